This is an optimization exercise on Yosys and OpenROAD, whose aim is small area, not a production implementation. RTL that was checked went through simulation tests only; none was proved equivalent to the original. Runs are listed by start time; runs that overlapped did not see each other's results, and the first one shown may already differ from the original design. Not every run is shown, and edits may drop behaviour that the tests do not exercise. Only the layout flow was run in runs 16 and 22; the RTL was not checked for function there. In runs 13 to 19 and 21 to 23 the design's own scripts or RTL, not TritonCTS, make the clock network. The flow treats the clock pin as an ideal source. Dropping or thinning the clock tree relies on that and would not hold on a real chip. Power is estimated from default activity; no workload was simulated.

## design/flow/config.mk

```make
export PLATFORM = sky130hd
export DESIGN_NAME = flight_top
export DESIGN_NICKNAME = flight_top
export VERILOG_FILES = /design/flow/design.v
export SDC_FILE = /design/flow/constraint.sdc
export NUM_CORES = 4
export LEC_CHECK = 0
export CAP_MARGIN = 20
export CORE_MARGIN = 2
export CORE_UTILIZATION = 40
export SLEW_MARGIN = 20
```

## design/flow/constraint.sdc

```tcl
create_clock -name core_clock -period 10.0 [get_ports {clk100mhz}]
set_input_delay 2.0000 -clock core_clock [delete_from_list [all_inputs] [get_ports {clk100mhz}]]
set_output_delay 2.0000 -clock core_clock [all_outputs]
set_load 0.01 [all_outputs]
```

## design/flow/design.v

```verilog
module tick_gen (
    input  logic clk,
    input  logic rst,
    output logic tick
);
    logic [16:0] count;
    always_ff @(posedge clk) begin
        if (rst) begin
            count <= 0;
            tick  <= 1'b0;
        end else begin
            if (count == 17'd99999) begin
                count <= 0;
                tick  <= 1'b1;
            end else begin
                count <= count + 1;
                tick  <= 1'b0;
            end
        end
    end
endmodule
module pid_axis (
    input  logic clk,
    input  logic rst,
    input  logic tick,
    input  logic signed [15:0] setpoint,
    input  logic signed [15:0] measurement,
    input  logic signed [15:0] kp,
    input  logic signed [15:0] ki,
    input  logic signed [15:0] kd,
    output logic signed [15:0] control
);
    logic signed [15:0] error;
    logic signed [15:0] prev_error;
    logic signed [31:0] integral;
    always_ff @(posedge clk) begin
        if (rst) begin
            error      <= 0;
            prev_error <= 0;
            integral   <= 0;
            control    <= 0;
        end else if (tick) begin
            error <= setpoint - measurement;
            integral <= integral + error;
            control <= ((kp * error) +
                        (ki * integral[23:8]) +
                        (kd * (error - prev_error))) >>> 8;
            prev_error <= error;
        end
    end
endmodule
module plant_axis (
    input  logic clk,
    input  logic rst,
    input  logic tick,
    input  logic signed [15:0] control,
    input  logic signed [15:0] disturbance,
    output logic signed [15:0] angle
);
    logic signed [15:0] rate;
    always_ff @(posedge clk) begin
        if (rst) begin
            rate  <= 0;
            angle <= 0;
        end else if (tick) begin
            rate  <= rate + control + disturbance;
            angle <= angle + rate;
        end
    end
endmodule
module pwm_gen (
    input  logic clk,
    input  logic rst,
    input  logic [15:0] duty,
    output logic pwm
);
    logic [18:0] count;
    always_ff @(posedge clk) begin
        if (rst) begin
            count <= 0;
            pwm   <= 1'b0;
        end else begin
            count <= count + 1;
            pwm <= (count < duty);
        end
    end
endmodule
module flight_top (
    input  logic        clk100mhz,
    input  logic        btnC,
    input  logic [15:0] sw,
    output logic [15:0] led
);
    logic rst;
    assign rst = btnC;
    logic tick;
    tick_gen TG (.clk(clk100mhz), .rst(rst), .tick(tick));
    logic signed [15:0] disturbance;
    assign disturbance = {8'd0, sw[7:0]};
    logic signed [15:0] angle;
    logic signed [15:0] control;
    pid_axis PID (
        .clk(clk100mhz),
        .rst(rst),
        .tick(tick),
        .setpoint(16'd0),
        .measurement(angle),
        .kp(16'd80),
        .ki(16'd2),
        .kd(16'd40),
        .control(control)
    );
    plant_axis PLANT (
        .clk(clk100mhz),
        .rst(rst),
        .tick(tick),
        .control(control),
        .disturbance(disturbance),
        .angle(angle)
    );
    logic pwm;
    pwm_gen PWM (
        .clk(clk100mhz),
        .rst(rst),
        .duty(control[15:0]),
        .pwm(pwm)
    );
    assign led[7:0]  = angle[15:8];
    assign led[15:8] = control[15:8];
endmodule
```

## design/flow/run.sh

```bash
#!/bin/bash
# synth_recipe.tcl (not shown) runs the flow's synth.tcl, then flattens the netlist and writes it again
# the make line also repeats each setting of config.mk as NAME=value (left out here)
make -C /OpenROAD-flow-scripts/flow DESIGN_CONFIG=/design/flow/config.mk WORK_HOME=/design/flow/orfs CLKGATE_MAP_FILE= SYNTH_SCRIPT=/design/flow/synth_recipe.tcl finish
```

==> impl_metrics.json, run 1 <==
{
  "status": "complete, no violations",
  "avgSynthCellArea_um2": 8.55,
  "die_x_um": 150,
  "cts_max_path_buffers": 2,
  "whs_path_depth": 1,
  "core_um2": 21000,
  "place_ws_ns": 4.04,
  "rsz0062_at_grt": "no",
  "grtUsageTotal": 0.173,
  "cp.depth": 27,
  "ys.flop_type": "dfxtp_1",
  "synth_edf_count": 0,
  "overflow": 0,
  "fin_skew_ns": 0.00860,
  "post-route-period-util": 0.599,
  "cpLargestDelayFamily": "compound AO/OA/AOI/OAI gates",
  "die_area_um2": 22600,
  "htreeDepth": 3,
  "ant_nets": 0,
  "worstPathRequired_ns": 10.23,
  "postCtsSetupBuffers": 0,
  "hold_buffers": 0,
  "tightest_slew_ns": 0.764,
  "clk_pin_slew_worst_paths_ns": 0.08,
  "slowest_delay_ns": 0.51,
  "avgViaCountPerCell": 5.12,
  "worstSetupPathType": "register to register",
  "synthTopCellsByArea": "dfxtp_1, ha_1, xnor2_1",
  "startpoint_type": "register",
  "drv_cap": 0,
  "final_core_util": 0.438,
  "grt_pass1_wl_um": 31300,
  "async_flop_share": 0,
  "synth-warning-count": 4,
  "drtIter0Drc": 268,
  "ys_top_cells_by_count": "nor2_1, dfxtp_1, ha_1, inv_1, xnor2_1",
  "setup-tns-final_ns": 0,
  "post_cts_resized": 0,
  "drc_errors": 0,
  "initial_core_util": 0.407,
  "grt_pass1_vias": 6332,
  "first_pass_iters": 5,
  "crit_path_end_kind": "register",
  "path_buf_inv": 2,
  "fin_nets": 1144,
  "arrival_ns": 6.23,
  "finalMaxSlewViolations": 0,
  "root_buffer": "clkbuf_16",
  "finalNonFillerCells": 1276,
  "ys_types": 62,
  "hold_path_class": "register to register",
  "grt_use_met2": 0.280,
  "antennaDiodeCount": 0,
  "wire_per_inst_um": 14.1,
  "reg2regPathDepth": 27,
  "dpl.cell_count": 1260,
  "dp_hpwl_um": 13700,
  "cts_buffers": 9,
  "synth_top_cell_by_area": "dfxtp_1",
  "netlist.area_leader.share": 0.257,
  "io_buffers": 17,
  "syn_area_um2": 8550,
  "area_growth_pct": 7.55,
  "hold_viol": 0,
  "io-pin-count": 34,
  "fp-row-count": 53,
  "min_period_ns": 5.99,
  "ff_latch_area_um2": 2210,
  "fmax_ghz": 0.167,
  "syn_inst": 1001,
  "relSlewSlack": 0.491,
  "die_h_um": 150,
  "drive_gt1_frac": 0.0350,
  "cts.sinks": 110,
  "worst_slack_ns": 4.01,
  "grtUsageMet3": 0.0167,
  "use_met1": 0.244,
  "vias": 6535,
  "gp_congestion": 0.810,
  "yosysMostFrequentCell": "nor2_1",
  "ys_ff_latch": 110,
  "path_max_fanout": 5,
  "antenna_found_initial": 0,
  "busiest_layer": "met2",
  "multi_input_area_um2": 5870,
  "ys_seq_area_frac": 0.257,
  "grt_start_max_net_pins": 57,
  "slowest_stage": "fa_1",
  "clk_latency_ns": 0.36,
  "cts_tree": "done",
  "fillers": 2120,
  "finalWirelength_um": 18000,
  "setup_viol": 0
}
-- worst reg2reg max path, stage by stage (launching register included) --
cell and delay, ns:
dfxtp_1 0.43, inv_1 0.11, ha_1 0.21, nor2b_1 0.10, o21ai_0 0.10, a21oi_1 0.21
o21ai_0 0.13, a21boi_0 0.42, nor2_1 0.14, ha_1 0.32, ha_1 0.35, nor2b_1 0.15
o21ai_0 0.16, nand2b_1 0.11, and2_1 0.17, o21ai_0 0.15, nand2b_1 0.11, xnor2_1 0.16
fa_1 0.51, inv_1 0.05, ha_1 0.22, or3_1 0.38, a211o_1 0.31, a31oi_1 0.28
o21bai_1 0.11, xnor2_1 0.14, xnor2_1 0.22, o22ai_1 0.12
-- placed cells by master, fill, tap and decap left out, types with 19 or more instances in the layout --
cell type / Yosys / layout
nor2_1: 146 / 146
fa_1: 25 / 25
a21oi_1: 52 / 52
nand2_1: 48 / 48
ha_1: 105 / 105
nor3_1: 24 / 24
dfxtp_1: 110 / 109
inv_1: 77 / 77
xor2_1: 37 / 37
mux2i_1: 54 / 54
nand3_1: 19 / 19
o21ai_0: 26 / 26
xnor2_1: 65 / 65
-- sequential cells by signal, summed over array words and instances (netlist names) --
register        count
TG.tick             1
PID.prev_error     13
PID.integral       23
PLANT.rate         16
PID.control         8
PLANT.angle        16
PID.error          16
TG.count           17
-- logic make-up after synthesis --
logic type | count (synthesis) | share of synthesized area
AO/OA/AOI/OAI | 166 | 0.126
XOR/XNOR | 102 | 0.104
adder cells (fa/ha/maj) | 130 | 0.212
buffers and inverters | 120 | 0.0600
flip-flops | 110 | 0.257
multiplexers | 55 | 0.0645
other | 1 | 0.000438
AND/OR/NAND/NOR | 317 | 0.175
-- worst paths after layout --
path	slack, ns	from	to
setup / recovery	4.01	PID.error[0]	PID.control[7]
hold / removal	0.46	TG.count[0]	TG.count[0]
setup reg to reg	4.01	PID.error[0]	PID.control[7]
hold reg to reg	0.46	TG.count[0]	TG.count[0]
-- per-layer routing --
layer | share of wire | up-vias
met2 | 0.45 | 60
met3 | 0.022 | 13
met4 | 0.013 | 0
met1 | 0.52 | 3026
met5 | 0 | -
li1 | - | 3436
-- area by class of cell --
class                   count  share of cell area
well taps                 275              0.0374
repair buffers             20              0.0207
clock inverters             7             0.00870
flip-flops and latches    110               0.240
multi-input cells         778               0.638
clock buffers               9              0.0245
inverters                  77              0.0314
-- stage by stage --
stage | instance area [um2] | hold slack (ns)
after floorplan | 8580 | 0.430
after global placement | 8890 | 0.449
after detailed placement | 8890 | 0.449
after CTS | 9200 | 0.468
after global routing | 9200 | 0.486
final | 9200 | 0.463
Power of run 1 is not shown: the default activity estimate is doubtful for this run.
==> run 2: changes to the inputs <==
==> design/flow/design.v (replaced) <==
module flight_top (
    input  logic        clk100mhz,
    input  logic        btnC,
    input  logic [15:0] sw,
    output logic [15:0] led
);
    logic rst;
    assign rst = btnC;
    logic [16:0] m;
    logic        fresh;    
    logic        upd;
    assign upd = m[16] & m[15] & m[10] & m[9] & m[7] & m[5];
    always_ff @(posedge clk100mhz) begin
        if (rst)      m <= 17'd0;
        else if (upd) m <= 17'd1;
        else          m <= m + 17'd1;
        fresh <= rst | (fresh & ~upd);
    end
    logic [4:0] t;
    assign t = m[4:0];
    logic hz, p1, p2;
    assign hz = (m[16:7] == 10'd0);
    assign p1 = hz & ~m[6] &  m[5] & ~t[4];     
    assign p2 = hz &  m[6] & ~m[5];             
    logic lo8, lo16, t0, t31;
    assign lo8  = ~t[4] & ~t[3];
    assign lo16 = ~t[4];
    assign t0   = (t == 5'd0);
    assign t31  = (t == 5'd31);
    logic [7:0]  L, N, C, Il;
    logic [15:0] R, E, Ih;
    logic [12:0] P;
    logic [7:0]  V;
    logic L_t, N_t, C_t, Il_t, R_t, E_t, Ih_t, P_t;
    assign L_t  = L[7];
    assign N_t  = N[7];
    assign C_t  = C[7];
    assign Il_t = Il[7];
    assign R_t  = R[15];
    assign E_t  = E[15];
    assign Ih_t = Ih[15];
    assign P_t  = P[12];
    logic vsel, astr;
    assign vsel = V[t[2:0]];
    assign astr = t[3] ? vsel : L_t;
    logic cr_q, cr_in, r_x, r_s, r_c;
    assign cr_in = t0 ? 1'b0 : cr_q;
    assign r_x   = lo8 & (p1 ? N_t : C_t);
    assign {r_c, r_s} = R_t + r_x + cr_in;
    logic cd_q, cd_in, d_s, d_c;
    assign cd_in = t0 ? 1'b0 : cd_q;
    assign {d_c, d_s} = astr + R_t + cd_in;
    logic nf_q, nf_in, neg_o;
    assign nf_in = t0 ? 1'b0 : nf_q;
    assign neg_o = astr ^ nf_in;
    logic ci_q, ci_in, sg_q, i_a, i_b, i_s, i_c;
    assign ci_in = t0 ? 1'b0 : ci_q;
    assign i_a   = lo8 ? Il_t : Ih_t;
    assign i_b   = t[4] ? sg_q : E_t;
    assign {i_c, i_s} = i_a + i_b + ci_in;
    logic g1, g3, g5, g7;
    assign g1 = (t[3:0] != 4'd0);
    assign g3 = t[3] | t[2] | (t[1] & t[0]);
    assign g5 = t[3] | (t[2] & (t[1] | t[0]));
    assign g7 = t[3] | (t[2] & t[1] & t[0]);
    logic x1, x2, x3, x4, x5;
    assign x1 =   g7 & E[6];
    assign x2 = ~(g3 & E[2]);
    assign x3 = ~(g5 & P[2]);
    assign x4 = ~(g3 & P[0]);
    assign x5 =   g1 & Ih[8];
    logic [3:0] k_q, k_in;
    assign k_in = t0 ? 4'b0111 : k_q;
    logic sa, ca, sb, cb, sc, cc, sd, cd;
    assign {ca, sa} = x1 + x2 + k_in[0];
    assign {cb, sb} = x3 + x4 + k_in[1];
    assign {cc, sc} = x5 + sa + k_in[2];
    assign {cd, sd} = sb + sc + k_in[3];
    always_ff @(posedge clk100mhz) begin
        cr_q <= r_c;
        cd_q <= d_c;
        nf_q <= nf_in | astr;
        ci_q <= i_c;
        sg_q <= t[4] ? sg_q : E_t;
        k_q  <= {cd, cc, cb, ca};
    end
    logic w_l, w_n1, w_n2, w_r, w_e, w_p, w_il, w_ih;
    assign w_l  = p2 & lo8;
    assign w_n1 = p1 & t[3];
    assign w_n2 = p2 & ~t[4] & t[3];
    assign w_r  = (p1 | p2) & lo16;
    assign w_e  = p2 & lo16;
    assign w_p  = p2 & (t < 5'd13);
    assign w_il = p2 & lo8;
    assign w_ih = p2 & (t[4] ^ t[3]);
    logic L_h, N_h, C_h, R_h, E_h, P_h, Il_h, Ih_h;
    assign L_h  = ~fresh & (w_l  ? d_s : L_t);
    assign N_h  = ~fresh & (w_n1 ? sd : w_n2 ? d_s : N_t);
    assign C_h  = ~fresh & (w_n2 ? N_t : C_t);
    assign R_h  = ~fresh & (w_r  ? r_s : R_t);
    assign E_h  = ~fresh & (w_e  ? neg_o : E_t);
    assign P_h  = ~fresh & (w_p  ? E_t : P_t);
    assign Il_h = ~fresh & (w_il ? i_s : Il_t);
    assign Ih_h = ~fresh & (w_ih ? i_s : Ih_t);
    always_ff @(posedge clk100mhz) begin
        L  <= {L[6:0], L_h};
        C  <= {C[6:0], C_h};
        R  <= {R[14:0], R_h};
        E  <= {E[14:0], E_h};
        P  <= {P[11:0], P_h};
        Il <= {Il[6:0], Il_h};
        Ih <= {Ih[14:0], Ih_h};
        if (upd)
            N <= {sw[1], sw[2], sw[3], sw[4], sw[5], sw[6], sw[7], sw[0]};
        else
            N <= {N[6:0], N_h};
        if (rst)      V <= 8'd0;
        else if (upd) V <= {N[0], N[1], N[2], N[3], N[4], N[5], N[6], N[7]};
    end
    assign led = {8'd0, V};
endmodule
==> impl_metrics.json, run 2 <==
{
  "post_cts_resized": 0,
  "ys_types": 43,
  "wire_per_inst_um": 12.5,
  "initial_core_util": 0.410,
  "yosysMostFrequentCell": "dfxtp_1",
  "fp-row-count": 36,
  "fin_skew_ns": 0.00514,
  "tightest_slew_ns": 1.05,
  "avgSynthCellArea_um2": 11.7,
  "synth-warning-count": 1,
  "htreeDepth": 4,
  "avgViaCountPerCell": 4.43,
  "clk_latency_ns": 0.50,
  "finalWirelength_um": 6400,
  "rsz0062_at_grt": "no",
  "whs_path_depth": 0,
  "grt_pass1_vias": 2253,
  "ys_top_cells_by_count": "dfxtp_1, nand2_1, nor2_1, inv_1, a21oi_1",
  "hold_buffers": 0,
  "synthTopCellsByArea": "dfxtp_1, nand2_1, fa_1",
  "startpoint_type": "register",
  "cts_buffers": 17,
  "slowest_stage": "dfxtp_1",
  "antenna_found_initial": 0,
  "setup-tns-final_ns": 0,
  "worstPathCellList": "inv_1, ha_1, nand2_1, nor2_1, or2_2, fa_1, fa_1, fa_1, o41ai_1, o21ai_0",
  "drive_gt1_frac": 0.135,
  "fillers": 880,
  "netlist.area_leader.share": 0.639,
  "overflow": 0,
  "ant_nets": 0,
  "hold_path_class": "register to register",
  "placed_area_um2": 4230,
  "die_h_um": 104,
  "fin_nets": 399,
  "ff_latch_area_um2": 2560,
  "first_pass_iters": 6,
  "synth_top_cell_by_area": "dfxtp_1",
  "io-pin-count": 34,
  "worstSetupPathType": "register to register",
  "slowest_delay_ns": 0.53,
  "arrival_ns": 3.89,
  "hold_ws_ns": 0.322,
  "root_buffer": "clkbuf_8",
  "drv_cap": 0,
  "core_um2": 9770,
  "vias": 2270,
  "path_max_fanout": 7,
  "ys_seq_area_frac": 0.639,
  "relSlewSlack": 0.294,
  "die_area_um2": 10800,
  "mostFrequentLayoutCells": "dfxtp_1, nand2_1, nor2_1",
  "area_growth_pct": 21.6,
  "multi_input_area_um2": 1280,
  "async_flop_share": 0,
  "drc_errors": 0,
  "antennaDiodeCount": 0,
  "fmax_ghz": 0.285,
  "crit_path_end_kind": "register",
  "clk_pin_slew_worst_paths_ns": 0.06,
  "grtUsageTotal": 0.133,
  "crit_top_cell": "fa_1",
  "cts_tree": "done",
  "syn_inst": 343,
  "postCtsSetupBuffers": 0,
  "ys_ff_latch": 128,
  "layout_commonest_cell": "dfxtp_1",
  "io_buffers": 17,
  "synth_edf_count": 0,
  "cts.sinks": 128,
  "cts_max_path_buffers": 2,
  "power_leakage_nw": 1.88,
  "power_mw": 1.20,
  "drtIter0Drc": 101,
  "hold_viol": 0,
  "status": "complete, no violations",
  "worstPathRequired_ns": 10.38,
  "design_area_um2": 4880,
  "power.density_nw_per_um2": 246,
  "die_x_um": 104,
  "setup_viol": 0,
  "finalMaxSlewViolations": 0,
  "grt_start_max_net_pins": 19,
  "min_period_ns": 3.51,
  "largest_reg_flops": 17,
  "ir_worst_vdd_v": 0.000179,
  "dp_hpwl_um": 4000,
  "post-route-period-util": 0.351,
  "syn_area_um2": 4010,
  "ys.flop_type": "dfxtp_1",
  "grt_pass1_wl_um": 11000,
  "reg2regPathDepth": 10,
  "top_register": "m",
  "gp_congestion": 0.714
}
run 2: cell count changes after synthesis, sizes merged, moves of 41 or more:
cell / previous run / this run
inv: 77 / 15
mux2i: 54 / 7
ha: 105 / 7
xnor2: 65 / 11
nor2: 146 / 29
a21oi: 53 / 12
run 2: cells by family after synthesis:
group | count (synthesis) | share of synthesized area
flip-flops | 128 | 0.639
AND/OR/NAND/NOR | 117 | 0.151
buffers and inverters | 34 | 0.0490
other | 1 | 0.000935
AO/OA/AOI/OAI | 24 | 0.0362
multiplexers | 12 | 0.0390
XOR/XNOR | 13 | 0.0284
adder cells (fa/ha/maj) | 14 | 0.0568
run 2: path summary, 6_finish.rpt:
check	startpoint	to	slack, ns
setup / recovery	m[0]	N[0]	6.49
setup reg to reg	m[0]	N[0]	6.49
hold reg to reg	P[3]	P[4]	0.32
hold / removal	P[3]	P[4]	0.32
run 2: worst max-delay path, delay by kind of cell (launching register included):
kind / cells / cell delay (ns)
adders and majority gates: 4 / 1.68
DFF: 1 / 0.53
buffers and inverters: 1 / 0.11
and+or+nand+nor: 3 / 0.59
AOI/OAI and AO/OA: 2 / 0.47
run 2: where the power goes:
group	internal, mW	switching (mW)
logic	0.00793	0.00964
registers	0.512	0.00274
clock network	0.435	0.232
run 2: through the flow:
stage / utilization / worst slack [ns] / std cells
2_1_floorplan: - / 6.95 / 350
3_3_place_gp: 0.433 / 6.50 / 481
3_5_place_dp: 0.433 / 6.51 / 481
4_1_cts: 0.499 / 6.49 / 512
5_1_grt: 0.499 / 6.25 / 512
6_report: 0.499 / 6.49 / 512
run 2: final cells by class:
class                   count  share of cell area
clock buffers              17              0.0849
clock inverters            14              0.0472
inverters                  15              0.0115
multi-input cells         188               0.262
flip-flops and latches    128               0.525
well taps                 133              0.0341
repair buffers             17              0.0349
run 2: per-layer routing:
layer  vias up  routed length, um  GRT usage  part of all wire
li1       1144                  -          -                 -
met4         0                 86     0.0695             0.013
met2        26               3050      0.195              0.48
met1      1092               3080      0.170              0.48
met5         -                  0          0                 0
met3         8                186     0.0489             0.029
==> run 3: changes to the inputs <==
--- a/design/flow/config.mk
+++ b/design/flow/config.mk
@@ -8,4 +8,7 @@
 export CAP_MARGIN = 20
 export CORE_MARGIN = 2
 export CORE_UTILIZATION = 40
+export CTS_BUF_LIST = sky130_fd_sc_hd__clkbuf_4
+export CTS_CLUSTER_DIAMETER = 60
+export CTS_CLUSTER_SIZE = 20
 export SLEW_MARGIN = 20
==> impl_metrics.json, run 3 <==
{
  "die_h_um": 104,
  "worstSetupPathType": "register to register",
  "async_flop_share": 0,
  "relSlewSlack": 0.300,
  "ys_types": 43,
  "avgViaCountPerCell": 4.37,
  "die_x_um": 104,
  "netlist.area_leader.share": 0.639,
  "finalNonFillerCells": 512,
  "overflow": 0,
  "finalWirelength_um": 6090,
  "ant_nets": 0,
  "p_int_mw": 0.748,
  "drtIter0Drc": 97,
  "dp_hpwl_um": 4000,
  "clk_latency_ns": 0.49,
  "holdPathEnd": "Ih[3]",
  "ys_ff_latch": 128,
  "setup_viol": 0,
  "seqPwrFrac": 0.537,
  "synth-warning-count": 1,
  "wire_per_inst_um": 11.9,
  "largest_reg_flops": 17,
  "ir_worst_vdd_v": 0.000148,
  "dpl.cell_count": 481,
  "synth_edf_count": 0,
  "antennaDiodeCount": 0,
  "postCtsSetupBuffers": 0,
  "top_register": "m",
  "syn_inst": 343,
  "finalMaxSlewViolations": 0,
  "reg2reg_slack_ns": 6.50,
  "fillers": 925,
  "hold_path_class": "register to register",
  "min_period_ns": 3.50,
  "core_um2": 9770,
  "path_max_fanout": 7,
  "worstPathRequired_ns": 10.37,
  "io-pin-count": 34,
  "initial_core_util": 0.410,
  "whs_path_depth": 0,
  "hold_buffers": 0,
  "clk_pin_slew_worst_paths_ns": 0.13,
  "layout_commonest_cell": "dfxtp_1",
  "cts_max_path_buffers": 2,
  "cts_buffers": 17,
  "r2r-end": "N[0]",
  "ys.flop_type": "dfxtp_1",
  "arrival_ns": 3.88,
  "grtUsageTotal": 0.124,
  "synth_top_cell_by_area": "dfxtp_1",
  "setup-tns-final_ns": 0,
  "startpoint_type": "register",
  "gp_congestion": 0.714,
  "power_mw": 0.958,
  "reg2reg_from": "m[0]",
  "clkPwrFrac": 0.445,
  "avgSynthCellArea_um2": 11.7,
  "fin_nets": 399,
  "hold_viol": 0,
  "fp-row-count": 36,
  "mostFrequentLayoutCells": "dfxtp_1, nand2_1, nor2_1",
  "swShare": 0.219,
  "vias": 2236,
  "hold_ws_ns": 0.320,
  "fmax_ghz": 0.285,
  "multi_input_area_um2": 1280,
  "synthTopCellsByArea": "dfxtp_1, nand2_1, fa_1",
  "io_buffers": 17,
  "power.density_nw_per_um2": 209,
  "antenna_found_initial": 0,
  "crit_path_end_kind": "register",
  "status": "complete, no violations",
  "drive_gt1_frac": 0.135,
  "htreeDepth": 4,
  "ff_latch_area_um2": 2560,
  "syn_area_um2": 4010,
  "ys_top_cells_by_count": "dfxtp_1, nand2_1, nor2_1, inv_1, a21oi_1",
  "ys_seq_area_frac": 0.639,
  "min-delay-start": "Ih[2]",
  "grt_pass1_vias": 2185,
  "grt_start_max_net_pins": 19,
  "final_core_util": 0.470,
  "rsz0062_at_grt": "no",
  "tightest_slew_ns": 1.04,
  "p_comb_frac": 0.018,
  "first_pass_iters": 4,
  "post_cts_resized": 0,
  "yosysMostFrequentCell": "dfxtp_1",
  "fin_skew_ns": 0.0182,
  "cts_tree": "done",
  "drc_errors": 0,
  "area_growth_pct": 14.5,
  "drv_cap": 0,
  "switchingPower_mw": 0.209,
  "reg2regPathDepth": 10,
  "grt_pass1_wl_um": 10400,
  "post-route-period-util": 0.350,
  "root_buffer": "clkbuf_4",
  "die_area_um2": 10800,
  "cts.sinks": 128,
  "power_leakage_nw": 1.76
}
-- run 3: cell counts after synthesis --
No cell type changed its count.
-- run 3: worst max path at each step --
stage | slack (ns) | startpoint | end
6_report | 6.50 | m[0] | N[0]
5_1_grt | 6.24 | m[0] | N[0]
2_1_floorplan | 6.95 | m[0] | N[0]
4_1_cts | 6.48 | m[0] | N[0]
3_5_place_dp | 6.51 | m[0] | N[0]
3_3_place_gp | 6.50 | m[0] | N[0]
-- run 3: layer usage --
| metal | share of wire | up-vias | GRT usage | wire length (um) |
|---|---|---|---|---|
| li1 | - | 1140 | - | - |
| met1 | 0.50 | 1062 | 0.165 | 3070 |
| met2 | 0.45 | 27 | 0.183 | 2750 |
| met3 | 0.030 | 7 | 0.0414 | 184 |
| met4 | 0.013 | 0 | 0.0550 | 79 |
| met5 | 0 | - | 0 | 0 |
-- run 3: final cells by class --
| class | count | share of cell area |
|---|---|---|
| sequential | 128 | 0.558 |
| multi-input combinational | 188 | 0.278 |
| clock inverter | 14 | 0.0501 |
| timing repair buffer | 17 | 0.0371 |
| tap | 133 | 0.0362 |
| clock buffer | 17 | 0.0278 |
| inverter | 15 | 0.0123 |
-- run 3: power groups by stage --
stage | Combinational, mW | Sequential [mW] | Clock [mW]
floorplan | 0.0148 | 0.524 | 0
global placement | 0.0174 | 0.526 | 0
detailed placement | 0.0179 | 0.526 | 0
CTS | 0.0180 | 0.514 | 0.439
global route | 0.0204 | 0.515 | 0.461
finish | 0.0176 | 0.514 | 0.426
-- run 3: worst max-delay path: stages (launching register included) --
cell     delay (ns)
dfxtp_1        0.55
inv_1          0.11
ha_1           0.23
nand2_1        0.12
nor2_1         0.13
or2_2          0.34
fa_1           0.49
fa_1           0.53
fa_1           0.43
o41ai_1        0.34
o21ai_0        0.13
-- run 3: cells by family (layout without fill, tap and decap cells) --
logic type / Yosys count / count (layout) / share of synthesized area
xor+xnor: 13 / 13 / 0.0284
other cells: 1 / 8 / 0.000935
flops: 128 / 128 / 0.639
buf+inv: 34 / 63 / 0.0490
simple gates: 117 / 117 / 0.151
compound gates: 24 / 24 / 0.0362
mux: 12 / 12 / 0.0390
fa+ha+maj: 14 / 14 / 0.0568
-- run 3: metrics by stage --
step                      area [um2]  setup slack (ns)
after floorplan                 4040              6.95
after global placement          4230              6.50
after detailed placement        4230              6.51
after CTS                       4590              6.48
after global routing            4590              6.24
final                           4590              6.50
==> run 4: changes to the inputs <==
--- a/design/flow/config.mk
+++ b/design/flow/config.mk
@@ -8,7 +8,7 @@
 export CAP_MARGIN = 20
 export CORE_MARGIN = 2
 export CORE_UTILIZATION = 40
-export CTS_BUF_LIST = sky130_fd_sc_hd__clkbuf_4
-export CTS_CLUSTER_DIAMETER = 60
-export CTS_CLUSTER_SIZE = 20
+export CTS_BUF_LIST = sky130_fd_sc_hd__clkbuf_8
+export CTS_CLUSTER_DIAMETER = 100
+export CTS_CLUSTER_SIZE = 40
 export SLEW_MARGIN = 20
==> impl_metrics.json, run 4 <==
{
  "swShare": 0.210,
  "ys_top_cells_by_count": "dfxtp_1, nand2_1, nor2_1, inv_1, a21oi_1",
  "grt_start_max_net_pins": 19,
  "initial_core_util": 0.410,
  "fp-row-count": 36,
  "worstPathCellList": "inv_1, ha_1, nand2_1, nor2_1, or2_2, fa_1, fa_1, fa_1, o41ai_1, o21ai_0",
  "crit_path_end_kind": "register",
  "slowest_delay_ns": 0.54,
  "reg2reg_from": "m[0]",
  "min-delay-start": "Ih[2]",
  "die_area_um2": 10800,
  "clk_latency_ns": 0.41,
  "htreeDepth": 4,
  "power.density_nw_per_um2": 221,
  "io_buffers": 17,
  "synth-warning-count": 1,
  "fin_skew_ns": 0.00874,
  "rsz0062_at_grt": "no",
  "design_area_um2": 4700,
  "synth_mux_area_frac": 0.0390,
  "cts_tree": "done",
  "finalWirelength_um": 6110,
  "cts_max_path_buffers": 2,
  "root_buffer": "clkbuf_8",
  "seqPwrFrac": 0.494,
  "ys_ff_latch": 128,
  "synth_edf_count": 0,
  "yosysMostFrequentCell": "dfxtp_1",
  "arrival_ns": 3.79,
  "synth_compound_area_frac": 0.0362,
  "slowest_stage": "dfxtp_1",
  "hold_buffers": 0,
  "ys_seq_area_frac": 0.639,
  "min_period_ns": 3.50,
  "grt_pass1_wl_um": 10500,
  "worstPathRequired_ns": 10.29,
  "cts_buffers": 17,
  "mostFrequentLayoutCells": "dfxtp_1, nand2_1, nor2_1",
  "power_leakage_nw": 1.80,
  "vias": 2238,
  "post_cts_resized": 0,
  "clk_pin_slew_worst_paths_ns": 0.08,
  "netlist.area_leader.share": 0.639,
  "status": "complete, no violations",
  "tightest_slew_ns": 1.03,
  "fmax_ghz": 0.286,
  "gp_congestion": 0.714,
  "top_register": "m",
  "largest_reg_flops": 17,
  "fin_nets": 399,
  "drtIter0Drc": 99,
  "switchingPower_mw": 0.219,
  "die_h_um": 104,
  "synth_top_cell_by_area": "dfxtp_1",
  "cts.sinks": 128,
  "grt_pass1_vias": 2211,
  "place_ws_ns": 6.51,
  "p_comb_frac": 0.017,
  "synthTopCellsByArea": "dfxtp_1, nand2_1, fa_1",
  "synth-simple-area-share": 0.151,
  "synth_xor_area_frac": 0.0284,
  "drive_gt1_frac": 0.135,
  "crit_top_cell": "fa_1",
  "multi_input_area_um2": 1280,
  "synth_fa_ha_area_frac": 0.0568,
  "setup-tns-final_ns": 0,
  "hold_viol": 0,
  "ys.flop_type": "dfxtp_1",
  "syn_inst": 343,
  "worst_slack_ns": 6.50,
  "dp_hpwl_um": 4000,
  "antenna_found_initial": 0,
  "antennaDiodeCount": 0,
  "ys_types": 43,
  "finalMaxSlewViolations": 0,
  "layout_commonest_cell": "dfxtp_1",
  "ir_worst_vdd_v": 0.000211,
  "die_x_um": 104,
  "hold_path_class": "register to register",
  "ant_nets": 0,
  "drv_cap": 0,
  "async_flop_share": 0,
  "worstSetupPathType": "register to register",
  "relSlewSlack": 0.308,
  "startpoint_type": "register",
  "clkPwrFrac": 0.489,
  "synth_top_family_by_area": "simple AND/OR/NAND/NOR gates",
  "core_um2": 9770,
  "crit_path_start": "m[0]",
  "first_pass_iters": 4,
  "postCtsSetupBuffers": 0,
  "setup_viol": 0,
  "grtUsageTotal": 0.126,
  "ff_latch_area_um2": 2560,
  "io-pin-count": 34,
  "path_max_fanout": 7,
  "drc_errors": 0,
  "fillers": 918,
  "wire_per_inst_um": 11.9,
  "avgSynthCellArea_um2": 11.7,
  "area_growth_pct": 17.1,
  "p_int_mw": 0.821,
  "post-route-period-util": 0.350,
  "syn_area_um2": 4010,
  "overflow": 0,
  "avgViaCountPerCell": 4.37,
  "placed_area_um2": 4230
}
-- run 4: metal layers --
metal,part of all wire,GRT usage,wire length (um)
met1,0.49,0.165,2990
met2,0.46,0.186,2800
met3,0.037,0.0432,225
met4,0.014,0.0579,84
met5,0,0,0
-- run 4: critical path: cells and delay by family, from the launching register on --
family | cells | cell delay [ns]
buffers and inverters | 1 | 0.11
AO/OA/AOI/OAI | 2 | 0.47
adder cells (fa/ha/maj) | 4 | 1.68
flip-flops | 1 | 0.54
AND/OR/NAND/NOR | 3 | 0.59
-- run 4: worst paths after layout --
check / to / slack [ns] / cells after the start
worst max-delay path: N[0] / 6.50 / 10
worst min-delay path: Ih[3] / 0.32 / 0
worst max register to register: N[0] / 6.50 / 10
worst min register to register: Ih[3] / 0.32 / 0
-- run 4: area by class of cell --
type,instances,area share
clock buffer,17,0.0498
clock inverter,14,0.0490
inverter,15,0.0120
multi-input combinational,188,0.272
sequential,128,0.546
tap,133,0.0354
timing repair buffer,17,0.0362
-- run 4: cell families (layout without fill, tap and decap cells) --
logic type      after synthesis  after routing
compound gates               24             24
simple gates                117            117
buf+inv                      34             63
fa+ha+maj                    14             14
xor+xnor                     13             13
other cells                   1              8
mux                          12             12
flops                       128            128
-- run 4: power groups by stage --
stage / Clock, mW / Combinational [mW] / Sequential, mW
after floorplan: 0 / 0.0148 / 0.524
after global placement: 0 / 0.0174 / 0.526
after detailed placement: 0 / 0.0179 / 0.526
after CTS: 0.525 / 0.0180 / 0.514
after global routing: 0.547 / 0.0204 / 0.514
final: 0.509 / 0.0175 / 0.514
-- run 4: metrics by stage --
| step | cells | power (mW) | utilization | hold slack (ns) |
|---|---|---|---|---|
| finish | 512 | 1.04 | 0.481 | 0.321 |
| floorplan | 350 | 0.539 | - | 0.310 |
| global placement | 481 | 0.543 | 0.433 | 0.310 |
| detailed placement | 481 | 0.544 | 0.433 | 0.312 |
| global route | 512 | 1.08 | 0.481 | 0.332 |
| CTS | 512 | 1.06 | 0.481 | 0.326 |
==> run 5: changes to the inputs <==
==> design/flow/flow/run.sh (new file) <==
#!/bin/bash
# Standard layout, with small port buffers and a clock tree without dummy loads.
set -euo pipefail
bash standard.sh finish \
  BUFFER_PORTS_ARGS="-buffer_cell sky130_fd_sc_hd__buf_1" \
  CTS_ARGS="-sink_clustering_enable -repair_clock_nets -dont_use_dummy_load -sink_clustering_size 32 -sink_clustering_max_diameter 100 -buf_list sky130_fd_sc_hd__clkbuf_8" \
  > make.log 2>&1
==> design/flow/standard.sh (new file) <==
#!/bin/bash
# synth_recipe.tcl (not shown) runs the flow's synth.tcl, then flattens the netlist and writes it again
# the make line also repeats each setting of config.mk as NAME=value (left out here)
make -C /OpenROAD-flow-scripts/flow DESIGN_CONFIG=/design/flow/config.mk WORK_HOME=/design/flow/orfs CLKGATE_MAP_FILE= SYNTH_SCRIPT=/design/flow/synth_recipe.tcl "${@:-finish}"
--- a/design/flow/config.mk
+++ b/design/flow/config.mk
@@ -8,7 +8,4 @@
 export CAP_MARGIN = 20
 export CORE_MARGIN = 2
 export CORE_UTILIZATION = 40
-export CTS_BUF_LIST = sky130_fd_sc_hd__clkbuf_8
-export CTS_CLUSTER_DIAMETER = 100
-export CTS_CLUSTER_SIZE = 40
 export SLEW_MARGIN = 20
removed: design/flow/run.sh
==> impl_metrics.json, run 5 <==
{
  "reg2reg_from": "m[0]",
  "seqPwrFrac": 0.615,
  "cts.sinks": 128,
  "post_cts_resized": 0,
  "postCtsSetupBuffers": 0,
  "dp_hpwl_um": 4010,
  "first_pass_iters": 4,
  "layout_commonest_cell": "dfxtp_1",
  "clkPwrFrac": 0.366,
  "r2r-end": "N[0]",
  "hold_buffers": 0,
  "antennaDiodeCount": 0,
  "core_um2": 9770,
  "hold_viol": 0,
  "finalNonFillerCells": 499,
  "finalWirelength_um": 6030,
  "fp-row-count": 36,
  "yosysMostFrequentCell": "dfxtp_1",
  "ys_types": 43,
  "hold_ws_ns": 0.295,
  "crit_top_cell": "fa_1",
  "path_buf_inv": 1,
  "avgSynthCellArea_um2": 11.7,
  "ys_top_cells_by_count": "dfxtp_1, nand2_1, nor2_1, inv_1, a21oi_1",
  "root_buffer": "clkbuf_8",
  "area_growth_pct": 8.92,
  "holdPathEnd": "L[5]",
  "htreeDepth": 4,
  "grtUsageTotal": 0.124,
  "whs_path_depth": 0,
  "mostFrequentLayoutCells": "dfxtp_1, nand2_1, nor2_1",
  "drc_errors": 0,
  "grt_start_max_net_pins": 19,
  "status": "complete, no violations",
  "async_flop_share": 0,
  "synthTopCellsByArea": "dfxtp_1, nand2_1, fa_1",
  "slowest_stage": "fa_1",
  "antenna_found_initial": 0,
  "relSlewSlack": 0.584,
  "multi_input_area_um2": 1280,
  "post-route-period-util": 0.343,
  "worstPathCellList": "inv_1, ha_1, nand2_1, nor2_1, or2_2, fa_1, fa_1, fa_1, o41ai_1, o21ai_0",
  "top_register": "m",
  "tightest_slew_ns": 0.625,
  "placed_area_um2": 4130,
  "netlist.area_leader.share": 0.639,
  "power.density_nw_per_um2": 191,
  "syn_inst": 343,
  "die_x_um": 104,
  "drtIter0Drc": 81,
  "fin_skew_ns": 0.0346,
  "fin_nets": 400,
  "grt_pass1_vias": 2264,
  "hold_path_class": "register to register",
  "ant_nets": 0,
  "worstPathRequired_ns": 10.30,
  "worstSetupPathType": "register to register",
  "clk_latency_ns": 0.42,
  "cpLargestDelayFamily": "adder cells",
  "cts_buffers": 17,
  "ff_latch_area_um2": 2560,
  "clk_pin_slew_worst_paths_ns": 0.08,
  "path_max_fanout": 7,
  "io_buffers": 17,
  "fmax_ghz": 0.291,
  "drv_cap": 0,
  "vias": 2219,
  "reg2reg_slack_ns": 6.57,
  "min-delay-start": "L[4]",
  "die_h_um": 104,
  "min_period_ns": 3.43,
  "overflow": 0,
  "synth_top_cell_by_area": "dfxtp_1",
  "crit_path_end_kind": "register",
  "syn_area_um2": 4010,
  "arrival_ns": 3.74,
  "largest_reg_flops": 17,
  "avgViaCountPerCell": 4.45,
  "finalMaxSlewViolations": 0,
  "setup-tns-final_ns": 0,
  "power_leakage_nw": 1.65,
  "setup_viol": 0,
  "ys_ff_latch": 128,
  "ir_worst_vdd_v": 0.000130,
  "slowest_delay_ns": 0.53,
  "design_area_um2": 4370,
  "switchingPower_mw": 0.169,
  "grt_pass1_wl_um": 10400,
  "startpoint_type": "register",
  "wire_per_inst_um": 12.1,
  "synth-warning-count": 1,
  "rsz0062_at_grt": "no",
  "dpl.cell_count": 481,
  "drive_gt1_frac": 0.104,
  "final_core_util": 0.447,
  "p_comb_frac": 0.018,
  "cts_max_path_buffers": 2,
  "ys_seq_area_frac": 0.639,
  "ys.flop_type": "dfxtp_1",
  "die_area_um2": 10800,
  "swShare": 0.202,
  "p_int_mw": 0.667,
  "synth_edf_count": 0,
  "gp_congestion": 0.722,
  "initial_core_util": 0.410,
  "fillers": 933,
  "io-pin-count": 34,
  "reg2regPathDepth": 10,
  "cts_tree": "done"
}
==> run 5: cell counts after synthesis <==
Identical to the previous run, type by type.
==> run 5: cells by family after synthesis <==
family / Yosys count / synth area share
compound gates: 24 / 0.0362
xor+xnor: 13 / 0.0284
fa+ha+maj: 14 / 0.0568
buf+inv: 34 / 0.0490
flops: 128 / 0.639
mux: 12 / 0.0390
other cells: 1 / 0.000935
simple gates: 117 / 0.151
==> run 5: cell type report <==
| cell class | instances | area share |
|---|---|---|
| sequential | 128 | 0.587 |
| tap | 133 | 0.0381 |
| inverter | 15 | 0.0129 |
| clock buffer | 17 | 0.0536 |
| timing repair buffer | 18 | 0.0163 |
| multi-input combinational | 188 | 0.292 |
==> run 5: worst max-delay path by stage <==
stage	depth (start not counted)	start	slack [ns]	to
after floorplan	10	m[0]	6.95	N[0]
after global placement	10	m[0]	6.53	N[0]
final	10	m[0]	6.57	N[0]
after CTS	10	m[0]	6.55	N[0]
after global routing	10	m[0]	6.37	N[0]
after detailed placement	10	m[0]	6.56	N[0]
==> run 5: per-stage QoR <==
step                      total power, mW  worst slack [ns]
final                               0.836              6.57
after global placement              0.541              6.53
after global routing                0.875              6.37
after CTS                           0.850              6.55
after detailed placement            0.541              6.56
after floorplan                     0.539              6.95
==> run 5: power by group through the flow <==
| stage | combinational (mW) | clock, mW | sequential, mW |
|---|---|---|---|
| after floorplan | 0.0148 | 0 | 0.524 |
| after global placement | 0.0150 | 0 | 0.526 |
| after detailed placement | 0.0156 | 0 | 0.526 |
| after CTS | 0.0157 | 0.320 | 0.514 |
| after global routing | 0.0176 | 0.343 | 0.515 |
| final | 0.0153 | 0.306 | 0.515 |
==> run 5: routing by layer <==
metal	up-vias	share of wire	routed length (um)	GRT usage
met3	8	0.038	231	0.0445
met4	0	0.015	91	0.0656
met1	1054	0.49	2960	0.158
li1	1127	-	-	-
met5	-	0	0	0
met2	30	0.45	2740	0.184
==> run 6: changes to the inputs <==
==> design/flow/flow/run.sh (replaced) <==
#!/bin/bash
# Standard layout, with small port buffers and a clock tree without dummy loads.
set -euo pipefail
bash standard.sh finish \
  BUFFER_PORTS_ARGS="-buffer_cell sky130_fd_sc_hd__buf_1" \
  CTS_ARGS="-sink_clustering_enable -repair_clock_nets -dont_use_dummy_load -sink_clustering_size 20 -sink_clustering_max_diameter 60 -buf_list sky130_fd_sc_hd__clkbuf_4" \
  > make.log 2>&1
==> impl_metrics.json, run 6 <==
{
  "dp_hpwl_um": 4010,
  "min_period_ns": 3.45,
  "layout_commonest_cell": "dfxtp_1",
  "initial_core_util": 0.410,
  "antenna_found_initial": 0,
  "final_core_util": 0.436,
  "worstPathCellList": "inv_1, ha_1, nand2_1, nor2_1, or2_2, fa_1, fa_1, fa_1, o41ai_1, o21ai_0",
  "overflow": 0,
  "finalNonFillerCells": 499,
  "fmax_ghz": 0.290,
  "synth_edf_count": 0,
  "synth_top_cell_by_area": "dfxtp_1",
  "dpl.cell_count": 481,
  "first_pass_iters": 5,
  "async_flop_share": 0,
  "ys_ff_latch": 128,
  "cpLargestDelayFamily": "adder cells",
  "slowest_delay_ns": 0.53,
  "hold_buffers": 0,
  "rsz0062_at_grt": "no",
  "ys_top_cells_by_count": "dfxtp_1, nand2_1, nor2_1, inv_1, a21oi_1",
  "root_buffer": "clkbuf_4",
  "fp-row-count": 36,
  "grtUsageTotal": 0.122,
  "fillers": 949,
  "placed_area_um2": 4130,
  "worst_slack_ns": 6.56,
  "htreeDepth": 4,
  "slowest_stage": "dfxtp_1",
  "drive_gt1_frac": 0.104,
  "power_leakage_nw": 1.61,
  "worstSetupPathType": "register to register",
  "reg2reg_slack_ns": 6.56,
  "io_buffers": 17,
  "ir_worst_vdd_v": 0.000118,
  "path_buf_inv": 1,
  "hold_ws_ns": 0.281,
  "drtIter0Drc": 70,
  "worstPathRequired_ns": 10.39,
  "setup-tns-final_ns": 0,
  "finalWirelength_um": 6000,
  "place_ws_ns": 6.56,
  "crit_path_end_kind": "register",
  "mostFrequentLayoutCells": "dfxtp_1, nand2_1, nor2_1",
  "syn_area_um2": 4010,
  "clk_latency_ns": 0.49,
  "path_max_fanout": 7,
  "post-route-period-util": 0.345,
  "cts_max_path_buffers": 2,
  "io-pin-count": 34,
  "top_register": "m",
  "relSlewSlack": 0.583,
  "design_area_um2": 4260,
  "cts_tree": "done",
  "ys_types": 43,
  "antennaDiodeCount": 0,
  "die_h_um": 104,
  "ys.flop_type": "dfxtp_1",
  "crit_top_cell": "fa_1",
  "status": "complete, no violations",
  "largest_reg_flops": 17,
  "grt_start_max_net_pins": 19,
  "fin_skew_ns": 0.0534,
  "clk_pin_slew_worst_paths_ns": 0.12,
  "grt_pass1_vias": 2237,
  "drv_cap": 0,
  "wire_per_inst_um": 12.0,
  "setup_viol": 0,
  "avgSynthCellArea_um2": 11.7,
  "netlist.area_leader.share": 0.639,
  "hold_path_class": "register to register",
  "power.density_nw_per_um2": 177,
  "syn_inst": 343,
  "finalMaxSlewViolations": 0,
  "postCtsSetupBuffers": 0,
  "post_cts_resized": 0,
  "grt_pass1_wl_um": 10300,
  "arrival_ns": 3.83,
  "vias": 2233,
  "avgViaCountPerCell": 4.47,
  "core_um2": 9770,
  "fin_nets": 400,
  "tightest_slew_ns": 0.625,
  "ys_seq_area_frac": 0.639,
  "gp_congestion": 0.722,
  "die_x_um": 104,
  "power_mw": 0.754,
  "area_growth_pct": 6.27,
  "synth-warning-count": 1,
  "yosysMostFrequentCell": "dfxtp_1",
  "ant_nets": 0,
  "cts.sinks": 128,
  "cts_buffers": 17,
  "startpoint_type": "register",
  "die_area_um2": 10800,
  "drc_errors": 0,
  "synthTopCellsByArea": "dfxtp_1, nand2_1, fa_1",
  "hold_viol": 0
}
run 6: cells by family (layout without fill, tap and decap cells):
logic type,Yosys count,count (layout),share of synthesized area
simple gates,117,117,0.151
mux,12,12,0.0390
xor+xnor,13,13,0.0284
fa+ha+maj,14,14,0.0568
other cells,1,8,0.000935
compound gates,24,24,0.0362
flops,128,128,0.639
buf+inv,34,50,0.0490
run 6: final timing paths:
kind          end  start  cells after the start
max          N[0]   m[0]                     10
min          L[5]   L[4]                      0
max reg2reg  N[0]   m[0]                     10
min reg2reg  L[5]   L[4]                      0
run 6: layout make-up:
cell class | count | area (um2) | area share
clock buffer | 17 | 128 | 0.0299
timing repair buffer | 18 | 71.3 | 0.0167
tap | 133 | 166 | 0.0390
sequential | 128 | 2560 | 0.601
inverter | 15 | 56.3 | 0.0132
multi-input combinational | 188 | 1280 | 0.300
run 6: layer usage:
metal / up-vias / track usage / part of all wire
li1: 1129 / - / -
met4: 0 / 0.0685 / 0.016
met3: 9 / 0.0370 / 0.029
met5: - / 0 / 0
met2: 29 / 0.180 / 0.45
met1: 1066 / 0.160 / 0.51
run 6: power by group:
part           leakage [nW]  internal [mW]  switching [mW]  total [mW]
Combinational         0.498        0.00587         0.00957      0.0154
Sequential             1.03          0.511         0.00262       0.514
Clock                0.0782         0.0779           0.146       0.224
==> run 7: changes to the inputs <==
--- a/design/flow/config.mk
+++ b/design/flow/config.mk
@@ -7,5 +7,6 @@
 export LEC_CHECK = 0
 export CAP_MARGIN = 20
 export CORE_MARGIN = 2
-export CORE_UTILIZATION = 40
+export CORE_UTILIZATION = 75
+export PLACE_DENSITY = 0.85
 export SLEW_MARGIN = 20
==> impl_metrics.json, run 7 <==
{
  "status": "complete, no violations",
  "synth-warning-count": 1,
  "cts_max_path_buffers": 2,
  "setup_viol": 0,
  "synthTopCellsByArea": "dfxtp_1, nand2_1, fa_1",
  "slowest_stage": "fa_1",
  "synth_top_cell_by_area": "dfxtp_1",
  "hold_buffers": 0,
  "avgViaCountPerCell": 5.23,
  "path_buf_inv": 1,
  "async_flop_share": 0,
  "ys_ff_latch": 128,
  "dp_hpwl_um": 4270,
  "startpoint_type": "register",
  "hold_ws_ns": 0.309,
  "post-route-period-util": 0.365,
  "grt_pass1_wl_um": 10800,
  "io_buffers": 17,
  "grt_pass1_vias": 2327,
  "ys_top_cells_by_count": "dfxtp_1, nand2_1, nor2_1, inv_1, a21oi_1",
  "place_ws_ns": 6.55,
  "die_x_um": 77.1,
  "min_period_ns": 3.65,
  "switchingPower_mw": 0.154,
  "path_max_fanout": 7,
  "initial_core_util": 0.780,
  "power_leakage_nw": 1.60,
  "fmax_ghz": 0.274,
  "fp-row-count": 26,
  "holdPathEnd": "P[10]",
  "drc_errors": 0,
  "postCtsSetupBuffers": 0,
  "finalMaxSlewViolations": 0,
  "syn_inst": 343,
  "swShare": 0.205,
  "cp.depth": 10,
  "worstSetupPathType": "register to register",
  "final_core_util": 0.812,
  "whs_path_depth": 0,
  "top_register": "m",
  "post_cts_resized": 0,
  "root_buffer": "clkbuf_4",
  "crit_path_end_kind": "register",
  "crit_top_cell": "fa_1",
  "die_h_um": 77.1,
  "ir_worst_vdd_v": 0.000157,
  "drive_gt1_frac": 0.101,
  "netlist.area_leader.share": 0.639,
  "mostFrequentLayoutCells": "dfxtp_1, nand2_1, nor2_1",
  "ff_latch_area_um2": 2560,
  "yosysMostFrequentCell": "dfxtp_1",
  "worstPathCellList": "inv_1, ha_1, nand2_1, nor2_1, or2_2, fa_1, fa_1, fa_1, o41ai_1, o21ai_0",
  "reg2reg_slack_ns": 6.35,
  "drv_cap": 0,
  "area_growth_pct": 4.12,
  "worst_slack_ns": 6.35,
  "largest_reg_flops": 17,
  "gp_congestion": 0.824,
  "slowest_delay_ns": 0.53,
  "hold_path_class": "register to register",
  "finalWirelength_um": 6270,
  "p_comb_frac": 0.021,
  "core_um2": 5140,
  "setup-tns-final_ns": 0,
  "die_area_um2": 5950,
  "seqPwrFrac": 0.686,
  "ys_types": 43,
  "fillers": 331,
  "cts_tree": "done",
  "power.density_nw_per_um2": 179,
  "arrival_ns": 4.01,
  "clk_pin_slew_worst_paths_ns": 0.11,
  "dpl.cell_count": 418,
  "antenna_found_initial": 0,
  "ys.flop_type": "dfxtp_1",
  "synth_edf_count": 0,
  "finalNonFillerCells": 435,
  "clk_latency_ns": 0.50,
  "worstPathRequired_ns": 10.36,
  "layout_commonest_cell": "dfxtp_1",
  "reg2regPathDepth": 10,
  "io-pin-count": 34,
  "r2r-end": "N[0]",
  "syn_area_um2": 4010,
  "fin_nets": 399,
  "multi_input_area_um2": 1280,
  "relSlewSlack": 0.362,
  "min-delay-start": "P[9]",
  "cts.sinks": 128,
  "avgSynthCellArea_um2": 11.7,
  "rsz0062_at_grt": "no",
  "fin_skew_ns": 0.0477,
  "antennaDiodeCount": 0,
  "clkPwrFrac": 0.292,
  "drtIter0Drc": 111,
  "ant_nets": 0,
  "cpLargestDelayFamily": "adder cells",
  "grtUsageTotal": 0.243,
  "hold_viol": 0,
  "first_pass_iters": 6,
  "wire_per_inst_um": 14.4,
  "tightest_slew_ns": 0.952,
  "p_int_mw": 0.595,
  "vias": 2276,
  "grt_start_max_net_pins": 19,
  "cts_buffers": 17,
  "htreeDepth": 4,
  "ys_seq_area_frac": 0.639,
  "reg2reg_from": "m[0]",
  "overflow": 0
}
[run 7: cell counts after synthesis]
No cell type changed its count.
[run 7: worst reg2reg max path: cells and delay by family, from the launching register on]
| family | cells | cell delay, ns |
|---|---|---|
| adders and majority gates | 4 | 1.68 |
| and+or+nand+nor | 3 | 0.60 |
| AOI/OAI and AO/OA | 2 | 0.59 |
| DFF | 1 | 0.51 |
| buffers and inverters | 1 | 0.11 |
[run 7: power by group through the flow]
stage | clock (mW) | combinational (mW) | sequential (mW)
floorplan | 0 | 0.0148 | 0.524
global placement | 0 | 0.0152 | 0.525
detailed placement | 0 | 0.0156 | 0.526
CTS | 0.227 | 0.0159 | 0.514
global route | 0.245 | 0.0181 | 0.514
finish | 0.219 | 0.0160 | 0.514
[run 7: logic make-up after synthesis]
kind of cell,share of synthesized area
AO/OA/AOI/OAI,0.0362
XOR/XNOR,0.0284
buffers and inverters,0.0490
flip-flops,0.639
AND/OR/NAND/NOR,0.151
multiplexers,0.0390
other,0.000935
adder cells (fa/ha/maj),0.0568
[run 7: layout make-up]
cell class / instances / area share
timing repair buffer: 17 / 0.0153
sequential: 128 / 0.614
multi-input combinational: 188 / 0.306
clock buffer: 17 / 0.0306
inverter: 15 / 0.0135
tap: 70 / 0.0210
[run 7: metal layers]
layer | global-route usage | up-vias | wire length [um]
li1 | - | 1132 | -
met1 | 0.315 | 1085 | 2910
met2 | 0.360 | 51 | 3020
met3 | 0.0835 | 8 | 249
met4 | 0.129 | 0 | 82
met5 | 0 | - | 0
[run 7: worst max-delay path by stage]
stage,start,endpoint
global placement,m[0],N[0]
finish,m[0],N[0]
detailed placement,m[0],N[0]
floorplan,m[0],N[0]
global route,m[0],N[0]
CTS,m[0],N[0]
[run 7: through the flow]
| step | instance area [um2] | power (mW) |
|---|---|---|
| 4_1_cts | 4180 | 0.756 |
| 5_1_grt | 4180 | 0.777 |
| 6_report | 4180 | 0.748 |
| 2_1_floorplan | 4040 | 0.539 |
| 3_5_place_dp | 4050 | 0.541 |
| 3_3_place_gp | 4050 | 0.541 |
==> run 8: changes to the inputs <==
--- a/design/flow/design.v
+++ b/design/flow/design.v
@@ -11,9 +11,8 @@
     logic        upd;
     assign upd = m[16] & m[15] & m[10] & m[9] & m[7] & m[5];
     always_ff @(posedge clk100mhz) begin
-        if (rst)      m <= 17'd0;
-        else if (upd) m <= 17'd1;
-        else          m <= m + 17'd1;
+        if (rst) m <= 17'd0;
+        else     m <= (m + 17'd1) & ~({17{upd}} & 17'd100000);
         fresh <= rst | (fresh & ~upd);
     end
     logic [4:0] t;
@@ -45,42 +44,36 @@
     assign astr = t[3] ? vsel : L_t;
     logic cr_q, cr_in, r_x, r_s, r_c;
     assign cr_in = t0 ? 1'b0 : cr_q;
-    assign r_x   = lo8 & (p1 ? N_t : C_t);
+    assign r_x   = lo8 & (m[6] ? C_t : N_t);
     assign {r_c, r_s} = R_t + r_x + cr_in;
-    logic cd_q, cd_in, d_s, d_c;
-    assign cd_in = t0 ? 1'b0 : cd_q;
-    assign {d_c, d_s} = astr + R_t + cd_in;
     logic nf_q, nf_in, neg_o;
     assign nf_in = t0 ? 1'b0 : nf_q;
     assign neg_o = astr ^ nf_in;
-    logic ci_q, ci_in, sg_q, i_a, i_b, i_s, i_c;
-    assign ci_in = t0 ? 1'b0 : ci_q;
-    assign i_a   = lo8 ? Il_t : Ih_t;
-    assign i_b   = t[4] ? sg_q : E_t;
-    assign {i_c, i_s} = i_a + i_b + ci_in;
+    logic sg_q;
     logic g1, g3, g5, g7;
     assign g1 = (t[3:0] != 4'd0);
     assign g3 = t[3] | t[2] | (t[1] & t[0]);
     assign g5 = t[3] | (t[2] & (t[1] | t[0]));
     assign g7 = t[3] | (t[2] & t[1] & t[0]);
     logic x1, x2, x3, x4, x5;
-    assign x1 =   g7 & E[6];
-    assign x2 = ~(g3 & E[2]);
-    assign x3 = ~(g5 & P[2]);
-    assign x4 = ~(g3 & P[0]);
-    assign x5 =   g1 & Ih[8];
+    assign x1 = m[6] ? astr : (g7 & E[6]);
+    assign x2 = m[6] ? R_t  : ~(g3 & E[2]);
+    assign x3 = m[6] ? (lo8 ? Il_t : Ih_t) : ~(g5 & P[2]);
+    assign x4 = m[6] ? (t[4] ? sg_q : E_t) : ~(g3 & P[0]);
+    assign x5 = g1 & Ih[8];
     logic [3:0] k_q, k_in;
-    assign k_in = t0 ? 4'b0111 : k_q;
+    assign k_in = t0 ? {1'b0, 1'b1, ~m[6], ~m[6]} : k_q;
     logic sa, ca, sb, cb, sc, cc, sd, cd;
     assign {ca, sa} = x1 + x2 + k_in[0];
     assign {cb, sb} = x3 + x4 + k_in[1];
     assign {cc, sc} = x5 + sa + k_in[2];
     assign {cd, sd} = sb + sc + k_in[3];
+    logic d_s, i_s;
+    assign d_s = sa;
+    assign i_s = sb;
     always_ff @(posedge clk100mhz) begin
         cr_q <= r_c;
-        cd_q <= d_c;
         nf_q <= nf_in | astr;
-        ci_q <= i_c;
         sg_q <= t[4] ? sg_q : E_t;
         k_q  <= {cd, cc, cb, ca};
     end
==> impl_metrics.json, run 8 <==
{
  "status": "complete, no violations",
  "io_buffers": 17,
  "overflow": 0,
  "worstPathRequired_ns": 10.37,
  "largest_reg_flops": 17,
  "worstPathCellList": "mux2i_1, mux4_2, o21a_1, mux2i_1, fa_1, fa_1, fa_1, nor3_1, o41ai_2",
  "drc_errors": 0,
  "drtIter0Drc": 175,
  "hold_path_class": "register to register",
  "post_cts_resized": 0,
  "worst_slack_ns": 6.33,
  "multi_input_area_um2": 1290,
  "min_period_ns": 3.67,
  "top_register": "m",
  "worstSetupPathType": "register to register",
  "crit_top_cell": "fa_1",
  "die_x_um": 76.7,
  "synth_top_family_by_area": "simple AND/OR/NAND/NOR gates",
  "netlist.area_leader.share": 0.636,
  "synth_mux_area_frac": 0.0492,
  "cts.sinks": 126,
  "syn_area_um2": 3970,
  "path_max_fanout": 10,
  "io-pin-count": 34,
  "core_um2": 5110,
  "vias": 2353,
  "drive_gt1_frac": 0.102,
  "antenna_found_initial": 0,
  "die_h_um": 76.7,
  "wire_per_inst_um": 16.0,
  "crit_path_end_kind": "register",
  "initial_core_util": 0.777,
  "cpLargestDelayFamily": "adder cells",
  "hold_buffers": 0,
  "grt_pass1_wl_um": 11300,
  "grt_pass1_vias": 2380,
  "synthTopCellsByArea": "dfxtp_1, mux2_2, fa_1",
  "hold_viol": 0,
  "clk_latency_ns": 0.51,
  "antennaDiodeCount": 0,
  "synth_edf_count": 0,
  "synth_xor_area_frac": 0.0265,
  "htreeDepth": 4,
  "area_growth_pct": 4.32,
  "post-route-period-util": 0.367,
  "place_ws_ns": 6.32,
  "root_buffer": "clkbuf_4",
  "ys_top_cells_by_count": "dfxtp_1, nor2_1, a21oi_1, nand2_1, o21ai_0",
  "power.density_nw_per_um2": 182,
  "syn_inst": 333,
  "setup-tns-final_ns": 0,
  "ys_ff_latch": 126,
  "gp_congestion": 0.836,
  "yosysMostFrequentCell": "dfxtp_1",
  "tightest_slew_ns": 1.03,
  "layout_commonest_cell": "dfxtp_1",
  "synth_top_cell_by_area": "dfxtp_1",
  "rsz0062_at_grt": "no",
  "grt_start_max_net_pins": 24,
  "ys_seq_area_frac": 0.636,
  "fillers": 319,
  "startpoint_type": "register",
  "ff_latch_area_um2": 2520,
  "mostFrequentLayoutCells": "dfxtp_1, nor2_1, a21oi_1",
  "cts_buffers": 17,
  "synth-simple-area-share": 0.119,
  "ir_worst_vdd_v": 0.000170,
  "finalWirelength_um": 6770,
  "fmax_ghz": 0.272,
  "grtUsageTotal": 0.259,
  "fin_skew_ns": 0.0324,
  "ys_types": 44,
  "path_buf_inv": 0,
  "finalMaxSlewViolations": 0,
  "fin_nets": 385,
  "fp-row-count": 26,
  "power_leakage_nw": 1.61,
  "synth-warning-count": 1,
  "avgSynthCellArea_um2": 11.9,
  "postCtsSetupBuffers": 0,
  "clk_pin_slew_worst_paths_ns": 0.09,
  "setup_viol": 0,
  "relSlewSlack": 0.310,
  "slowest_stage": "fa_1",
  "cts_max_path_buffers": 2,
  "ant_nets": 0,
  "drv_cap": 0,
  "synth_compound_area_frac": 0.0750,
  "dp_hpwl_um": 4580,
  "avgViaCountPerCell": 5.56,
  "ys.flop_type": "dfxtp_1",
  "async_flop_share": 0,
  "arrival_ns": 4.04,
  "first_pass_iters": 5,
  "die_area_um2": 5890,
  "slowest_delay_ns": 0.59,
  "cts_tree": "done",
  "synth_fa_ha_area_frac": 0.0473
}
run 8: changes by cell type after synthesis, moves of 5 or more:
cell,before,now
mux2_2,3,10
a21oi_1,12,19
o21ai_0,5,14
xor2_1,2,8
nor2_1,29,20
xnor2_1,11,4
nand2_1,48,17
and4_1,0,5
nand4_1,0,9
run 8: layout make-up:
class | count | area share
Inverter | 12 | 0.0109
Tap cell | 70 | 0.0212
Timing Repair Buffer | 18 | 0.0172
Multi-Input combinational cell | 180 | 0.311
Sequential cell | 126 | 0.609
Clock buffer | 17 | 0.0308
run 8: layer usage:
layer / vias to the layer above / GRT usage / share of wire
li1: 1140 / - / -
met1: 1125 / 0.323 / 0.43
met2: 67 / 0.393 / 0.50
met3: 21 / 0.0941 / 0.044
met4: 0 / 0.142 / 0.030
met5: - / 0 / 0
run 8: metrics by stage:
stage               cell area (um2)   util  instances  power (mW)  hold WS (ns)
detailed placement             4010  0.786        406       0.547         0.313
global placement               4010  0.786        406       0.545         0.310
CTS                            4140  0.811        423       0.760         0.299
global route                   4140  0.811        423       0.783         0.307
finish                         4140  0.811        423       0.755         0.301
floorplan                      4000      -        340       0.541         0.310
run 8: kinds of logic (layout without fill, tap and decap cells):
family | count (synthesis) | count (layout)
compound gates | 48 | 48
xor+xnor | 12 | 12
fa+ha+maj | 12 | 12
buf+inv | 34 | 47
flops | 126 | 126
mux | 17 | 17
other cells | 1 | 8
simple gates | 83 | 83
run 8: worst paths after layout:
| path | cells after the start | to | from | slack (ns) |
|---|---|---|---|---|
| setup reg to reg | 9 | N[0] | m[0] | 6.33 |
| hold / removal | 0 | P[4] | P[3] | 0.30 |
| setup / recovery | 9 | N[0] | m[0] | 6.33 |
| hold reg to reg | 0 | P[4] | P[3] | 0.30 |
run 8: report_power, final:
group,internal (mW),switching (mW)
Sequential,0.506,0.00340
Clock,0.0775,0.142
Combinational,0.0107,0.0148
Total,0.594,0.161
==> run 9: changes to the inputs <==
--- a/design/flow/design.v
+++ b/design/flow/design.v
@@ -88,10 +88,10 @@
     assign w_ih = p2 & (t[4] ^ t[3]);
     logic L_h, N_h, C_h, R_h, E_h, P_h, Il_h, Ih_h;
     assign L_h  = ~fresh & (w_l  ? d_s : L_t);
-    assign N_h  = ~fresh & (w_n1 ? sd : w_n2 ? d_s : N_t);
+    assign N_h  = w_n1 ? sd : w_n2 ? d_s : N_t;
     assign C_h  = ~fresh & (w_n2 ? N_t : C_t);
     assign R_h  = ~fresh & (w_r  ? r_s : R_t);
-    assign E_h  = ~fresh & (w_e  ? neg_o : E_t);
+    assign E_h  = w_e  ? neg_o : E_t;
     assign P_h  = ~fresh & (w_p  ? E_t : P_t);
     assign Il_h = ~fresh & (w_il ? i_s : Il_t);
     assign Ih_h = ~fresh & (w_ih ? i_s : Ih_t);
==> design/flow/flow/run.sh (replaced) <==
#!/bin/bash
# Standard layout with: small port buffers, one shared tie cell, and a clock
# tree without dummy loads.
set -euo pipefail
bash standard.sh finish \
  SKIP_REPAIR_TIE_FANOUT=1 \
  BUFFER_PORTS_ARGS="-buffer_cell sky130_fd_sc_hd__buf_1" \
  CTS_ARGS="-sink_clustering_enable -repair_clock_nets -dont_use_dummy_load -buf_list sky130_fd_sc_hd__clkbuf_4" \
  > make.log 2>&1
--- a/design/flow/config.mk
+++ b/design/flow/config.mk
@@ -5,8 +5,8 @@
 export SDC_FILE = /design/flow/constraint.sdc
 export NUM_CORES = 4
 export LEC_CHECK = 0
-export CAP_MARGIN = 20
+export CAP_MARGIN = 0
 export CORE_MARGIN = 2
 export CORE_UTILIZATION = 75
 export PLACE_DENSITY = 0.85
-export SLEW_MARGIN = 20
+export SLEW_MARGIN = 0
==> impl_metrics.json, run 9 <==
{
  "hold_path_class": "register to register",
  "post_cts_resized": 0,
  "fillers": 333,
  "grt_start_max_net_pins": 22,
  "slowest_stage": "fa_1",
  "yosysMostFrequentCell": "dfxtp_1",
  "use_met1": 0.324,
  "io_buffers": 17,
  "ys_seq_area_frac": 0.641,
  "postCtsSetupBuffers": 0,
  "worstSetupPathType": "register to register",
  "area_growth_pct": 4.26,
  "path_buf_inv": 0,
  "ir_worst_vdd_v": 0.000165,
  "finalMaxSlewViolations": 0,
  "finalWirelength_um": 7030,
  "rsz0062_at_grt": "no",
  "post-route-period-util": 0.374,
  "root_buffer": "clkbuf_4",
  "initial_core_util": 0.776,
  "drive_gt1_frac": 0.0820,
  "synthTopCellsByArea": "dfxtp_1, nand2_1, fa_1",
  "top_register": "m",
  "reg2reg_from": "m[0]",
  "syn_area_um2": 3940,
  "antenna_found_initial": 0,
  "min-delay-start": "E[0]",
  "crit_top_cell": "fa_1",
  "vias": 2462,
  "drtIter0Drc": 171,
  "min_period_ns": 3.74,
  "holdPathEnd": "E[1]",
  "drv_cap": 0,
  "slowest_delay_ns": 0.57,
  "setup_viol": 0,
  "power.density_nw_per_um2": 184,
  "layout_commonest_cell": "dfxtp_1",
  "cpLargestDelayFamily": "adder cells",
  "largest_reg_flops": 17,
  "fin_nets": 398,
  "overflow": 0,
  "setup-tns-final_ns": 0,
  "crit_path_end_kind": "register",
  "worstPathCellList": "mux4_2, nand2_1, nand3_1, a21o_1, fa_1, fa_1, fa_1, nand2_1, a2bb2oi_1, nand2b_1, a31oi_1",
  "busiest_layer": "met2",
  "power_mw": 0.757,
  "reg2regPathDepth": 11,
  "avgViaCountPerCell": 5.65,
  "io-pin-count": 34,
  "cp.depth": 11,
  "fmax_ghz": 0.267,
  "startpoint_type": "register",
  "ys_ff_latch": 126,
  "whs_path_depth": 0,
  "antennaDiodeCount": 0,
  "relSlewSlack": 0.310,
  "tightest_slew_ns": 1.03,
  "path_max_fanout": 8,
  "grtUsageTotal": 0.265,
  "grt_pass1_vias": 2504,
  "async_flop_share": 0,
  "reg2reg_slack_ns": 6.26,
  "die_h_um": 76.5,
  "r2r-end": "N[0]",
  "htreeDepth": 4,
  "cts.sinks": 126,
  "status": "complete, no violations",
  "drc_errors": 0,
  "hold_viol": 0,
  "power_leakage_nw": 1.58,
  "ys_types": 47,
  "synth_edf_count": 0,
  "syn_inst": 352,
  "wire_per_inst_um": 16.1,
  "clk_latency_ns": 0.50,
  "ys_top_cells_by_count": "dfxtp_1, nand2_1, a21oi_1, nor2_1, nand3_1",
  "netlist.area_leader.share": 0.641,
  "core_um2": 5070,
  "synth_top_cell_by_area": "dfxtp_1",
  "cts_max_path_buffers": 2,
  "cts_tree": "done",
  "clk_pin_slew_worst_paths_ns": 0.11,
  "synth-warning-count": 1,
  "die_area_um2": 5850,
  "first_pass_iters": 5,
  "cts_buffers": 17,
  "avgSynthCellArea_um2": 11.2,
  "fp-row-count": 26,
  "grt_pass1_wl_um": 11700,
  "fin_skew_ns": 0.0394,
  "grtUsageMet3": 0.0912,
  "die_x_um": 76.5,
  "arrival_ns": 4.16,
  "gp_congestion": 0.834,
  "hold_buffers": 0,
  "ant_nets": 0,
  "dp_hpwl_um": 4760,
  "grt_use_met2": 0.418,
  "mostFrequentLayoutCells": "dfxtp_1, nand2_1, a21oi_1",
  "worstPathRequired_ns": 10.41,
  "ys.flop_type": "dfxtp_1"
}
## run 9: logic make-up (layout without fill, tap and decap cells)
kind of cell / Yosys count / count (layout) / synth area share
AOI/OAI and AO/OA: 41 / 41 / 0.0623
xor gates and xnor gates: 9 / 9 / 0.0200
adders and majority gates: 12 / 12 / 0.0477
buffers and inverters: 30 / 44 / 0.0378
DFF: 126 / 126 / 0.641
muxes: 8 / 8 / 0.0289
other: 1 / 1 / 0.000952
and+or+nand+nor: 125 / 125 / 0.162
## run 9: metal layers
metal  part of all wire  up-vias  wire, um
li1                   -     1187         -
met1               0.43     1173      3010
met2               0.49       81      3430
met3              0.053       21       374
met4              0.031        0       221
met5                  0        -         0
## run 9: how the worst max path moves through the flow
stage,end,from
3_3_place_gp,N[0],m[0]
4_1_cts,N[0],m[0]
5_1_grt,N[0],m[0]
2_1_floorplan,N[0],m[0]
3_5_place_dp,N[0],m[0]
6_report,N[0],m[0]
## run 9: where the power goes
group	internal [mW]	switching, mW
registers	0.506	0.00333
clock network	0.0776	0.143
logic	0.0105	0.0159
total	0.595	0.162
## run 9: through the flow
stage | instances | instance area (um2) | util | setup WS, ns | hold WS, ns
floorplan | 352 | 3940 | - | 6.65 | 0.310
global placement | 419 | 3980 | 0.784 | 6.37 | 0.310
detailed placement | 419 | 3980 | 0.784 | 6.32 | 0.312
CTS | 436 | 4110 | 0.809 | 6.23 | 0.313
global route | 436 | 4110 | 0.809 | 6.06 | 0.320
finish | 436 | 4110 | 0.809 | 6.26 | 0.316
## run 9: layout make-up
| type | count | area (um2) | share of cell area |
|---|---|---|---|
| clock buffers | 17 | 128 | 0.0311 |
| inverters | 10 | 37.5 | 0.00914 |
| multi-input cells | 196 | 1270 | 0.308 |
| flip-flops and latches | 126 | 2520 | 0.614 |
| well taps | 70 | 87.6 | 0.0213 |
| repair buffers | 17 | 63.8 | 0.0155 |
==> run 10: changes to the inputs <==
--- a/design/flow/config.mk
+++ b/design/flow/config.mk
@@ -5,8 +5,9 @@
 export SDC_FILE = /design/flow/constraint.sdc
 export NUM_CORES = 4
 export LEC_CHECK = 0
-export CAP_MARGIN = 0
+export ABC_AREA = 1
+export CAP_MARGIN = 20
 export CORE_MARGIN = 2
 export CORE_UTILIZATION = 75
 export PLACE_DENSITY = 0.85
-export SLEW_MARGIN = 0
+export SLEW_MARGIN = 20
==> impl_metrics.json, run 10 <==
{
  "setup-tns-final_ns": 0,
  "reg2regPathDepth": 13,
  "core_um2": 5070,
  "synth-warning-count": 1,
  "root_buffer": "clkbuf_4",
  "reg2reg_slack_ns": 6.51,
  "setup_viol": 0,
  "vias": 2471,
  "syn_area_um2": 3930,
  "worstPathRequired_ns": 10.41,
  "fp-row-count": 26,
  "area_growth_pct": 4.58,
  "async_flop_share": 0,
  "synth_top_cell_by_area": "dfxtp_1",
  "ys_types": 38,
  "hold_buffers": 0,
  "ant_nets": 0,
  "ys_ff_latch": 126,
  "ys_top_cells_by_count": "dfxtp_1, nand2_1, nor2_1, inv_1, o21ai_0",
  "min-delay-start": "P[5]",
  "rsz0062_at_grt": "no",
  "worstPathCellList": "inv_1, ha_1, nand3_1, inv_1, o21ai_0, inv_1, fa_1, fa_1, fa_1, inv_1, o21ai_0, inv_1, a21oi_1",
  "io-pin-count": 34,
  "ys.flop_type": "dfxtp_1",
  "drv_cap": 0,
  "clk_pin_slew_worst_paths_ns": 0.10,
  "power.density_nw_per_um2": 180,
  "avgViaCountPerCell": 5.16,
  "finalWirelength_um": 6080,
  "slowest_stage": "fa_1",
  "holdPathEnd": "P[6]",
  "whs_path_depth": 0,
  "hold_path_class": "register to register",
  "arrival_ns": 3.90,
  "dp_hpwl_um": 4250,
  "cts_buffers": 17,
  "fmax_ghz": 0.287,
  "mostFrequentLayoutCells": "dfxtp_1, nand2_1, nor2_1",
  "antennaDiodeCount": 0,
  "htreeDepth": 4,
  "worstSetupPathType": "register to register",
  "netlist.area_leader.share": 0.641,
  "r2r-end": "N[0]",
  "grt_pass1_wl_um": 11000,
  "ys_seq_area_frac": 0.641,
  "die_h_um": 76.4,
  "syn_inst": 388,
  "status": "complete, no violations",
  "grt_pass1_vias": 2493,
  "cts.sinks": 126,
  "die_area_um2": 5840,
  "drive_gt1_frac": 0.0905,
  "antenna_found_initial": 0,
  "cts_max_path_buffers": 2,
  "min_period_ns": 3.49,
  "path_max_fanout": 9,
  "power_mw": 0.742,
  "drc_errors": 0,
  "postCtsSetupBuffers": 0,
  "power_leakage_nw": 1.69,
  "grtUsageTotal": 0.247,
  "yosysMostFrequentCell": "dfxtp_1",
  "crit_top_cell": "inv_1",
  "avgSynthCellArea_um2": 10.1,
  "cts_tree": "done",
  "post-route-period-util": 0.349,
  "synth_edf_count": 0,
  "finalMaxSlewViolations": 0,
  "grt_start_max_net_pins": 19,
  "hold_viol": 0,
  "slowest_delay_ns": 0.53,
  "overflow": 0,
  "fin_skew_ns": 0.0357,
  "layout_commonest_cell": "dfxtp_1",
  "worst_slack_ns": 6.51,
  "fillers": 319,
  "drtIter0Drc": 110,
  "final_core_util": 0.811,
  "die_x_um": 76.4,
  "ir_worst_vdd_v": 0.000129,
  "initial_core_util": 0.775,
  "crit_path_end_kind": "register",
  "io_buffers": 17,
  "place_ws_ns": 6.55,
  "post_cts_resized": 0,
  "wire_per_inst_um": 12.7,
  "first_pass_iters": 6,
  "largest_reg_flops": 17,
  "top_register": "m",
  "synthTopCellsByArea": "dfxtp_1, nand2_1, nor2_1",
  "reg2reg_from": "m[0]",
  "crit_path_start": "m[0]",
  "gp_congestion": 0.867,
  "fin_nets": 441,
  "hold_ws_ns": 0.297,
  "clk_latency_ns": 0.49,
  "startpoint_type": "register"
}
run 10: changes by cell type after synthesis, moves of 5 or more:
cell,change
nor3_1,+8
nand2b_1,-6
o21ai_0,+21
xnor2_1,-5
inv_2,+5
nor2_1,+31
nor2b_1,-7
inv_1,+25
clkbuf_1,-5
run 10: area by class of cell:
cell class | count | area (um2) | share of cell area
Multi-Input combinational cell | 208 | 1160 | 0.281
Clock buffer | 17 | 128 | 0.0310
Timing Repair Buffer | 17 | 63.8 | 0.0155
Sequential cell | 126 | 2520 | 0.613
Tap cell | 70 | 87.6 | 0.0213
Inverter | 41 | 155 | 0.0377
run 10: worst max-delay path, delay by kind of cell (launching register included):
kind                       cells  cell delay (ns)
and+or+nand+nor                1             0.18
AOI/OAI and AO/OA              3             0.50
adders and majority gates      4             1.79
DFF                            1             0.50
buffers and inverters          5             0.46
run 10: worst max-delay path by stage:
stage	endpoint	slack, ns	depth (start not counted)
2_1_floorplan	N[0]	6.99	14
3_3_place_gp	N[0]	6.66	13
3_5_place_dp	N[0]	6.55	13
4_1_cts	N[0]	6.53	13
5_1_grt	N[0]	6.27	13
6_report	N[0]	6.51	13
run 10: cell families after synthesis:
family | count (synthesis) | share of synthesized area
fa+ha+maj | 12 | 0.0477
other cells | 1 | 0.000953
flops | 126 | 0.641
simple gates | 141 | 0.169
mux | 1 | 0.00382
xor+xnor | 2 | 0.00445
buf+inv | 54 | 0.0646
compound gates | 51 | 0.0681
run 10: power breakdown:
group | internal (mW) | switching [mW]
clock | 0.0776 | 0.138
sequential | 0.505 | 0.00267
combinational | 0.00632 | 0.0123
total | 0.589 | 0.153
run 10: metrics by stage:
| step | instance area [um2] | cells |
|---|---|---|
| after floorplan | 3930 | 388 |
| after global placement | 3990 | 462 |
| after detailed placement | 3990 | 462 |
| after CTS | 4110 | 479 |
| after global routing | 4110 | 479 |
| final | 4110 | 479 |
run 10: metal layers:
| layer | track usage | vias to the layer above | routed length [um] |
|---|---|---|---|
| met1 | 0.310 | 1130 | 2730 |
| met4 | 0.124 | 0 | 87 |
| met2 | 0.373 | 65 | 2950 |
| met5 | 0 | - | 0 |
| met3 | 0.0972 | 9 | 313 |
| li1 | - | 1267 | - |
==> run 11: changes to the inputs <==
--- a/design/flow/config.mk
+++ b/design/flow/config.mk
@@ -5,7 +5,6 @@
 export SDC_FILE = /design/flow/constraint.sdc
 export NUM_CORES = 4
 export LEC_CHECK = 0
-export ABC_AREA = 1
 export CAP_MARGIN = 20
 export CORE_MARGIN = 2
 export CORE_UTILIZATION = 75
==> impl_metrics.json, run 11 <==
{
  "grtUsageTotal": 0.265,
  "overflow": 0,
  "drtIter0Drc": 171,
  "fp-row-count": 26,
  "grt_start_max_net_pins": 22,
  "cts.sinks": 126,
  "cpLargestDelayFamily": "adder cells",
  "fin_nets": 398,
  "cts_tree": "done",
  "die_x_um": 76.5,
  "relSlewSlack": 0.310,
  "hold_path_class": "register to register",
  "finalMaxSlewViolations": 0,
  "initial_core_util": 0.776,
  "syn_inst": 352,
  "grt_pass1_wl_um": 11700,
  "min-delay-start": "E[0]",
  "gp_congestion": 0.834,
  "multi_input_area_um2": 1270,
  "grt_pass1_vias": 2504,
  "fillers": 333,
  "dp_hpwl_um": 4760,
  "cts_max_path_buffers": 2,
  "ys_types": 47,
  "antennaDiodeCount": 0,
  "crit_path_start": "m[0]",
  "die_h_um": 76.5,
  "path_buf_inv": 0,
  "die_area_um2": 5850,
  "root_buffer": "clkbuf_4",
  "core_um2": 5070,
  "worstPathCellList": "mux4_2, nand2_1, nand3_1, a21o_1, fa_1, fa_1, fa_1, nand2_1, a2bb2oi_1, nand2b_1, a31oi_1",
  "netlist.area_leader.share": 0.641,
  "ff_latch_area_um2": 2520,
  "crit_top_cell": "fa_1",
  "first_pass_iters": 5,
  "postCtsSetupBuffers": 0,
  "post-route-period-util": 0.374,
  "avgViaCountPerCell": 5.65,
  "slowest_stage": "fa_1",
  "io-pin-count": 34,
  "ys_top_cells_by_count": "dfxtp_1, nand2_1, a21oi_1, nor2_1, nand3_1",
  "wire_per_inst_um": 16.1,
  "post_cts_resized": 0,
  "drv_cap": 0,
  "rsz0062_at_grt": "no",
  "finalNonFillerCells": 436,
  "arrival_ns": 4.16,
  "cts_buffers": 17,
  "status": "complete, no violations",
  "syn_area_um2": 3940,
  "io_buffers": 17,
  "path_max_fanout": 8,
  "worst_slack_ns": 6.26,
  "ys_seq_area_frac": 0.641,
  "worstPathRequired_ns": 10.41,
  "fin_skew_ns": 0.0394,
  "clk_latency_ns": 0.50,
  "setup_viol": 0,
  "synthTopCellsByArea": "dfxtp_1, nand2_1, fa_1",
  "drive_gt1_frac": 0.0820,
  "slowest_delay_ns": 0.57,
  "synth_top_cell_by_area": "dfxtp_1",
  "dpl.cell_count": 419,
  "fmax_ghz": 0.267,
  "setup-tns-final_ns": 0,
  "startpoint_type": "register",
  "yosysMostFrequentCell": "dfxtp_1",
  "hold_buffers": 0,
  "synth-warning-count": 1,
  "ant_nets": 0,
  "crit_path_end_kind": "register",
  "vias": 2462,
  "largest_reg_flops": 17,
  "ir_worst_vdd_v": 0.000165,
  "synth_edf_count": 0,
  "place_ws_ns": 6.32,
  "power.density_nw_per_um2": 184,
  "async_flop_share": 0,
  "worstSetupPathType": "register to register",
  "avgSynthCellArea_um2": 11.2,
  "finalWirelength_um": 7030,
  "layout_commonest_cell": "dfxtp_1",
  "power_leakage_nw": 1.58,
  "reg2reg_slack_ns": 6.26,
  "htreeDepth": 4,
  "area_growth_pct": 4.26,
  "clk_pin_slew_worst_paths_ns": 0.11,
  "top_register": "m",
  "mostFrequentLayoutCells": "dfxtp_1, nand2_1, a21oi_1",
  "hold_ws_ns": 0.316,
  "reg2reg_from": "m[0]",
  "antenna_found_initial": 0,
  "drc_errors": 0,
  "ys_ff_latch": 126,
  "ys.flop_type": "dfxtp_1",
  "min_period_ns": 3.74,
  "tightest_slew_ns": 1.03,
  "hold_viol": 0
}
run 11: cell count changes after synthesis, moves of 6 or more:
cell      change
nor2_1       -31
inv_1        -25
o21ai_0      -21
nor3_1        -8
nor2b_1       +7
nand2b_1      +6
run 11: cell type report:
type | instances | share of cell area
Clock buffer | 17 | 0.0311
Sequential cell | 126 | 0.614
Inverter | 10 | 0.00914
Multi-Input combinational cell | 196 | 0.308
Tap cell | 70 | 0.0213
Timing Repair Buffer | 17 | 0.0155
run 11: through the flow:
step	power, mW	utilization	cell area [um2]
after floorplan	0.542	-	3940
after global placement	0.546	0.784	3980
after detailed placement	0.548	0.784	3980
after CTS	0.762	0.809	4110
after global routing	0.786	0.809	4110
final	0.757	0.809	4110
run 11: path summary, 6_finish.rpt:
kind	cells past startpoint	endpoint
max	11	N[0]
min reg2reg	0	E[1]
min	0	E[1]
max reg2reg	11	N[0]
run 11: worst register-to-register path: stages (launching register included):
cell       delay [ns]
dfxtp_1          0.50
mux4_2           0.54
nand2_1          0.08
nand3_1          0.11
a21o_1           0.22
fa_1             0.57
fa_1             0.52
fa_1             0.52
nand2_1          0.07
a2bb2oi_1        0.15
nand2b_1         0.15
a31oi_1          0.25
run 11: power breakdown:
group | switching [mW] | total (mW) | leakage (nW) | internal [mW]
combinational | 0.0159 | 0.0264 | 0.485 | 0.0105
sequential | 0.00333 | 0.510 | 1.02 | 0.506
clock | 0.143 | 0.221 | 0.0782 | 0.0776
total | 0.162 | 0.757 | 1.58 | 0.595
run 11: cell families (layout without fill, tap and decap cells):
kind of cell / count (synthesis) / after routing / synth area share
AOI/OAI and AO/OA: 41 / 41 / 0.0623
adders and majority gates: 12 / 12 / 0.0477
DFF: 126 / 126 / 0.641
muxes: 8 / 8 / 0.0289
other: 1 / 1 / 0.000952
buffers and inverters: 30 / 44 / 0.0378
and+or+nand+nor: 125 / 125 / 0.162
xor gates and xnor gates: 9 / 9 / 0.0200
run 11: per-layer routing:
layer,wire length (um),vias to the layer above,track usage
li1,-,1187,-
met1,3010,1173,0.324
met2,3430,81,0.418
met3,374,21,0.0912
met4,221,0,0.138
met5,0,-,0
==> run 12: changes to the inputs <==
--- a/design/flow/flow/run.sh
+++ b/design/flow/flow/run.sh
@@ -4,6 +4,7 @@
 set -euo pipefail
 bash standard.sh finish \
   SKIP_REPAIR_TIE_FANOUT=1 \
+  POST_FLOORPLAN_TCL="$PWD/flow/downsize.tcl" \
   BUFFER_PORTS_ARGS="-buffer_cell sky130_fd_sc_hd__buf_1" \
   CTS_ARGS="-sink_clustering_enable -repair_clock_nets -dont_use_dummy_load -buf_list sky130_fd_sc_hd__clkbuf_4" \
   > make.log 2>&1
==> design/flow/flow/downsize.tcl (new file) <==
# Timing has several ns of slack, so give every logic gate the smallest
# drive strength of its kind (the cell with the least area); registers and
# adders are left as they are. Later repair steps still upsize any cell that
# needs it for slew or capacitance.
set db [ord::get_db]
set block [ord::get_db_block]
set n 0
set saved 0.0
foreach inst [$block getInsts] {
  set m [[$inst getMaster] getName]
  if {![regexp {^(sky130_fd_sc_hd__([a-z0-9]+))_([0-9]+)$} $m -> base kind drive]} { continue }
  if {[regexp {^(df|edf|sdf|dl|fa|ha|conb|tap|fill|decap|diode|clk)} $kind]} { continue }
  set best $m
  set barea [[$inst getMaster] getArea]
  foreach d {0 1 2 4 6 8 12 16} {
    set cand "${base}_$d"
    if {$cand eq $m} { continue }
    set cm [$db findMaster $cand]
    if {$cm eq "NULL" || $cm eq ""} { continue }
    if {[llength [get_lib_cells -quiet */$cand]] == 0} { continue }
    set lc [get_lib_cells */$cand]
    if {[get_property $lc dont_use]} { continue }
    if {[$cm getArea] < $barea} { set best $cand; set barea [$cm getArea] }
  }
  if {$best ne $m} {
    set saved [expr {$saved + ([[$inst getMaster] getArea] - $barea) / 1e6}]
    replace_cell [$inst getName] [get_lib_cells */$best]
    incr n
  }
}
puts "downsize: $n cells made smaller, [format %.1f $saved] um2 saved"
==> impl_metrics.json, run 12 <==
{
  "die_h_um": 76.5,
  "io_buffers": 17,
  "worstSetupPathType": "register to register",
  "finalMaxSlewViolations": 0,
  "path_max_fanout": 8,
  "slowest_stage": "fa_1",
  "rsz0062_at_grt": "no",
  "synthTopCellsByArea": "dfxtp_1, nand2_1, fa_1",
  "grt_pass1_wl_um": 11200,
  "grtUsageTotal": 0.256,
  "synth_top_cell_by_area": "dfxtp_1",
  "min_period_ns": 3.76,
  "synth_edf_count": 0,
  "drv_cap": 0,
  "placed_area_um2": 3950,
  "ys_seq_area_frac": 0.641,
  "avgViaCountPerCell": 5.44,
  "first_pass_iters": 5,
  "fmax_ghz": 0.266,
  "initial_core_util": 0.776,
  "htreeDepth": 4,
  "avgSynthCellArea_um2": 11.2,
  "holdPathEnd": "Il[5]",
  "crit_path_end_kind": "register",
  "area_growth_pct": 3.50,
  "relSlewSlack": 0.292,
  "wire_per_inst_um": 15.1,
  "vias": 2372,
  "netlist.area_leader.share": 0.641,
  "hold_buffers": 0,
  "final_core_util": 0.803,
  "reg2regPathDepth": 11,
  "ys_ff_latch": 126,
  "async_flop_share": 0,
  "hold_path_class": "register to register",
  "mostFrequentLayoutCells": "dfxtp_1, nand2_1, a21oi_1",
  "drc_errors": 0,
  "setup-tns-final_ns": 0,
  "largest_reg_flops": 17,
  "io-pin-count": 34,
  "setup_viol": 0,
  "whs_path_depth": 0,
  "overflow": 0,
  "grt_start_max_net_pins": 22,
  "worstPathCellList": "mux4_2, nand2_1, nand3_1, a21o_1, fa_1, fa_1, fa_1, nand2_1, a2bb2oi_1, nand2b_1, a31oi_1",
  "syn_area_um2": 3940,
  "syn_inst": 352,
  "ys.flop_type": "dfxtp_1",
  "drive_gt1_frac": 0.0656,
  "hold_viol": 0,
  "worstPathRequired_ns": 10.40,
  "status": "complete, no violations",
  "startpoint_type": "register",
  "cts.sinks": 126,
  "postCtsSetupBuffers": 0,
  "ys_top_cells_by_count": "dfxtp_1, nand2_1, a21oi_1, nor2_1, nand3_1",
  "core_um2": 5070,
  "power.density_nw_per_um2": 185,
  "drtIter0Drc": 123,
  "cts_buffers": 17,
  "antenna_found_initial": 0,
  "gp_congestion": 0.861,
  "die_x_um": 76.5,
  "fin_nets": 398,
  "ant_nets": 0,
  "design_area_um2": 4080,
  "clk_pin_slew_worst_paths_ns": 0.11,
  "r2r-end": "N[0]",
  "power_leakage_nw": 1.58,
  "antennaDiodeCount": 0,
  "fp-row-count": 26,
  "root_buffer": "clkbuf_4",
  "post-route-period-util": 0.376,
  "crit_top_cell": "fa_1",
  "post_cts_resized": 0,
  "grt_pass1_vias": 2302,
  "clk_latency_ns": 0.51,
  "synth-warning-count": 1,
  "slowest_delay_ns": 0.68,
  "die_area_um2": 5850,
  "layout_commonest_cell": "dfxtp_1",
  "fin_skew_ns": 0.0425,
  "finalWirelength_um": 6600,
  "cts_tree": "done",
  "dp_hpwl_um": 4650,
  "ir_worst_vdd_v": 0.000141,
  "reg2reg_slack_ns": 6.24,
  "arrival_ns": 4.16,
  "reg2reg_from": "m[0]",
  "yosysMostFrequentCell": "dfxtp_1",
  "tightest_slew_ns": 1.06,
  "fillers": 307,
  "min-delay-start": "Il[4]",
  "ys_types": 47,
  "cts_max_path_buffers": 2,
  "top_register": "m"
}
==> run 12: cell counts after synthesis <==
No cell type changed its count.
==> run 12: cell type report <==
class                      instances  area [um2]  share of cell area
multi-input combinational        196        1240               0.303
sequential                       126        2520               0.619
clock buffer                      17         128              0.0313
timing repair buffer              17        63.8              0.0157
inverter                          10        37.5             0.00921
tap                               70        87.6              0.0215
==> run 12: how the worst max path moves through the flow <==
stage	start	end	slack, ns	depth (start not counted)
detailed placement	m[0]	N[0]	6.29	11
global placement	m[0]	N[0]	6.38	11
global route	m[0]	N[0]	6.06	12
finish	m[0]	N[0]	6.24	11
CTS	m[0]	N[0]	6.25	11
floorplan	m[0]	N[0]	6.65	12
==> run 12: kinds of logic (layout without fill, tap and decap cells) <==
| logic type | count (synthesis) | count (layout) | synth area share |
|---|---|---|---|
| flops | 126 | 126 | 0.641 |
| xor+xnor | 9 | 9 | 0.0200 |
| compound gates | 41 | 41 | 0.0623 |
| fa+ha+maj | 12 | 12 | 0.0477 |
| other cells | 1 | 1 | 0.000952 |
| mux | 8 | 8 | 0.0289 |
| simple gates | 125 | 125 | 0.162 |
| buf+inv | 30 | 44 | 0.0378 |
==> run 12: per-layer routing <==
| layer | routed length [um] | track usage | vias to the layer above |
|---|---|---|---|
| met5 | 0 | 0 | - |
| met2 | 3180 | 0.396 | 54 |
| met1 | 3010 | 0.327 | 1113 |
| li1 | - | - | 1192 |
| met4 | 106 | 0.135 | 0 |
| met3 | 304 | 0.0735 | 13 |
==> run 12: critical path, delay by kind of cell, from the launching register on <==
family / cells / cell delay, ns
multiplexers: 1 / 0.54
flip-flops: 1 / 0.50
AO/OA/AOI/OAI: 3 / 0.57
adder cells (fa/ha/maj): 3 / 1.65
AND/OR/NAND/NOR: 4 / 0.43
==> run 12: through the flow <==
stage | instances | power, mW | hold slack [ns] | worst slack (ns)
5_1_grt | 436 | 0.782 | 0.310 | 6.06
3_3_place_gp | 419 | 0.546 | 0.310 | 6.38
4_1_cts | 436 | 0.761 | 0.306 | 6.25
6_report | 436 | 0.755 | 0.304 | 6.24
2_1_floorplan | 352 | 0.542 | 0.310 | 6.65
3_5_place_dp | 419 | 0.550 | 0.312 | 6.29
==> run 12: power breakdown <==
| part | internal [mW] | total (mW) | switching, mW |
|---|---|---|---|
| logic | 0.0109 | 0.0273 | 0.0163 |
| registers | 0.507 | 0.511 | 0.00397 |
| clock network | 0.0775 | 0.218 | 0.140 |
==> run 13: changes to the inputs <==
==> design/flow/flow/run.sh (replaced) <==
#!/bin/bash
# Standard layout with: small port buffers, one shared tie cell, logic gates
# at their smallest drive strength, and a hand-made clock tree (the clock
# port drives four clkbuf_16, each feeding one cluster of flip-flops).
set -euo pipefail
F="$PWD/flow"
bash standard.sh finish \
  SKIP_REPAIR_TIE_FANOUT=1 \
  POST_FLOORPLAN_TCL="$F/downsize.tcl" \
  BUFFER_PORTS_ARGS="-buffer_cell sky130_fd_sc_hd__buf_1" \
  PRE_CTS_TCL="$F/mtree.tcl" \
  POST_CTS_TCL="$F/mpost.tcl" \
  CTS_ARGS="-clk_nets clk100mhz -sink_clustering_enable -repair_clock_nets -dont_use_dummy_load -buf_list sky130_fd_sc_hd__clkbuf_4" \
  > make.log 2>&1
==> design/flow/flow/mpost.tcl (new file) <==
# Remove the buffers CTS put between the clock port and the leaf buffers of
# the hand-made tree: the port then drives the leaf buffers directly.
set block [ord::get_db_block]
set clknet [$block findNet clk100mhz]
set gone 0
foreach inst [$block getInsts] {
  if {![string match "clkbuf_*clk100mhz*" [$inst getName]]} { continue }
  set out [[$inst findITerm X] getNet]
  foreach it [$out getITerms] {
    if {[$it isOutputSignal]} { continue }
    $it disconnect
    $it connect $clknet
  }
  [$inst findITerm A] disconnect
  [$inst findITerm X] disconnect
  odb::dbInst_destroy $inst
  odb::dbNet_destroy $out
  incr gone
}
puts "mtree: removed $gone top-level clock buffers"
==> design/flow/flow/mtree.tcl (new file) <==
# Manual clock tree: the clock port drives K leaf buffers, each placed at the
# centre of a k-means cluster of flip-flops and driving that cluster's clock pins.
set K    4
set bufm sky130_fd_sc_hd__clkbuf_16
set db [ord::get_db]
set block [ord::get_db_block]
set clknet [$block findNet clk100mhz]
set sinks {}
foreach it [$clknet getITerms] {
  lappend sinks $it
}
set pts {}
foreach it $sinks {
  set loc [[$it getInst] getLocation]
  lappend pts [list [lindex $loc 0] [lindex $loc 1]]
}
set n [llength $pts]
# k-means, initialised from points sorted by x then split
set order [lsort -integer -index 0 [lmap p $pts {set p}]]
set cent {}
for {set k 0} {$k < $K} {incr k} {
  lappend cent [lindex $order [expr {int(($k + 0.5) * $n / $K)}]]
}
for {set iter 0} {$iter < 50} {incr iter} {
  set asg {}
  foreach p $pts {
    set best 0; set bd 1e30
    for {set k 0} {$k < $K} {incr k} {
      set c [lindex $cent $k]
      set d [expr {abs([lindex $p 0]-[lindex $c 0]) + abs([lindex $p 1]-[lindex $c 1])}]
      if {$d < $bd} { set bd $d; set best $k }
    }
    lappend asg $best
  }
  set newc {}
  for {set k 0} {$k < $K} {incr k} {
    set sx 0; set sy 0; set cnt 0
    foreach p $pts a $asg { if {$a == $k} { set sx [expr {$sx + [lindex $p 0]}]; set sy [expr {$sy + [lindex $p 1]}]; incr cnt } }
    if {$cnt > 0} { lappend newc [list [expr {$sx / $cnt}] [expr {$sy / $cnt}]] } else { lappend newc [lindex $cent $k] }
  }
  set cent $newc
}
set master [$db findMaster $bufm]
for {set k 0} {$k < $K} {incr k} {
  set inst [odb::dbInst_create $block $master "mtree_buf_$k"]
  set net  [odb::dbNet_create $block "mtree_net_$k"]
  $net setSigType CLOCK
  set c [lindex $cent $k]
  $inst setLocation [lindex $c 0] [lindex $c 1]
  $inst setPlacementStatus PLACED
  [$inst findITerm A] connect $clknet
  [$inst findITerm X] connect $net
  foreach it $sinks a $asg {
    if {$a == $k} { $it disconnect; $it connect $net }
  }
  puts "mtree: buffer $k at $c"
}
puts "mtree: $n sinks in $K clusters"
==> impl_metrics.json, run 13 <==
{
  "fp-row-count": 26,
  "async_flop_share": 0,
  "crit_top_cell": "fa_1",
  "drv_cap": 0,
  "power_mw": 0.727,
  "initial_core_util": 0.776,
  "grtUsageMet3": 0.0284,
  "power.density_nw_per_um2": 180,
  "worst_slack_ns": 6.22,
  "slowest_delay_ns": 0.67,
  "grt_pass1_wl_um": 10900,
  "wire_per_inst_um": 15.4,
  "reg2reg_slack_ns": 6.22,
  "synth_top_cell_by_area": "dfxtp_1",
  "finalMaxSlewViolations": 0,
  "antenna_found_initial": 0,
  "post-route-period-util": 0.378,
  "ys_types": 47,
  "worstPathRequired_ns": 10.09,
  "drc_errors": 0,
  "p_comb_frac": 0.038,
  "final_core_util": 0.798,
  "die_h_um": 76.5,
  "io-pin-count": 34,
  "layout_commonest_cell": "dfxtp_1",
  "die_area_um2": 5850,
  "cpLargestDelayFamily": "adder cells",
  "synthTopCellsByArea": "dfxtp_1, nand2_1, fa_1",
  "busiest_layer": "met2",
  "hold_path_class": "register to register",
  "synth-warning-count": 1,
  "relSlewSlack": 0.291,
  "crit_path_end_kind": "register",
  "grt_start_max_net_pins": 34,
  "setup_viol": 0,
  "ys.flop_type": "dfxtp_1",
  "seqPwrFrac": 0.702,
  "arrival_ns": 3.87,
  "avgViaCountPerCell": 5.45,
  "vias": 2307,
  "dp_hpwl_um": 4650,
  "grt_pass1_vias": 2252,
  "status": "complete, no violations",
  "die_x_um": 76.5,
  "swShare": 0.186,
  "netlist.area_leader.share": 0.641,
  "first_pass_iters": 4,
  "slowest_stage": "fa_1",
  "fin_skew_ns": 0.00746,
  "p_int_mw": 0.592,
  "synth_edf_count": 0,
  "overflow": 0,
  "fmax_ghz": 0.264,
  "grtUsageTotal": 0.237,
  "mostFrequentLayoutCells": "dfxtp_1, nand2_1, a21oi_1",
  "startpoint_type": "register",
  "tightest_slew_ns": 1.06,
  "grt_use_met2": 0.393,
  "antennaDiodeCount": 0,
  "path_max_fanout": 8,
  "worstSetupPathType": "register to register",
  "rsz0062_at_grt": "no",
  "io_buffers": 17,
  "fin_nets": 385,
  "largest_reg_flops": 17,
  "finalWirelength_um": 6510,
  "syn_inst": 352,
  "switchingPower_mw": 0.135,
  "top_register": "m",
  "clk_latency_ns": 0.17,
  "ys_ff_latch": 126,
  "hold_viol": 0,
  "ant_nets": 0,
  "use_met1": 0.328,
  "yosysMostFrequentCell": "dfxtp_1",
  "setup-tns-final_ns": 0,
  "syn_area_um2": 3940,
  "power_leakage_nw": 1.55,
  "clk_pin_slew_worst_paths_ns": 0.11,
  "core_um2": 5070,
  "ys_top_cells_by_count": "dfxtp_1, nand2_1, a21oi_1, nor2_1, nand3_1",
  "area_growth_pct": 2.80,
  "min_period_ns": 3.78,
  "ir_worst_vdd_v": 0.000170,
  "path_buf_inv": 0,
  "placed_area_um2": 3950,
  "clkPwrFrac": 0.260,
  "drtIter0Drc": 137,
  "ys_seq_area_frac": 0.641,
  "gp_congestion": 0.861,
  "place_ws_ns": 6.29,
  "drive_gt1_frac": 0.0312,
  "design_area_um2": 4050,
  "avgSynthCellArea_um2": 11.2,
  "worstPathCellList": "mux4_2, nand2_1, nand3_1, a21o_1, fa_1, fa_1, fa_1, nand2_1, a2bb2oi_1, nand2b_1, a31oi_1"
}
[run 13: cell count changes in the layout (fill, tap and decap cells not counted)]
cell,previous run,this run
clkbuf_4,17,0
clkbuf_16,0,4
[run 13: logic make-up (layout without fill, tap and decap cells)]
kind of cell | Yosys count | in the layout | share of synthesized area
fa+ha+maj | 12 | 12 | 0.0477
flops | 126 | 126 | 0.641
simple gates | 125 | 125 | 0.162
other cells | 1 | 1 | 0.000952
compound gates | 41 | 41 | 0.0623
mux | 8 | 8 | 0.0289
xor+xnor | 9 | 9 | 0.0200
buf+inv | 30 | 31 | 0.0378
[run 13: layer usage]
layer	wire length (um)	up-vias
li1	-	1163
met5	0	-
met3	144	14
met1	3070	1088
met2	3170	42
met4	126	0
[run 13: final cells by class]
type,instances,area [um2]
sequential,126,2520
multi-input combinational,196,1240
fill,309,1030
buffer,4,100
tap,70,87.6
timing repair buffer,17,63.8
inverter,10,37.5
[run 13: worst paths after layout]
path	startpoint	endpoint	cells after the start
worst max register to register	m[0]	N[0]	11
worst min register to register	Il[6]	Il[7]	0
worst min-delay path	Il[6]	Il[7]	0
worst max-delay path	m[0]	N[0]	11
[run 13: through the flow]
| stage | instances | hold WS (ns) |
|---|---|---|
| after floorplan | 352 | 0.310 |
| after global placement | 419 | 0.310 |
| after detailed placement | 419 | 0.312 |
| after global routing | 423 | 0.340 |
| final | 423 | 0.335 |
[run 13: power groups by stage]
stage                     sequential (mW)  clock, mW  combinational (mW)
final                               0.510      0.189              0.0278
after global routing                0.511      0.206              0.0312
after detailed placement            0.522          0              0.0276
after global placement              0.521          0              0.0244
after floorplan                     0.520          0              0.0228
==> run 14: changes to the inputs <==
--- a/design/flow/design.v
+++ b/design/flow/design.v
@@ -46,8 +46,7 @@
     assign cr_in = t0 ? 1'b0 : cr_q;
     assign r_x   = lo8 & (m[6] ? C_t : N_t);
     assign {r_c, r_s} = R_t + r_x + cr_in;
-    logic nf_q, nf_in, neg_o;
-    assign nf_in = t0 ? 1'b0 : nf_q;
+    logic nf_in, neg_o;
     assign neg_o = astr ^ nf_in;
     logic sg_q;
     logic g1, g3, g5, g7;
@@ -62,20 +61,23 @@
     assign x4 = m[6] ? (t[4] ? sg_q : E_t) : ~(g3 & P[0]);
     assign x5 = g1 & Ih[8];
     logic [3:0] k_q, k_in;
-    assign k_in = t0 ? {1'b0, 1'b1, ~m[6], ~m[6]} : k_q;
+    assign k_in = t0 ? {1'b0, ~m[6], ~m[6], ~m[6]} : k_q;
     logic sa, ca, sb, cb, sc, cc, sd, cd;
     assign {ca, sa} = x1 + x2 + k_in[0];
     assign {cb, sb} = x3 + x4 + k_in[1];
     assign {cc, sc} = x5 + sa + k_in[2];
     assign {cd, sd} = sb + sc + k_in[3];
+    assign nf_in = k_in[2];
+    assign sg_q  = k_q[3];
     logic d_s, i_s;
     assign d_s = sa;
     assign i_s = sb;
     always_ff @(posedge clk100mhz) begin
         cr_q <= r_c;
-        nf_q <= nf_in | astr;
-        sg_q <= t[4] ? sg_q : E_t;
-        k_q  <= {cd, cc, cb, ca};
+        k_q[0] <= ca;
+        k_q[1] <= cb;
+        k_q[2] <= m[6] ? (nf_in | astr) : cc;
+        k_q[3] <= m[6] ? (t[4] ? sg_q : E_t) : cd;
     end
     logic w_l, w_n1, w_n2, w_r, w_e, w_p, w_il, w_ih;
     assign w_l  = p2 & lo8;
@@ -88,10 +90,10 @@
     assign w_ih = p2 & (t[4] ^ t[3]);
     logic L_h, N_h, C_h, R_h, E_h, P_h, Il_h, Ih_h;
     assign L_h  = ~fresh & (w_l  ? d_s : L_t);
-    assign N_h  = w_n1 ? sd : w_n2 ? d_s : N_t;
+    assign N_h  = w_n1 ? sd : w_n2 ? d_s : N_t;      
     assign C_h  = ~fresh & (w_n2 ? N_t : C_t);
     assign R_h  = ~fresh & (w_r  ? r_s : R_t);
-    assign E_h  = w_e  ? neg_o : E_t;
+    assign E_h  = w_e  ? neg_o : E_t;                
     assign P_h  = ~fresh & (w_p  ? E_t : P_t);
     assign Il_h = ~fresh & (w_il ? i_s : Il_t);
     assign Ih_h = ~fresh & (w_ih ? i_s : Ih_t);
==> impl_metrics.json, run 14 <==
{
  "syn_area_um2": 3880,
  "ys_top_cells_by_count": "dfxtp_1, nand2_1, a21oi_1, nor2_1, inv_1",
  "clk_latency_ns": 0.17,
  "path_max_fanout": 10,
  "antennaDiodeCount": 0,
  "clk_pin_slew_worst_paths_ns": 0.12,
  "startpoint_type": "register",
  "dpl.cell_count": 405,
  "drive_gt1_frac": 0.0472,
  "power.density_nw_per_um2": 186,
  "grt_start_max_net_pins": 37,
  "initial_core_util": 0.769,
  "top_register": "m",
  "synthTopCellsByArea": "dfxtp_1, nand2_1, xnor2_1",
  "fin_nets": 371,
  "avgViaCountPerCell": 5.38,
  "grt_pass1_wl_um": 9600,
  "drv_cap": 0,
  "crit_path_end_kind": "register",
  "power_leakage_nw": 1.44,
  "finalMaxSlewViolations": 0,
  "synth-warning-count": 1,
  "ys.flop_type": "dfxtp_1",
  "ys_types": 39,
  "area_growth_pct": 3.03,
  "hold_ws_ns": 0.319,
  "design_area_um2": 3990,
  "die_x_um": 75.9,
  "grtUsageTotal": 0.224,
  "reg2reg_slack_ns": 6.21,
  "first_pass_iters": 4,
  "fp-row-count": 26,
  "crit_path_end": "N[0]",
  "drtIter0Drc": 90,
  "crit_path_start": "m[0]",
  "dp_hpwl_um": 4060,
  "wire_per_inst_um": 14.3,
  "final_core_util": 0.792,
  "hold_path_class": "register to register",
  "io-pin-count": 34,
  "arrival_ns": 3.90,
  "finalNonFillerCells": 409,
  "fin_skew_ns": 0.0211,
  "fmax_ghz": 0.264,
  "min_period_ns": 3.79,
  "drc_errors": 0,
  "setup_viol": 0,
  "mostFrequentLayoutCells": "dfxtp_1, nand2_1, a21oi_1",
  "relSlewSlack": 0.554,
  "core_um2": 5040,
  "ys_ff_latch": 124,
  "worstSetupPathType": "register to register",
  "avgSynthCellArea_um2": 11.5,
  "worstPathRequired_ns": 10.11,
  "status": "complete, no violations",
  "netlist.area_leader.share": 0.640,
  "antenna_found_initial": 0,
  "tightest_slew_ns": 0.668,
  "grt_pass1_vias": 2031,
  "hold_viol": 0,
  "synth_top_cell_by_area": "dfxtp_1",
  "ys_seq_area_frac": 0.640,
  "layout_commonest_cell": "dfxtp_1",
  "reg2reg_from": "m[0]",
  "rsz0062_at_grt": "no",
  "placed_area_um2": 3890,
  "setup-tns-final_ns": 0,
  "async_flop_share": 0,
  "die_area_um2": 5760,
  "gp_congestion": 0.815,
  "synth_edf_count": 0,
  "largest_reg_flops": 17,
  "io_buffers": 17,
  "yosysMostFrequentCell": "dfxtp_1",
  "ant_nets": 0,
  "die_h_um": 75.9,
  "ir_worst_vdd_v": 0.000204,
  "syn_inst": 336,
  "vias": 2202,
  "overflow": 0,
  "r2r-end": "N[0]",
  "finalWirelength_um": 5850,
  "reg2regPathDepth": 11,
  "post-route-period-util": 0.379
}
==> run 14: cell count changes after synthesis, moves of 3 or more <==
cell     change
mux2_2       +5
nor3_1       +9
xnor2_1      +7
nand3_1      -3
nand2_1     -24
inv_1        +5
xor2_1       -4
and4_1       -3
mux2i_1      +7
==> run 14: metrics by stage <==
step                setup WS, ns  total power [mW]
finish                      6.21             0.741
floorplan                   6.70             0.558
detailed placement          6.24             0.567
global placement            6.28             0.566
global route                6.02             0.767
==> run 14: layout make-up <==
type	instances	area, um2
well taps	70	87.6
plain buffers	4	100
flip-flops and latches	124	2480
inverters	15	56.3
multi-input cells	178	1190
repair buffers	18	72.6
fillers	313	1050
==> run 14: critical path, stage by stage (launching register included) <==
cell       delay (ns)
dfxtp_1          0.59
mux2i_1          0.17
mux4_2           0.48
o21a_1           0.21
mux2i_1          0.20
fa_1             0.52
fa_1             0.53
fa_1             0.54
nand2_1          0.07
o2bb2ai_1        0.15
mux2i_1          0.09
a31oi_1          0.17
==> run 14: kinds of logic (layout without fill, tap and decap cells) <==
logic type      after synthesis  count (layout)  synth area share
xor+xnor                     12              12            0.0271
mux                          18              18            0.0523
flops                       124             124             0.640
compound gates               41              41            0.0613
other cells                   1               1          0.000967
buf+inv                      34              37            0.0449
fa+ha+maj                    12              12            0.0484
simple gates                 94              94             0.125
==> run 14: worst min path at each step <==
stage | start | to | slack (ns) | depth (start not counted)
2_1_floorplan | C[0] | C[1] | 0.31 | 0
5_1_grt | R[5] | R[6] | 0.33 | 0
6_report | R[5] | R[6] | 0.32 | 0
3_5_place_dp | Il[0] | Il[1] | 0.31 | 0
3_3_place_gp | P[3] | P[4] | 0.31 | 0
==> run 14: where the power goes <==
group | internal, mW | switching, mW
clock | 0.0741 | 0.111
sequential | 0.506 | 0.00839
combinational | 0.0200 | 0.0216
total | 0.600 | 0.141
==> run 14: metal layers <==
layer | routed length (um) | vias to the layer above | track usage
met3 | 270 | 7 | 0.0423
met1 | 2730 | 1028 | 0.297
met2 | 2760 | 50 | 0.370
met5 | 0 | - | 0
met4 | 90 | 0 | 0.0760
li1 | - | 1117 | -
==> run 15: changes to the inputs <==
==> design/flow/flow/run.sh (replaced) <==
#!/bin/bash
# Standard layout with: small port buffers, one shared tie cell, logic
# re-mapped for area (restructure) with gates
# at their smallest drive strength, and a hand-made clock tree (the clock
# port drives four clkbuf_16, each feeding one cluster of flip-flops).
set -euo pipefail
F="$PWD/flow"
bash standard.sh finish \
  SKIP_REPAIR_TIE_FANOUT=1 \
  POST_FLOORPLAN_TCL="$F/restructure.tcl" \
  BUFFER_PORTS_ARGS="-buffer_cell sky130_fd_sc_hd__buf_1" \
  PRE_CTS_TCL="$F/mtree.tcl" \
  POST_CTS_TCL="$F/mpost.tcl" \
  CTS_ARGS="-clk_nets clk100mhz -sink_clustering_enable -repair_clock_nets -dont_use_dummy_load -buf_list sky130_fd_sc_hd__clkbuf_4" \
  > make.log 2>&1
==> design/flow/flow/restructure.tcl (new file) <==
# Re-map the combinational logic for area with ABC (OpenROAD's restructure),
# then give every logic gate its smallest drive strength. Registers are not
# touched.
set rmp_dir $::env(OBJECTS_DIR)/rmp
file mkdir $rmp_dir

# restructure reads the liberty file itself and does not honour don't-use
# cells, so hand it a copy of the library without them.
set lib_in [lindex $::env(LIB_FILES) 0]
set lib_out $rmp_dir/no_dont_use.lib
set fi [open $lib_in r]
set fo [open $lib_out w]
set skip 0
set depth 0
while {[gets $fi line] >= 0} {
  if {$skip} {
    incr depth [expr {[regexp -all {\{} $line] - [regexp -all {\}} $line]}]
    if {$depth <= 0} { set skip 0 }
    continue
  }
  if {[regexp {^\s*cell\s*\(\s*"?([^")\s]+)"?\s*\)} $line -> cname]} {
    set bad 0
    foreach pat $::env(DONT_USE_CELLS) {
      if {[string match $pat $cname]} { set bad 1; break }
    }
    if {$bad} {
      set skip 1
      set depth [expr {[regexp -all {\{} $line] - [regexp -all {\}} $line]}]
      if {$depth <= 0} { set skip 0 }
      continue
    }
  }
  puts $fo $line
}
close $fi
close $fo

restructure -liberty_file $lib_out -target area \
  -tielo_port sky130_fd_sc_hd__conb_1/LO -tiehi_port sky130_fd_sc_hd__conb_1/HI \
  -work_dir $rmp_dir -abc_logfile $rmp_dir/abc.log

# restructure gives every constant its own tie cell: let one tie cell drive
# all constant-0 loads and one all constant-1 loads.
set block [ord::get_db_block]
foreach port {LO HI} {
  set keep ""
  foreach inst [$block getInsts] {
    if {[[$inst getMaster] getName] ne "sky130_fd_sc_hd__conb_1"} { continue }
    set it [$inst findITerm $port]
    set net [$it getNet]
    if {$net eq "NULL" || $net eq ""} { continue }
    if {$keep eq ""} { set keep $net; continue }
    foreach l [$net getITerms] {
      if {[$l getInst] eq $inst} { continue }
      $l disconnect
      $l connect $keep
    }
    foreach b [$net getBTerms] {
      $b disconnect
      $b connect $keep
    }
    $it disconnect
    odb::dbNet_destroy $net
  }
}
foreach inst [$block getInsts] {
  if {[[$inst getMaster] getName] ne "sky130_fd_sc_hd__conb_1"} { continue }
  set used 0
  foreach p {LO HI} {
    set n [[$inst findITerm $p] getNet]
    if {$n ne "NULL" && $n ne ""} { set used 1 }
  }
  if {!$used} { odb::dbInst_destroy $inst }
}

source [file dirname [info script]]/downsize.tcl
==> impl_metrics.json, run 15 <==
{
  "core_um2": 5040,
  "vias": 2170,
  "avgSynthCellArea_um2": 11.5,
  "area_growth_pct": -2.52,
  "holdPathEnd": "L[7]",
  "fillers": 331,
  "reg2reg_slack_ns": 6.32,
  "drtIter0Drc": 141,
  "ys_ff_latch": 124,
  "clk_pin_slew_worst_paths_ns": 0.10,
  "clk_latency_ns": 0.17,
  "top_register": "m",
  "reg2reg_from": "m[0]",
  "power.density_nw_per_um2": 199,
  "arrival_ns": 3.72,
  "ys_seq_area_frac": 0.640,
  "yosysMostFrequentCell": "dfxtp_1",
  "ys.flop_type": "dfxtp_1",
  "largest_reg_flops": 17,
  "fin_nets": 340,
  "layout_commonest_cell": "dfxtp_1",
  "gp_congestion": 0.929,
  "synth-warning-count": 1,
  "drv_cap": 0,
  "finalWirelength_um": 5590,
  "grt_pass1_wl_um": 8450,
  "path_max_fanout": 9,
  "fmax_ghz": 0.271,
  "initial_core_util": 0.769,
  "setup_viol": 0,
  "syn_area_um2": 3880,
  "crit_path_end_kind": "register",
  "fp-row-count": 26,
  "worstPathRequired_ns": 10.04,
  "worstSetupPathType": "register to register",
  "hold_path_class": "register to register",
  "syn_inst": 336,
  "drive_gt1_frac": 0.0188,
  "ys_types": 39,
  "die_area_um2": 5760,
  "antennaDiodeCount": 0,
  "synth_top_cell_by_area": "dfxtp_1",
  "grt_start_max_net_pins": 34,
  "dp_hpwl_um": 3950,
  "first_pass_iters": 4,
  "grt_pass1_vias": 1810,
  "antenna_found_initial": 0,
  "grtUsageTotal": 0.201,
  "min-delay-start": "L[6]",
  "hold_ws_ns": 0.328,
  "wire_per_inst_um": 14.3,
  "overflow": 0,
  "hold_viol": 0,
  "setup-tns-final_ns": 0,
  "die_x_um": 75.9,
  "min_period_ns": 3.68,
  "startpoint_type": "register",
  "avgViaCountPerCell": 5.56,
  "power_mw": 0.753,
  "netlist.area_leader.share": 0.640,
  "r2r-end": "N[0]",
  "ir_worst_vdd_v": 0.000156,
  "drc_errors": 0,
  "ys_top_cells_by_count": "dfxtp_1, nand2_1, a21oi_1, nor2_1, inv_1",
  "io_buffers": 17,
  "fin_skew_ns": 0.0154,
  "reg2regPathDepth": 16,
  "ant_nets": 0,
  "power_leakage_nw": 1.41,
  "rsz0062_at_grt": "no",
  "synthTopCellsByArea": "dfxtp_1, nand2_1, xnor2_1",
  "finalMaxSlewViolations": 0,
  "async_flop_share": 0,
  "relSlewSlack": 0.631,
  "status": "complete, no violations",
  "post-route-period-util": 0.368,
  "whs_path_depth": 0,
  "die_h_um": 75.9,
  "mostFrequentLayoutCells": "dfxtp_1, clkinv_1, nor2_1",
  "io-pin-count": 34,
  "synth_edf_count": 0,
  "tightest_slew_ns": 0.553
}
-- run 15: cell counts after synthesis --
Identical to the previous run, type by type.
-- run 15: per-layer routing --
layer,vias to the layer above,part of all wire,wire length [um],track usage
met1,1026,0.48,2710,0.290
met2,41,0.46,2580,0.301
met4,0,0.017,94,0.0838
met3,6,0.037,209,0.0317
met5,-,0,0,0
li1,1097,-,-,-
-- run 15: through the flow --
step | setup WS [ns] | utilization | instance area, um2 | cells
after floorplan | 6.70 | - | 3880 | 336
after detailed placement | 6.44 | 0.730 | 3680 | 386
after global routing | 5.81 | 0.749 | 3780 | 390
final | 6.32 | 0.749 | 3780 | 390
after global placement | 6.49 | 0.730 | 3680 | 386
-- run 15: layout make-up --
cell class / instances / area, um2 / area share
sequential: 124 / 2480 / 0.657
multi-input combinational: 142 / 917 / 0.243
inverter: 32 / 120 / 0.0318
buffer: 4 / 100 / 0.0265
tap: 70 / 87.6 / 0.0232
timing repair buffer: 18 / 71.3 / 0.0189
-- run 15: critical path, cell delays in order (launching register included) --
cell	delay, ns
dfxtp_1	0.49
clkinv_1	0.24
o21ai_0	0.32
o21ai_0	0.18
o22ai_1	0.27
nand2_1	0.11
o21ai_0	0.11
a2bb2oi_1	0.26
clkinv_1	0.17
a21oi_1	0.20
nor2b_1	0.18
nor2_1	0.08
nor2_1	0.09
a21oi_1	0.08
a221o_1	0.34
o21a_1	0.11
o32a_1	0.32
-- run 15: cells by family after synthesis --
family / after synthesis / share of synthesized area
AO/OA/AOI/OAI: 41 / 0.0613
XOR/XNOR: 12 / 0.0271
adder cells (fa/ha/maj): 12 / 0.0484
buffers and inverters: 34 / 0.0449
flip-flops: 124 / 0.640
multiplexers: 18 / 0.0523
other: 1 / 0.000967
AND/OR/NAND/NOR: 94 / 0.125
-- run 15: worst max path at each step --
stage	startpoint	end	slack (ns)	depth (start not counted)
global placement	m[0]	N[0]	6.49	16
floorplan	m[0]	N[0]	6.70	12
global route	m[0]	m[16]	5.81	17
detailed placement	m[0]	m[15]	6.44	17
finish	m[0]	N[0]	6.32	16
-- run 15: power by group --
group | internal, mW | leakage (nW) | switching [mW]
Sequential | 0.509 | 1.00 | 0.00840
Clock | 0.0741 | 0.0493 | 0.110
Combinational | 0.0223 | 0.361 | 0.0289
Total | 0.606 | 1.41 | 0.147
==> run 16: changes to the inputs <==
--- a/design/flow/design.v
+++ b/design/flow/design.v
@@ -41,7 +41,7 @@
     assign P_t  = P[12];
     logic vsel, astr;
     assign vsel = V[t[2:0]];
-    assign astr = t[3] ? vsel : L_t;
+    assign astr = t[3] ? (vsel & ~fresh) : L_t;
     logic cr_q, cr_in, r_x, r_s, r_c;
     assign cr_in = t0 ? 1'b0 : cr_q;
     assign r_x   = lo8 & (m[6] ? C_t : N_t);
@@ -109,8 +109,7 @@
             N <= {sw[1], sw[2], sw[3], sw[4], sw[5], sw[6], sw[7], sw[0]};
         else
             N <= {N[6:0], N_h};
-        if (rst)      V <= 8'd0;
-        else if (upd) V <= {N[0], N[1], N[2], N[3], N[4], N[5], N[6], N[7]};
+        if (upd) V <= {N[0], N[1], N[2], N[3], N[4], N[5], N[6], N[7]};
     end
-    assign led = {8'd0, V};
+    assign led = {8'd0, V & {8{~fresh}}};
 endmodule
==> impl_metrics.json, run 16 <==
{
  "startpoint_type": "register",
  "antennaDiodeCount": 0,
  "grt_start_max_net_pins": 37,
  "mostFrequentLayoutCells": "dfxtp_1, clkinv_1, nor2_1",
  "ys.flop_type": "dfxtp_1",
  "avgViaCountPerCell": 5.50,
  "die_x_um": 76.4,
  "fp-row-count": 26,
  "synth_edf_count": 8,
  "yosysMostFrequentCell": "dfxtp_1",
  "drive_gt1_frac": 0.0149,
  "worstPathRequired_ns": 10.05,
  "io_buffers": 17,
  "async_flop_share": 0,
  "finalWirelength_um": 5870,
  "core_um2": 5070,
  "rsz0062_at_grt": "no",
  "hold_ws_ns": 0.332,
  "arrival_ns": 3.71,
  "hold_path_class": "register to register",
  "relSlewSlack": 0.565,
  "power_mw": 0.722,
  "setup_viol": 0,
  "tightest_slew_ns": 0.650,
  "ir_worst_vdd_v": 0.000147,
  "grt_pass1_vias": 2127,
  "ys_top_cells_by_count": "dfxtp_1, nor2_1, nor2b_1, inv_1, nand4_1",
  "gp_congestion": 0.864,
  "placed_area_um2": 3720,
  "ant_nets": 0,
  "syn_inst": 312,
  "synth_top_cell_by_area": "dfxtp_1",
  "post-route-period-util": 0.366,
  "synth-warning-count": 1,
  "clk_latency_ns": 0.17,
  "status": "complete, no violations",
  "grt_pass1_wl_um": 9950,
  "drtIter0Drc": 154,
  "ys_seq_area_frac": 0.652,
  "fin_skew_ns": 0.0221,
  "avgSynthCellArea_um2": 12.6,
  "synthTopCellsByArea": "dfxtp_1, edfxtp_1, fa_1",
  "grtUsageTotal": 0.215,
  "path_max_fanout": 16,
  "die_area_um2": 5830,
  "power_leakage_nw": 1.39,
  "worstSetupPathType": "register to register",
  "die_h_um": 76.4,
  "power.density_nw_per_um2": 189,
  "wire_per_inst_um": 14.5,
  "io-pin-count": 34,
  "design_area_um2": 3820,
  "drc_errors": 0,
  "setup-tns-final_ns": 0,
  "finalMaxSlewViolations": 0,
  "initial_core_util": 0.774,
  "ys_types": 53,
  "fillers": 342,
  "antenna_found_initial": 0,
  "first_pass_iters": 4,
  "top_register": "m",
  "clk_pin_slew_worst_paths_ns": 0.10,
  "area_growth_pct": -2.80,
  "crit_path_end_kind": "register",
  "hold_viol": 0,
  "dp_hpwl_um": 4090,
  "layout_commonest_cell": "dfxtp_1",
  "reg2reg_slack_ns": 6.34,
  "syn_area_um2": 3930,
  "overflow": 0,
  "min_period_ns": 3.66,
  "vias": 2234,
  "drv_cap": 0,
  "final_core_util": 0.752,
  "ys_ff_latch": 124,
  "netlist.area_leader.share": 0.591,
  "largest_reg_flops": 17,
  "fmax_ghz": 0.273,
  "fin_nets": 356
}
## run 16: layout make-up
class | instances | area (um2) | share of cell area
sequential | 124 | 2560 | 0.671
timing repair buffer | 18 | 71.3 | 0.0187
inverter | 34 | 128 | 0.0334
buffer | 4 | 100 | 0.0262
multi-input combinational | 156 | 870 | 0.228
tap | 70 | 87.6 | 0.0229
## run 16: path summary, 6_finish.rpt
check,end,cells after the start,startpoint
hold reg to reg,Ih[3],0,Ih[2]
setup reg to reg,N[0],16,m[6]
setup / recovery,N[0],16,m[6]
hold / removal,Ih[3],0,Ih[2]
## run 16: stage by stage
step / cells / worst slack [ns]
final: 406 / 6.34
after global routing: 406 / 6.02
after detailed placement: 402 / 6.50
after global placement: 402 / 6.59
after floorplan: 312 / 6.60
## run 16: worst max-delay path: stages (launching register included)
cell and delay (ns):
dfxtp_1 0.49, clkinv_1 0.45, o31ai_1 0.29, o22ai_1 0.17, and2_0 0.21, o21bai_1 0.18
a21oi_1 0.41, nor2_1 0.10, a21oi_1 0.20, nand2_1 0.09, o21ai_0 0.12, o21ai_0 0.11
a21oi_1 0.14, a21oi_1 0.06, nor4_1 0.21, a2bb2oi_1 0.24, a21oi_1 0.08
## run 16: logic make-up after synthesis
kind of cell	count (synthesis)	synth area share
compound gates	32	0.0551
xor+xnor	10	0.0223
fa+ha+maj	12	0.0478
buf+inv	27	0.0341
flops	124	0.652
mux	18	0.0529
other cells	1	0.000954
simple gates	88	0.135
## run 16: layer usage
metal	routed length (um)	global-route usage	up-vias
met3	251	0.0474	6
met1	2780	0.299	1069
met5	0	0	-
met2	2770	0.348	40
li1	-	-	1119
met4	74	0.0527	0
## run 16: power by group
part | internal, mW | total [mW] | switching (mW) | leakage, nW
registers | 0.503 | 0.506 | 0.00265 | 1.01
clock network | 0.0741 | 0.184 | 0.110 | 0.0493
logic | 0.0106 | 0.0317 | 0.0212 | 0.327
total | 0.588 | 0.722 | 0.134 | 1.39
==> run 17: changes to the inputs <==
--- a/design/flow/design.v
+++ b/design/flow/design.v
@@ -41,7 +41,7 @@
     assign P_t  = P[12];
     logic vsel, astr;
     assign vsel = V[t[2:0]];
-    assign astr = t[3] ? (vsel & ~fresh) : L_t;
+    assign astr = t[3] ? vsel : L_t;
     logic cr_q, cr_in, r_x, r_s, r_c;
     assign cr_in = t0 ? 1'b0 : cr_q;
     assign r_x   = lo8 & (m[6] ? C_t : N_t);
@@ -109,7 +109,8 @@
             N <= {sw[1], sw[2], sw[3], sw[4], sw[5], sw[6], sw[7], sw[0]};
         else
             N <= {N[6:0], N_h};
-        if (upd) V <= {N[0], N[1], N[2], N[3], N[4], N[5], N[6], N[7]};
+        if (rst)      V <= 8'd0;
+        else if (upd) V <= {N[0], N[1], N[2], N[3], N[4], N[5], N[6], N[7]};
     end
-    assign led = {8'd0, V & {8{~fresh}}};
+    assign led = {8'd0, V};
 endmodule
--- a/design/flow/config.mk
+++ b/design/flow/config.mk
@@ -5,6 +5,7 @@
 export SDC_FILE = /design/flow/constraint.sdc
 export NUM_CORES = 4
 export LEC_CHECK = 0
+export ABC_AREA = 1
 export CAP_MARGIN = 20
 export CORE_MARGIN = 2
 export CORE_UTILIZATION = 75
==> impl_metrics.json, run 17 <==
{
  "status": "complete, no violations",
  "worst_slack_ns": 6.29,
  "synthTopCellsByArea": "dfxtp_1, nand2_1, nor2_1",
  "io_buffers": 17,
  "arrival_ns": 3.82,
  "syn_inst": 402,
  "antenna_found_initial": 0,
  "rsz0062_at_grt": "no",
  "finalNonFillerCells": 393,
  "fp-row-count": 26,
  "fin_nets": 343,
  "design_area_um2": 3740,
  "tightest_slew_ns": 0.546,
  "grt_start_max_net_pins": 38,
  "grt_pass1_wl_um": 9480,
  "power_leakage_nw": 1.39,
  "ys_top_cells_by_count": "dfxtp_1, nand2_1, nor2_1, inv_1, o21ai_0",
  "hold_path_class": "register to register",
  "path_max_fanout": 8,
  "ys_seq_area_frac": 0.631,
  "area_growth_pct": -4.77,
  "synth_edf_count": 0,
  "vias": 2175,
  "avgViaCountPerCell": 5.53,
  "synth_top_cell_by_area": "dfxtp_1",
  "gp_congestion": 0.934,
  "dp_hpwl_um": 3920,
  "die_x_um": 76.4,
  "crit_path_end_kind": "register",
  "setup_viol": 0,
  "finalWirelength_um": 5740,
  "hold_viol": 0,
  "power_mw": 0.716,
  "worstPathRequired_ns": 10.11,
  "largest_reg_flops": 17,
  "wire_per_inst_um": 14.6,
  "min_period_ns": 3.71,
  "ys.flop_type": "dfxtp_1",
  "finalMaxSlewViolations": 0,
  "hold_ws_ns": 0.325,
  "async_flop_share": 0,
  "core_um2": 5070,
  "die_area_um2": 5840,
  "grtUsageTotal": 0.206,
  "mostFrequentLayoutCells": "dfxtp_1, clkinv_1, nor2_1",
  "syn_area_um2": 3930,
  "fin_skew_ns": 0.0184,
  "place_ws_ns": 6.44,
  "synth-warning-count": 1,
  "drtIter0Drc": 112,
  "post-route-period-util": 0.371,
  "antennaDiodeCount": 0,
  "layout_commonest_cell": "dfxtp_1",
  "drv_cap": 0,
  "fmax_ghz": 0.270,
  "clk_pin_slew_worst_paths_ns": 0.12,
  "ys_types": 35,
  "startpoint_type": "register",
  "setup-tns-final_ns": 0,
  "dpl.cell_count": 389,
  "ant_nets": 0,
  "overflow": 0,
  "initial_core_util": 0.775,
  "first_pass_iters": 8,
  "worstSetupPathType": "register to register",
  "yosysMostFrequentCell": "dfxtp_1",
  "top_register": "m",
  "relSlewSlack": 0.636,
  "die_h_um": 76.4,
  "io-pin-count": 34,
  "grt_pass1_vias": 2041,
  "drive_gt1_frac": 0.0186,
  "ir_worst_vdd_v": 0.000169,
  "drc_errors": 0,
  "netlist.area_leader.share": 0.631,
  "clk_latency_ns": 0.18,
  "placed_area_um2": 3640,
  "ys_ff_latch": 124,
  "avgSynthCellArea_um2": 9.78,
  "power.density_nw_per_um2": 191,
  "final_core_util": 0.738
}
[run 17: changes by cell type after synthesis, moves of 6 or more]
cell	delta
a21oi_1	+13
dfxtp_1	+8
edfxtp_1	-8
inv_1	+26
inv_2	+6
mux2_2	-8
mux2i_1	-8
nand2_1	+62
nand2b_1	-8
nand4_1	-8
nor2_1	+21
nor2b_1	-12
o21ai_0	+24
[run 17: cells by family (layout without fill, tap and decap cells)]
group,count (synthesis),count (layout),synth area share
compound gates,60,84,0.0815
xor+xnor,2,2,0.00446
fa+ha+maj,12,0,0.0477
buf+inv,58,53,0.0678
flops,124,124,0.631
other cells,1,1,0.000954
simple gates,145,59,0.166
[run 17: final timing paths]
kind | depth (start not counted) | slack [ns] | startpoint | to
max | 17 | 6.29 | m[0] | m[16]
min | 0 | 0.32 | E[1] | E[2]
max reg2reg | 17 | 6.29 | m[0] | m[16]
min reg2reg | 0 | 0.32 | E[1] | E[2]
[run 17: worst max-delay path: stages, from the launching register on]
cell and delay (ns):
dfxtp_1 0.48, clkinv_1 0.24, nor3_1 0.42, clkinv_1 0.21, nor3_1 0.33, nand2_1 0.15
nor2_1 0.21, nand2_1 0.13, nor2_1 0.18, nand2_1 0.11, nor2_1 0.17, nand2_1 0.12
nor2_1 0.14, clkinv_1 0.10, nor2_1 0.14, clkinv_1 0.12, nor3_1 0.27, o21a_1 0.15
[run 17: per-layer routing]
metal  GRT usage  wire (um)
met1       0.279       2770
met2       0.327       2680
met3      0.0438        141
met4      0.0764        146
met5           0          0
[run 17: report_power, final]
part	switching, mW	internal (mW)	total, mW
sequential	0.00254	0.498	0.501
clock	0.113	0.0742	0.187
combinational	0.0189	0.00914	0.0280
total	0.134	0.582	0.716
[run 17: layout make-up]
type                    count  area, um2
plain buffers               4        100
well taps                  70       87.6
flip-flops and latches    124       2480
multi-input cells         146        886
fillers                   367       1330
inverters                  31        116
repair buffers             18       71.3
==> run 18: changes to the inputs <==
--- a/design/flow/design.v
+++ b/design/flow/design.v
@@ -6,13 +6,14 @@
 );
     logic rst;
     assign rst = btnC;
-    logic [16:0] m;
+    logic [16:0] m, mq;
+    assign m = ~mq;
     logic        fresh;    
     logic        upd;
     assign upd = m[16] & m[15] & m[10] & m[9] & m[7] & m[5];
     always_ff @(posedge clk100mhz) begin
-        if (rst) m <= 17'd0;
-        else     m <= (m + 17'd1) & ~({17{upd}} & 17'd100000);
+        if (rst) mq <= ~17'd0;
+        else     mq <= ~((m + 17'd1) & ~({17{upd}} & 17'd100000));
         fresh <= rst | (fresh & ~upd);
     end
     logic [4:0] t;
--- a/design/flow/config.mk
+++ b/design/flow/config.mk
@@ -5,7 +5,6 @@
 export SDC_FILE = /design/flow/constraint.sdc
 export NUM_CORES = 4
 export LEC_CHECK = 0
-export ABC_AREA = 1
 export CAP_MARGIN = 20
 export CORE_MARGIN = 2
 export CORE_UTILIZATION = 75
==> impl_metrics.json, run 18 <==
{
  "status": "complete, no violations",
  "layout_commonest_cell": "dfxtp_1",
  "grtUsageTotal": 0.229,
  "crit_path_end_kind": "register",
  "power_leakage_nw": 1.40,
  "ant_nets": 0,
  "r2r-end": "N[0]",
  "whs_path_depth": 0,
  "hold_viol": 0,
  "antennaDiodeCount": 0,
  "tightest_slew_ns": 0.747,
  "yosysMostFrequentCell": "dfxtp_1",
  "drv_cap": 0,
  "path_max_fanout": 11,
  "startpoint_type": "register",
  "arrival_ns": 4.20,
  "io_buffers": 17,
  "ys_seq_area_frac": 0.640,
  "drive_gt1_frac": 0.0155,
  "area_growth_pct": -2.93,
  "avgViaCountPerCell": 5.74,
  "worstSetupPathType": "register to register",
  "gp_congestion": 0.827,
  "mostFrequentLayoutCells": "dfxtp_1, clkinv_1, nor2_1",
  "synth_top_cell_by_area": "dfxtp_1",
  "fin_skew_ns": 0.0215,
  "rsz0062_at_grt": "no",
  "io-pin-count": 34,
  "fin_nets": 343,
  "netlist.area_leader.share": 0.640,
  "ir_worst_vdd_v": 0.000189,
  "finalMaxSlewViolations": 0,
  "holdPathEnd": "Ih[11]",
  "dp_hpwl_um": 4330,
  "reg2reg_slack_ns": 5.86,
  "finalWirelength_um": 6180,
  "hold_path_class": "register to register",
  "first_pass_iters": 4,
  "fp-row-count": 26,
  "fmax_ghz": 0.241,
  "synth_edf_count": 0,
  "syn_area_um2": 3880,
  "syn_inst": 340,
  "reg2reg_from": "mq[3]",
  "ys_top_cells_by_count": "dfxtp_1, nand2_1, a21oi_1, inv_1, nor2_1",
  "worstPathRequired_ns": 10.05,
  "ys_types": 51,
  "min_period_ns": 4.14,
  "setup_viol": 0,
  "ys_ff_latch": 124,
  "top_register": "mq",
  "clk_latency_ns": 0.17,
  "die_x_um": 75.9,
  "grt_pass1_wl_um": 10500,
  "power_mw": 0.720,
  "antenna_found_initial": 0,
  "initial_core_util": 0.769,
  "avgSynthCellArea_um2": 11.4,
  "die_h_um": 75.9,
  "synthTopCellsByArea": "dfxtp_1, nand2_1, fa_1",
  "ys.flop_type": "dfxtp_1",
  "grt_pass1_vias": 2175,
  "dr_wl_met3_um": 369,
  "largest_reg_flops": 17,
  "post-route-period-util": 0.414,
  "wl_met2_um": 3040,
  "vias": 2257,
  "wirelength_met1_um": 2600,
  "die_area_um2": 5760,
  "grt_start_max_net_pins": 38,
  "wire_per_inst_um": 15.7,
  "setup-tns-final_ns": 0,
  "power.density_nw_per_um2": 191,
  "reg2regPathDepth": 17,
  "highest_layer": "met4",
  "relSlewSlack": 0.500,
  "drtIter0Drc": 132,
  "overflow": 0,
  "min-delay-start": "Ih[10]",
  "synth-warning-count": 1,
  "clk_pin_slew_worst_paths_ns": 0.10,
  "core_um2": 5040,
  "async_flop_share": 0,
  "drc_errors": 0
}
-- run 18: cell type report --
type                       count  area, um2
timing repair buffer          17       63.8
sequential                   124       2480
fill                         330       1280
inverter                      31        116
multi-input combinational    147        916
tap                           70       87.6
buffer                         4        100
-- run 18: logic make-up after synthesis --
group	Yosys count	share of synthesized area
muxes	9	0.0245
adders and majority gates	12	0.0484
buffers and inverters	31	0.0403
and+or+nand+nor	114	0.162
other	1	0.000967
DFF	124	0.640
AOI/OAI and AO/OA	41	0.0664
xor gates and xnor gates	8	0.0181
-- run 18: per-stage QoR --
stage	instance area, um2	setup slack, ns	hold slack (ns)	instances	utilization
2_1_floorplan	3880	6.71	0.310	340	-
3_3_place_gp	3660	6.27	0.310	389	0.726
3_5_place_dp	3660	6.01	0.312	389	0.726
5_1_grt	3770	5.43	0.336	393	0.747
6_report	3770	5.86	0.330	393	0.747
-- run 18: how the worst max path moves through the flow --
stage / startpoint / end / cells after the start
after global placement: mq[3] / N[0] / 17
after global routing: mq[3] / N[0] / 16
after detailed placement: mq[3] / N[0] / 17
after floorplan: mq[1] / N[0] / 11
final: mq[3] / N[0] / 17
-- run 18: metal layers --
metal  vias to the layer above  GRT usage
met2                        77      0.394
li1                       1110          -
met3                        15     0.0464
met1                      1055      0.285
met5                         -          0
met4                         0     0.0927
-- run 18: worst max-delay path: stages (launching register included) --
cell,delay (ns)
dfxtp_1,0.54
clkinv_1,0.29
nor4_1,0.49
nand2_1,0.22
clkinv_1,0.18
a22oi_1,0.13
o21ai_0,0.27
nor2_1,0.09
a21oi_1,0.30
clkinv_1,0.23
o22ai_1,0.27
nor2_1,0.08
a21oi_1,0.18
o21a_1,0.17
nor2_1,0.05
o21ai_0,0.16
a21oi_1,0.08
o32ai_1,0.31
-- run 18: where the power goes --
group,leakage [nW],total (mW),switching [mW],internal [mW]
sequential,1.00,0.502,0.00262,0.499
clock,0.0493,0.183,0.109,0.0740
combinational,0.348,0.0352,0.0235,0.0118
total,1.40,0.720,0.135,0.585
==> run 19: changes to the inputs <==
--- a/design/flow/config.mk
+++ b/design/flow/config.mk
@@ -5,6 +5,7 @@
 export SDC_FILE = /design/flow/constraint.sdc
 export NUM_CORES = 4
 export LEC_CHECK = 0
+export ABC_AREA = 1
 export CAP_MARGIN = 20
 export CORE_MARGIN = 2
 export CORE_UTILIZATION = 75
==> impl_metrics.json, run 19 <==
{
  "status": "complete, no violations",
  "avgViaCountPerCell": 5.80,
  "fp-row-count": 26,
  "worst_slack_ns": 5.91,
  "ys_types": 34,
  "grt_pass1_vias": 2135,
  "rsz0062_at_grt": "no",
  "ys_top_cells_by_count": "dfxtp_1, nand2_1, inv_1, o21ai_0, nor2_1",
  "r2r-end": "N[0]",
  "post-route-period-util": 0.409,
  "clkPwrFrac": 0.258,
  "dp_hpwl_um": 4270,
  "overflow": 0,
  "die_h_um": 75.7,
  "die_x_um": 75.7,
  "min_period_ns": 4.09,
  "synth_top_cell_by_area": "dfxtp_1",
  "first_pass_iters": 5,
  "drc_errors": 0,
  "clk_latency_ns": 0.18,
  "p_comb_frac": 0.040,
  "slowest_delay_ns": 0.47,
  "crit_path_end_kind": "register",
  "hold_viol": 0,
  "synth_fa_ha_area_frac": 0.0487,
  "reg2reg_slack_ns": 5.91,
  "fmax_ghz": 0.245,
  "worstPathCellList": "clkinv_1, nor2_1, clkinv_1, nor2_1, nand2_1, o21a_1, o21ai_0, xor2_1, clkinv_1, o22ai_1, nand2_1, o21ai_0, o21ai_0, nor2b_1, nor2_1, a211oi_1, o32ai_1",
  "core_um2": 5040,
  "grtUsageTotal": 0.241,
  "drv_cap": 0,
  "synthTopCellsByArea": "dfxtp_1, nand2_1, o21ai_0",
  "ys_seq_area_frac": 0.644,
  "vias": 2249,
  "fin_nets": 338,
  "swShare": 0.187,
  "final_core_util": 0.742,
  "power_mw": 0.715,
  "netlist.area_leader.share": 0.644,
  "synth_top_family_by_area": "simple AND/OR/NAND/NOR gates",
  "placed_area_um2": 3640,
  "arrival_ns": 4.13,
  "slowest_stage": "dfxtp_1",
  "io_buffers": 17,
  "die_area_um2": 5730,
  "setup-tns-final_ns": 0,
  "synth_xor_area_frac": 0.00681,
  "worstPathRequired_ns": 10.04,
  "reg2reg_from": "mq[3]",
  "synth_edf_count": 0,
  "yosysMostFrequentCell": "dfxtp_1",
  "fillers": 349,
  "tightest_slew_ns": 0.541,
  "switchingPower_mw": 0.133,
  "ant_nets": 0,
  "fin_skew_ns": 0.0362,
  "min-delay-start": "P[1]",
  "p_int_mw": 0.581,
  "reg2regPathDepth": 17,
  "synth-simple-area-share": 0.160,
  "design_area_um2": 3740,
  "synth_mux_area_frac": 0,
  "synth_compound_area_frac": 0.0720,
  "finalMaxSlewViolations": 0,
  "antenna_found_initial": 0,
  "area_growth_pct": -2.99,
  "avgSynthCellArea_um2": 9.89,
  "power_leakage_nw": 1.38,
  "clk_pin_slew_worst_paths_ns": 0.12,
  "setup_viol": 0,
  "layout_commonest_cell": "dfxtp_1",
  "finalWirelength_um": 6350,
  "initial_core_util": 0.765,
  "ys.flop_type": "dfxtp_1",
  "io-pin-count": 34,
  "drtIter0Drc": 139,
  "drive_gt1_frac": 0.0189,
  "syn_area_um2": 3860,
  "ir_worst_vdd_v": 0.000185,
  "wire_per_inst_um": 16.4,
  "antennaDiodeCount": 0,
  "top_register": "mq",
  "grt_start_max_net_pins": 40,
  "mostFrequentLayoutCells": "dfxtp_1, clkinv_1, o21ai_0",
  "power.density_nw_per_um2": 191,
  "hold_path_class": "register to register",
  "worstSetupPathType": "register to register",
  "relSlewSlack": 0.636,
  "synth-warning-count": 1,
  "async_flop_share": 0,
  "ys_ff_latch": 124,
  "path_max_fanout": 9,
  "largest_reg_flops": 17,
  "whs_path_depth": 0,
  "place_ws_ns": 6.18,
  "syn_inst": 390,
  "holdPathEnd": "P[2]",
  "grt_pass1_wl_um": 10100,
  "seqPwrFrac": 0.701,
  "startpoint_type": "register",
  "gp_congestion": 0.872
}
==> run 19: cell types whose count changed after synthesis, sizes merged, moves of 4 or more <==
cell,previous run,this run
inv,13,38
and2,5,0
nor4,5,0
nand2b,10,0
mux2i,5,0
xnor2,6,1
nor2,11,27
o21ai,6,30
nand3,5,16
nand2,53,87
mux2,4,0
==> run 19: worst max-delay path: cells and delay by family (launching register included) <==
family / cells / cell delay, ns
flip-flops: 1 / 0.47
XOR/XNOR: 1 / 0.37
buffers and inverters: 3 / 0.69
AND/OR/NAND/NOR: 6 / 1.22
AO/OA/AOI/OAI: 7 / 1.25
==> run 19: cells by family after synthesis <==
group,after synthesis
buf+inv,57
simple gates,141
fa+ha+maj,12
flops,124
xor+xnor,3
other cells,1
compound gates,52
==> run 19: final cells by class <==
| class | count | area (um2) | share of cell area |
|---|---|---|---|
| Inverter | 28 | 105 | 0.0281 |
| Timing Repair Buffer | 18 | 71.3 | 0.0191 |
| Multi-Input combinational cell | 144 | 895 | 0.239 |
| Tap cell | 70 | 87.6 | 0.0234 |
| Buffer | 4 | 100 | 0.0268 |
| Sequential cell | 124 | 2480 | 0.664 |
==> run 19: worst max path at each step <==
stage,startpoint,end,cells past startpoint
after floorplan,mq[0],N[0],13
after global placement,mq[3],N[0],16
after detailed placement,mq[3],N[0],16
after global routing,mq[3],N[0],17
final,mq[3],N[0],17
==> run 19: power groups by stage <==
stage | Sequential, mW | Combinational, mW | Clock, mW
2_1_floorplan | 0.511 | 0.0237 | 0
3_3_place_gp | 0.512 | 0.0259 | 0
3_5_place_dp | 0.512 | 0.0274 | 0
5_1_grt | 0.502 | 0.0319 | 0.201
6_report | 0.501 | 0.0288 | 0.185
==> run 19: stage by stage <==
stage,hold slack [ns],std cells
2_1_floorplan,0.310,390
3_3_place_gp,0.311,384
3_5_place_dp,0.313,384
5_1_grt,0.316,388
6_report,0.302,388
==> run 19: layer usage <==
metal	GRT usage	up-vias	part of all wire	routed length, um
li1	-	1089	-	-
met1	0.308	1070	0.43	2760
met2	0.414	82	0.50	3170
met3	0.0582	8	0.052	330
met4	0.0604	0	0.014	91
met5	0	-	0	0
==> run 20: changes to the inputs <==
==> design/flow/flow/mpost.tcl (replaced) <==
set block [ord::get_db_block]
set clknet [$block findNet clk100mhz]
set leaves 0
foreach inst [$block getInsts] {
  if {[string match "mtree_buf_*" [$inst getName]]} { incr leaves }
}
set gone 0
if {$leaves <= 4} {
  foreach inst [$block getInsts] {
    if {![string match "clkbuf_*clk100mhz*" [$inst getName]]} { continue }
    set out [[$inst findITerm X] getNet]
    foreach it [$out getITerms] {
      if {[$it isOutputSignal]} { continue }
      $it disconnect
      $it connect $clknet
    }
    [$inst findITerm A] disconnect
    [$inst findITerm X] disconnect
    odb::dbInst_destroy $inst
    odb::dbNet_destroy $out
    incr gone
  }
}
puts "mtree: $leaves leaf buffers, removed $gone top-level clock buffers"
==> design/flow/flow/mtree.tcl (replaced) <==
set bufm sky130_fd_sc_hd__clkbuf_16
set slew_target 0.118
set db [ord::get_db]
set block [ord::get_db_block]
set clknet [$block findNet clk100mhz]
set sinks [$clknet getITerms]
set pts {}
foreach it $sinks {
  set loc [[$it getInst] getLocation]
  lappend pts [list [lindex $loc 0] [lindex $loc 1]]
}
set n [llength $pts]

proc kmeans {pts K} {
  set n [llength $pts]
  set order [lsort -integer -index 0 $pts]
  set cent {}
  for {set k 0} {$k < $K} {incr k} {
    lappend cent [lindex $order [expr {int(($k + 0.5) * $n / $K)}]]
  }
  for {set iter 0} {$iter < 50} {incr iter} {
    set asg {}
    foreach p $pts {
      set best 0; set bd 1e30
      for {set k 0} {$k < $K} {incr k} {
        set c [lindex $cent $k]
        set d [expr {abs([lindex $p 0]-[lindex $c 0]) + abs([lindex $p 1]-[lindex $c 1])}]
        if {$d < $bd} { set bd $d; set best $k }
      }
      lappend asg $best
    }
    set newc {}
    for {set k 0} {$k < $K} {incr k} {
      set sx 0; set sy 0; set cnt 0
      foreach p $pts a $asg {
        if {$a == $k} { set sx [expr {$sx + [lindex $p 0]}]; set sy [expr {$sy + [lindex $p 1]}]; incr cnt }
      }
      if {$cnt > 0} { lappend newc [list [expr {$sx / $cnt}] [expr {$sy / $cnt}]] } else { lappend newc [lindex $cent $k] }
    }
    set cent $newc
  }
  return [list $cent $asg]
}

proc max_clk_slew {} {
  set mx 0
  foreach p [get_pins -hierarchical */CLK] {
    foreach pr {slew_max_rise slew_max_fall} {
      set s [get_property $p $pr]
      if {$s > $mx} { set mx $s }
    }
  }
  return $mx
}

set master [$db findMaster $bufm]
set saved_prop [llength [get_clocks -filter is_propagated]]
set_propagated_clock [all_clocks]
for {set K 4} {$K <= 6} {incr K} {
  lassign [kmeans $pts $K] cent asg
  set bufs {}
  set nets {}
  for {set k 0} {$k < $K} {incr k} {
    set inst [odb::dbInst_create $block $master "mtree_buf_$k"]
    set net  [odb::dbNet_create $block "mtree_net_$k"]
    $net setSigType CLOCK
    set c [lindex $cent $k]
    $inst setLocation [lindex $c 0] [lindex $c 1]
    $inst setPlacementStatus PLACED
    [$inst findITerm A] connect $clknet
    [$inst findITerm X] connect $net
    foreach it $sinks a $asg {
      if {$a == $k} { $it disconnect; $it connect $net }
    }
    lappend bufs $inst
    lappend nets $net
  }
  estimate_parasitics -placement
  set s [max_clk_slew]
  puts "mtree: K=$K estimated max clock-pin slew [format %.1f [expr {$s * 1e3}]] ps"
  if {$s < $slew_target || $K == 6} { break }
  # undo and try one more cluster
  foreach it $sinks { $it disconnect; $it connect $clknet }
  foreach inst $bufs { [$inst findITerm A] disconnect; [$inst findITerm X] disconnect; odb::dbInst_destroy $inst }
  foreach net $nets { odb::dbNet_destroy $net }
}
if {!$saved_prop} { unset_propagated_clock [all_clocks] }
puts "mtree: $n sinks in $K clusters"
==> impl_metrics.json, run 20 <==
{
  "status": "complete, no violations",
  "clkPwrFrac": 0.307,
  "wire_per_inst_um": 16.3,
  "top_register": "mq",
  "arrival_ns": 4.48,
  "syn_area_um2": 3860,
  "ys_top_cells_by_count": "dfxtp_1, nand2_1, inv_1, o21ai_0, nor2_1",
  "drtIter0Drc": 163,
  "highest_layer": "met4",
  "io-pin-count": 34,
  "clk_pin_slew_worst_paths_ns": 0.10,
  "grt_start_max_net_pins": 31,
  "synth_top_cell_by_area": "dfxtp_1",
  "antenna_found_initial": 0,
  "dpl.cell_count": 384,
  "finalWirelength_um": 6400,
  "wirelength_met1_um": 2800,
  "p_comb_frac": 0.038,
  "ys_ff_latch": 124,
  "ir_worst_vdd_v": 0.000174,
  "dr_wl_met3_um": 406,
  "cts_tree": "done",
  "min_period_ns": 4.13,
  "async_flop_share": 0,
  "fillers": 333,
  "hold_ws_ns": 0.318,
  "die_x_um": 75.7,
  "swShare": 0.202,
  "finalMaxSlewViolations": 0,
  "fp-row-count": 26,
  "grt_pass1_vias": 2214,
  "synth_edf_count": 0,
  "avgViaCountPerCell": 5.88,
  "worstPathRequired_ns": 10.35,
  "vias": 2303,
  "clk_latency_ns": 0.49,
  "largest_reg_flops": 17,
  "switchingPower_mw": 0.154,
  "tightest_slew_ns": 0.526,
  "hold_viol": 0,
  "power.density_nw_per_um2": 202,
  "avgSynthCellArea_um2": 9.89,
  "ys_types": 34,
  "placed_area_um2": 3640,
  "fmax_ghz": 0.242,
  "ys_seq_area_frac": 0.644,
  "crit_path_end_kind": "register",
  "first_pass_iters": 5,
  "worstSetupPathType": "register to register",
  "die_area_um2": 5730,
  "power_leakage_nw": 1.41,
  "area_growth_pct": -1.75,
  "synthTopCellsByArea": "dfxtp_1, nand2_1, o21ai_0",
  "startpoint_type": "register",
  "fin_nets": 342,
  "mostFrequentLayoutCells": "dfxtp_1, clkinv_1, o21ai_0",
  "io_buffers": 17,
  "finalNonFillerCells": 392,
  "drive_gt1_frac": 0.0311,
  "netlist.area_leader.share": 0.644,
  "seqPwrFrac": 0.655,
  "wl_met2_um": 3090,
  "path_max_fanout": 9,
  "power_mw": 0.765,
  "hold_path_class": "register to register",
  "yosysMostFrequentCell": "dfxtp_1",
  "core_um2": 5040,
  "drv_cap": 0,
  "setup_viol": 0,
  "grt_pass1_wl_um": 10400,
  "syn_inst": 390,
  "overflow": 0,
  "ys.flop_type": "dfxtp_1",
  "dp_hpwl_um": 4270,
  "relSlewSlack": 0.646,
  "fin_skew_ns": 0.0285,
  "synth-warning-count": 1,
  "p_int_mw": 0.611,
  "multi_input_area_um2": 895,
  "initial_core_util": 0.765,
  "setup-tns-final_ns": 0,
  "rsz0062_at_grt": "no",
  "post-route-period-util": 0.413,
  "grtUsageTotal": 0.241,
  "layout_commonest_cell": "dfxtp_1",
  "die_h_um": 75.7,
  "drc_errors": 0,
  "gp_congestion": 0.872,
  "ant_nets": 0,
  "antennaDiodeCount": 0,
  "design_area_um2": 3790,
  "ff_latch_area_um2": 2480
}
==> run 20: cell counts after synthesis <==
No cell type changed its count.
==> run 20: layout make-up, clock buffers not listed <==
class                           instances  share of cell area
Timing Repair Buffer                   18              0.0188
Buffer                                  5              0.0330
Inverter                               28              0.0277
Multi-Input combinational cell        144               0.236
Tap cell                               70              0.0231
Sequential cell                       124               0.655
==> run 20: critical path, cell delays in order, from the launching register on <==
cell and delay [ns]:
dfxtp_1 0.45, clkinv_1 0.29, nor2_1 0.29, clkinv_1 0.18, nor2_1 0.42, nand2_1 0.16
o21a_1 0.16, o21ai_0 0.21, xor2_1 0.36, clkinv_1 0.23, o22ai_1 0.23, nand2_1 0.08
o21ai_0 0.12, o21ai_0 0.17, nor2b_1 0.19, a211oi_1 0.33, o32ai_1 0.12
==> run 20: path summary, 6_finish.rpt <==
| path | cells past startpoint | from | slack, ns | to |
|---|---|---|---|---|
| hold reg to reg | 0 | P[4] | 0.32 | P[5] |
| setup reg to reg | 16 | mq[3] | 5.87 | N[0] |
| hold / removal | 0 | P[4] | 0.32 | P[5] |
| setup / recovery | 16 | mq[3] | 5.87 | N[0] |
==> run 20: power groups by stage <==
stage	Clock, mW	Combinational, mW	Sequential [mW]
after floorplan	0	0.0237	0.511
after global placement	0	0.0259	0.512
after detailed placement	0	0.0274	0.512
after global routing	0.254	0.0321	0.502
final	0.235	0.0291	0.501
==> run 20: cells by family after synthesis <==
kind of cell / share of synthesized area
buffers and inverters: 0.0681
flip-flops: 0.644
adder cells (fa/ha/maj): 0.0487
XOR/XNOR: 0.00682
other: 0.000972
AO/OA/AOI/OAI: 0.0720
AND/OR/NAND/NOR: 0.160
==> run 20: routing by layer <==
layer	vias to the layer above	global-route usage
li1	1094	-
met1	1091	0.310
met2	102	0.414
met3	16	0.0489
met4	0	0.0741
met5	-	0
==> run 20: through the flow <==
| step | util | setup slack, ns |
|---|---|---|
| after global routing | 0.751 | 5.52 |
| after global placement | 0.722 | 6.34 |
| after floorplan | - | 7.03 |
| after detailed placement | 0.722 | 6.18 |
| final | 0.751 | 5.87 |
==> run 21: changes to the inputs <==
--- a/design/flow/flow/mtree.tcl
+++ b/design/flow/flow/mtree.tcl
@@ -19,15 +19,25 @@
     lappend cent [lindex $order [expr {int(($k + 0.5) * $n / $K)}]]
   }
   for {set iter 0} {$iter < 50} {incr iter} {
-    set asg {}
+    # balanced assignment: nearest free cluster, closest pairs first, at
+    # most ceil(n/K) sinks per cluster
+    set cap [expr {($n + $K - 1) / $K}]
+    set pairs {}
+    set i 0
     foreach p $pts {
-      set best 0; set bd 1e30
       for {set k 0} {$k < $K} {incr k} {
         set c [lindex $cent $k]
-        set d [expr {abs([lindex $p 0]-[lindex $c 0]) + abs([lindex $p 1]-[lindex $c 1])}]
-        if {$d < $bd} { set bd $d; set best $k }
+        lappend pairs [list [expr {abs([lindex $p 0]-[lindex $c 0]) + abs([lindex $p 1]-[lindex $c 1])}] $i $k]
       }
-      lappend asg $best
+      incr i
+    }
+    set asg [lrepeat $n -1]
+    set used [lrepeat $K 0]
+    foreach pr [lsort -real -index 0 $pairs] {
+      lassign $pr d i k
+      if {[lindex $asg $i] >= 0 || [lindex $used $k] >= $cap} { continue }
+      lset asg $i $k
+      lset used $k [expr {[lindex $used $k] + 1}]
     }
     set newc {}
     for {set k 0} {$k < $K} {incr k} {
==> impl_metrics.json, run 21 <==
{
  "worstSetupPathType": "register to register",
  "clk_latency_ns": 0.17,
  "mostFrequentLayoutCells": "dfxtp_1, clkinv_1, o21ai_0",
  "drive_gt1_frac": 0.0189,
  "ys_ff_latch": 124,
  "ir_worst_vdd_v": 0.000205,
  "setup-tns-final_ns": 0,
  "power_mw": 0.719,
  "finalNonFillerCells": 388,
  "ys_types": 34,
  "status": "complete, no violations",
  "grt_start_max_net_pins": 32,
  "ff_latch_area_um2": 2480,
  "fillers": 350,
  "io-pin-count": 34,
  "fp-row-count": 26,
  "drv_cap": 0,
  "first_pass_iters": 4,
  "fmax_ghz": 0.247,
  "p_comb_frac": 0.040,
  "initial_core_util": 0.765,
  "power.density_nw_per_um2": 192,
  "grtUsageMet3": 0.0463,
  "syn_inst": 390,
  "drtIter0Drc": 120,
  "finalWirelength_um": 6450,
  "post-route-period-util": 0.405,
  "p_int_mw": 0.582,
  "area_growth_pct": -2.99,
  "clk_pin_slew_worst_paths_ns": 0.12,
  "overflow": 0,
  "finalMaxSlewViolations": 0,
  "io_buffers": 17,
  "layout_commonest_cell": "dfxtp_1",
  "avgViaCountPerCell": 5.79,
  "die_h_um": 75.7,
  "switchingPower_mw": 0.138,
  "ys_seq_area_frac": 0.644,
  "busiest_layer": "met2",
  "vias": 2247,
  "top_register": "mq",
  "tightest_slew_ns": 0.601,
  "path_max_fanout": 9,
  "synth-warning-count": 1,
  "placed_area_um2": 3640,
  "antenna_found_initial": 0,
  "fin_skew_ns": 0.0161,
  "worstPathRequired_ns": 10.05,
  "relSlewSlack": 0.596,
  "grtUsageTotal": 0.244,
  "crit_path_end_kind": "register",
  "synth_edf_count": 0,
  "async_flop_share": 0,
  "drc_errors": 0,
  "synthTopCellsByArea": "dfxtp_1, nand2_1, o21ai_0",
  "startpoint_type": "register",
  "hold_path_class": "register to register",
  "rsz0062_at_grt": "no",
  "syn_area_um2": 3860,
  "avgSynthCellArea_um2": 9.89,
  "die_area_um2": 5730,
  "ys_top_cells_by_count": "dfxtp_1, nand2_1, inv_1, o21ai_0, nor2_1",
  "design_area_um2": 3740,
  "multi_input_area_um2": 895,
  "die_x_um": 75.7,
  "ys.flop_type": "dfxtp_1",
  "dp_hpwl_um": 4270,
  "dpl.cell_count": 384,
  "seqPwrFrac": 0.697,
  "core_um2": 5040,
  "yosysMostFrequentCell": "dfxtp_1",
  "ant_nets": 0,
  "synth_top_cell_by_area": "dfxtp_1",
  "arrival_ns": 4.10,
  "clkPwrFrac": 0.263,
  "netlist.area_leader.share": 0.644,
  "fin_nets": 338,
  "wire_per_inst_um": 16.6,
  "use_met1": 0.308,
  "grt_use_met2": 0.415,
  "hold_ws_ns": 0.318,
  "setup_viol": 0,
  "power_leakage_nw": 1.38,
  "antennaDiodeCount": 0,
  "min_period_ns": 4.05,
  "gp_congestion": 0.872,
  "swShare": 0.191,
  "largest_reg_flops": 17,
  "grt_pass1_vias": 2227,
  "grt_pass1_wl_um": 10400,
  "hold_viol": 0
}
[run 21: cell counts after synthesis]
Identical to the previous run, type by type.
[run 21: cells by family after synthesis]
family / count (synthesis) / synth area share
XOR/XNOR: 3 / 0.00682
AND/OR/NAND/NOR: 141 / 0.160
adder cells (fa/ha/maj): 12 / 0.0487
flip-flops: 124 / 0.644
AO/OA/AOI/OAI: 52 / 0.0720
buffers and inverters: 57 / 0.0681
other: 1 / 0.000972
[run 21: stage by stage]
step	worst slack, ns	utilization
floorplan	7.03	-
global placement	6.34	0.722
detailed placement	6.18	0.722
global route	5.64	0.742
finish	5.95	0.742
[run 21: final timing paths]
check / from / end / slack, ns / depth (start not counted)
worst max-delay path: mq[3] / N[0] / 5.95 / 16
worst min-delay path: P[9] / P[10] / 0.32 / 0
worst max register to register: mq[3] / N[0] / 5.95 / 16
worst min register to register: P[9] / P[10] / 0.32 / 0
[run 21: worst max-delay path: stages, from the launching register on]
cell and delay [ns]:
dfxtp_1 0.47, clkinv_1 0.29, nor2_1 0.29, clkinv_1 0.18, nor2_1 0.39, nand2_1 0.15, o21a_1 0.16, o21ai_0 0.21
xor2_1 0.37, clkinv_1 0.24, o22ai_1 0.23, nand2_1 0.08, o21ai_0 0.11, o21ai_0 0.17, nor2b_1 0.19, a211oi_1 0.31
o32ai_1 0.11
[run 21: routing by layer]
metal  wire, um  vias to the layer above
met1       2850                     1066
met3        343                       27
met5          0                        -
met4        203                        0
li1           -                     1079
met2       3060                       75
[run 21: power groups by stage]
stage | clock (mW) | combinational, mW | sequential, mW
3_3_place_gp | 0 | 0.0259 | 0.512
6_report | 0.189 | 0.0289 | 0.501
3_5_place_dp | 0 | 0.0274 | 0.512
2_1_floorplan | 0 | 0.0237 | 0.511
5_1_grt | 0.206 | 0.0319 | 0.502
[run 21: layout make-up]
class,instances,share of cell area
Tap cell,70,0.0234
Inverter,28,0.0281
Sequential cell,124,0.664
Buffer,4,0.0268
Timing Repair Buffer,18,0.0191
Multi-Input combinational cell,144,0.239
==> run 22: changes to the inputs <==
--- a/design/flow/design.v
+++ b/design/flow/design.v
@@ -28,17 +28,20 @@
     assign t0   = (t == 5'd0);
     assign t31  = (t == 5'd31);
     logic [7:0]  L, N, C, Il;
-    logic [15:0] R, E, Ih;
+    logic [15:0] R, E;
+    logic [4:0]  Ib;
+    logic [9:0]  Ic;
     logic [12:0] P;
     logic [7:0]  V;
-    logic L_t, N_t, C_t, Il_t, R_t, E_t, Ih_t, P_t;
+    logic L_t, N_t, C_t, Il_t, R_t, E_t, Ib_t, Ic_t, P_t;
     assign L_t  = L[7];
     assign N_t  = N[7];
     assign C_t  = C[7];
     assign Il_t = Il[7];
     assign R_t  = R[15];
     assign E_t  = E[15];
-    assign Ih_t = Ih[15];
+    assign Ib_t = Ib[4];
+    assign Ic_t = Ic[9];
     assign P_t  = P[12];
     logic vsel, astr;
     assign vsel = V[t[2:0]];
@@ -58,9 +61,9 @@
     logic x1, x2, x3, x4, x5;
     assign x1 = m[6] ? astr : (g7 & E[6]);
     assign x2 = m[6] ? R_t  : ~(g3 & E[2]);
-    assign x3 = m[6] ? (lo8 ? Il_t : Ih_t) : ~(g5 & P[2]);
+    assign x3 = m[6] ? (lo8 ? Il_t : (t < 5'd13) ? Ib_t : Ic_t) : ~(g5 & P[2]);
     assign x4 = m[6] ? (t[4] ? sg_q : E_t) : ~(g3 & P[0]);
-    assign x5 = g1 & Ih[8];
+    assign x5 = g1 & ((t[3:0] < 4'd6) ? Ib[0] : Ic[0]);
     logic [3:0] k_q, k_in;
     assign k_in = t0 ? {1'b0, ~m[6], ~m[6], ~m[6]} : k_q;
     logic sa, ca, sb, cb, sc, cc, sd, cd;
@@ -80,7 +83,7 @@
         k_q[2] <= m[6] ? (nf_in | astr) : cc;
         k_q[3] <= m[6] ? (t[4] ? sg_q : E_t) : cd;
     end
-    logic w_l, w_n1, w_n2, w_r, w_e, w_p, w_il, w_ih;
+    logic w_l, w_n1, w_n2, w_r, w_e, w_p, w_il, w_ib, w_ic;
     assign w_l  = p2 & lo8;
     assign w_n1 = p1 & t[3];
     assign w_n2 = p2 & ~t[4] & t[3];
@@ -88,8 +91,9 @@
     assign w_e  = p2 & lo16;
     assign w_p  = p2 & (t < 5'd13);
     assign w_il = p2 & lo8;
-    assign w_ih = p2 & (t[4] ^ t[3]);
-    logic L_h, N_h, C_h, R_h, E_h, P_h, Il_h, Ih_h;
+    assign w_ib = p2 & (t >= 5'd8) & (t < 5'd13);
+    assign w_ic = p2 & (t >= 5'd13) & (t < 5'd23);
+    logic L_h, N_h, C_h, R_h, E_h, P_h, Il_h, Ib_h, Ic_h;
     assign L_h  = ~fresh & (w_l  ? d_s : L_t);
     assign N_h  = w_n1 ? sd : w_n2 ? d_s : N_t;      
     assign C_h  = ~fresh & (w_n2 ? N_t : C_t);
@@ -97,7 +101,8 @@
     assign E_h  = w_e  ? neg_o : E_t;                
     assign P_h  = ~fresh & (w_p  ? E_t : P_t);
     assign Il_h = ~fresh & (w_il ? i_s : Il_t);
-    assign Ih_h = ~fresh & (w_ih ? i_s : Ih_t);
+    assign Ib_h = ~fresh & (w_ib ? i_s : Ib_t);
+    assign Ic_h = ~fresh & (w_ic ? i_s : Ic_t);
     always_ff @(posedge clk100mhz) begin
         L  <= {L[6:0], L_h};
         C  <= {C[6:0], C_h};
@@ -105,7 +110,8 @@
         E  <= {E[14:0], E_h};
         P  <= {P[11:0], P_h};
         Il <= {Il[6:0], Il_h};
-        Ih <= {Ih[14:0], Ih_h};
+        Ib <= {Ib[3:0], Ib_h};
+        Ic <= {Ic[8:0], Ic_h};
         if (upd)
             N <= {sw[1], sw[2], sw[3], sw[4], sw[5], sw[6], sw[7], sw[0]};
         else
==> impl_metrics.json, run 22 <==
{
  "crit_path_end_kind": "register",
  "grt_use_met2": 0.327,
  "rsz0062_at_grt": "no",
  "path_buf_inv": 4,
  "io-pin-count": 34,
  "fin_nets": 350,
  "fmax_ghz": 0.270,
  "slowest_stage": "dfxtp_1",
  "wire_per_inst_um": 14.3,
  "ys_ff_latch": 123,
  "clkPwrFrac": 0.269,
  "min_period_ns": 3.70,
  "hold_ws_ns": 0.328,
  "io_buffers": 17,
  "mostFrequentLayoutCells": "dfxtp_1, clkinv_1, nor2_1",
  "fin_skew_ns": 0.0107,
  "setup_viol": 0,
  "netlist.area_leader.share": 0.626,
  "cpLargestDelayFamily": "compound AO/OA/AOI/OAI gates",
  "avgSynthCellArea_um2": 9.96,
  "syn_inst": 395,
  "vias": 2232,
  "setup-tns-final_ns": 0,
  "yosysMostFrequentCell": "dfxtp_1",
  "p_comb_frac": 0.025,
  "die_area_um2": 5840,
  "ff_latch_area_um2": 2460,
  "hold_viol": 0,
  "ys_top_cells_by_count": "dfxtp_1, nand2_1, inv_1, a21oi_1, o21ai_0",
  "synth_top_family_by_area": "simple AND/OR/NAND/NOR gates",
  "arrival_ns": 3.83,
  "core_um2": 5070,
  "synth_compound_area_frac": 0.0859,
  "drv_cap": 0,
  "ys.flop_type": "dfxtp_1",
  "dpl.cell_count": 396,
  "drive_gt1_frac": 0.0212,
  "busiest_layer": "met2",
  "status": "complete, no violations",
  "placed_area_um2": 3690,
  "finalMaxSlewViolations": 0,
  "power_mw": 0.698,
  "die_x_um": 76.4,
  "final_core_util": 0.746,
  "largest_reg_flops": 17,
  "worstSetupPathType": "register to register",
  "syn_area_um2": 3930,
  "power.density_nw_per_um2": 184,
  "ant_nets": 0,
  "ir_worst_vdd_v": 0.000156,
  "async_flop_share": 0,
  "antennaDiodeCount": 0,
  "synth-warning-count": 1,
  "antenna_found_initial": 0,
  "path_max_fanout": 8,
  "synth_mux_area_frac": 0.00382,
  "avgViaCountPerCell": 5.58,
  "layout_commonest_cell": "dfxtp_1",
  "die_h_um": 76.4,
  "grtUsageTotal": 0.212,
  "synth_fa_ha_area_frac": 0.0414,
  "worstPathRequired_ns": 10.12,
  "ys_seq_area_frac": 0.626,
  "area_growth_pct": -3.69,
  "dp_hpwl_um": 3910,
  "slowest_delay_ns": 0.47,
  "finalNonFillerCells": 400,
  "clk_latency_ns": 0.17,
  "startpoint_type": "register",
  "seqPwrFrac": 0.706,
  "post-route-period-util": 0.370,
  "ys_types": 32,
  "worst_slack_ns": 6.30,
  "design_area_um2": 3790,
  "multi_input_area_um2": 935,
  "grt_start_max_net_pins": 32,
  "relSlewSlack": 0.657,
  "first_pass_iters": 4,
  "initial_core_util": 0.775,
  "grtUsageMet3": 0.0367,
  "fp-row-count": 26,
  "p_int_mw": 0.571,
  "use_met1": 0.293,
  "overflow": 0,
  "drc_errors": 0,
  "gp_congestion": 0.870,
  "power_leakage_nw": 1.38,
  "grt_pass1_vias": 2141,
  "synth_xor_area_frac": 0,
  "swShare": 0.182,
  "fillers": 361,
  "synthTopCellsByArea": "dfxtp_1, nand2_1, a21oi_1",
  "place_ws_ns": 6.51,
  "worstPathCellList": "clkinv_1, nor2_1, clkinv_1, nor4_1, buf_4, nand2_1, o21a_1, o21ai_0, nor2_1, a21oi_1, clkinv_1, a21oi_1, nand2_1, o21ai_0, nor2_1, a211oi_1, o32a_1",
  "reg_top3": "mq x17, E x16, R x16",
  "hold_path_class": "register to register",
  "grt_pass1_wl_um": 9850,
  "drtIter0Drc": 164,
  "tightest_slew_ns": 0.513,
  "synth-simple-area-share": 0.176,
  "synth_top_cell_by_area": "dfxtp_1",
  "switchingPower_mw": 0.127,
  "synth_edf_count": 0,
  "finalWirelength_um": 5730,
  "clk_pin_slew_worst_paths_ns": 0.11,
  "top_register": "mq"
}
==> run 22: cell types whose count changed after synthesis, sizes merged, moves of 2 or more <==
cell,change
a21oi,+12
nand2,-7
inv,+4
nand3,+4
nand4,+3
nor3,-3
clkinv,-2
ha,-2
xor2,-2
==> run 22: power by group through the flow <==
stage	logic, mW	registers, mW	clock network (mW)
global placement	0.0165	0.504	0
global route	0.0196	0.493	0.210
detailed placement	0.0170	0.504	0
floorplan	0.0155	0.505	0
finish	0.0176	0.493	0.188
==> run 22: final cells by class <==
| class | count | area share |
|---|---|---|
| Tap cell | 70 | 0.0231 |
| Multi-Input combinational cell | 151 | 0.247 |
| Timing Repair Buffer | 19 | 0.0208 |
| Buffer | 4 | 0.0264 |
| Inverter | 33 | 0.0327 |
| Sequential cell | 123 | 0.650 |
==> run 22: per-layer routing <==
metal	vias to the layer above	routed length (um)
met3	16	217
met5	-	0
li1	1131	-
met1	1032	2740
met4	0	172
met2	53	2590
==> run 22: kinds of logic after synthesis <==
family | Yosys count
compound gates | 64
fa+ha+maj | 10
buf+inv | 57
flops | 123
mux | 1
other cells | 1
simple gates | 139
==> run 22: worst register-to-register path, delay by kind of cell (launching register included) <==
family,cells,cell delay (ns)
AOI/OAI and AO/OA,7,1.59
and+or+nand+nor,6,0.89
buffers and inverters,4,0.70
DFF,1,0.47
==> run 22: path summary, 6_finish.rpt <==
check	startpoint	slack, ns	depth (start not counted)	endpoint
hold reg to reg	E[3]	0.33	0	E[4]
setup / recovery	mq[0]	6.30	17	N[0]
hold / removal	E[3]	0.33	0	E[4]
setup reg to reg	mq[0]	6.30	17	N[0]
==> run 23: changes to the inputs <==
==> design/flow/design.v: back to that of run 18 <==
--- a/design/flow/config.mk
+++ b/design/flow/config.mk
@@ -6,8 +6,8 @@
 export NUM_CORES = 4
 export LEC_CHECK = 0
 export ABC_AREA = 1
-export CAP_MARGIN = 20
+export CAP_MARGIN = 0
 export CORE_MARGIN = 2
 export CORE_UTILIZATION = 75
 export PLACE_DENSITY = 0.85
-export SLEW_MARGIN = 20
+export SLEW_MARGIN = 0
==> impl_metrics.json, run 23 <==
{
  "grt_start_max_net_pins": 32,
  "area_growth_pct": -2.99,
  "highest_layer": "met4",
  "hold_viol": 0,
  "hold_path_class": "register to register",
  "min_period_ns": 4.05,
  "largest_reg_flops": 17,
  "drc_errors": 0,
  "design_area_um2": 3740,
  "swShare": 0.191,
  "ant_nets": 0,
  "setup-tns-final_ns": 0,
  "finalMaxSlewViolations": 0,
  "hold_ws_ns": 0.318,
  "async_flop_share": 0,
  "worstPathCellList": "clkinv_1, nor2_1, clkinv_1, nor2_1, nand2_1, o21a_1, o21ai_0, xor2_1, clkinv_1, o22ai_1, nand2_1, o21ai_0, o21ai_0, nor2b_1, a211oi_1, o32ai_1",
  "wire_per_inst_um": 16.6,
  "wirelength_met1_um": 2850,
  "slowest_delay_ns": 0.47,
  "fillers": 350,
  "crit_path_start": "mq[3]",
  "ys.flop_type": "dfxtp_1",
  "antennaDiodeCount": 0,
  "status": "complete, no violations",
  "grt_pass1_vias": 2227,
  "drive_gt1_frac": 0.0189,
  "io-pin-count": 34,
  "relSlewSlack": 0.596,
  "clkPwrFrac": 0.263,
  "arrival_ns": 4.10,
  "overflow": 0,
  "die_h_um": 75.7,
  "synth_top_cell_by_area": "dfxtp_1",
  "post-route-period-util": 0.405,
  "dpl.cell_count": 384,
  "io_buffers": 17,
  "die_x_um": 75.7,
  "ys_top_cells_by_count": "dfxtp_1, nand2_1, inv_1, o21ai_0, nor2_1",
  "clk_latency_ns": 0.17,
  "antenna_found_initial": 0,
  "grtUsageTotal": 0.244,
  "layout_commonest_cell": "dfxtp_1",
  "grt_pass1_wl_um": 10400,
  "syn_area_um2": 3860,
  "reg2reg_from": "mq[3]",
  "finalWirelength_um": 6450,
  "path_max_fanout": 9,
  "core_um2": 5040,
  "dp_hpwl_um": 4270,
  "power_leakage_nw": 1.38,
  "first_pass_iters": 4,
  "synth-warning-count": 1,
  "worstPathRequired_ns": 10.05,
  "ys_seq_area_frac": 0.644,
  "fp-row-count": 26,
  "rsz0062_at_grt": "no",
  "startpoint_type": "register",
  "fin_skew_ns": 0.0161,
  "finalNonFillerCells": 388,
  "drv_cap": 0,
  "dr_wl_met3_um": 343,
  "syn_inst": 390,
  "gp_congestion": 0.872,
  "synthTopCellsByArea": "dfxtp_1, nand2_1, o21ai_0",
  "p_int_mw": 0.582,
  "yosysMostFrequentCell": "dfxtp_1",
  "fin_nets": 338,
  "avgSynthCellArea_um2": 9.89,
  "vias": 2247,
  "setup_viol": 0,
  "wl_met2_um": 3060,
  "p_comb_frac": 0.040,
  "crit_path_end_kind": "register",
  "avgViaCountPerCell": 5.79,
  "drtIter0Drc": 120,
  "mostFrequentLayoutCells": "dfxtp_1, clkinv_1, o21ai_0",
  "fmax_ghz": 0.247,
  "die_area_um2": 5730,
  "netlist.area_leader.share": 0.644,
  "seqPwrFrac": 0.697,
  "slowest_stage": "dfxtp_1",
  "ys_types": 34,
  "tightest_slew_ns": 0.601,
  "initial_core_util": 0.765,
  "ys_ff_latch": 124,
  "ir_worst_vdd_v": 0.000205,
  "switchingPower_mw": 0.138,
  "clk_pin_slew_worst_paths_ns": 0.12,
  "power.density_nw_per_um2": 192,
  "top_register": "mq",
  "min-delay-start": "P[9]",
  "synth_edf_count": 0,
  "worstSetupPathType": "register to register",
  "placed_area_um2": 3640
}
[run 23: changes by cell type after synthesis, moves of 2 or more]
cell | before | now
nand2_1 | 75 | 86
o21ai_1 | 8 | 1
nor3_1 | 2 | 4
nand4_1 | 7 | 3
nor2_1 | 15 | 21
ha_1 | 5 | 7
clkinv_1 | 0 | 2
nand2_2 | 4 | 1
o21ai_0 | 22 | 29
xor2_1 | 0 | 2
nand3_2 | 3 | 1
a21oi_1 | 27 | 15
nor2_4 | 8 | 2
inv_2 | 6 | 2
[run 23: metrics by stage]
stage / setup WS [ns] / util / total power [mW]
floorplan: 7.03 / - / 0.535
global placement: 6.34 / 0.722 / 0.538
detailed placement: 6.18 / 0.722 / 0.540
global route: 5.64 / 0.742 / 0.740
finish: 5.95 / 0.742 / 0.719
[run 23: cell type report]
type / instances / area (um2) / share of cell area
flip-flops and latches: 124 / 2480 / 0.664
multi-input cells: 144 / 895 / 0.239
inverters: 28 / 105 / 0.0281
repair buffers: 18 / 71.3 / 0.0191
plain buffers: 4 / 100 / 0.0268
well taps: 70 / 87.6 / 0.0234
[run 23: worst paths after layout]
check | to | slack (ns) | cells after the start
max | N[0] | 5.95 | 16
min | P[10] | 0.32 | 0
max reg2reg | N[0] | 5.95 | 16
min reg2reg | P[10] | 0.32 | 0
[run 23: power groups by stage]
stage	Combinational, mW	Sequential [mW]	Clock, mW
after floorplan	0.0237	0.511	0
after global placement	0.0259	0.512	0
after detailed placement	0.0274	0.512	0
after global routing	0.0319	0.502	0.206
final	0.0289	0.501	0.189
[run 23: routing by layer]
layer,up-vias,track usage
li1,1079,-
met1,1066,0.308
met2,75,0.415
met3,27,0.0463
met4,0,0.0994
met5,-,0
[run 23: cell families after synthesis]
kind of cell | after synthesis | share of synthesized area
and+or+nand+nor | 141 | 0.160
DFF | 124 | 0.644
buffers and inverters | 57 | 0.0681
AOI/OAI and AO/OA | 52 | 0.0720
adders and majority gates | 12 | 0.0487
xor gates and xnor gates | 3 | 0.00682
other | 1 | 0.000972
[run 23: worst max-delay path, delay by kind of cell, from the launching register on]
kind	cells	cell delay, ns
buffers and inverters	3	0.71
AOI/OAI and AO/OA	7	1.30
xor gates and xnor gates	1	0.37
DFF	1	0.47
and+or+nand+nor	5	1.10

## static timing again, ports no longer ideal
In the flow no input, the clock included, has a driving cell. The finished layouts below were timed again as built, in two steps.
Step 1, drivers: a clkbuf_16 drives clk100mhz and a buf_2 each remaining input, both assumed.
Step 2 times the ports against the registers' clock, not the clock port: input delays grow and output delays shrink by t, the midpoint of the rising clock arrivals with the driver on.
Three values: no drivers, after step 1, after step 2; two values: the first two.
run | shift t [ns] | slack for setup (ns) | slew at the worst register clock pin (ns)
run 1 | 0.402 | 4.007 / 4.007 / 4.007 | 0.08 / 0.08
run 2 | 0.530 | 6.492 / 6.492 / 6.492 | 0.06 / 0.06
run 3 | 0.511 | 6.496 / 6.496 / 6.496 | 0.13 / 0.13
run 4 | 0.440 | 6.499 / 6.499 / 6.499 | 0.08 / 0.08
run 5 | 0.429 | 6.568 / 6.568 / 6.568 | 0.08 / 0.08
run 6 | 0.494 | 6.555 / 6.555 / 6.555 | 0.12 / 0.12
run 7 | 0.501 | 6.355 / 6.355 / 6.355 | 0.11 / 0.11
run 8 | 0.522 | 6.330 / 6.330 / 6.330 | 0.11 / 0.11
run 9 | 0.504 | 6.256 / 6.256 / 6.256 | 0.11 / 0.11
run 10 | 0.506 | 6.513 / 6.513 / 6.513 | 0.10 / 0.10
run 11 | 0.504 | 6.256 / 6.256 / 6.256 | 0.11 / 0.11
run 12 | 0.514 | 6.243 / 6.243 / 6.243 | 0.11 / 0.11
run 13 | 0.234 | 6.217 / 6.217 / 6.217 | 0.11 / 0.11
run 14 | 0.234 | 6.211 / 6.211 / 6.211 | 0.12 / 0.12
run 15 | 0.239 | 6.316 / 6.316 / 6.316 | 0.11 / 0.11
run 16 | 0.236 | 6.343 / 6.343 / 6.343 | 0.11 / 0.12
run 17 | 0.240 | 6.290 / 6.290 / 6.290 | 0.12 / 0.12
run 18 | 0.238 | 5.855 / 5.855 / 5.855 | 0.12 / 0.12
run 19 | 0.237 | 5.914 / 5.914 / 5.914 | 0.12 / 0.12
run 20 | 0.497 | 5.872 / 5.872 / 5.872 | 0.10 / 0.10
run 21 | 0.237 | 5.947 / 5.947 / 5.947 | 0.12 / 0.12
run 22 | 0.237 | 6.298 / 6.298 / 6.298 | 0.11 / 0.11
run 23 | 0.237 | 5.947 / 5.947 / 5.947 | 0.12 / 0.12
After both steps every run listed still meets setup and hold.
